This is an optimization exercise on Yosys and OpenROAD, whose aim is small area and a short achievable clock period, not a production implementation. Where RTL was checked, it was by simulation tests only, not by an equivalence proof against the original. Order is by start time. A run may have started before the one above it ended, and the first run may already hold edits. Some runs may be left out. An edit can pass the tests and still lose a function that they never use. For runs 1 to 4, 8, 9, 13 and 15, only the layout was checked, not whether the RTL still works.

<file path="flow/config.mk">
export PLATFORM = sky130hd
export DESIGN_NAME = OnboardTop
export DESIGN_NICKNAME = OnboardTop
export VERILOG_FILES = /design/flow/design.v
export SDC_FILE = /design/flow/constraint.sdc
export NUM_CORES = 8
export LEC_CHECK = 0
export CAP_MARGIN = 20
export CORE_MARGIN = 2
export CORE_UTILIZATION = 40
export SLEW_MARGIN = 20
</file>
<file path="flow/constraint.sdc">
create_clock -name core_clock -period 7.0 [get_ports {JB_TCK}]
set_input_delay 1.4000 -clock core_clock [delete_from_list [all_inputs] [get_ports {JB_TCK}]]
set_output_delay 1.4000 -clock core_clock [all_outputs]
set_load 0.01 [all_outputs]
</file>
<file path="flow/design.v">
`timescale 1ns / 1ps
module DebugSYS(
    input                           TCK,
    input                           RST,
    input                           TMS,
    input                           TDI,
    output                          TDO,
    input  [4:0]                    from_SYS_to_BSR,
    output [4:0]                    from_BSR_to_CL,
    input  [3:0]                    from_CL_to_BSR,
    output [3:0]                    from_BSR_to_SYS,
    output [7:0]                    start_addr,
    output [7:0]                    end_addr,
    output reg                      state_idle,
    output                          runbist,
    input  [13:0]                   signature,
    output                          write_en,
    output reg [7:0]                addr,
    output reg [7:0]                write_data,
    output                          mem_reset
    );
    localparam [3:0] STATE_TEST_LOGIC_RESET   = 4'b0000;
    localparam [3:0] STATE_RUN_TEST_IDLE      = 4'b0001;
    localparam [3:0] STATE_SELECT_DR_SCAN     = 4'b0010;
    localparam [3:0] STATE_CAPTURE_DR         = 4'b0011;
    localparam [3:0] STATE_SHIFT_DR           = 4'b0100;
    localparam [3:0] STATE_EXIT1_DR           = 4'b0101;
    localparam [3:0] STATE_PAUSE_DR           = 4'b0110;
    localparam [3:0] STATE_EXIT2_DR           = 4'b0111;
    localparam [3:0] STATE_UPDATE_DR          = 4'b1000;
    localparam [3:0] STATE_SELECT_IR_SCAN     = 4'b1001;
    localparam [3:0] STATE_CAPTURE_IR         = 4'b1010;
    localparam [3:0] STATE_SHIFT_IR           = 4'b1011;
    localparam [3:0] STATE_EXIT1_IR           = 4'b1100;
    localparam [3:0] STATE_PAUSE_IR           = 4'b1101;
    localparam [3:0] STATE_EXIT2_IR           = 4'b1110;
    localparam [3:0] STATE_UPDATE_IR          = 4'b1111;
    localparam [3:0] CMD_BYPASS               = 4'b1111;
    localparam [3:0] CMD_SAMPLE_PRELOAD       = 4'b0001;
    localparam [3:0] CMD_EXTEST               = 4'b0010;
    localparam [3:0] CMD_INTEST               = 4'b0011;
    localparam [3:0] CMD_IDCODE               = 4'b0100;
    localparam [3:0] CMD_RUNBIST              = 4'b0101;
    localparam [3:0] CMD_DATALOAD             = 4'b0110;
    localparam [3:0] CMD_ADDRLOAD             = 4'b0111;
    localparam [2:0] NUM_BYPASS               = 3'b000;
    localparam [2:0] NUM_DEVICEID             = 3'b001;
    localparam [2:0] NUM_BSR                  = 3'b010;
    localparam [2:0] NUM_ADDR                 = 3'b011;
    localparam [2:0] NUM_DLOAD                = 3'b100;
    localparam [2:0] NUM_BIST                 = 3'b101;
    localparam INPUT_WIDTH  = 5;
    localparam OUTPUT_WIDTH = 4;
    localparam TOTAL_WIDTH  = INPUT_WIDTH + OUTPUT_WIDTH;
    reg         enable;          
    reg         select;          
    reg         clk_DR;          
    reg         update_DR;
    reg         shift_DR;
    reg         clk_IR;          
    reg         update_IR;
    reg         shift_IR;
    reg         rst;             
    reg [3:0]   state;           
    wire        tdo_IR;
    wire [2:0]  num_DR;
    wire        intest;
    wire        extest;
    reg [3:0]   shifted_IR;
    reg [3:0]   main_IR;
    wire        tdo_DR;
    reg         tdo_output;
    reg [31:0]  shifted_deviceID;
    reg         bypass;
    reg [TOTAL_WIDTH-1:0]   shifted_BSR;
    reg [TOTAL_WIDTH-1:0]   main_BSR;
    reg [15:0]  shifted_ADDR;
    reg [15:0]  main_ADDR;
    reg [15:0]  shifted_DLOAD;
    reg [13:0]  shifted_BIST;
    assign mem_reset = rst;
    reg [3:0]   state_nx;
    always @(*) begin
        state_nx = state;
        if (RST) begin
            state_nx = STATE_TEST_LOGIC_RESET;
        end else begin
            case (state)
            STATE_TEST_LOGIC_RESET: if (!TMS) state_nx = STATE_RUN_TEST_IDLE;
            STATE_RUN_TEST_IDLE:    if (TMS)  state_nx = STATE_SELECT_DR_SCAN;
            STATE_SELECT_DR_SCAN:   state_nx = TMS ? STATE_SELECT_IR_SCAN : STATE_CAPTURE_DR;
            STATE_CAPTURE_DR:       state_nx = TMS ? STATE_EXIT1_DR : STATE_SHIFT_DR;
            STATE_SHIFT_DR:         if (TMS)  state_nx = STATE_EXIT1_DR;
            STATE_EXIT1_DR:         state_nx = TMS ? STATE_UPDATE_DR : STATE_PAUSE_DR;
            STATE_PAUSE_DR:         if (TMS)  state_nx = STATE_EXIT2_DR;
            STATE_EXIT2_DR:         state_nx = TMS ? STATE_UPDATE_DR : STATE_SHIFT_DR;
            STATE_UPDATE_DR:        state_nx = TMS ? STATE_SELECT_DR_SCAN : STATE_RUN_TEST_IDLE;
            STATE_SELECT_IR_SCAN:   state_nx = TMS ? STATE_TEST_LOGIC_RESET : STATE_CAPTURE_IR;
            STATE_CAPTURE_IR:       state_nx = TMS ? STATE_EXIT1_IR : STATE_SHIFT_IR;
            STATE_SHIFT_IR:         if (TMS)  state_nx = STATE_EXIT1_IR;
            STATE_EXIT1_IR:         state_nx = TMS ? STATE_UPDATE_IR : STATE_PAUSE_IR;
            STATE_PAUSE_IR:         if (TMS)  state_nx = STATE_EXIT2_IR;
            STATE_EXIT2_IR:         state_nx = TMS ? STATE_UPDATE_IR : STATE_SHIFT_IR;
            STATE_UPDATE_IR:        state_nx = TMS ? STATE_SELECT_DR_SCAN : STATE_RUN_TEST_IDLE;
            endcase
        end
    end
    always @(posedge TCK) begin
        state <= state_nx;
    end
    always @(posedge TCK) begin
        case (state_nx)
        STATE_TEST_LOGIC_RESET: begin
            update_DR   <= 0;
            shift_DR    <= 0;
            update_IR   <= 0;
            shift_IR    <= 0;
            clk_DR      <= 0;
            clk_IR      <= 0;
            select      <= 0;
            rst         <= 1;
            state_idle  <= 0;
        end
        STATE_RUN_TEST_IDLE: begin
            update_IR   <= 0;
            update_DR   <= 0;
            rst         <= 0;
            state_idle  <= 1;
        end
        STATE_SELECT_DR_SCAN: begin
            update_IR   <= 0;
            update_DR   <= 0;
            state_idle  <= 0;
        end
        STATE_CAPTURE_DR: begin
            select      <= 0;
            clk_DR      <= 1;
        end
        STATE_SHIFT_DR: begin
            shift_DR    <= 1;
        end
        STATE_EXIT1_DR: begin
            shift_DR    <= 0;
            clk_DR      <= 0;
        end
        STATE_UPDATE_DR: begin
            update_DR   <= 1;
        end
        STATE_CAPTURE_IR: begin
            select      <= 1;
            shift_IR    <= 0;
            clk_IR      <= 1;
        end
        STATE_SHIFT_IR: begin
            shift_IR    <= 1;
        end
        STATE_EXIT1_IR: begin
            shift_IR    <= 0;
            clk_IR      <= 0;
        end
        STATE_UPDATE_IR: begin
            update_IR   <= 1;
        end
        default: ;
        endcase
    end
    always @(posedge TCK) begin
        case (state_nx)
        STATE_TEST_LOGIC_RESET, STATE_EXIT1_DR, STATE_EXIT1_IR: enable <= 1'b0;
        STATE_SHIFT_DR, STATE_SHIFT_IR:                         enable <= 1'b1;
        default: ;
        endcase
    end
    wire upd_IR_rise = (state_nx == STATE_UPDATE_IR) && !update_IR;
    wire upd_DR_rise = (state_nx == STATE_UPDATE_DR) && !update_DR;
    assign tdo_IR = shifted_IR[0];
    assign num_DR = (main_IR == CMD_BYPASS) ? NUM_BYPASS :
                    (main_IR == CMD_IDCODE) ? NUM_DEVICEID :
                    (main_IR == CMD_SAMPLE_PRELOAD || main_IR == CMD_INTEST || main_IR == CMD_EXTEST) ? NUM_BSR :
                    (main_IR == CMD_ADDRLOAD) ? NUM_ADDR :
                    (main_IR == CMD_DATALOAD) ? NUM_DLOAD :
                    (main_IR == CMD_RUNBIST) ? NUM_BIST :
                    3'b111;
    assign extest   = (main_IR == CMD_EXTEST);
    assign intest   = (main_IR == CMD_INTEST);
    assign runbist  = (main_IR == CMD_RUNBIST);
    always @(posedge TCK) begin
        if (RST)
            shifted_IR <= CMD_IDCODE;
        else if (clk_IR && shift_IR)
            shifted_IR <= {TDI, shifted_IR[3:1]};
    end
    always @(posedge TCK) begin
        if (RST)
            main_IR <= CMD_IDCODE;
        else if (upd_IR_rise)
            main_IR <= shifted_IR;
    end
    wire en_bypass   = clk_DR && (num_DR == NUM_BYPASS);
    wire en_deviceID = clk_DR && (num_DR == NUM_DEVICEID);
    wire en_BSR      = clk_DR && (num_DR == NUM_BSR);
    wire en_ADDR     = clk_DR && (num_DR == NUM_ADDR);
    wire en_DLOAD    = clk_DR && (num_DR == NUM_DLOAD);
    wire en_BIST     = clk_DR && (num_DR == NUM_BIST);
    assign tdo_DR = (num_DR == NUM_BYPASS)   ? bypass :
                    (num_DR == NUM_DEVICEID) ? shifted_deviceID[0] :
                    (num_DR == NUM_BSR)      ? shifted_BSR[0] :
                    (num_DR == NUM_ADDR)     ? shifted_ADDR[0] :
                    (num_DR == NUM_DLOAD)    ? shifted_DLOAD[0] :
                    (num_DR == NUM_BIST)     ? shifted_BIST[0] :
                    1'b0;
    always @(*) begin
        tdo_output = select ? tdo_IR : tdo_DR;
    end
    assign TDO = enable & tdo_output;
    always @(posedge TCK) begin
        if (en_deviceID) begin
            if (shift_DR)
                shifted_deviceID <= {1'b1, shifted_deviceID[31:1]};
            else
                shifted_deviceID <= 32'hDEAD104D;
        end
    end
    always @(posedge TCK) begin
        if (en_bypass)
            bypass <= shift_DR ? TDI : 1'b0;
    end
    assign from_BSR_to_CL  = intest ? main_BSR[TOTAL_WIDTH-1:OUTPUT_WIDTH] : from_SYS_to_BSR;
    assign from_BSR_to_SYS = extest ? main_BSR[OUTPUT_WIDTH-1:0] : from_CL_to_BSR;
    always @(posedge TCK) begin
        if (RST)
            shifted_BSR <= {TOTAL_WIDTH{1'b0}};
        else if (en_BSR) begin
            if (shift_DR)
                shifted_BSR <= {TDI, shifted_BSR[TOTAL_WIDTH-1:1]};
            else
                shifted_BSR <= {from_SYS_to_BSR, from_CL_to_BSR};
        end
    end
    always @(posedge TCK) begin
        if (RST)
            main_BSR <= {TOTAL_WIDTH{1'b0}};
        else if (upd_DR_rise)
            main_BSR <= shifted_BSR;
    end
    assign start_addr = main_ADDR[15:8];
    assign end_addr   = main_ADDR[7:0];
    always @(posedge TCK) begin
        if (rst)
            main_ADDR <= {8'h00, 8'h6C};
        else if (update_DR && (main_IR == CMD_ADDRLOAD))
            main_ADDR <= shifted_ADDR;
    end
    always @(posedge TCK) begin
        if (en_ADDR) begin
            if (shift_DR)
                shifted_ADDR <= {TDI, shifted_ADDR[15:1]};
            else
                shifted_ADDR <= main_ADDR;
        end
    end
    assign write_en = update_DR && (main_IR == CMD_DATALOAD);
    always @(posedge TCK) begin
        if (en_DLOAD) begin
            if (shift_DR)
                shifted_DLOAD <= {TDI, shifted_DLOAD[15:1]};
            else
                shifted_DLOAD <= 16'h0000;
        end
    end
    always @(posedge TCK) begin
        if (upd_DR_rise) begin
            addr       <= shifted_DLOAD[15:8];
            write_data <= shifted_DLOAD[7:0];
        end
    end
    always @(posedge TCK) begin
        if (en_BIST) begin
            if (shift_DR)
                shifted_BIST <= {1'b0, shifted_BIST[13:1]};
            else
                shifted_BIST <= signature;
        end
    end
endmodule
`timescale 1ns / 1ps
module TMemory(
    input clk,
    input rst,
    input write_en,
    input [7:0] addr,
    input [7:0] write_data,
    output [7:0] read_data
    );
    localparam integer NWORDS = 256;
    localparam integer NINIT  = 109;
    localparam [NINIT*8-1:0] INIT = {
        256'h4C6FB3A128F532FAFDC0E5FD0017D40E5C54FB5CD49E2BF1A4931D3AC7AEA9EC,
        256'h0902C0251609522DD8BBA80AEF965CD4FE965C549B86C0F53A373886C025A66F,
        256'hD3285517F4F5325517A4E35CA4C36FB3F1CEC21704090200670220FDC0F5329A,
        104'hF0A12BA1C8F1A4B31186F0B102
    };
    reg [NWORDS*8-1:0] MEM;
    integer k;
    always @(posedge clk) begin
        if (rst) begin
            for (k = 0; k < NINIT; k = k + 1)
                MEM[k*8 +: 8] <= INIT[k*8 +: 8];
        end else if (write_en) begin
            for (k = 0; k < NWORDS; k = k + 1)
                if (addr == k[7:0])
                    MEM[k*8 +: 8] <= write_data;
        end
    end
    assign read_data = MEM[addr*8 +: 8];
endmodule
`timescale 1ns / 1ps
module BIST_FSM(
    input                   clk,
    input                   RST,
    input                   runbist_en,
    input                   idle_en,
    output     [13:0]       signature,
    input   [7:0]           mem_data,
    output reg [7:0]        addr,
    input   [7:0]           start_addr,
    input   [7:0]           end_addr,
    input   [3:0]           result,
    output reg [4:0]        impact
    );
    localparam [2:0] STATE_IDLE         = 3'b000;
    localparam [2:0] STATE_TEST_INIT    = 3'b001;
    localparam [2:0] STATE_MEM_ASK      = 3'b010;
    localparam [2:0] STATE_MEM_GET      = 3'b011;
    localparam [2:0] STATE_FSM_IMPACT   = 3'b100;
    localparam [2:0] STATE_VERIF_RESULT = 3'b101;
    localparam [2:0] STATE_WAIT_FOR_END = 3'b110;
    reg [2:0]  state;
    reg [2:0]  state_nx;
    reg [7:0]  actual_addr;
    reg [3:0]  ref_data;
    reg [3:0]  impact_data;
    reg [13:0] actual_sig;
    wire       enabled;
    reg        failed, done;
    assign enabled   = runbist_en && idle_en;
    assign signature = actual_sig;
    always @(*) begin
        state_nx = state;
        if (RST) begin
            state_nx = STATE_IDLE;
        end else begin
            case (state)
            STATE_IDLE: begin
                if (enabled)
                    state_nx = STATE_TEST_INIT;
            end
            STATE_TEST_INIT: begin
                if (enabled)
                    state_nx = STATE_MEM_ASK;
                else
                    state_nx = STATE_IDLE;
            end
            STATE_MEM_ASK: begin
                if (enabled && !done)
                    state_nx = STATE_MEM_GET;
                else if (done && enabled)
                    state_nx = STATE_WAIT_FOR_END;
                else
                    state_nx = STATE_IDLE;
            end
            STATE_MEM_GET: begin
                if (enabled)
                    state_nx = STATE_FSM_IMPACT;
                else
                    state_nx = STATE_IDLE;
            end
            STATE_FSM_IMPACT: begin
                if (enabled)
                    state_nx = STATE_VERIF_RESULT;
                else
                    state_nx = STATE_IDLE;
            end
            STATE_VERIF_RESULT: begin
                if (enabled && !failed)
                    state_nx = STATE_MEM_ASK;
                else if (failed && enabled)
                    state_nx = STATE_WAIT_FOR_END;
                else
                    state_nx = STATE_IDLE;
            end
            STATE_WAIT_FOR_END: begin
                if (!enabled)
                    state_nx = STATE_IDLE;
            end
            default: state_nx = STATE_IDLE;
            endcase
        end
    end
    always @(posedge clk) begin
        state <= state_nx;
    end
    always @(posedge clk) begin
        case (state_nx)
        STATE_IDLE: begin
            addr        <= 8'b00000000;
            impact      <= 5'b00000;
            done        <= 1'b0;
            failed      <= 1'b0;
        end
        STATE_TEST_INIT: begin
            actual_addr <= start_addr;
            actual_sig  <= 14'b0;
        end
        STATE_MEM_ASK: begin
            if (actual_addr > end_addr) begin
                done            <= 1'b1;
                actual_sig[12]  <= 1'b0;
            end else begin
                addr            <= actual_addr;
            end
        end
        STATE_MEM_GET: begin
            actual_addr         <= actual_addr + 1'b1;
            impact[4]           <= 1'b0;
            impact_data         <= mem_data[7:4];
            impact[3:0]         <= mem_data[7:4];
            ref_data            <= mem_data[3:0];
        end
        STATE_FSM_IMPACT: begin
            impact[4]   <= 1'b1;
        end
        STATE_VERIF_RESULT: begin
            impact[4] <= 1'b0;
            if (result != ref_data) begin
                failed      <= 1'b1;
                actual_sig  <= {1'b1, (actual_addr - 1'b1) != end_addr, impact_data, ref_data, result};
            end else begin
                actual_sig  <= {1'b0, (actual_addr - 1'b1) != end_addr, 12'b0000_0000_0000};
            end
        end
        default: ;
        endcase
        if (RST)
            actual_sig <= 14'b0;
    end
endmodule
`timescale 1ns / 1ps
module Core_FSM(
    input           clk,
    input           RST,
    input           core_clk,
    input [3:0]     impact,
    output reg [3:0]    result,
    output     [3:0]    result_nx    
    );
    reg [3:0] state;
    reg [3:0] nextstate;
    reg       core_clk_q;
    assign result_nx = RST ? 4'b0000 : (core_clk && !core_clk_q) ? nextstate : result;
    always @(posedge clk) begin
        core_clk_q <= core_clk;
        if (RST) begin
            state  <= 4'b0000;
            result <= 4'b0000;
        end else if (core_clk && !core_clk_q) begin
            state  <= nextstate;
            result <= nextstate;
        end
    end
    always @(*) begin
        nextstate = state;
        case (state)
            4'b0000: begin
                case(impact)
                    4'b0000: begin nextstate = 4'b0010; end
                    4'b1000: begin nextstate = 4'b0110; end
                    4'b1001: begin nextstate = 4'b1010; end
                    4'b1111: begin nextstate = 4'b1101; end
                endcase
            end
            4'b0001: begin
                case(impact)
                    4'b1111: begin nextstate = 4'b0000; end
                    4'b1011: begin nextstate = 4'b0011; end
                    4'b1100: begin nextstate = 4'b1000; end
                    4'b0010: begin nextstate = 4'b1011; end
                endcase
            end
            4'b0010: begin
                case(impact)
                    4'b1011: begin nextstate = 4'b0001; end
                    4'b1111: begin nextstate = 4'b0101; end
                    4'b0110: begin nextstate = 4'b0111; end
                    4'b0000: begin nextstate = 4'b1001; end
                    4'b1100: begin nextstate = 4'b1110; end
                endcase
            end
            4'b0011: begin
                case(impact)
                    4'b1010: begin nextstate = 4'b0100; end
                    4'b0110: begin nextstate = 4'b1111; end
                endcase
            end
            4'b0100: begin
                case(impact)
                    4'b1111: begin nextstate = 4'b0001; end
                    4'b0001: begin nextstate = 4'b0111; end
                    4'b0101: begin nextstate = 4'b1100; end
                endcase
            end
            4'b0101: begin
                case(impact)
                    4'b1100: begin nextstate = 4'b0000; end
                    4'b0011: begin nextstate = 4'b0010; end
                    4'b1111: begin nextstate = 4'b0100; end
                    4'b0010: begin nextstate = 4'b1000; end
                endcase
            end
            4'b0110: begin
                case(impact)
                    4'b0001: begin nextstate = 4'b0001; end
                    4'b0010: begin nextstate = 4'b0101; end
                    4'b0011: begin nextstate = 4'b1000; end
                    4'b1001: begin nextstate = 4'b1011; end
                    4'b1111: begin nextstate = 4'b1110; end
                    4'b1110: begin nextstate = 4'b1111; end
                endcase
            end
            4'b0111: begin
                case(impact)
                    4'b0000: begin nextstate = 4'b0000; end
                    4'b1100: begin nextstate = 4'b0010; end
                    4'b0101: begin nextstate = 4'b0101; end
                    4'b0011: begin nextstate = 4'b1010; end
                endcase
            end
            4'b1000: begin
                case(impact)
                    4'b1010: begin nextstate = 4'b0001; end
                    4'b1101: begin nextstate = 4'b0011; end
                    4'b0011: begin nextstate = 4'b0111; end
                    4'b1011: begin nextstate = 4'b1011; end
                    4'b0010: begin nextstate = 4'b1101; end
                endcase
            end
            4'b1001: begin
                case(impact)
                    4'b0000: begin nextstate = 4'b0100; end
                    4'b0001: begin nextstate = 4'b0110; end
                    4'b1110: begin nextstate = 4'b1100; end
                    4'b1010: begin nextstate = 4'b1110; end
                endcase
            end
            4'b1010: begin
                case(impact)
                    4'b0011: begin nextstate = 4'b0010; end
                    4'b1111: begin nextstate = 4'b0101; end
                    4'b1010: begin nextstate = 4'b1000; end
                    4'b0001: begin nextstate = 4'b1101; end
                endcase
            end
            4'b1011: begin
                case(impact)
                    4'b1010: begin nextstate = 4'b0001; end
                    4'b0101: begin nextstate = 4'b0100; end
                    4'b1101: begin nextstate = 4'b1000; end
                    4'b1001: begin nextstate = 4'b1110; end
                endcase
            end
            4'b1100: begin
                case(impact)
                    4'b1110: begin nextstate = 4'b0011; end
                    4'b1001: begin nextstate = 4'b0110; end
                    4'b1010: begin nextstate = 4'b1001; end
                    4'b1111: begin nextstate = 4'b1011; end
                    4'b0000: begin nextstate = 4'b1110; end
                endcase
            end
            4'b1101: begin
                case(impact)
                    4'b0010: begin nextstate = 4'b0000; end
                    4'b0101: begin nextstate = 4'b0010; end
                    4'b1001: begin nextstate = 4'b0011; end
                    4'b1110: begin nextstate = 4'b0101; end
                    4'b1111: begin nextstate = 4'b1010; end
                endcase
            end
            4'b1110: begin
                case(impact)
                    4'b1111: begin nextstate = 4'b0001; end
                    4'b1101: begin nextstate = 4'b0100; end
                    4'b1100: begin nextstate = 4'b0111; end
                endcase
            end
            4'b1111: begin
                case(impact)
                    4'b1100: begin nextstate = 4'b0011; end
                    4'b1010: begin nextstate = 4'b0110; end
                    4'b0000: begin nextstate = 4'b1010; end
                    4'b0100: begin nextstate = 4'b1100; end
                endcase
            end
        endcase
    end
endmodule
`timescale 1ns / 1ps
module OnboardTop(
    input   [15:0]  SW,
    output  [15:0]  LED,
    input           RST,
    input           JB_TCK,
    input           JB_TMS,
    input           JB_TDI,
    output          JB_TDO,
    output          JA_1,
    output          JA_2,
    output          JA_3,
    output          JA_4,
    output          JA_5,
    output          JC_1,
    output          JC_2,
    output          JC_3,
    output          JC_4
    );
    wire TCK, TMS, TDI, TDO;
    wire [4:0] from_SYS_to_BSR;
    wire [4:0] from_BSR_to_CL;
    wire [3:0] from_CL_to_BSR;
    wire [3:0] from_BSR_to_SYS;
    wire [7:0] start_addr;
    wire [7:0] end_addr;
    wire write_en;
    wire [7:0] write_data;
    wire [7:0] addr_debug;
    wire [7:0] addr_bistfsm;
    wire [7:0] addr_result;
    wire runbist;
    wire state_idle;
    wire [13:0] signature;
    wire mem_reset;
    wire [7:0] read_data;
    wire [3:0] from_CL_to_BISTFSM;
    wire [4:0] from_BISTFSM_to_CL;
    wire [4:0] result_to_CL;
    wire [3:0] result_from_CL;
    wire [3:0] result_nx_from_CL;
    assign from_SYS_to_BSR = SW[15:11];
    assign LED[15:12] = result_from_CL;
    assign LED[11:5]  = 7'b0000000;
    assign LED[4:0]   = from_BISTFSM_to_CL;
    assign JA_1 = result_to_CL[4];
    assign JA_2 = result_to_CL[3];
    assign JA_3 = result_to_CL[2];
    assign JA_4 = result_to_CL[1];
    assign JA_5 = result_to_CL[0];
    assign JC_1 = result_from_CL[3];
    assign JC_2 = result_from_CL[2];
    assign JC_3 = result_from_CL[1];
    assign JC_4 = result_from_CL[0];
    assign TDI = JB_TDI;
    assign TMS = JB_TMS;
    assign TCK = JB_TCK;
    assign JB_TDO = TDO;
    assign addr_result        = runbist ? addr_bistfsm : addr_debug;
    assign result_to_CL       = runbist ? from_BISTFSM_to_CL : from_BSR_to_CL;
    assign from_CL_to_BSR     = runbist ? 4'b0000 : result_from_CL;
    assign from_CL_to_BISTFSM = runbist ? result_nx_from_CL : 4'b0000;
DebugSYS debugsys1(
    .TCK(TCK),
    .RST(RST),
    .TMS(TMS),
    .TDI(TDI),
    .TDO(TDO),
    .from_SYS_to_BSR(from_SYS_to_BSR),
    .from_BSR_to_CL(from_BSR_to_CL),
    .from_CL_to_BSR(from_CL_to_BSR),
    .from_BSR_to_SYS(from_BSR_to_SYS),
    .start_addr(start_addr),
    .end_addr(end_addr),
    .write_en(write_en),
    .write_data(write_data),
    .addr(addr_debug),
    .runbist(runbist),
    .state_idle(state_idle),
    .signature(signature),
    .mem_reset(mem_reset)
    );
TMemory tmem1(
    .clk(TCK),
    .rst(mem_reset),
    .write_en(write_en),
    .addr(addr_result),
    .write_data(write_data),
    .read_data(read_data)
    );
BIST_FSM bistfsm1(
    .clk(TCK),
    .RST(RST),
    .runbist_en(runbist),
    .idle_en(state_idle),
    .signature(signature),
    .mem_data(read_data),
    .addr(addr_bistfsm),
    .start_addr(start_addr),
    .end_addr(end_addr),
    .result(from_CL_to_BISTFSM),
    .impact(from_BISTFSM_to_CL)
    );
Core_FSM cfsm1(
    .clk(TCK),
    .RST(RST),
    .core_clk(result_to_CL[4]),
    .impact(result_to_CL[3:0]),
    .result(result_from_CL),
    .result_nx(result_nx_from_CL)
    );
endmodule
</file>
<file path="flow/run.sh">
#!/bin/bash
# synth_recipe.tcl (not shown) runs the flow's synth.tcl, then flattens the netlist and writes it again
# the make line also repeats each setting of config.mk as NAME=value (left out here)
make -C /OpenROAD-flow-scripts/flow DESIGN_CONFIG=/design/flow/config.mk WORK_HOME=/design/flow/orfs CLKGATE_MAP_FILE= SYNTH_SCRIPT=/design/flow/synth_recipe.tcl finish
</file>
==> results of run 1 <==
registers in the layout, indices dropped and copies added, names as in the netlist, 5 cells and up:
register and count:
debugsys1.shifted_BIST 14, tmem1.MEM 2048, bistfsm1.actual_sig 14, bistfsm1.addr 8, debugsys1.shifted_deviceID 30, debugsys1.main_BSR 5
bistfsm1.impact 5, debugsys1.shifted_DLOAD 16, bistfsm1.actual_addr 8, debugsys1.shifted_ADDR 16, debugsys1.addr 8, debugsys1.shifted_BSR 9
debugsys1.write_data 8, debugsys1.main_ADDR 16
worst max-delay path, stage by stage (launching register included):
cell	delay [ns]
dfxtp_1	0.69
nor4bb_4	0.66
mux2_8	0.72
buf_4	0.32
buf_4	0.27
mux4_2	0.54
nand2_1	0.09
and3_1	0.24
a211oi_1	0.08
or4_1	0.72
nor4_1	0.34
nand3_1	0.36
and2_1	0.30
metrics by stage:
stage | setup WS (ns) | instance area, sq um | cells
global route | 0.900 | 107000 | 10800
global placement | 0.857 | 98800 | 10300
detailed placement | 0.946 | 98900 | 10300
floorplan | 2.51 | 95700 | 7623
CTS | 1.22 | 107000 | 10800
finish | 1.24 | 107000 | 10800
worst max path at each step:
stage	from	endpoint	slack, ns
floorplan	RST	bistfsm1.impact_data[0]	2.51
global placement	SW[12]	bistfsm1.failed	0.86
detailed placement	SW[12]	bistfsm1.failed	0.95
CTS	debugsys1.main_IR[0]	bistfsm1.impact[0]	1.22
global route	debugsys1.main_IR[0]	bistfsm1.impact[0]	0.90
finish	debugsys1.main_IR[0]	bistfsm1.impact[0]	1.24
Yosys cell counts (164+ instances only):
cell type  instances
a211o_1          339
a21oi_1          377
clkbuf_1         385
dfxtp_1          940
edfxtp_1        1310
mux2i_1          187
mux4_2           512
nand2_1         1356
nand3_1          299
nor2_1           486
nor2b_1          349
o21ai_0          164
layout make-up:
| type | count | area share (%) |
|---|---|---|
| clock inverters | 117 | 1.35 |
| clock buffers | 307 | 5.88 |
| inverters | 32 | 0.115 |
| well taps | 3167 | 3.72 |
| diodes | 3 | 0.00704 |
| repair buffers | 188 | 1.85 |
| flip-flops and latches | 2250 | 54.5 |
| multi-input cells | 4712 | 32.5 |
cells by family (layout without fill, tap and decap cells):
family	Yosys count	after routing	share of synthesized area, %
simple gates	2847	2847	13.6
flops	2250	2250	60.8
compound gates	1099	1099	7.76
mux	722	722	14.3
buf+inv	661	644	3.15
xor+xnor	27	27	0.247
fa+ha+maj	10	10	0.131
other cells	1	10	0.00392
placed cells by master (no fill, tap or decap), types with 33 or more instances in the layout:
master     instances
nor2b_1          349
a21oi_1          377
clkinv_2          42
mux4_2           512
and2_1            60
nand2b_1          39
clkbuf_1          48
a211oi_1          35
o21ai_0          164
nand3b_1          90
clkbuf_16        225
edfxtp_1        1310
buf_12            38
mux2i_1          185
clkbuf_8          33
buf_4            122
nor2_1           470
and3_1            54
nand2_1         1354
nand3_1          299
dfxtp_1          940
a211o_1          339
per-layer routing:
layer,vias to the layer above,GRT usage [%],share of wire [%]
met3,460,3.89,7.8
met4,10,7.48,3.4
met5,-,0,0.023
li1,27600,-,-
met2,2405,33.7,47
met1,31600,29.5,42
==> impl_metrics.csv, run 1 <==
group,metric,value,unit
setup_path,r2r_cells,12,
timing,drv_slew,0,
timing,hold-worst-slack,0.445,ns
layout,drive_above_1_share,14.7,%
setup_path,crit_type,"flip-flop to flip-flop",
clocking,clockBufferDepth,3,
drt,wl_per_cell,24.7,um
yosys,yosys-top-cells-area,"edfxtp_1, dfxtp_1, mux4_2",
timing,tightest_slew,1.18,ns
drt,vias,62100,
die,die-area,243000,sq um
layout,multi_input_area,34700,sq um
yosys,seq_area_frac_synth,60.8,%
timing,fmax,174,MHz
yosys,ys_types,89,
yosys,yosys_warnings,4,
global_routing,antenna_found_initial,15,
timing,fin_skew,0.0680,ns
timing,finalSetupTns,0,ns
worst_hold_path,hp-start,"debugsys1.shifted_DLOAD[9]",
clocking,clkSlewWorstSetupHoldPaths,0.07,ns
setup_path,r2r_setup_slack,1.24,ns
clocking,cts_inserted_buffers,225,
place,gp_congestion,0.875,
clocking,clk-insertion-delay-late,0.90,ns
drt,drc,0,
yosys,synthCells,7617,
die,start_util,40.2,%
layout,final_util,44.8,%
yosys,avgSynthCellArea,12.6,sq um
drt,drt_wl_total,266,mm
yosys,synth_area,95600,sq um
die,die_x,493,um
global_routing,grt_max_degree,243,
timing,post-route-period-util,82.3,%
global_routing,grtUsageTotal,21.3,%
place,port-buffer-count,27,
clocking,clockRootBuffer,"clkbuf_16",
timing,final_hold_viol_count,0,
yosys,synth-edff-count,1310,
yosys,ys_ff_latch,2250,
yosys,synth_ff_type,"edfxtp_1",
job,cap_violations,0,
setup_path,r2r_end,"bistfsm1.impact[0]",
die,die_height,493,um
drt,ant_nets,0,
setup_path,r2r_start,"debugsys1.main_IR[0]",
clocking,htreeDepth,4,
die,rows,179,
drt,drtIter0Drc,6660,
clocking,cts_sinks,2250,
clocking,post_cts_buffers,0,
worst_hold_path,worstHoldPathCells,0,
setup_path,start_kind,"flip-flop",
yosys,yosys.area.top_type,"edfxtp_1",
timing,relSlewSlack,20.7,%
die,core,238000,sq um
global_routing,grt_pass1_wl,393,mm
setup_path,cp.required,7.59,ns
timing,period_needed,5.76,ns
clocking,cts_tree,"yes",
global_routing,gr-total-overflow,0,
global_routing,grt_pass1_vias,60300,
outcome,status,"timing/DRC/antenna clean",
drt,viasPerCell,5.76,
layout,syn_to_final_growth,11.5,%
layout,regArea,58200,sq um
worst_hold_path,hp-class,"flip-flop to flip-flop",
worst_hold_path,holdPathEnd,"debugsys1.addr[1]",
layout,fin_nets,7439,
yosys,async_flop_share,0,%
yosys,synth_top_area_share,41.1,%
setup_path,cp_max_fo,43,
die,pin_count,46,
timing,rsz0062_at_grt,"no",
clocking,ctsResizeCount,0,
place,hpwl,158,mm
drt,dr.pass1.iters,17,
clocking,holdBufCountCts,0,
layout,fillers,21300,
timing,setup_viol,0,
setup_path,crit_arrival,6.35,ns
setup_path,endpoint_kind,"flip-flop",
Power of run 1 is not shown: the default activity estimate is doubtful for this run.
==> inputs of run 2 (changes only) <==
==> flow/design.v (replaced) <==
`timescale 1ns / 1ps
`timescale 1ns / 1ps
module TMemory(
    input           clk,
    input           rst,
    input           write_en,
    input  [7:0]    addr,
    input  [7:0]    write_data,
    output [7:0]    read_data
    );
    localparam integer NWORDS = 256;
    localparam integer NINIT  = 109;
    localparam [NINIT*8-1:0] INIT = {
        256'h4C6FB3A128F532FAFDC0E5FD0017D40E5C54FB5CD49E2BF1A4931D3AC7AEA9EC,
        256'h0902C0251609522DD8BBA80AEF965CD4FE965C549B86C0F53A373886C025A66F,
        256'hD3285517F4F5325517A4E35CA4C36FB3F1CEC21704090200670220FDC0F5329A,
        104'hF0A12BA1C8F1A4B31186F0B102
    };
    wire [7:0] d_set = write_data | {8{rst}};
    wire [7:0] d_clr = write_data & ~{8{rst}};
    wire [15:0] hi = 16'd1 << addr[7:4];
    wire [15:0] lo = 16'd1 << addr[3:0];
    reg  [NWORDS*8-1:0] MEM;
    wire [NWORDS-1:0]   sel;
    wire [NWORDS-1:0]   wen;
    genvar k, j;
    generate
        for (k = 0; k < NWORDS; k = k + 1) begin : g_word
            assign sel[k] = hi[k / 16] & lo[k % 16];
            if (k < NINIT) begin : g_init
                assign wen[k] = (write_en & sel[k]) | rst;
                for (j = 0; j < 8; j = j + 1) begin : g_bit
                    wire d = INIT[k*8+j] ? d_set[j] : d_clr[j];
                    always @(posedge clk)
                        MEM[k*8+j] <= (wen[k] & d) | (~wen[k] & MEM[k*8+j]);
                end
            end else begin : g_plain
                assign wen[k] = write_en & sel[k];
                for (j = 0; j < 8; j = j + 1) begin : g_bit
                    always @(posedge clk)
                        MEM[k*8+j] <= (wen[k] & write_data[j]) | (~wen[k] & MEM[k*8+j]);
                end
            end
        end
        for (j = 0; j < 8; j = j + 1) begin : g_rd
            wire [NWORDS-1:0] t;
            for (k = 0; k < NWORDS; k = k + 1) begin : g_t
                assign t[k] = sel[k] & MEM[k*8+j];
            end
            assign read_data[j] = |t;
        end
    endgenerate
endmodule
`timescale 1ns / 1ps
`timescale 1ns / 1ps
module Core_FSM(
    input      [3:0]    state,
    input      [3:0]    impact,
    output reg [3:0]    nextstate
    );
    always @(*) begin
        nextstate = state;
        case (state)
            4'b0000: case (impact)
                4'b0000: nextstate = 4'b0010;
                4'b1000: nextstate = 4'b0110;
                4'b1001: nextstate = 4'b1010;
                4'b1111: nextstate = 4'b1101;
                default: ;
            endcase
            4'b0001: case (impact)
                4'b1111: nextstate = 4'b0000;
                4'b1011: nextstate = 4'b0011;
                4'b1100: nextstate = 4'b1000;
                4'b0010: nextstate = 4'b1011;
                default: ;
            endcase
            4'b0010: case (impact)
                4'b1011: nextstate = 4'b0001;
                4'b1111: nextstate = 4'b0101;
                4'b0110: nextstate = 4'b0111;
                4'b0000: nextstate = 4'b1001;
                4'b1100: nextstate = 4'b1110;
                default: ;
            endcase
            4'b0011: case (impact)
                4'b1010: nextstate = 4'b0100;
                4'b0110: nextstate = 4'b1111;
                default: ;
            endcase
            4'b0100: case (impact)
                4'b1111: nextstate = 4'b0001;
                4'b0001: nextstate = 4'b0111;
                4'b0101: nextstate = 4'b1100;
                default: ;
            endcase
            4'b0101: case (impact)
                4'b1100: nextstate = 4'b0000;
                4'b0011: nextstate = 4'b0010;
                4'b1111: nextstate = 4'b0100;
                4'b0010: nextstate = 4'b1000;
                default: ;
            endcase
            4'b0110: case (impact)
                4'b0001: nextstate = 4'b0001;
                4'b0010: nextstate = 4'b0101;
                4'b0011: nextstate = 4'b1000;
                4'b1001: nextstate = 4'b1011;
                4'b1111: nextstate = 4'b1110;
                4'b1110: nextstate = 4'b1111;
                default: ;
            endcase
            4'b0111: case (impact)
                4'b0000: nextstate = 4'b0000;
                4'b1100: nextstate = 4'b0010;
                4'b0101: nextstate = 4'b0101;
                4'b0011: nextstate = 4'b1010;
                default: ;
            endcase
            4'b1000: case (impact)
                4'b1010: nextstate = 4'b0001;
                4'b1101: nextstate = 4'b0011;
                4'b0011: nextstate = 4'b0111;
                4'b1011: nextstate = 4'b1011;
                4'b0010: nextstate = 4'b1101;
                default: ;
            endcase
            4'b1001: case (impact)
                4'b0000: nextstate = 4'b0100;
                4'b0001: nextstate = 4'b0110;
                4'b1110: nextstate = 4'b1100;
                4'b1010: nextstate = 4'b1110;
                default: ;
            endcase
            4'b1010: case (impact)
                4'b0011: nextstate = 4'b0010;
                4'b1111: nextstate = 4'b0101;
                4'b1010: nextstate = 4'b1000;
                4'b0001: nextstate = 4'b1101;
                default: ;
            endcase
            4'b1011: case (impact)
                4'b1010: nextstate = 4'b0001;
                4'b0101: nextstate = 4'b0100;
                4'b1101: nextstate = 4'b1000;
                4'b1001: nextstate = 4'b1110;
                default: ;
            endcase
            4'b1100: case (impact)
                4'b1110: nextstate = 4'b0011;
                4'b1001: nextstate = 4'b0110;
                4'b1010: nextstate = 4'b1001;
                4'b1111: nextstate = 4'b1011;
                4'b0000: nextstate = 4'b1110;
                default: ;
            endcase
            4'b1101: case (impact)
                4'b0010: nextstate = 4'b0000;
                4'b0101: nextstate = 4'b0010;
                4'b1001: nextstate = 4'b0011;
                4'b1110: nextstate = 4'b0101;
                4'b1111: nextstate = 4'b1010;
                default: ;
            endcase
            4'b1110: case (impact)
                4'b1111: nextstate = 4'b0001;
                4'b1101: nextstate = 4'b0100;
                4'b1100: nextstate = 4'b0111;
                default: ;
            endcase
            4'b1111: case (impact)
                4'b1100: nextstate = 4'b0011;
                4'b1010: nextstate = 4'b0110;
                4'b0000: nextstate = 4'b1010;
                4'b0100: nextstate = 4'b1100;
                default: ;
            endcase
        endcase
    end
endmodule
`timescale 1ns / 1ps
module OnboardTop(
    input   [15:0]  SW,
    output  [15:0]  LED,
    input           RST,
    input           JB_TCK,
    input           JB_TMS,
    input           JB_TDI,
    output          JB_TDO,
    output          JA_1,
    output          JA_2,
    output          JA_3,
    output          JA_4,
    output          JA_5,
    output          JC_1,
    output          JC_2,
    output          JC_3,
    output          JC_4
    );
    wire TCK = JB_TCK;
    wire TMS = JB_TMS;
    wire TDI = JB_TDI;
    localparam [3:0] S_TLR   = 4'd0,  S_RTI   = 4'd1,  S_SELDR = 4'd2,  S_CAPDR = 4'd3;
    localparam [3:0] S_SHDR  = 4'd4,  S_EX1DR = 4'd5,  S_PDR   = 4'd6,  S_EX2DR = 4'd7;
    localparam [3:0] S_UPDR  = 4'd8,  S_SELIR = 4'd9,  S_CAPIR = 4'd10, S_SHIR  = 4'd11;
    localparam [3:0] S_EX1IR = 4'd12, S_PIR   = 4'd13, S_EX2IR = 4'd14, S_UPIR  = 4'd15;
    localparam [3:0] CMD_BYPASS   = 4'b1111;
    localparam [3:0] CMD_SAMPLE   = 4'b0001;
    localparam [3:0] CMD_EXTEST   = 4'b0010;
    localparam [3:0] CMD_INTEST   = 4'b0011;
    localparam [3:0] CMD_IDCODE   = 4'b0100;
    localparam [3:0] CMD_RUNBIST  = 4'b0101;
    localparam [3:0] CMD_DATALOAD = 4'b0110;
    localparam [3:0] CMD_ADDRLOAD = 4'b0111;
    localparam [31:0] IDCODE = 32'hDEAD104D;
    localparam [2:0] B_IDLE = 3'd0, B_INIT = 3'd1, B_ASK = 3'd2, B_GET = 3'd3;
    localparam [2:0] B_IMP  = 3'd4, B_VER  = 3'd5, B_WAIT = 3'd6;
    reg  [3:0]  ts;          
    reg         clk_DR;      
    reg         clk_IR;      
    reg  [3:0]  sir;         
    reg  [3:0]  ir;          
    reg         bypass;
    reg  [5:0]  idcnt;       
    reg  [8:0]  sbsr;        
    reg  [4:0]  mbsr;        
    reg  [15:0] sr;          
    reg  [15:0] maddr;       
    reg         mrst;        
    reg         we;          
    reg         ben;         
    reg         tdo_q;
    reg  [4:0]  ja_q;        
    reg         sw_sel;      
    reg  [2:0]  bs;          
    reg  [7:0]  q;           
    reg         done;
    reg  [3:0]  ref_data;
    reg  [3:0]  imp_data;
    reg  [4:0]  impact;
    reg         sig_f;       
    reg         sig_nl;      
    reg  [3:0]  sig_res;     
    reg  [3:0]  cstate;      
    reg         cclk_q;
    reg [3:0] ts_n;
    always @(*) begin
        ts_n = ts;
        if (RST) begin
            ts_n = S_TLR;
        end else begin
            case (ts)
            S_TLR:   if (!TMS) ts_n = S_RTI;
            S_RTI:   if (TMS)  ts_n = S_SELDR;
            S_SELDR: ts_n = TMS ? S_SELIR : S_CAPDR;
            S_CAPDR: ts_n = TMS ? S_EX1DR : S_SHDR;
            S_SHDR:  if (TMS)  ts_n = S_EX1DR;
            S_EX1DR: ts_n = TMS ? S_UPDR : S_PDR;
            S_PDR:   if (TMS)  ts_n = S_EX2DR;
            S_EX2DR: ts_n = TMS ? S_UPDR : S_SHDR;
            S_UPDR:  ts_n = TMS ? S_SELDR : S_RTI;
            S_SELIR: ts_n = TMS ? S_TLR : S_CAPIR;
            S_CAPIR: ts_n = TMS ? S_EX1IR : S_SHIR;
            S_SHIR:  if (TMS)  ts_n = S_EX1IR;
            S_EX1IR: ts_n = TMS ? S_UPIR : S_PIR;
            S_PIR:   if (TMS)  ts_n = S_EX2IR;
            S_EX2IR: ts_n = TMS ? S_UPIR : S_SHIR;
            S_UPIR:  ts_n = TMS ? S_SELDR : S_RTI;
            endcase
        end
    end
    wire shDR = (ts == S_SHDR);
    wire shIR = (ts == S_SHIR);
    wire updDR = (ts == S_UPDR);
    wire clk_DR_n = (ts_n == S_CAPDR) ? 1'b1 :
                    (ts_n == S_EX1DR || ts_n == S_TLR) ? 1'b0 : clk_DR;
    wire clk_IR_n = (ts_n == S_CAPIR) ? 1'b1 :
                    (ts_n == S_EX1IR || ts_n == S_TLR) ? 1'b0 : clk_IR;
    wire [3:0] sir_n = RST ? CMD_IDCODE :
                       (clk_IR && shIR) ? {TDI, sir[3:1]} : sir;
    wire [3:0] ir_n  = RST ? CMD_IDCODE :
                       (ts_n == S_UPIR) ? sir : ir;
    wire i_bypass = (ir == CMD_BYPASS);
    wire i_idcode = (ir == CMD_IDCODE);
    wire i_bsr    = (ir == CMD_SAMPLE || ir == CMD_EXTEST || ir == CMD_INTEST);
    wire i_addr   = (ir == CMD_ADDRLOAD);
    wire i_dload  = (ir == CMD_DATALOAD);
    wire i_bist   = (ir == CMD_RUNBIST);
    wire i_sr     = i_addr | i_dload | i_bist;
    wire rb_n = (ir_n == CMD_RUNBIST);
    wire it_n = (ir_n == CMD_INTEST);
    wire byp_n = (clk_DR && i_bypass) ? (shDR & TDI) : bypass;
    wire [5:0] idcnt_n = !(clk_DR && i_idcode) ? idcnt :
                         !shDR ? 6'd0 :
                         idcnt[5] ? idcnt : idcnt + 6'd1;
    wire id_bit_n = idcnt_n[5] | IDCODE[idcnt_n[4:0]];
    wire [8:0] sbsr_n = RST ? 9'd0 :
                        !(clk_DR && i_bsr) ? sbsr :
                        shDR ? {TDI, sbsr[8:1]} : {SW[15:11], cstate};
    wire [4:0] mbsr_n = RST ? 5'd0 :
                        (ts_n == S_UPDR) ? sbsr[8:4] : mbsr;
    wire [13:0] signature = {sig_f, sig_nl, imp_data & {4{sig_f}}, ref_data & {4{sig_f}}, sig_res};
    wire [15:0] sr_cap = i_addr ? maddr : i_bist ? {2'b00, signature} : 16'd0;
    wire [15:0] sr_n = !(clk_DR && i_sr) ? sr :
                       shDR ? {TDI & ~i_bist, sr[15:1]} : sr_cap;
    wire [7:0] start_addr = maddr[15:8];
    wire [7:0] end_addr   = maddr[7:0];
    wire tdo_dr_n = i_bypass ? byp_n :
                    i_idcode ? id_bit_n :
                    i_bsr    ? sbsr_n[0] :
                    i_sr     ? sr_n[0] : 1'b0;
    wire tdo_n = ((ts_n == S_SHIR) & sir_n[0]) | ((ts_n == S_SHDR) & tdo_dr_n);
    wire [7:0] rd;
    wire [3:0] cnext;
    reg [2:0] bs_n;
    always @(*) begin
        bs_n = bs;
        if (RST) begin
            bs_n = B_IDLE;
        end else begin
            case (bs)
            B_IDLE: if (ben) bs_n = B_INIT;
            B_INIT: bs_n = ben ? B_ASK : B_IDLE;
            B_ASK:  bs_n = !ben ? B_IDLE : done ? B_WAIT : B_GET;
            B_GET:  bs_n = ben ? B_IMP : B_IDLE;
            B_IMP:  bs_n = ben ? B_VER : B_IDLE;
            B_VER:  bs_n = !ben ? B_IDLE : sig_f ? B_WAIT : B_ASK;
            B_WAIT: if (!ben) bs_n = B_IDLE;
            default: bs_n = B_IDLE;
            endcase
        end
    end
    wire [7:0] q_inc = q + 8'd1;
    wire [7:0] q_ask = (bs == B_VER) ? q_inc : q;
    wire       past_end = (q_ask > end_addr);
    wire       mismatch = (cnext != ref_data);
    reg [4:0] impact_n;
    always @(*) begin
        impact_n = impact;
        case (bs_n)
        B_IDLE: impact_n = 5'd0;
        B_GET:  impact_n = {1'b0, rd[7:4]};
        B_IMP:  impact_n[4] = 1'b1;
        B_VER:  impact_n[4] = 1'b0;
        default: ;
        endcase
    end
    always @(posedge TCK) begin
        bs     <= bs_n;
        impact <= impact_n;
        case (bs_n)
        B_INIT: q <= start_addr;
        B_ASK: begin
            q    <= q_ask;
            done <= past_end;
        end
        B_GET: begin
            imp_data <= rd[7:4];
            ref_data <= rd[3:0];
        end
        default: ;
        endcase
        if (ts_n == S_UPDR && i_dload)
            q <= sr[15:8];
        if (RST || bs_n == B_INIT) begin
            sig_f   <= 1'b0;
            sig_nl  <= 1'b0;
            sig_res <= 4'd0;
        end else if (bs_n == B_ASK) begin
            if (past_end)
                sig_nl <= 1'b0;
        end else if (bs_n == B_VER) begin
            sig_f   <= mismatch;
            sig_nl  <= (q != end_addr);
            sig_res <= mismatch ? cnext : 4'd0;
        end
    end
    wire       rb = (ir == CMD_RUNBIST);
    wire       it = (ir == CMD_INTEST);
    wire [4:0] to_core = rb ? impact : it ? mbsr : SW[15:11];
    wire       cstep = to_core[4] & ~cclk_q;
    Core_FSM cfsm1(
        .state(cstate),
        .impact(to_core[3:0]),
        .nextstate(cnext)
    );
    always @(posedge TCK) begin
        cclk_q <= to_core[4];
        if (RST)
            cstate <= 4'd0;
        else if (cstep)
            cstate <= cnext;
    end
    always @(posedge TCK) begin
        ts     <= ts_n;
        clk_DR <= clk_DR_n;
        clk_IR <= clk_IR_n;
        sir    <= sir_n;
        ir     <= ir_n;
        bypass <= byp_n;
        idcnt  <= idcnt_n;
        sbsr   <= sbsr_n;
        mbsr   <= mbsr_n;
        sr     <= sr_n;
        mrst   <= (ts_n == S_TLR);
        we     <= (ts_n == S_UPDR) && i_dload;
        ben    <= rb_n && (ts_n == S_RTI);
        tdo_q  <= tdo_n;
        ja_q   <= rb_n ? impact_n : it_n ? mbsr_n : 5'd0;
        sw_sel <= !rb_n && !it_n;
        if (mrst)
            maddr <= {8'h00, 8'h6C};
        else if (updDR && i_addr)
            maddr <= sr;
    end
    TMemory tmem1(
        .clk(TCK),
        .rst(mrst),
        .write_en(we),
        .addr(q),
        .write_data(sr[7:0]),
        .read_data(rd)
    );
    wire [4:0] ja = ja_q | (SW[15:11] & {5{sw_sel}});
    assign JB_TDO = tdo_q;
    assign LED[15:12] = cstate;
    assign LED[11:5]  = 7'b0000000;
    assign LED[4:0]   = impact;
    assign JA_1 = ja[4];
    assign JA_2 = ja[3];
    assign JA_3 = ja[2];
    assign JA_4 = ja[1];
    assign JA_5 = ja[0];
    assign JC_1 = cstate[3];
    assign JC_2 = cstate[2];
    assign JC_3 = cstate[1];
    assign JC_4 = cstate[0];
endmodule
==> run 2 against run 1 <==
- now fails the layout checks on capacitance limit, slew limit
- clock skew down 0.011 ns
- global-route usage grew 36 points
- largest cell class unchanged
- routed wire length rose by 130%
==> impl_metrics.csv, run 2 <==
group,metric,value,unit
outcome,status,"failed layout checks",
outcome,failed_checks,"capacitance limit, slew limit",
clocking,clockRootBuffer,"clkbuf_16",
yosys,synth-edff-count,2080,
layout,fillers,17900,
setup_path,crit_arrival,7.67,ns
drt,dr.pass1.iters,8,
timing,hold-worst-slack,0.488,ns
place,port-buffer-count,27,
clocking,post_cts_buffers,0,
clocking,clockBufferDepth,3,
yosys,yosys-top-cells-area,"edfxtp_1, a22oi_1, dfxtp_1",
clocking,htreeDepth,4,
die,die-area,212000,sq um
yosys,yosys_warnings,3,
yosys,ys_types,91,
yosys,async_flop_share,0,%
timing,final_hold_viol_count,0,
place,hpwl,434,mm
global_routing,antenna_found_initial,146,
drt,vias,73300,
clocking,clk-insertion-delay-late,0.92,ns
setup_path,critPathSlowestCell,"edfxtp_1",
timing,period_needed,6.88,ns
timing,rsz0062_at_grt,"no",
layout,syn_to_final_growth,20.3,%
die,start_util,40.3,%
clocking,clkSlewWorstSetupHoldPaths,0.06,ns
setup_path,r2r_end,"ja_q[0]",
clocking,ctsResizeCount,0,
timing,tightest_slew,1.59,ns
setup_path,r2r_cells,12,
setup_path,r2r_start,"q[3]",
place,gp_congestion,1.14,
die,die_height,461,um
global_routing,grtUsageTotal,57.4,%
clocking,holdBufCountCts,0,
setup_path,cp.required,7.79,ns
setup_path,worstPathCellList,"nor2b_1, nand2_1, buf_4, nor2_1, buf_4, a22oi_1, nand4_1, nor4_1, nand4_1, or4_1, a22oi_1, o32ai_1",
layout,final_common_cell,"edfxtp_1",
worst_hold_path,worstHoldPathCells,2,
timing,fmax,145,MHz
global_routing,grt_pass1_wl,748,mm
timing,relSlewSlack,-5.74,%
worst_hold_path,hp-class,"flip-flop to flip-flop",
job,cap_violations,1,
global_routing,grt_pass1_vias,60300,
setup_path,r2r_setup_slack,0.12,ns
layout,drive_above_1_share,21.7,%
die,rows,167,
setup_path,cp_top_family,"simple AND/OR/NAND/NOR gates",
drt,drc,0,
layout,fin_nets,5891,
timing,setup_viol,0,
drt,drtIter0Drc,19000,
drt,wl_per_cell,69.1,um
clocking,cts_sinks,2161,
yosys,synth_top_area_share,74.8,%
setup_path,endpoint_kind,"flip-flop",
yosys,ys_ff_latch,2161,
drt,viasPerCell,8.17,
yosys,avgSynthCellArea,15.9,sq um
timing,finalSetupTns,0,ns
global_routing,grt_max_degree,101,
setup_path,crit_type,"flip-flop to flip-flop",
global_routing,gr-total-overflow,0,
clocking,cts_inserted_buffers,227,
drt,ant_nets,0,
yosys,synth.most_common_cell,"edfxtp_1",
die,die_x,461,um
die,core,207000,sq um
drt,drt_wl_total,620,mm
place,placed_area,92500,sq um
yosys,synth_ff_type,"edfxtp_1",
timing,fin_skew,0.0565,ns
setup_path,start_kind,"flip-flop",
worst_hold_path,hp-start,"maddr[13]",
setup_path,crit_buf_inv,2,
timing,drv_slew,8,
yosys,synthCells,5243,
layout,final_cell_mix,"edfxtp_1, buf_4, a22oi_1, nor2_1, clkbuf_16",
die,pin_count,46,
worst_hold_path,holdPathEnd,"maddr[13]",
setup_path,cp_max_fo,14,
yosys,yosys.area.top_type,"edfxtp_1",
setup_path,max_stage_delay,1.16,ns
yosys,seq_area_frac_synth,76.8,%
clocking,cts_tree,"yes",
timing,post-route-period-util,98.3,%
layout,final_cell_area,100000,sq um
yosys,synth_area,83400,sq um
yosys,synthTopCellsByCount,"edfxtp_1, a22oi_1, nor2_1, clkbuf_1, nand2_1",
==> run 2: cells by family (layout without fill, tap and decap cells) <==
group,count (synthesis),after routing,synth area share [%]
buffers and inverters,354,1151,1.67
AND/OR/NAND/NOR,1117,1117,6.41
other,1,144,0.00449
XOR/XNOR,23,23,0.241
adder cells (fa/ha/maj),15,15,0.225
multiplexers,50,50,0.613
AO/OA/AOI/OAI,1522,1522,14.0
flip-flops,2161,2161,76.8
==> run 2: routing by layer <==
metal | share of wire [%] | global-route usage (%)
met5 | 0.31 | 10.4
met4 | 12 | 52.3
met3 | 20 | 40.2
met2 | 37 | 71.9
met1 | 31 | 62.3
==> run 2: cell type report <==
type                       count  area (sq um)  area share (%)
antenna                      137           343           0.341
multi-input combinational   2734         19200            19.1
clock inverter               149          1470            1.47
sequential                  2161         64100            63.8
inverter                      29           109           0.108
tap                         2788          3490            3.47
clock buffer                 270          5860            5.84
timing repair buffer         703          5870            5.85
==> run 2: metrics by stage <==
stage          util (%)  instances  setup WS (ns)
2_1_floorplan         -       5249           2.58
3_3_place_gp       44.5       8397           1.12
3_5_place_dp       44.6       8401          0.916
4_1_cts            48.1       8820          0.912
5_1_grt            48.3       8865          0.780
6_report           48.4       8971          0.118
==> run 2: worst min-delay path: cells and delay by family, from the launching register on <==
family / cells / cell delay, ns
flip-flops: 1 / 0.32
AND/OR/NAND/NOR: 1 / 0.06
AO/OA/AOI/OAI: 1 / 0.06
==> run 2: worst max-delay path by stage <==
stage | cells past startpoint | end | slack [ns] | startpoint
finish | 12 | ja_q[0] | 0.12 | q[3]
global route | 12 | ja_q[0] | 0.78 | q[3]
CTS | 10 | ja_q[0] | 0.91 | q[3]
detailed placement | 13 | ja_q[2] | 0.92 | q[3]
global placement | 12 | sig_res[2] | 1.12 | SW[11]
floorplan | 1 | flip-flop | 2.58 | sr[3]
Power of run 2 is not shown: the default activity estimate is doubtful for this run.
==> inputs of run 3 (changes only) <==
--- a/flow/config.mk
+++ b/flow/config.mk
@@ -5,7 +5,9 @@
 export SDC_FILE = /design/flow/constraint.sdc
 export NUM_CORES = 8
 export LEC_CHECK = 0
+export ABC_CLOCK_PERIOD_IN_PS = 3300
 export CAP_MARGIN = 20
 export CORE_MARGIN = 2
-export CORE_UTILIZATION = 40
+export CORE_UTILIZATION = 60
+export SETUP_SLACK_MARGIN = 3.5
 export SLEW_MARGIN = 20
==> run 3 against run 2 <==
- area after synthesis unchanged
- synthesized cell count is the same
- the flow now stops in global routing
==> impl_metrics.csv, run 3 <==
group,metric,value,unit
die,die_height,377,um
clocking,htreeDepth,4,
yosys,synthCells,5243,
place,hpwl,351,mm
yosys,synth_simple_gate_area_share,6.41,%
yosys,post_synth_fa_ha_maj_area_fraction,0.225,%
yosys,synth_top_area_share,74.8,%
yosys,synth_area,83400,sq um
clocking,clockBufferDepth,3,
yosys,synth_top_family_by_area,"compound AO/OA/AOI/OAI gates",
yosys,yosys-top-cells-area,"edfxtp_1, a22oi_1, dfxtp_1",
outcome,lastStage,"global routing",
clocking,cts_inserted_buffers,207,
yosys,synth-compound-area-share,14.0,%
place,port-buffer-count,27,
global_routing,grtUsageTotal,79.4,%
yosys,async_flop_share,0,%
global_routing,gr-total-overflow,2,
clocking,cts_sinks,2161,
yosys,seq_area_frac_synth,76.8,%
yosys,synth.most_common_cell,"edfxtp_1",
outcome,status,"stopped before the end",
die,start_util,60.5,%
yosys,avgSynthCellArea,15.9,sq um
yosys,yosys_warnings,3,
die,die_x,377,um
yosys,synthTopCellsByCount,"edfxtp_1, a22oi_1, nor2_1, clkbuf_1, nand2_1",
yosys,synthMuxAreaShare,0.613,%
die,rows,136,
yosys,synth_ff_type,"edfxtp_1",
yosys,synth-edff-count,2080,
clocking,clockRootBuffer,"clkbuf_16",
global_routing,grt_max_degree,151,
outcome,error_line,"[ERROR GRT-0232] Routing congestion too high. Check the congestion heatmap in the GUI.",
place,gp_congestion,1.28,
yosys,ys_types,91,
yosys,yosys.area.top_type,"edfxtp_1",
yosys,synth_xor_area_share,0.241,%
yosys,ys_ff_latch,2161,
clocking,holdBufCountCts,0,
die,pin_count,46,
## run 3: kinds of logic after synthesis
kind of cell             Yosys count
flip-flops                      2161
AO/OA/AOI/OAI                   1522
AND/OR/NAND/NOR                 1117
buffers and inverters            354
multiplexers                      50
XOR/XNOR                          23
adder cells (fa/ha/maj)           15
other                              1
## run 3: stage by stage
stage | instances | area, sq um | setup slack, ns
after floorplan | 5249 | 83800 | 2.66
after global placement | 7213 | 89400 | 1.12
after detailed placement | 7220 | 89600 | 1.30
after CTS | 7764 | 100000 | 2.65
## run 3: timing repair
action	in CTS
endpoints found under the setup margin	1583
resized for setup	531
setup buffers	162
pin swaps	87
cloned	9
## run 3: worst min path at each step
stage          cells after the start  slack [ns]      start   endpoint
3_5_place_dp                       2        0.46     bypass     bypass
3_3_place_gp                       2        0.46  maddr[10]  maddr[10]
2_1_floorplan                      2        0.43     bypass     bypass
4_1_cts                            2        0.47     bypass     bypass
## run 3: metal layers
metal,GRT overflow,track usage (%)
met1,0,80.7
met4,2,73.7
met3,0,73.9
met2,0,86.5
met5,0,61.8
==> inputs of run 4 (changes only) <==
--- a/flow/design.v
+++ b/flow/design.v
@@ -4,7 +4,8 @@
     input           clk,
     input           rst,
     input           write_en,
-    input  [7:0]    addr,
+    input  [15:0]   hi,          
+    input  [15:0]   lo,          
     input  [7:0]    write_data,
     output [7:0]    read_data
     );
@@ -18,8 +19,6 @@
     };
     wire [7:0] d_set = write_data | {8{rst}};
     wire [7:0] d_clr = write_data & ~{8{rst}};
-    wire [15:0] hi = 16'd1 << addr[7:4];
-    wire [15:0] lo = 16'd1 << addr[3:0];
     reg  [NWORDS*8-1:0] MEM;
     wire [NWORDS-1:0]   sel;
     wire [NWORDS-1:0]   wen;
@@ -43,11 +42,16 @@
             end
         end
         for (j = 0; j < 8; j = j + 1) begin : g_rd
-            wire [NWORDS-1:0] t;
-            for (k = 0; k < NWORDS; k = k + 1) begin : g_t
-                assign t[k] = sel[k] & MEM[k*8+j];
+            wire [15:0] g;
+            genvar i, w;
+            for (i = 0; i < 16; i = i + 1) begin : g_grp
+                wire [15:0] t;
+                for (w = 0; w < 16; w = w + 1) begin : g_t
+                    assign t[w] = lo[w] & MEM[(16*i+w)*8+j];
+                end
+                assign g[i] = hi[i] & (|t);
             end
-            assign read_data[j] = |t;
+            assign read_data[j] = |g;
         end
     endgenerate
 endmodule
@@ -234,6 +238,10 @@
     reg         sw_sel;      
     reg  [2:0]  bs;          
     reg  [7:0]  q;           
+    reg  [7:0]  rdq;         
+    reg  [15:0] q_hi;        
+    reg  [15:0] q_lo;        
+    reg         lastw;       
     reg         done;
     reg  [3:0]  ref_data;
     reg  [3:0]  imp_data;
@@ -330,38 +338,39 @@
             endcase
         end
     end
-    wire [7:0] q_inc = q + 8'd1;
-    wire [7:0] q_ask = (bs == B_VER) ? q_inc : q;
-    wire       past_end = (q_ask > end_addr);
+    wire       past_end = (q > end_addr);
+    wire       at_end   = (q == end_addr);
     wire       mismatch = (cnext != ref_data);
     reg [4:0] impact_n;
     always @(*) begin
         impact_n = impact;
         case (bs_n)
         B_IDLE: impact_n = 5'd0;
-        B_GET:  impact_n = {1'b0, rd[7:4]};
+        B_GET:  impact_n = {1'b0, rdq[7:4]};
         B_IMP:  impact_n[4] = 1'b1;
         B_VER:  impact_n[4] = 1'b0;
         default: ;
         endcase
     end
+    wire [7:0] q_n = (bs_n == B_INIT) ? start_addr :
+                     (bs_n == B_GET)  ? q + 8'd1 :
+                     (ts_n == S_UPDR && i_dload) ? sr[15:8] : q;
     always @(posedge TCK) begin
         bs     <= bs_n;
         impact <= impact_n;
+        rdq    <= rd;
+        q    <= q_n;
+        q_hi <= 16'd1 << q_n[7:4];
+        q_lo <= 16'd1 << q_n[3:0];
         case (bs_n)
-        B_INIT: q <= start_addr;
-        B_ASK: begin
-            q    <= q_ask;
-            done <= past_end;
-        end
+        B_ASK:  done <= past_end;
         B_GET: begin
-            imp_data <= rd[7:4];
-            ref_data <= rd[3:0];
+            lastw    <= at_end;
+            imp_data <= rdq[7:4];
+            ref_data <= rdq[3:0];
         end
         default: ;
         endcase
-        if (ts_n == S_UPDR && i_dload)
-            q <= sr[15:8];
         if (RST || bs_n == B_INIT) begin
             sig_f   <= 1'b0;
             sig_nl  <= 1'b0;
@@ -371,7 +380,7 @@
                 sig_nl <= 1'b0;
         end else if (bs_n == B_VER) begin
             sig_f   <= mismatch;
-            sig_nl  <= (q != end_addr);
+            sig_nl  <= !lastw;
             sig_res <= mismatch ? cnext : 4'd0;
         end
     end
@@ -417,7 +426,8 @@
         .clk(TCK),
         .rst(mrst),
         .write_en(we),
-        .addr(q),
+        .hi(q_hi),
+        .lo(q_lo),
         .write_data(sr[7:0]),
         .read_data(rd)
     );
==> flow/config.mk (replaced) <==
export PLATFORM = sky130hd
export DESIGN_NAME = OnboardTop
export DESIGN_NICKNAME = OnboardTop
export VERILOG_FILES = /design/flow/design.v
export SDC_FILE = /design/flow/constraint.sdc
export NUM_CORES = 8
export LEC_CHECK = 0
export CAP_MARGIN = 20
export CORE_MARGIN = 2
export CORE_UTILIZATION = 50
export SETUP_SLACK_MARGIN = 3.8
export SLEW_MARGIN = 20
==> run 4 against run 3 <==
- now clean on timing, DRC and antenna
- area after synthesis decreased by 0.75%
- synthesized cell count decreased by 6.2%
==> impl_metrics.csv, run 4 <==
group,metric,value,unit
outcome,status,"timing/DRC/antenna clean",
yosys,yosys.area.top_type,"edfxtp_1",
timing,post-route-period-util,47.7,%
setup_path,endpoint_kind,"flip-flop",
timing,setup_viol,0,
setup_path,cp_max_fo,43,
yosys,avgSynthCellArea,16.8,sq um
drt,vias,49400,
setup_path,critPathSlowestCell,"a221oi_1",
yosys,synth_ff_type,"edfxtp_1",
timing,tightest_slew,1.12,ns
yosys,ys_types,83,
setup_path,crit_arrival,3.98,ns
timing,relSlewSlack,25.4,%
drt,drt_wl_total,247,mm
drt,wl_per_cell,33.8,um
layout,final_util,56.6,%
place,placed_area,85600,sq um
job,cap_violations,0,
clocking,cts_tree,"yes",
drt,ant_nets,0,
drt,drc,0,
place,port-buffer-count,27,
die,start_util,50.3,%
clocking,clkSlewWorstSetupHoldPaths,0.06,ns
clocking,cts_sinks,2202,
yosys,synth.most_common_cell,"edfxtp_1",
place,gp_congestion,0.857,
timing,drv_slew,0,
global_routing,grtUsageTotal,29.0,%
clocking,htreeDepth,4,
layout,final_cell_mix,"edfxtp_1, a22oi_1, a221oi_1, a22o_1, clkbuf_16",
die,die_x,411,um
clocking,cts_inserted_buffers,217,
yosys,synthTopCellsByCount,"edfxtp_1, a22oi_1, a221oi_1, a22o_1, clkbuf_1",
setup_path,max_stage_delay,0.78,ns
clocking,holdBufCountCts,0,
setup_path,crit_type,"flip-flop to flip-flop",
setup_path,cp.required,7.64,ns
yosys,synthCells,4918,
yosys,ys_ff_latch,2202,
timing,period_needed,3.34,ns
global_routing,antenna_found_initial,6,
layout,final_cell_area,93300,sq um
global_routing,gr-total-overflow,0,
yosys,async_flop_share,0,%
yosys,seq_area_frac_synth,78.3,%
layout,fin_nets,4982,
layout,syn_to_final_growth,12.7,%
drt,viasPerCell,6.75,
clocking,clockRootBuffer,"clkbuf_16",
yosys,synth_top_area_share,75.2,%
drt,drtIter0Drc,6532,
yosys,yosys-top-cells-area,"edfxtp_1, a221oi_1, a22oi_1",
yosys,yosys_warnings,3,
global_routing,grt_max_degree,152,
die,rows,149,
place,hpwl,138,mm
setup_path,start_kind,"flip-flop",
global_routing,grt_pass1_wl,352,mm
clocking,clockBufferDepth,3,
worst_hold_path,hp-class,"flip-flop to flip-flop",
timing,rsz0062_at_grt,"yes",
layout,final_common_cell,"edfxtp_1",
layout,fillers,12700,
setup_path,worstPathCellList,"buf_4, a22o_1, a221oi_1, nand4_1, a221oi_1, nand4_1",
timing,fmax,300,MHz
yosys,synth-edff-count,2073,
die,die-area,169000,sq um
timing,fin_skew,0.0319,ns
drt,dr.pass1.iters,6,
layout,regArea,64900,sq um
timing,finalSetupTns,0,ns
clocking,clk-insertion-delay-late,0.85,ns
yosys,synth_area,82800,sq um
global_routing,grt_pass1_vias,47400,
layout,drive_above_1_share,12.1,%
timing,final_hold_viol_count,0,
die,pin_count,46,
place,dpl.cell_count,6859,
layout,multi_input_area,17000,sq um
layout,fin_cells,7319,
die,core,165000,sq um
die,die_height,411,um
==> run 4: changes by cell type after synthesis, sizes merged, moves of 89 or more <==
cell | previous run | this run
nor2 | 421 | 131
a221oi | 142 | 360
a22o | 118 | 334
a22oi | 518 | 391
o22ai | 116 | 12
and3 | 63 | 152
o21bai | 91 | 2
==> run 4: worst max-delay path, delay by kind of cell (launching register included) <==
| family | cells | cell delay (ns) |
|---|---|---|
| compound gates | 3 | 1.29 |
| simple gates | 2 | 0.77 |
| buf+inv | 1 | 0.42 |
| flops | 1 | 0.59 |
==> run 4: worst paths after layout <==
check | cells past startpoint | end | slack, ns | startpoint
worst min register to register | 0 | ref_data[1] | 0.41 | rdq[1]
worst min-delay path | 0 | ref_data[1] | 0.41 | rdq[1]
worst max register to register | 6 | rdq[6] | 3.66 | q_lo[6]
worst max-delay path | 6 | rdq[6] | 3.66 | q_lo[6]
==> run 4: logic make-up after synthesis <==
group	share of synthesized area, %
flip-flops	78.3
AO/OA/AOI/OAI	13.9
AND/OR/NAND/NOR	5.22
buffers and inverters	1.96
multiplexers	0.354
XOR/XNOR	0.169
adder cells (fa/ha/maj)	0.151
other	0.00453
==> run 4: layer usage <==
layer | wire (um) | track usage (%)
met5 | 39 | 0
met4 | 7780 | 8.92
met3 | 22700 | 5.34
met2 | 115000 | 45.0
met1 | 102000 | 41.8
==> run 4: layout make-up <==
class                      count  area share (%)
clock inverter               122            1.03
multi-input combinational   2309            18.2
sequential                  2202            69.6
inverter                      27           0.122
tap                         2189            2.93
clock buffer                 273            6.18
timing repair buffer         195            1.95
antenna                        2         0.00536
==> run 4: metrics by stage <==
| stage | setup slack [ns] | hold WS [ns] |
|---|---|---|
| after detailed placement | 1.71 | 0.396 |
| final | 3.66 | 0.413 |
| after global placement | 1.76 | 0.396 |
| after global routing | 3.57 | 0.409 |
| after CTS | 3.73 | 0.406 |
| after floorplan | 3.25 | 0.386 |
==> run 4: what timing repair did <==
item,in CTS,in global routing
gates resized for setup,146,50
setup buffers,48,13
setup endpoints to repair,76,81
cloned,1,1
pin swaps,28,24
Power of run 4 is not shown: the default activity estimate is doubtful for this run.
==> inputs of run 5 (changes only) <==
--- a/flow/design.v
+++ b/flow/design.v
@@ -21,20 +21,21 @@
     wire [7:0] d_clr = write_data & ~{8{rst}};
     reg  [NWORDS*8-1:0] MEM;
     wire [NWORDS-1:0]   sel;
+    wire [15:0]         whi = hi & {16{write_en}};
     wire [NWORDS-1:0]   wen;
     genvar k, j;
     generate
         for (k = 0; k < NWORDS; k = k + 1) begin : g_word
-            assign sel[k] = hi[k / 16] & lo[k % 16];
+            assign sel[k] = whi[k / 16] & lo[k % 16];
             if (k < NINIT) begin : g_init
-                assign wen[k] = (write_en & sel[k]) | rst;
+                assign wen[k] = sel[k] | rst;
                 for (j = 0; j < 8; j = j + 1) begin : g_bit
                     wire d = INIT[k*8+j] ? d_set[j] : d_clr[j];
                     always @(posedge clk)
                         MEM[k*8+j] <= (wen[k] & d) | (~wen[k] & MEM[k*8+j]);
                 end
             end else begin : g_plain
-                assign wen[k] = write_en & sel[k];
+                assign wen[k] = sel[k];
                 for (j = 0; j < 8; j = j + 1) begin : g_bit
                     always @(posedge clk)
                         MEM[k*8+j] <= (wen[k] & write_data[j]) | (~wen[k] & MEM[k*8+j]);
@@ -64,121 +65,74 @@
     );
     always @(*) begin
         nextstate = state;
-        case (state)
-            4'b0000: case (impact)
-                4'b0000: nextstate = 4'b0010;
-                4'b1000: nextstate = 4'b0110;
-                4'b1001: nextstate = 4'b1010;
-                4'b1111: nextstate = 4'b1101;
-                default: ;
-            endcase
-            4'b0001: case (impact)
-                4'b1111: nextstate = 4'b0000;
-                4'b1011: nextstate = 4'b0011;
-                4'b1100: nextstate = 4'b1000;
-                4'b0010: nextstate = 4'b1011;
-                default: ;
-            endcase
-            4'b0010: case (impact)
-                4'b1011: nextstate = 4'b0001;
-                4'b1111: nextstate = 4'b0101;
-                4'b0110: nextstate = 4'b0111;
-                4'b0000: nextstate = 4'b1001;
-                4'b1100: nextstate = 4'b1110;
-                default: ;
-            endcase
-            4'b0011: case (impact)
-                4'b1010: nextstate = 4'b0100;
-                4'b0110: nextstate = 4'b1111;
-                default: ;
-            endcase
-            4'b0100: case (impact)
-                4'b1111: nextstate = 4'b0001;
-                4'b0001: nextstate = 4'b0111;
-                4'b0101: nextstate = 4'b1100;
-                default: ;
-            endcase
-            4'b0101: case (impact)
-                4'b1100: nextstate = 4'b0000;
-                4'b0011: nextstate = 4'b0010;
-                4'b1111: nextstate = 4'b0100;
-                4'b0010: nextstate = 4'b1000;
-                default: ;
-            endcase
-            4'b0110: case (impact)
-                4'b0001: nextstate = 4'b0001;
-                4'b0010: nextstate = 4'b0101;
-                4'b0011: nextstate = 4'b1000;
-                4'b1001: nextstate = 4'b1011;
-                4'b1111: nextstate = 4'b1110;
-                4'b1110: nextstate = 4'b1111;
-                default: ;
-            endcase
-            4'b0111: case (impact)
-                4'b0000: nextstate = 4'b0000;
-                4'b1100: nextstate = 4'b0010;
-                4'b0101: nextstate = 4'b0101;
-                4'b0011: nextstate = 4'b1010;
-                default: ;
-            endcase
-            4'b1000: case (impact)
-                4'b1010: nextstate = 4'b0001;
-                4'b1101: nextstate = 4'b0011;
-                4'b0011: nextstate = 4'b0111;
-                4'b1011: nextstate = 4'b1011;
-                4'b0010: nextstate = 4'b1101;
-                default: ;
-            endcase
-            4'b1001: case (impact)
-                4'b0000: nextstate = 4'b0100;
-                4'b0001: nextstate = 4'b0110;
-                4'b1110: nextstate = 4'b1100;
-                4'b1010: nextstate = 4'b1110;
-                default: ;
-            endcase
-            4'b1010: case (impact)
-                4'b0011: nextstate = 4'b0010;
-                4'b1111: nextstate = 4'b0101;
-                4'b1010: nextstate = 4'b1000;
-                4'b0001: nextstate = 4'b1101;
-                default: ;
-            endcase
-            4'b1011: case (impact)
-                4'b1010: nextstate = 4'b0001;
-                4'b0101: nextstate = 4'b0100;
-                4'b1101: nextstate = 4'b1000;
-                4'b1001: nextstate = 4'b1110;
-                default: ;
-            endcase
-            4'b1100: case (impact)
-                4'b1110: nextstate = 4'b0011;
-                4'b1001: nextstate = 4'b0110;
-                4'b1010: nextstate = 4'b1001;
-                4'b1111: nextstate = 4'b1011;
-                4'b0000: nextstate = 4'b1110;
-                default: ;
-            endcase
-            4'b1101: case (impact)
-                4'b0010: nextstate = 4'b0000;
-                4'b0101: nextstate = 4'b0010;
-                4'b1001: nextstate = 4'b0011;
-                4'b1110: nextstate = 4'b0101;
-                4'b1111: nextstate = 4'b1010;
-                default: ;
-            endcase
-            4'b1110: case (impact)
-                4'b1111: nextstate = 4'b0001;
-                4'b1101: nextstate = 4'b0100;
-                4'b1100: nextstate = 4'b0111;
-                default: ;
-            endcase
-            4'b1111: case (impact)
-                4'b1100: nextstate = 4'b0011;
-                4'b1010: nextstate = 4'b0110;
-                4'b0000: nextstate = 4'b1010;
-                4'b0100: nextstate = 4'b1100;
-                default: ;
-            endcase
+        case ({state, impact})
+            8'h00: nextstate = 4'h2;
+            8'h08: nextstate = 4'h6;
+            8'h09: nextstate = 4'hA;
+            8'h0F: nextstate = 4'hD;
+            8'h1F: nextstate = 4'h0;
+            8'h1B: nextstate = 4'h3;
+            8'h1C: nextstate = 4'h8;
+            8'h12: nextstate = 4'hB;
+            8'h2B: nextstate = 4'h1;
+            8'h2F: nextstate = 4'h5;
+            8'h26: nextstate = 4'h7;
+            8'h20: nextstate = 4'h9;
+            8'h2C: nextstate = 4'hE;
+            8'h3A: nextstate = 4'h4;
+            8'h36: nextstate = 4'hF;
+            8'h4F: nextstate = 4'h1;
+            8'h41: nextstate = 4'h7;
+            8'h45: nextstate = 4'hC;
+            8'h5C: nextstate = 4'h0;
+            8'h53: nextstate = 4'h2;
+            8'h5F: nextstate = 4'h4;
+            8'h52: nextstate = 4'h8;
+            8'h61: nextstate = 4'h1;
+            8'h62: nextstate = 4'h5;
+            8'h63: nextstate = 4'h8;
+            8'h69: nextstate = 4'hB;
+            8'h6F: nextstate = 4'hE;
+            8'h6E: nextstate = 4'hF;
+            8'h70: nextstate = 4'h0;
+            8'h7C: nextstate = 4'h2;
+            8'h75: nextstate = 4'h5;
+            8'h73: nextstate = 4'hA;
+            8'h8A: nextstate = 4'h1;
+            8'h8D: nextstate = 4'h3;
+            8'h83: nextstate = 4'h7;
+            8'h8B: nextstate = 4'hB;
+            8'h82: nextstate = 4'hD;
+            8'h90: nextstate = 4'h4;
+            8'h91: nextstate = 4'h6;
+            8'h9E: nextstate = 4'hC;
+            8'h9A: nextstate = 4'hE;
+            8'hA3: nextstate = 4'h2;
+            8'hAF: nextstate = 4'h5;
+            8'hAA: nextstate = 4'h8;
+            8'hA1: nextstate = 4'hD;
+            8'hBA: nextstate = 4'h1;
+            8'hB5: nextstate = 4'h4;
+            8'hBD: nextstate = 4'h8;
+            8'hB9: nextstate = 4'hE;
+            8'hCE: nextstate = 4'h3;
+            8'hC9: nextstate = 4'h6;
+            8'hCA: nextstate = 4'h9;
+            8'hCF: nextstate = 4'hB;
+            8'hC0: nextstate = 4'hE;
+            8'hD2: nextstate = 4'h0;
+            8'hD5: nextstate = 4'h2;
+            8'hD9: nextstate = 4'h3;
+            8'hDE: nextstate = 4'h5;
+            8'hDF: nextstate = 4'hA;
+            8'hEF: nextstate = 4'h1;
+            8'hED: nextstate = 4'h4;
+            8'hEC: nextstate = 4'h7;
+            8'hFC: nextstate = 4'h3;
+            8'hFA: nextstate = 4'h6;
+            8'hF0: nextstate = 4'hA;
+            8'hF4: nextstate = 4'hC;
+            default: ;
         endcase
     end
 endmodule
@@ -223,7 +177,13 @@
     reg         clk_DR;      
     reg         clk_IR;      
     reg  [3:0]  sir;         
-    reg  [3:0]  ir;          
+    reg         i_bypass;    
+    reg         i_idcode;    
+    reg         i_bsr;       
+    reg         it;          
+    reg         i_addr;      
+    reg         i_dload;     
+    reg         i_bist;      
     reg         bypass;
     reg  [5:0]  idcnt;       
     reg  [8:0]  sbsr;        
@@ -242,6 +202,7 @@
     reg  [15:0] q_hi;        
     reg  [15:0] q_lo;        
     reg         lastw;       
+    reg         mis_q;       
     reg         done;
     reg  [3:0]  ref_data;
     reg  [3:0]  imp_data;
@@ -286,17 +247,16 @@
                     (ts_n == S_EX1IR || ts_n == S_TLR) ? 1'b0 : clk_IR;
     wire [3:0] sir_n = RST ? CMD_IDCODE :
                        (clk_IR && shIR) ? {TDI, sir[3:1]} : sir;
-    wire [3:0] ir_n  = RST ? CMD_IDCODE :
-                       (ts_n == S_UPIR) ? sir : ir;
-    wire i_bypass = (ir == CMD_BYPASS);
-    wire i_idcode = (ir == CMD_IDCODE);
-    wire i_bsr    = (ir == CMD_SAMPLE || ir == CMD_EXTEST || ir == CMD_INTEST);
-    wire i_addr   = (ir == CMD_ADDRLOAD);
-    wire i_dload  = (ir == CMD_DATALOAD);
-    wire i_bist   = (ir == CMD_RUNBIST);
+    wire [3:0] ir_src = (ts_n == S_UPIR) ? sir : CMD_IDCODE;
+    wire upd_ir = RST || (ts_n == S_UPIR);
+    wire i_bypass_n = upd_ir ? (ir_src == CMD_BYPASS) : i_bypass;
+    wire i_idcode_n = upd_ir ? (ir_src == CMD_IDCODE) : i_idcode;
+    wire i_bsr_n    = upd_ir ? (ir_src == CMD_SAMPLE || ir_src == CMD_EXTEST || ir_src == CMD_INTEST) : i_bsr;
+    wire it_n       = upd_ir ? (ir_src == CMD_INTEST) : it;
+    wire i_addr_n   = upd_ir ? (ir_src == CMD_ADDRLOAD) : i_addr;
+    wire i_dload_n  = upd_ir ? (ir_src == CMD_DATALOAD) : i_dload;
+    wire rb_n       = upd_ir ? (ir_src == CMD_RUNBIST) : i_bist;
     wire i_sr     = i_addr | i_dload | i_bist;
-    wire rb_n = (ir_n == CMD_RUNBIST);
-    wire it_n = (ir_n == CMD_INTEST);
     wire byp_n = (clk_DR && i_bypass) ? (shDR & TDI) : bypass;
     wire [5:0] idcnt_n = !(clk_DR && i_idcode) ? idcnt :
                          !shDR ? 6'd0 :
@@ -364,6 +324,7 @@
         q_lo <= 16'd1 << q_n[3:0];
         case (bs_n)
         B_ASK:  done <= past_end;
+        B_IMP:  mis_q <= mismatch;
         B_GET: begin
             lastw    <= at_end;
             imp_data <= rdq[7:4];
@@ -374,19 +335,19 @@
         if (RST || bs_n == B_INIT) begin
             sig_f   <= 1'b0;
             sig_nl  <= 1'b0;
-            sig_res <= 4'd0;
         end else if (bs_n == B_ASK) begin
             if (past_end)
                 sig_nl <= 1'b0;
         end else if (bs_n == B_VER) begin
-            sig_f   <= mismatch;
+            sig_f   <= mis_q;
             sig_nl  <= !lastw;
-            sig_res <= mismatch ? cnext : 4'd0;
         end
+        if (RST || bs_n == B_INIT)
+            sig_res <= 4'd0;
+        else if (bs == B_VER && sig_f)
+            sig_res <= cstate;
     end
-    wire       rb = (ir == CMD_RUNBIST);
-    wire       it = (ir == CMD_INTEST);
-    wire [4:0] to_core = rb ? impact : it ? mbsr : SW[15:11];
+    wire [4:0] to_core = i_bist ? impact : it ? mbsr : SW[15:11];
     wire       cstep = to_core[4] & ~cclk_q;
     Core_FSM cfsm1(
         .state(cstate),
@@ -405,7 +366,13 @@
         clk_DR <= clk_DR_n;
         clk_IR <= clk_IR_n;
         sir    <= sir_n;
-        ir     <= ir_n;
+        i_bypass <= i_bypass_n;
+        i_idcode <= i_idcode_n;
+        i_bsr    <= i_bsr_n;
+        it       <= it_n;
+        i_addr   <= i_addr_n;
+        i_dload  <= i_dload_n;
+        i_bist   <= rb_n;
         bypass <= byp_n;
         idcnt  <= idcnt_n;
         sbsr   <= sbsr_n;
--- a/flow/config.mk
+++ b/flow/config.mk
@@ -8,5 +8,7 @@
 export CAP_MARGIN = 20
 export CORE_MARGIN = 2
 export CORE_UTILIZATION = 50
+export CTS_CLUSTER_DIAMETER = 80
+export CTS_CLUSTER_SIZE = 30
 export SETUP_SLACK_MARGIN = 3.8
 export SLEW_MARGIN = 20
==> run 5 against run 4 <==
- worst hold slack worse by 0.0034 ns
- synthesized cell count down 0.59%
- critical path depth increased by 5
- area after synthesis about the same
- highest routed layer unchanged
==> impl_metrics.csv, run 5 <==
group,metric,value,unit
yosys,synth_ff_type,"edfxtp_1",
timing,drv_slew,0,
clocking,clkSlewWorstSetupHoldPaths,0.11,ns
layout,fillers,12700,
setup_path,cp.required,7.50,ns
yosys,yosys.area.top_type,"edfxtp_1",
die,core,165000,sq um
timing,setup_viol,0,
clocking,cts_sinks,2206,
setup_path,r2r_start,"q_lo[7]",
timing,relSlewSlack,22.2,%
global_routing,grt_max_degree,152,
global_routing,antenna_found_initial,6,
die,die_x,411,um
setup_path,crit_arrival,3.83,ns
yosys,seq_area_frac_synth,78.5,%
outcome,status,"timing/DRC/antenna clean",
yosys,ys_types,82,
clocking,cts_inserted_buffers,105,
drt,vias,48200,
place,gp_congestion,0.843,
timing,post-route-period-util,47.5,%
global_routing,gr-total-overflow,0,
place,dpl_worst_slack,2.06,ns
timing,finalSetupTns,0,ns
setup_path,start_kind,"input pin",
timing,final_hold_viol_count,0,
global_routing,grtUsageTotal,27.6,%
yosys,synth_area,82800,sq um
setup_path,endpoint_kind,"flip-flop",
setup_path,r2r_cells,7,
die,pin_count,46,
yosys,synth_top_area_share,75.4,%
yosys,ys_ff_latch,2206,
place,port-buffer-count,27,
die,die-area,169000,sq um
setup_path,crit_type,"input pin to flip-flop",
layout,drive_above_1_share,10.4,%
yosys,yosys_warnings,3,
drt,dr.pass1.iters,5,
clocking,clk-insertion-delay-late,0.78,ns
layout,syn_to_final_growth,9.13,%
yosys,synthCells,4889,
yosys,avgSynthCellArea,16.9,sq um
timing,fin_skew,0.0409,ns
global_routing,grt_pass1_vias,45700,
job,cap_violations,0,
yosys,synth-edff-count,2079,
drt,drt_wl_total,239,mm
clocking,htreeDepth,3,
drt,wl_per_cell,33.7,um
setup_path,crit_end,"mis_q",
layout,final_cell_mix,"edfxtp_1, a22oi_1, a22o_1, a221oi_1, nand4_1",
worst_hold_path,hp-class,"flip-flop to flip-flop",
drt,drc,0,
drt,drtIter0Drc,6381,
setup_path,cp_max_fo,11,
yosys,yosys-top-cells-area,"edfxtp_1, a22oi_1, a22o_1",
clocking,clockBufferDepth,3,
timing,rsz0062_at_grt,"yes",
setup_path,crit_start,"SW[12]",
timing,fmax,300,MHz
timing,worst_slack,3.67,ns
clocking,cts_tree,"yes",
global_routing,grt_pass1_wl,337,mm
setup_path,r2r_end,"rdq[7]",
timing,period_needed,3.33,ns
layout,final_common_cell,"edfxtp_1",
clocking,clockRootBuffer,"clkbuf_16",
layout,fin_nets,4863,
setup_path,r2r_setup_slack,3.76,ns
die,start_util,50.3,%
drt,viasPerCell,6.79,
layout,multi_input_area,16600,sq um
place,hpwl,133,mm
die,die_height,411,um
yosys,async_flop_share,0,%
yosys,synthTopCellsByCount,"edfxtp_1, a22oi_1, a22o_1, a221oi_1, clkbuf_1",
clocking,holdBufCountCts,0,
die,rows,149,
drt,ant_nets,0,
timing,tightest_slew,1.17,ns
yosys,synth.most_common_cell,"edfxtp_1",
layout,regArea,65100,sq um
==> run 5: cell count changes after synthesis, moves of 11 or more <==
cell      change
o21ai_0      +19
nor4_1       +14
nor2_1       -20
buf_1        -16
a221oi_1     -43
a22o_1       -15
a22oi_1      +55
nand2_1      -13
nand3_1      +11
==> run 5: layer usage <==
| metal | vias to the layer above | track usage, % | share of wire (%) | wire length, um |
|---|---|---|---|---|
| li1 | 20100 | - | - | - |
| met1 | 25500 | 40.6 | 42 | 99400 |
| met2 | 2415 | 43.5 | 47 | 113000 |
| met3 | 215 | 4.57 | 9.4 | 22500 |
| met4 | 2 | 5.98 | 1.9 | 4610 |
| met5 | - | 0 | 0.0054 | 13 |
==> run 5: worst min-delay path by stage <==
stage	cells past startpoint	from	slack, ns	end
after floorplan	0	rdq[0]	0.39	ref_data[0]
after global placement	0	rdq[3]	0.39	ref_data[3]
after detailed placement	0	rdq[3]	0.39	ref_data[3]
after CTS	0	rdq[3]	0.41	ref_data[3]
after global routing	0	rdq[2]	0.41	ref_data[2]
final	0	rdq[2]	0.41	ref_data[2]
==> run 5: critical path: stages <==
cell and delay (ns):
buf_8 0.10, mux2_4 0.30, o21ai_4 0.18, buf_12 0.15
mux2_4 0.30, nand4_1 0.10, o211ai_1 0.20, or4_4 0.58
a41oi_4 0.23, xor2_1 0.17, nand4_1 0.11
==> run 5: layout make-up <==
class                      count  share of cell area [%]
antenna                        1                 0.00277
clock buffer                 107                    2.94
clock inverter                77                    1.11
inverter                      33                   0.145
multi-input combinational   2276                    18.4
sequential                  2206                    72.0
tap                         2189                    3.03
timing repair buffer         211                    2.32
==> run 5: repair_timing <==
| action | in CTS | in global routing |
|---|---|---|
| buffers inserted | 44 | 33 |
| gates cloned | 3 | 1 |
| setup endpoints to repair | 73 | 53 |
| pin swaps | 22 | 16 |
| resized for setup | 139 | 41 |
==> run 5: stage by stage <==
| stage | utilization, % | instance area [sq um] | hold slack (ns) | instances |
|---|---|---|---|---|
| after floorplan | - | 83000 | 0.386 | 4895 |
| after global placement | 51.9 | 85500 | 0.393 | 6833 |
| after detailed placement | 51.9 | 85500 | 0.389 | 6833 |
| after CTS | 54.6 | 89800 | 0.414 | 7064 |
| after global routing | 54.9 | 90300 | 0.412 | 7099 |
| final | 54.9 | 90300 | 0.410 | 7100 |
==> run 5: cells by family after synthesis <==
kind of cell	count (synthesis)	synth area share [%]
flip-flops	2206	78.5
AO/OA/AOI/OAI	1435	13.7
AND/OR/NAND/NOR	769	5.03
buffers and inverters	415	2.00
multiplexers	41	0.520
XOR/XNOR	12	0.127
adder cells (fa/ha/maj)	10	0.151
other	1	0.00453
Power of run 5 is not shown: the default activity estimate is doubtful for this run.
==> inputs of run 6 (changes only) <==
--- a/flow/design.v
+++ b/flow/design.v
@@ -3,11 +3,14 @@
 module TMemory(
     input           clk,
     input           rst,
-    input           write_en,
+    input           rst_n,       
+    input  [15:0]   whi,         
     input  [15:0]   hi,          
     input  [15:0]   lo,          
+    input  [15:0]   lo_n,        
     input  [7:0]    write_data,
-    output [7:0]    read_data
+    input           par,
+    output [7:0]    read_raw
     );
     localparam integer NWORDS = 256;
     localparam integer NINIT  = 109;
@@ -17,28 +20,29 @@
         256'hD3285517F4F5325517A4E35CA4C36FB3F1CEC21704090200670220FDC0F5329A,
         104'hF0A12BA1C8F1A4B31186F0B102
     };
-    wire [7:0] d_set = write_data | {8{rst}};
-    wire [7:0] d_clr = write_data & ~{8{rst}};
+    wire [7:0] c_wr  = write_data ^ {8{par}};
+    wire [7:0] c_one = rst ? {8{~par}} : c_wr;      
+    wire [7:0] c_zer = rst ? {8{par}}  : c_wr;      
     reg  [NWORDS*8-1:0] MEM;
-    wire [NWORDS-1:0]   sel;
-    wire [15:0]         whi = hi & {16{write_en}};
-    wire [NWORDS-1:0]   wen;
+    wire [NWORDS-1:0]   wen;         
+    wire [NWORDS-1:0]   keep;        
     genvar k, j;
     generate
         for (k = 0; k < NWORDS; k = k + 1) begin : g_word
-            assign sel[k] = whi[k / 16] & lo[k % 16];
             if (k < NINIT) begin : g_init
-                assign wen[k] = sel[k] | rst;
+                assign wen[k]  = (whi[k / 16] & ~lo_n[k % 16]) | rst;
+                assign keep[k] = ~(whi[k / 16] & lo[k % 16]) & rst_n;
                 for (j = 0; j < 8; j = j + 1) begin : g_bit
-                    wire d = INIT[k*8+j] ? d_set[j] : d_clr[j];
+                    wire c = INIT[k*8+j] ? c_one[j] : c_zer[j];
                     always @(posedge clk)
-                        MEM[k*8+j] <= (wen[k] & d) | (~wen[k] & MEM[k*8+j]);
+                        MEM[k*8+j] <= ~((wen[k] | MEM[k*8+j]) & (keep[k] | c));
                 end
             end else begin : g_plain
-                assign wen[k] = sel[k];
+                assign wen[k]  = whi[k / 16] & ~lo_n[k % 16];
+                assign keep[k] = ~(whi[k / 16] & lo[k % 16]);
                 for (j = 0; j < 8; j = j + 1) begin : g_bit
                     always @(posedge clk)
-                        MEM[k*8+j] <= (wen[k] & write_data[j]) | (~wen[k] & MEM[k*8+j]);
+                        MEM[k*8+j] <= ~((wen[k] | MEM[k*8+j]) & (keep[k] | c_wr[j]));
                 end
             end
         end
@@ -48,11 +52,11 @@
             for (i = 0; i < 16; i = i + 1) begin : g_grp
                 wire [15:0] t;
                 for (w = 0; w < 16; w = w + 1) begin : g_t
-                    assign t[w] = lo[w] & MEM[(16*i+w)*8+j];
+                    assign t[w] = lo_n[w] | MEM[(16*i+w)*8+j];
                 end
-                assign g[i] = hi[i] & (|t);
+                assign g[i] = hi[i] & (&t);
             end
-            assign read_data[j] = |g;
+            assign read_raw[j] = |g;
         end
     endgenerate
 endmodule
@@ -191,7 +195,6 @@
     reg  [15:0] sr;          
     reg  [15:0] maddr;       
     reg         mrst;        
-    reg         we;          
     reg         ben;         
     reg         tdo_q;
     reg  [4:0]  ja_q;        
@@ -199,10 +202,13 @@
     reg  [2:0]  bs;          
     reg  [7:0]  q;           
     reg  [7:0]  rdq;         
+    reg         par;         
     reg  [15:0] q_hi;        
     reg  [15:0] q_lo;        
+    reg  [15:0] q_lo_n;      
+    reg  [15:0] q_wh;        
+    reg         mrst_n;      
     reg         lastw;       
-    reg         mis_q;       
     reg         done;
     reg  [3:0]  ref_data;
     reg  [3:0]  imp_data;
@@ -278,7 +284,8 @@
                     i_bsr    ? sbsr_n[0] :
                     i_sr     ? sr_n[0] : 1'b0;
     wire tdo_n = ((ts_n == S_SHIR) & sir_n[0]) | ((ts_n == S_SHDR) & tdo_dr_n);
-    wire [7:0] rd;
+    wire [7:0] rd_raw;
+    wire [7:0] rdv = rdq ^ {8{~par}};    
     wire [3:0] cnext;
     reg [2:0] bs_n;
     always @(*) begin
@@ -292,7 +299,7 @@
             B_ASK:  bs_n = !ben ? B_IDLE : done ? B_WAIT : B_GET;
             B_GET:  bs_n = ben ? B_IMP : B_IDLE;
             B_IMP:  bs_n = ben ? B_VER : B_IDLE;
-            B_VER:  bs_n = !ben ? B_IDLE : sig_f ? B_WAIT : B_ASK;
+            B_VER:  bs_n = !ben ? B_IDLE : fail_now ? B_WAIT : B_ASK;
             B_WAIT: if (!ben) bs_n = B_IDLE;
             default: bs_n = B_IDLE;
             endcase
@@ -300,13 +307,13 @@
     end
     wire       past_end = (q > end_addr);
     wire       at_end   = (q == end_addr);
-    wire       mismatch = (cnext != ref_data);
+    wire       fail_now = (cstate != ref_data);
     reg [4:0] impact_n;
     always @(*) begin
         impact_n = impact;
         case (bs_n)
         B_IDLE: impact_n = 5'd0;
-        B_GET:  impact_n = {1'b0, rdq[7:4]};
+        B_GET:  impact_n = {1'b0, rdv[7:4]};
         B_IMP:  impact_n[4] = 1'b1;
         B_VER:  impact_n[4] = 1'b0;
         default: ;
@@ -318,34 +325,37 @@
     always @(posedge TCK) begin
         bs     <= bs_n;
         impact <= impact_n;
-        rdq    <= rd;
+        rdq    <= rd_raw;
+        par    <= ~par;
         q    <= q_n;
         q_hi <= 16'd1 << q_n[7:4];
         q_lo <= 16'd1 << q_n[3:0];
+        q_wh <= ((ts_n == S_UPDR) && i_dload) ? (16'd1 << q_n[7:4]) : 16'd0;
+        q_lo_n <= ~(16'd1 << q_n[3:0]);
         case (bs_n)
         B_ASK:  done <= past_end;
-        B_IMP:  mis_q <= mismatch;
         B_GET: begin
             lastw    <= at_end;
-            imp_data <= rdq[7:4];
-            ref_data <= rdq[3:0];
+            imp_data <= rdv[7:4];
+            ref_data <= rdv[3:0];
         end
         default: ;
         endcase
         if (RST || bs_n == B_INIT) begin
             sig_f   <= 1'b0;
             sig_nl  <= 1'b0;
-        end else if (bs_n == B_ASK) begin
-            if (past_end)
+            sig_res <= 4'd0;
+        end else begin
+            if (bs_n == B_ASK && past_end)
                 sig_nl <= 1'b0;
-        end else if (bs_n == B_VER) begin
-            sig_f   <= mis_q;
-            sig_nl  <= !lastw;
+            else if (bs_n == B_VER)
+                sig_nl <= !lastw;
+            if (bs == B_VER) begin
+                sig_f <= fail_now;
+                if (fail_now)
+                    sig_res <= cstate;
+            end
         end
-        if (RST || bs_n == B_INIT)
-            sig_res <= 4'd0;
-        else if (bs == B_VER && sig_f)
-            sig_res <= cstate;
     end
     wire [4:0] to_core = i_bist ? impact : it ? mbsr : SW[15:11];
     wire       cstep = to_core[4] & ~cclk_q;
@@ -379,7 +389,7 @@
         mbsr   <= mbsr_n;
         sr     <= sr_n;
         mrst   <= (ts_n == S_TLR);
-        we     <= (ts_n == S_UPDR) && i_dload;
+        mrst_n <= (ts_n != S_TLR);
         ben    <= rb_n && (ts_n == S_RTI);
         tdo_q  <= tdo_n;
         ja_q   <= rb_n ? impact_n : it_n ? mbsr_n : 5'd0;
@@ -392,11 +402,14 @@
     TMemory tmem1(
         .clk(TCK),
         .rst(mrst),
-        .write_en(we),
+        .rst_n(mrst_n),
+        .whi(q_wh),
         .hi(q_hi),
         .lo(q_lo),
+        .lo_n(q_lo_n),
         .write_data(sr[7:0]),
-        .read_data(rd)
+        .par(par),
+        .read_raw(rd_raw)
     );
     wire [4:0] ja = ja_q | (SW[15:11] & {5{sw_sel}});
     assign JB_TDO = tdo_q;
--- a/flow/config.mk
+++ b/flow/config.mk
@@ -5,6 +5,7 @@
 export SDC_FILE = /design/flow/constraint.sdc
 export NUM_CORES = 8
 export LEC_CHECK = 0
+export ABC_AREA = 1
 export CAP_MARGIN = 20
 export CORE_MARGIN = 2
 export CORE_UTILIZATION = 50
==> run 6 against run 5 <==
- worst setup slack gained 0.041 ns
- maximum frequency grew 1.2%
- clock skew grew 0.0069 ns
- sequential share of layout area shrank 18 points
- critical path type is now flip-flop to flip-flop
==> impl_metrics.csv, run 6 <==
group,metric,value,unit
die,die-area,159000,sq um
clocking,clockRootBuffer,"clkbuf_16",
layout,final_cell_mix,"o22ai_1, dfxtp_1, nor2_1, nand2_1, nor4_1",
die,pin_count,46,
clocking,clk-insertion-delay-late,0.79,ns
timing,setup_viol,0,
yosys,synth_top_area_share,56.7,%
global_routing,grt_pass1_wl,420,mm
setup_path,max_stage_delay,0.63,ns
setup_path,cp_max_fo,108,
global_routing,grt_pass1_vias,63900,
timing,fmax,304,MHz
yosys,async_flop_share,0,%
place,gp_congestion,0.895,
yosys,synthCells,8525,
yosys,synth_ff_type,"dfxtp_1",
drt,drt_wl_total,290,mm
yosys,synth_area,78000,sq um
yosys,synthTopCellsByCount,"o22ai_1, dfxtp_1, nor2_1, clkbuf_1, nand2_1",
timing,drv_slew,0,
setup_path,critPathSlowestCell,"dfxtp_4",
yosys,ys_ff_latch,2238,
worst_hold_path,hp-class,"flip-flop to flip-flop",
clocking,cts_inserted_buffers,107,
layout,final_common_cell,"o22ai_1",
layout,largest_reg_flops,2048,
yosys,synth_simple_gate_area_share,13.6,%
layout,largest_register,"tmem1.MEM",
die,start_util,50.5,%
timing,fin_skew,0.0478,ns
setup_path,endpoint_kind,"flip-flop",
timing,finalSetupTns,0,ns
timing,relSlewSlack,16.4,%
layout,syn_to_final_growth,7.77,%
clocking,cts_sinks,2238,
place,dpl.cell_count,10100,
yosys,post_synth_fa_ha_maj_area_fraction,0.160,%
setup_path,cp.required,7.73,ns
die,core,155000,sq um
drt,viasPerCell,6.83,
drt,dr.pass1.iters,6,
global_routing,busiest_layer,"met2",
yosys,yosys-top-cells-area,"dfxtp_1, o22ai_1, nor2_1",
global_routing,gr-total-overflow,0,
yosys,yosys_warnings,3,
die,die_x,399,um
global_routing,grtUsageTotal,34.5,%
yosys,synth_top_family_by_area,"compound AO/OA/AOI/OAI gates",
timing,rsz0062_at_grt,"yes",
yosys,synth-edff-count,30,
layout,fin_cells,10300,
clocking,clkSlewWorstSetupHoldPaths,0.11,ns
die,rows,144,
yosys,ys_types,59,
layout,fin_nets,8200,
timing,period_needed,3.29,ns
timing,post-route-period-util,47.0,%
clocking,htreeDepth,3,
drt,wl_per_cell,28.2,um
yosys,avgSynthCellArea,9.15,sq um
setup_path,crit_type,"flip-flop to flip-flop",
place,port-buffer-count,27,
clocking,cts_tree,"yes",
setup_path,worstPathCellList,"buf_12, nor2_1, nor4_1, nand4_1, nand4_1, nor3_1, clkbuf_4, nand3_1",
yosys,synth_xor_area_share,0.292,%
setup_path,start_kind,"flip-flop",
global_routing,grt_max_degree,148,
global_routing,antenna_found_initial,7,
yosys,synth-compound-area-share,24.2,%
drt,vias,70300,
drt,ant_nets,0,
yosys,synth.most_common_cell,"o22ai_1",
yosys,synthMuxAreaShare,0.0513,%
global_routing,grt_use_met1,48.6,%
place,hpwl,170,mm
global_routing,grt_util_met2,52.1,%
outcome,status,"timing/DRC/antenna clean",
timing,tightest_slew,1.25,ns
global_routing,use_met3,6.39,%
setup_path,crit_arrival,4.02,ns
timing,final_hold_viol_count,0,
yosys,yosys.area.top_type,"dfxtp_1",
clocking,clockBufferDepth,3,
drt,drtIter0Drc,8510,
die,die_height,399,um
drt,drc,0,
yosys,seq_area_frac_synth,57.8,%
job,cap_violations,0,
layout,drive_above_1_share,6.27,%
layout,fillers,14200,
setup_path,path_common_cell,"nand4_1",
==> run 6: path summary, 6_finish.rpt <==
kind                  startpoint             end  slack [ns]  cells after the start
hold reg to reg   tmem1.MEM[435]  tmem1.MEM[435]        0.45                      1
setup reg to reg       q_lo_n[4]          rdq[3]        3.71                      8
setup / recovery       q_lo_n[4]          rdq[3]        3.71                      8
hold / removal    tmem1.MEM[435]  tmem1.MEM[435]        0.45                      1
==> run 6: cell families (layout without fill, tap and decap cells) <==
kind of cell | after synthesis | count (layout)
AOI/OAI and AO/OA | 3045 | 3045
and+or+nand+nor | 2405 | 2406
DFF | 2238 | 2238
buffers and inverters | 796 | 515
xor gates and xnor gates | 26 | 26
adders and majority gates | 10 | 10
muxes | 4 | 4
other | 1 | 9
==> run 6: worst max-delay path: cells and delay by family (launching register included) <==
kind	cells	cell delay (ns)
simple gates	6	1.72
flops	1	0.63
buf+inv	2	0.56
==> run 6: per-layer routing <==
metal / wire, um / vias to the layer above
met5: 25 / -
met4: 14000 / 4
met3: 27800 / 594
met2: 126000 / 3429
met1: 122000 / 34900
li1: - / 31400
==> run 6: cell type report <==
type | instances | area [sq um] | area share, %
inverter | 169 | 652 | 0.775
multi-input combinational | 5498 | 30200 | 35.9
clock buffer | 115 | 2790 | 3.32
antenna | 2 | 5.00 | 0.00595
clock inverter | 75 | 986 | 1.17
sequential | 2238 | 45200 | 53.8
timing repair buffer | 156 | 1720 | 2.04
tap | 2044 | 2560 | 3.04
==> run 6: metrics by stage <==
stage / hold WS, ns / setup WS [ns] / instance area (sq um) / util, %
6_report: 0.453 / 3.71 / 84100 / 54.4
5_1_grt: 0.465 / 3.76 / 84100 / 54.4
4_1_cts: 0.454 / 3.80 / 83700 / 54.1
3_5_place_dp: 0.440 / 1.82 / 79600 / 51.5
3_3_place_gp: 0.433 / 1.85 / 79600 / 51.5
2_1_floorplan: 0.426 / 3.86 / 78000 / -
==> run 6: repair_timing <==
action / in CTS / in global routing
hold buffers: 0 / 0
gates cloned: 1 / 1
pin swaps: 7 / 4
resized for setup: 87 / 41
endpoints found under the setup margin: 94 / 297
buffers inserted: 18 / 16
endpoints found under the hold margin: 0 / 0
Power of run 6 is not shown: the default activity estimate is doubtful for this run.
==> inputs of run 7 (changes only) <==
--- a/flow/design.v
+++ b/flow/design.v
@@ -4,7 +4,7 @@
     input           clk,
     input           rst,
     input           rst_n,       
-    input  [15:0]   whi,         
+    input  [3:0]    we4,         
     input  [15:0]   hi,          
     input  [15:0]   lo,          
     input  [15:0]   lo_n,        
@@ -24,10 +24,14 @@
     wire [7:0] c_one = rst ? {8{~par}} : c_wr;      
     wire [7:0] c_zer = rst ? {8{par}}  : c_wr;      
     reg  [NWORDS*8-1:0] MEM;
+    wire [15:0]         whi;
     wire [NWORDS-1:0]   wen;         
     wire [NWORDS-1:0]   keep;        
     genvar k, j;
     generate
+        for (k = 0; k < 16; k = k + 1) begin : g_whi
+            assign whi[k] = hi[k] & we4[k / 4];
+        end
         for (k = 0; k < NWORDS; k = k + 1) begin : g_word
             if (k < NINIT) begin : g_init
                 assign wen[k]  = (whi[k / 16] & ~lo_n[k % 16]) | rst;
@@ -206,7 +210,7 @@
     reg  [15:0] q_hi;        
     reg  [15:0] q_lo;        
     reg  [15:0] q_lo_n;      
-    reg  [15:0] q_wh;        
+    reg  [3:0]  we4;         
     reg         mrst_n;      
     reg         lastw;       
     reg         done;
@@ -330,7 +334,7 @@
         q    <= q_n;
         q_hi <= 16'd1 << q_n[7:4];
         q_lo <= 16'd1 << q_n[3:0];
-        q_wh <= ((ts_n == S_UPDR) && i_dload) ? (16'd1 << q_n[7:4]) : 16'd0;
+        we4  <= ((ts_n == S_UPDR) && i_dload) ? (4'd1 << q_n[7:6]) : 4'd0;
         q_lo_n <= ~(16'd1 << q_n[3:0]);
         case (bs_n)
         B_ASK:  done <= past_end;
@@ -403,7 +407,7 @@
         .clk(TCK),
         .rst(mrst),
         .rst_n(mrst_n),
-        .whi(q_wh),
+        .we4(we4),
         .hi(q_hi),
         .lo(q_lo),
         .lo_n(q_lo_n),
--- a/flow/config.mk
+++ b/flow/config.mk
@@ -5,7 +5,6 @@
 export SDC_FILE = /design/flow/constraint.sdc
 export NUM_CORES = 8
 export LEC_CHECK = 0
-export ABC_AREA = 1
 export CAP_MARGIN = 20
 export CORE_MARGIN = 2
 export CORE_UTILIZATION = 50
==> run 7 against run 6 <==
- largest cell class unchanged
- via count is 5.0% higher
- critical path type unchanged
- still clean on timing, DRC and antenna
- synthesized cell count down 11%
- register-to-register slack lost 0.20 ns
- maximum frequency down 5.8%
==> impl_metrics.csv, run 7 <==
group,metric,value,unit
outcome,status,"timing/DRC/antenna clean",
yosys,synthTopCellsByCount,"o22ai_1, dfxtp_1, clkbuf_1, nor2_1, nand2_1",
drt,ant_nets,0,
place,port-buffer-count,27,
clocking,htreeDepth,3,
timing,drv_slew,0,
layout,fin_cells,9491,
timing,rsz0062_at_grt,"yes",
timing,fmax,287,MHz
job,cap_violations,0,
clocking,cts_inserted_buffers,109,
yosys,async_flop_share,0,%
setup_path,worstPathCellList,"buf_4, o22ai_1, nor4_1, o2111ai_1, nand4_1, or4_1",
layout,largest_register,"tmem1.MEM",
place,gp_congestion,1.02,
setup_path,crit_start,"q_lo_n[3]",
timing,finalSetupTns,0,ns
setup_path,crit_type,"flip-flop to flip-flop",
layout,fin_nets,7355,
yosys,synth_ff_type,"dfxtp_1",
drt,top_layer,"met5",
global_routing,gr-total-overflow,0,
drt,drc,0,
die,die-area,157000,sq um
yosys,ys_types,90,
clocking,holdBufCountCts,0,
die,core,154000,sq um
yosys,seq_area_frac_synth,58.2,%
timing,relSlewSlack,10.4,%
place,dpl.cell_count,9221,
timing,setup_viol,0,
global_routing,grt_max_degree,100,
layout,final_common_cell,"o22ai_1",
timing,worst_slack,3.51,ns
global_routing,grt_pass1_vias,65500,
die,start_util,50.2,%
clocking,clockBufferDepth,3,
global_routing,grt_pass1_wl,513,mm
setup_path,cp_max_fo,28,
setup_path,max_stage_delay,0.79,ns
setup_path,start_kind,"flip-flop",
die,die_height,397,um
yosys,ys_ff_latch,2226,
place,dpl_worst_slack,2.30,ns
clocking,clkSlewWorstSetupHoldPaths,0.11,ns
drt,met1_length,138,mm
global_routing,grtUsageTotal,45.5,%
layout,final_cell_mix,"o22ai_1, dfxtp_1, nor2_1, nand2_1, nor3_1",
setup_path,critPathSlowestCell,"dfxtp_4",
die,pin_count,46,
setup_path,endpoint_kind,"flip-flop",
setup_path,r2r_start,"q_lo_n[3]",
layout,syn_to_final_growth,9.31,%
worst_hold_path,hp-start,"tmem1.MEM[405]",
drt,vias,73800,
yosys,synth_top_area_share,57.1,%
clocking,cts_tree,"yes",
drt,drtIter0Drc,12700,
worst_hold_path,hp-class,"flip-flop to flip-flop",
yosys,synthCells,7607,
timing,fin_skew,0.0631,ns
yosys,avgSynthCellArea,10.1,sq um
setup_path,cp.required,7.78,ns
drt,wl_per_cell,39.7,um
yosys,synth.most_common_cell,"o22ai_1",
setup_path,cp_top_family,"simple AND/OR/NAND/NOR gates",
clocking,clk-insertion-delay-late,0.86,ns
drt,viasPerCell,7.78,
place,hpwl,224,mm
die,rows,144,
yosys,yosys-top-cells-area,"dfxtp_1, o22ai_1, clkbuf_1",
die,die_x,397,um
timing,tightest_slew,1.34,ns
clocking,clockRootBuffer,"clkbuf_16",
timing,period_needed,3.49,ns
layout,largest_reg_flops,2048,
setup_path,crit_arrival,4.27,ns
drt,dr.pass1.iters,6,
timing,post-route-period-util,49.9,%
yosys,synth_area,77000,sq um
layout,drive_above_1_share,7.95,%
global_routing,antenna_found_initial,39,
drt,met2WireLength,146,mm
clocking,cts_sinks,2226,
setup_path,crit_buf_inv,1,
timing,final_hold_viol_count,0,
drt,wl_met3,58.9,mm
yosys,yosys.area.top_type,"dfxtp_1",
yosys,synth-edff-count,30,
yosys,yosys_warnings,3,
drt,drt_wl_total,377,mm
run 7: path summary, 6_finish.rpt:
kind	endpoint	slack, ns	cells past startpoint
hold reg to reg	tmem1.MEM[405]	0.43	1
setup reg to reg	rdq[1]	3.51	6
hold / removal	tmem1.MEM[405]	0.43	1
setup / recovery	rdq[1]	3.51	6
run 7: cell families after synthesis:
family | share of synthesized area, %
buffers and inverters | 3.59
DFF | 58.2
AOI/OAI and AO/OA | 30.4
xor gates and xnor gates | 0.546
adders and majority gates | 0.162
other | 0.00487
muxes | 0.557
and+or+nand+nor | 6.52
run 7: worst reg2reg max path: stages (launching register included):
cell       delay, ns
dfxtp_4         0.79
buf_4           0.59
o22ai_1         0.26
nor4_1          0.51
o2111ai_1       0.62
nand4_1         0.51
or4_1           0.17
run 7: final cells by class:
| cell class | count | area [sq um] |
|---|---|---|
| antenna | 38 | 95.1 |
| clock buffer | 118 | 2810 |
| clock inverter | 77 | 1040 |
| fill | 13600 | 69300 |
| inverter | 45 | 169 |
| multi-input combinational | 4693 | 30000 |
| sequential | 2226 | 45000 |
| tap | 2044 | 2560 |
| timing repair buffer | 250 | 2580 |
run 7: timing repair:
| action | in CTS | in global routing |
|---|---|---|
| setup endpoints to repair | 233 | 326 |
| pin swaps | 5 | 10 |
| hold endpoints to repair | 0 | 0 |
| gates cloned | 0 | 2 |
| gates resized for setup | 85 | 59 |
| setup buffers | 14 | 17 |
run 7: metrics by stage:
stage / hold slack (ns) / utilization (%) / area [sq um]
floorplan: 0.406 / - / 77100
global placement: 0.415 / 51.5 / 79100
detailed placement: 0.422 / 51.7 / 79400
CTS: 0.436 / 54.4 / 83500
global route: 0.447 / 54.8 / 84100
finish: 0.434 / 54.9 / 84200
run 7: per-layer routing:
layer  track usage, %  up-vias
met2             60.5     6503
met1             57.8    36000
met3             19.7     1562
met5             1.14        -
li1                 -    29700
met4             33.2       34
Power of run 7 is not shown: the default activity estimate is doubtful for this run.
==> inputs of run 8 (changes only) <==
--- a/flow/design.v
+++ b/flow/design.v
@@ -7,7 +7,7 @@
     input  [3:0]    we4,         
     input  [15:0]   hi,          
     input  [15:0]   lo,          
-    input  [15:0]   lo_n,        
+    input  [31:0]   lo_n,        
     input  [7:0]    write_data,
     input           par,
     output [7:0]    read_raw
@@ -34,7 +34,7 @@
         end
         for (k = 0; k < NWORDS; k = k + 1) begin : g_word
             if (k < NINIT) begin : g_init
-                assign wen[k]  = (whi[k / 16] & ~lo_n[k % 16]) | rst;
+                assign wen[k]  = (whi[k / 16] & ~lo_n[(k / 128) * 16 + k % 16]) | rst;
                 assign keep[k] = ~(whi[k / 16] & lo[k % 16]) & rst_n;
                 for (j = 0; j < 8; j = j + 1) begin : g_bit
                     wire c = INIT[k*8+j] ? c_one[j] : c_zer[j];
@@ -42,7 +42,7 @@
                         MEM[k*8+j] <= ~((wen[k] | MEM[k*8+j]) & (keep[k] | c));
                 end
             end else begin : g_plain
-                assign wen[k]  = whi[k / 16] & ~lo_n[k % 16];
+                assign wen[k]  = whi[k / 16] & ~lo_n[(k / 128) * 16 + k % 16];
                 assign keep[k] = ~(whi[k / 16] & lo[k % 16]);
                 for (j = 0; j < 8; j = j + 1) begin : g_bit
                     always @(posedge clk)
@@ -56,7 +56,7 @@
             for (i = 0; i < 16; i = i + 1) begin : g_grp
                 wire [15:0] t;
                 for (w = 0; w < 16; w = w + 1) begin : g_t
-                    assign t[w] = lo_n[w] | MEM[(16*i+w)*8+j];
+                    assign t[w] = lo_n[(i / 8) * 16 + w] | MEM[(16*i+w)*8+j];
                 end
                 assign g[i] = hi[i] & (&t);
             end
@@ -209,7 +209,7 @@
     reg         par;         
     reg  [15:0] q_hi;        
     reg  [15:0] q_lo;        
-    reg  [15:0] q_lo_n;      
+    reg  [31:0] q_lo_n;      
     reg  [3:0]  we4;         
     reg         mrst_n;      
     reg         lastw;       
@@ -335,7 +335,7 @@
         q_hi <= 16'd1 << q_n[7:4];
         q_lo <= 16'd1 << q_n[3:0];
         we4  <= ((ts_n == S_UPDR) && i_dload) ? (4'd1 << q_n[7:6]) : 4'd0;
-        q_lo_n <= ~(16'd1 << q_n[3:0]);
+        q_lo_n <= ~(32'd1 << {q_n[7], q_n[3:0]});
         case (bs_n)
         B_ASK:  done <= past_end;
         B_GET: begin
==> run 8 against run 7 <==
- worst setup slack got worse by 0.034 ns
- global-route usage rose by 0.36 points
- core utilization rose by 0.22 points
- count of clock-buffer cells in the layout fell by 1
- largest cell class unchanged
- via count rose by 0.79%
- die area rose by 0.47%
==> impl_metrics.csv, run 8 <==
group,metric,value,unit
yosys,synth-edff-count,30,
yosys,synth.most_common_cell,"o22ai_1",
layout,top_regs,"tmem1.MEM x2048, q_lo_n x32",
yosys,async_flop_share,0,%
global_routing,gr-total-overflow,0,
yosys,synthTopCellsByCount,"o22ai_1, dfxtp_1, clkbuf_1, nor2_1, nand2_1",
layout,drive_above_1_share,8.75,%
layout,final_cell_area,84800,sq um
layout,syn_to_final_growth,9.49,%
place,port-buffer-count,27,
timing,drv_slew,0,
die,pin_count,46,
timing,fmax,284,MHz
yosys,synth_ff_type,"dfxtp_1",
layout,final_cell_mix,"o22ai_1, dfxtp_1, nor2_1, nand2_1, nor3_1",
drt,wl_per_cell,39.6,um
yosys,synth_area,77400,sq um
setup_path,r2r_start,"q_lo_n[20]",
clocking,clockRootBuffer,"clkbuf_16",
worst_hold_path,hp-class,"flip-flop to flip-flop",
layout,fillers,13700,
setup_path,path_depth,7,
timing,rsz0062_at_grt,"yes",
global_routing,antenna_found_initial,40,
place,placed_area,79800,sq um
setup_path,endpoint_kind,"flip-flop",
yosys,synth_top_area_share,57.2,%
setup_path,worstPathCellList,"buf_6, o22a_1, o221ai_1, nor3_1, o2111ai_1, nand4_1, or4_1",
yosys,ys_types,87,
place,gp_congestion,1.02,
drt,viasPerCell,7.77,
setup_path,cp_top_family,"simple AND/OR/NAND/NOR gates",
setup_path,r2r_end,"rdq[2]",
die,die_height,397,um
setup_path,r2r_setup_slack,3.48,ns
yosys,yosys_warnings,3,
global_routing,grt_pass1_vias,66100,
setup_path,critPathSlowestCell,"dfxtp_4",
yosys,synthCells,7680,
timing,period_needed,3.52,ns
yosys,yosys-top-cells-area,"dfxtp_1, o22ai_1, clkbuf_1",
drt,drt_wl_total,379,mm
timing,final_hold_viol_count,0,
clocking,clk-insertion-delay-late,0.84,ns
setup_path,crit_type,"flip-flop to flip-flop",
die,core,154000,sq um
timing,setup_viol,0,
clocking,clkSlewWorstSetupHoldPaths,0.11,ns
timing,post-route-period-util,50.3,%
job,cap_violations,0,
global_routing,grt_max_degree,91,
drt,drc,0,
layout,final_common_cell,"o22ai_1",
drt,ant_nets,0,
setup_path,r2r_cells,7,
layout,largest_register,"tmem1.MEM",
yosys,yosys.area.top_type,"dfxtp_1",
drt,dr.pass1.iters,9,
die,start_util,50.3,%
clocking,htreeDepth,3,
setup_path,crit_buf_inv,1,
drt,vias,74400,
layout,fin_nets,7434,
die,die_x,397,um
yosys,avgSynthCellArea,10.1,sq um
clocking,cts_inserted_buffers,109,
outcome,status,"timing/DRC/antenna clean",
setup_path,crit_arrival,4.28,ns
place,hpwl,230,mm
clocking,cts_tree,"yes",
die,die-area,158000,sq um
timing,fin_skew,0.0660,ns
setup_path,max_stage_delay,0.70,ns
clocking,clockBufferDepth,3,
global_routing,grt_pass1_wl,518,mm
setup_path,start_kind,"flip-flop",
yosys,seq_area_frac_synth,58.4,%
die,rows,144,
timing,relSlewSlack,3.92,%
layout,largest_reg_flops,2048,
yosys,ys_ff_latch,2242,
setup_path,crit_end,"rdq[2]",
setup_path,crit_start,"q_lo_n[20]",
clocking,holdBufCountCts,0,
global_routing,grtUsageTotal,45.8,%
setup_path,cp.required,7.75,ns
timing,tightest_slew,1.44,ns
setup_path,cp_max_fo,46,
timing,hold-worst-slack,0.437,ns
timing,finalSetupTns,0,ns
clocking,cts_sinks,2242,
drt,drtIter0Drc,12600,
run 8: changes by cell type after synthesis, moves of 13 or more:
cell	delta
clkbuf_1	+32
dfxtp_1	+16
nand2_1	+39
nor2_1	+22
inv_1	-13
o22ai_1	+17
buf_1	-26
run 8: metrics by stage:
step	instances	worst slack, ns	util (%)
floorplan	7686	3.41	-
global placement	9289	1.57	51.8
detailed placement	9294	1.56	51.9
CTS	9520	3.80	54.7
global route	9535	3.72	55.0
finish	9570	3.48	55.1
run 8: repair_timing:
action | CTS | global route
cloned | 1 | 2
setup endpoints to repair | 112 | 216
pin swaps | 19 | 14
setup buffers | 31 | 8
resized for setup | 119 | 59
run 8: per-layer routing:
layer | vias up | global-route usage (%) | part of all wire, %
met5 | - | 1.79 | 0.16
li1 | 30000 | - | -
met3 | 1484 | 18.8 | 15
met1 | 36400 | 59.4 | 37
met4 | 26 | 31.0 | 8.1
met2 | 6422 | 61.6 | 39
run 8: worst register-to-register path, stage by stage, from the launching register on:
cell       delay, ns
dfxtp_4         0.70
buf_6           0.59
o22a_1          0.31
o221ai_1        0.12
nor3_1          0.56
o2111ai_1       0.40
nand4_1         0.55
or4_1           0.24
run 8: cell type report:
class | count | area [sq um] | share of cell area, %
sequential | 2242 | 45300 | 53.5
multi-input combinational | 4759 | 30300 | 35.8
clock buffer | 117 | 2870 | 3.39
tap | 2044 | 2560 | 3.02
timing repair buffer | 257 | 2390 | 2.81
clock inverter | 77 | 1030 | 1.21
inverter | 35 | 151 | 0.179
antenna | 39 | 97.6 | 0.115
run 8: logic make-up (layout without fill, tap and decap cells):
logic type,count (synthesis),in the layout,share of synthesized area (%)
buf+inv,686,486,3.47
xor+xnor,41,41,0.464
compound gates,3532,3533,30.3
mux,36,36,0.525
fa+ha+maj,10,10,0.162
flops,2242,2242,58.4
other cells,1,46,0.00484
simple gates,1132,1132,6.75
run 8: worst min path at each step:
stage	slack (ns)	to	cells after the start	start
6_report	0.44	tmem1.MEM[400]	1	tmem1.MEM[400]
5_1_grt	0.45	tmem1.MEM[1338]	1	tmem1.MEM[1338]
4_1_cts	0.44	tmem1.MEM[1131]	1	tmem1.MEM[1131]
3_5_place_dp	0.42	tmem1.MEM[1559]	1	tmem1.MEM[1559]
3_3_place_gp	0.41	tmem1.MEM[531]	1	tmem1.MEM[531]
2_1_floorplan	0.41	tmem1.MEM[1024]	1	tmem1.MEM[1024]
Power of run 8 is not shown: the default activity estimate is doubtful for this run.
==> inputs of run 9 (changes only) <==
--- a/flow/config.mk
+++ b/flow/config.mk
@@ -5,6 +5,7 @@
 export SDC_FILE = /design/flow/constraint.sdc
 export NUM_CORES = 8
 export LEC_CHECK = 0
+export ABC_AREA = 1
 export CAP_MARGIN = 20
 export CORE_MARGIN = 2
 export CORE_UTILIZATION = 50
==> run 9 against run 8 <==
- still clean
- register-to-register slack better by 0.28 ns
- clock skew is 0.017 ns lower
- count of clock-buffer cells in the layout is 3 lower
- flip-flop and latch count stayed put
- via count is 5.7% lower
- final area is 0.37% lower
- area after synthesis is 1.7% higher
- routed wire length is 26% lower
- cell count is 9.1% higher
- critical endpoint unchanged
==> impl_metrics.csv, run 9 <==
group,metric,value,unit
drt,drt_wl_total,281,mm
yosys,synth.most_common_cell,"o22ai_1",
clocking,cts_tree,"yes",
clocking,cts_sinks,2242,
timing,drv_slew,0,
die,die-area,161000,sq um
layout,largest_register,"tmem1.MEM",
layout,largest_reg_flops,2048,
timing,period_needed,3.25,ns
clocking,clockRootBuffer,"clkbuf_16",
yosys,avgSynthCellArea,9.10,sq um
die,start_util,50.4,%
global_routing,grt_util_met2,51.0,%
timing,fin_skew,0.0490,ns
yosys,synth_area,78700,sq um
outcome,status,"timing/DRC/antenna clean",
layout,fillers,14500,
layout,top_regs,"tmem1.MEM x2048, q_lo_n x32",
die,die_height,401,um
layout,syn_to_final_growth,7.27,%
yosys,yosys_warnings,3,
global_routing,grt_pass1_wl,416,mm
place,port-buffer-count,27,
die,core,156000,sq um
yosys,synth_ff_type,"dfxtp_1",
clocking,htreeDepth,3,
timing,fmax,308,MHz
global_routing,antenna_found_initial,9,
clocking,holdBufCountCts,0,
yosys,synth_top_area_share,56.3,%
setup_path,crit_arrival,3.93,ns
setup_path,start_kind,"flip-flop",
yosys,synthCells,8648,
worst_hold_path,hp-class,"flip-flop to flip-flop",
global_routing,grtUsageTotal,33.3,%
timing,tightest_slew,1.16,ns
layout,drive_above_1_share,6.30,%
layout,final_common_cell,"o22ai_1",
timing,setup_viol,0,
timing,rsz0062_at_grt,"yes",
timing,finalSetupTns,0,ns
global_routing,use_met3,5.22,%
setup_path,critPathSlowestCell,"dfxtp_4",
setup_path,path_common_cell,"nand4_1",
die,die_x,401,um
global_routing,grt_use_met1,46.4,%
global_routing,gr-total-overflow,0,
clocking,clkSlewWorstSetupHoldPaths,0.10,ns
layout,multi_input_area,30300,sq um
clocking,cts_inserted_buffers,109,
drt,drc,0,
drt,dr.pass1.iters,6,
setup_path,crit_type,"flip-flop to flip-flop",
setup_path,cp.required,7.68,ns
setup_path,endpoint_kind,"flip-flop",
drt,ant_nets,0,
drt,vias,70100,
place,hpwl,171,mm
yosys,ys_ff_latch,2242,
timing,post-route-period-util,46.4,%
yosys,ys_types,58,
yosys,synthTopCellsByCount,"o22ai_1, dfxtp_1, nor2_1, clkbuf_1, nand2_1",
drt,drtIter0Drc,8353,
die,rows,145,
layout,fin_nets,8322,
yosys,yosys.area.top_type,"dfxtp_1",
global_routing,grt_pass1_vias,64600,
yosys,async_flop_share,0,%
setup_path,r2r_cells,7,
worst_hold_path,worstHoldPathCells,1,
die,pin_count,46,
place,gp_congestion,0.895,
yosys,seq_area_frac_synth,57.4,%
clocking,clk-insertion-delay-late,0.79,ns
global_routing,busiest_layer,"met2",
yosys,yosys-top-cells-area,"dfxtp_1, o22ai_1, nor2_1",
timing,final_hold_viol_count,0,
layout,final_cell_mix,"o22ai_1, dfxtp_1, nor2_1, nand2_1, nor4_1",
yosys,synth-edff-count,30,
job,cap_violations,0,
layout,regArea,45300,sq um
setup_path,cp_max_fo,37,
setup_path,r2r_setup_slack,3.75,ns
global_routing,grt_max_degree,150,
clocking,clockBufferDepth,3,
drt,viasPerCell,6.72,
setup_path,worstPathCellList,"buf_4, o22ai_1, nor4_1, nand4_1, nand4_1, nor2_1, nand2_1",
drt,wl_per_cell,26.9,um
timing,relSlewSlack,22.4,%
setup_path,max_stage_delay,0.71,ns
## run 9: critical path, delay by kind of cell (launching register included)
family	cells	cell delay, ns
buffers and inverters	1	0.60
AND/OR/NAND/NOR	5	1.52
AO/OA/AOI/OAI	1	0.22
flip-flops	1	0.71
## run 9: final cells by class
class | instances | area share [%]
timing repair inverter | 1 | 0.00741
inverter | 283 | 1.28
clock buffer | 114 | 3.29
sequential | 2242 | 53.6
multi-input combinational | 5510 | 35.9
timing repair buffer | 145 | 1.61
clock inverter | 81 | 1.24
tap | 2058 | 3.05
antenna | 5 | 0.0148
## run 9: timing repair
item	CTS	global route
cloned	4	0
gates resized for setup	81	27
setup buffers	9	6
pin swaps	8	5
setup endpoints to repair	728	128
## run 9: kinds of logic (layout without fill, tap and decap cells)
group	count (synthesis)	in the layout	share of synthesized area (%)
AO/OA/AOI/OAI	3052	3054	24.1
AND/OR/NAND/NOR	2412	2412	13.6
flip-flops	2242	2242	57.4
buffers and inverters	904	624	4.45
XOR/XNOR	26	26	0.289
adder cells (fa/ha/maj)	10	10	0.159
other	1	12	0.00476
multiplexers	1	1	0.0143
## run 9: layer usage
metal  share of wire (%)  wire length, um
met5               0.018               50
met4                 4.9            13900
met3                 8.2            23000
met2                  44           124000
met1                  43           120000
## run 9: final timing paths
kind	startpoint	end
worst max-delay path	q_lo_n[26]	rdq[2]
worst min-delay path	tmem1.MEM[417]	tmem1.MEM[417]
worst max register to register	q_lo_n[26]	rdq[2]
worst min register to register	tmem1.MEM[417]	tmem1.MEM[417]
## run 9: stage by stage
stage               utilization, %  cell area (sq um)  hold WS, ns  worst slack [ns]  std cells
global placement              51.4              80200        0.433              1.99      10200
global route                  54.1              84400        0.466              3.76      10400
finish                        54.1              84400        0.452              3.75      10400
detailed placement            51.4              80200        0.440              2.02      10200
floorplan                        -              78700        0.426              3.94       8654
CTS                           53.9              84300        0.455              3.70      10400
Power of run 9 is not shown: the default activity estimate is doubtful for this run.
==> inputs of run 10 (changes only) <==
--- a/flow/design.v
+++ b/flow/design.v
@@ -193,7 +193,6 @@
     reg         i_dload;     
     reg         i_bist;      
     reg         bypass;
-    reg  [5:0]  idcnt;       
     reg  [8:0]  sbsr;        
     reg  [4:0]  mbsr;        
     reg  [15:0] sr;          
@@ -208,7 +207,6 @@
     reg  [7:0]  rdq;         
     reg         par;         
     reg  [15:0] q_hi;        
-    reg  [15:0] q_lo;        
     reg  [31:0] q_lo_n;      
     reg  [3:0]  we4;         
     reg         mrst_n;      
@@ -268,10 +266,6 @@
     wire rb_n       = upd_ir ? (ir_src == CMD_RUNBIST) : i_bist;
     wire i_sr     = i_addr | i_dload | i_bist;
     wire byp_n = (clk_DR && i_bypass) ? (shDR & TDI) : bypass;
-    wire [5:0] idcnt_n = !(clk_DR && i_idcode) ? idcnt :
-                         !shDR ? 6'd0 :
-                         idcnt[5] ? idcnt : idcnt + 6'd1;
-    wire id_bit_n = idcnt_n[5] | IDCODE[idcnt_n[4:0]];
     wire [8:0] sbsr_n = RST ? 9'd0 :
                         !(clk_DR && i_bsr) ? sbsr :
                         shDR ? {TDI, sbsr[8:1]} : {SW[15:11], cstate};
@@ -279,8 +273,11 @@
                         (ts_n == S_UPDR) ? sbsr[8:4] : mbsr;
     wire [13:0] signature = {sig_f, sig_nl, imp_data & {4{sig_f}}, ref_data & {4{sig_f}}, sig_res};
     wire [15:0] sr_cap = i_addr ? maddr : i_bist ? {2'b00, signature} : 16'd0;
-    wire [15:0] sr_n = !(clk_DR && i_sr) ? sr :
+    wire [5:0]  id_inc = sr[5] ? sr[5:0] : sr[5:0] + 6'd1;
+    wire [15:0] sr_n = !(clk_DR && (i_sr || i_idcode)) ? sr :
+                       i_idcode ? {sr[15:6], shDR ? id_inc : 6'd0} :
                        shDR ? {TDI & ~i_bist, sr[15:1]} : sr_cap;
+    wire id_bit_n = sr_n[5] | IDCODE[sr_n[4:0]];
     wire [7:0] start_addr = maddr[15:8];
     wire [7:0] end_addr   = maddr[7:0];
     wire tdo_dr_n = i_bypass ? byp_n :
@@ -333,7 +330,6 @@
         par    <= ~par;
         q    <= q_n;
         q_hi <= 16'd1 << q_n[7:4];
-        q_lo <= 16'd1 << q_n[3:0];
         we4  <= ((ts_n == S_UPDR) && i_dload) ? (4'd1 << q_n[7:6]) : 4'd0;
         q_lo_n <= ~(32'd1 << {q_n[7], q_n[3:0]});
         case (bs_n)
@@ -388,7 +384,6 @@
         i_dload  <= i_dload_n;
         i_bist   <= rb_n;
         bypass <= byp_n;
-        idcnt  <= idcnt_n;
         sbsr   <= sbsr_n;
         mbsr   <= mbsr_n;
         sr     <= sr_n;
@@ -409,7 +404,7 @@
         .rst_n(mrst_n),
         .we4(we4),
         .hi(q_hi),
-        .lo(q_lo),
+        .lo(16'd1 << q[3:0]),
         .lo_n(q_lo_n),
         .write_data(sr[7:0]),
         .par(par),
==> run 10 against run 9 <==
- maximum frequency down 3.0%
- global-route usage up 0.46 points
- worst setup slack worse by 0.10 ns
- first-iteration DRC count down 3.7%
- routed wire length down 0.64%
- area after synthesis down 1.1%
- non-clock buffer count up 4
- core utilization about the same
- cell count down 1.5%
- clock skew down 0.013 ns
- critical endpoint is now rdq[3]
- highest routed layer is now met4
==> impl_metrics.csv, run 10 <==
group,metric,value,unit
timing,fmax,299,MHz
yosys,synthTopCellsByCount,"o22ai_1, dfxtp_1, nor2_1, clkbuf_1, nand2_1",
timing,rsz0062_at_grt,"yes",
layout,fillers,14100,
die,die-area,159000,sq um
drt,wl_per_cell,27.2,um
timing,final_hold_viol_count,0,
yosys,synth_simple_gate_area_share,13.7,%
clocking,cts_inserted_buffers,104,
timing,tightest_slew,1.20,ns
yosys,synth-compound-area-share,24.4,%
yosys,synth_xor_area_share,0.281,%
clocking,clkSlewWorstSetupHoldPaths,0.12,ns
layout,largest_register,"tmem1.MEM",
setup_path,crit_arrival,4.05,ns
yosys,synth_top_area_share,56.4,%
place,port-buffer-count,27,
yosys,synthCells,8511,
setup_path,cp_max_fo,27,
yosys,ys_ff_latch,2220,
drt,dr.pass1.iters,8,
yosys,ys_types,55,
clocking,cts_tree,"yes",
outcome,status,"timing/DRC/antenna clean",
yosys,synth_ff_type,"dfxtp_1",
drt,drtIter0Drc,8047,
setup_path,r2r_end,"rdq[3]",
layout,multi_input_area,30400,sq um
place,gp_congestion,0.919,
yosys,synth_top_family_by_area,"compound AO/OA/AOI/OAI gates",
yosys,post_synth_fa_ha_maj_area_fraction,0.241,%
timing,post-route-period-util,47.8,%
drt,wl_met3,22.9,mm
timing,fin_skew,0.0360,ns
clocking,cts_sinks,2220,
layout,largest_reg_flops,2048,
global_routing,grt_pass1_wl,412,mm
yosys,yosys.area.top_type,"dfxtp_1",
clocking,holdBufCountCts,0,
die,rows,144,
drt,vias,69800,
yosys,synthMuxAreaShare,0,%
job,cap_violations,0,
setup_path,start_kind,"flip-flop",
drt,drc,0,
global_routing,antenna_found_initial,3,
yosys,async_flop_share,0,%
drt,met1_length,118,mm
drt,met2WireLength,126,mm
timing,finalSetupTns,0,ns
layout,final_cell_mix,"o22ai_1, dfxtp_1, nor2_1, nand2_1, nor4_1",
setup_path,r2r_cells,7,
clocking,clk-insertion-delay-late,0.79,ns
layout,drive_above_1_share,6.09,%
timing,hold-worst-slack,0.453,ns
setup_path,crit_type,"flip-flop to flip-flop",
clocking,clockRootBuffer,"clkbuf_16",
layout,regArea,44800,sq um
drt,drt_wl_total,279,mm
yosys,yosys_warnings,3,
setup_path,endpoint_kind,"flip-flop",
timing,drv_slew,0,
timing,relSlewSlack,20.0,%
layout,fin_nets,8190,
yosys,yosys-top-cells-area,"dfxtp_1, o22ai_1, nor2_1",
die,pin_count,46,
setup_path,r2r_setup_slack,3.65,ns
worst_hold_path,hp-class,"flip-flop to flip-flop",
yosys,seq_area_frac_synth,57.4,%
clocking,htreeDepth,3,
yosys,synth.most_common_cell,"o22ai_1",
drt,viasPerCell,6.79,
drt,ant_nets,0,
yosys,synth_area,77900,sq um
timing,setup_viol,0,
global_routing,gr-total-overflow,0,
yosys,avgSynthCellArea,9.15,sq um
die,start_util,50.4,%
layout,final_common_cell,"o22ai_1",
worst_hold_path,holdPathEnd,"tmem1.MEM[286]",
place,hpwl,170,mm
global_routing,grt_max_degree,150,
global_routing,grtUsageTotal,33.8,%
layout,top_regs,"tmem1.MEM x2048, q_lo_n x32",
drt,top_layer,"met4",
die,die_x,399,um
clocking,clockBufferDepth,3,
yosys,synth-edff-count,25,
setup_path,cp.required,7.70,ns
worst_hold_path,hp-start,"tmem1.MEM[286]",
die,die_height,399,um
setup_path,r2r_start,"q_lo_n[30]",
timing,period_needed,3.35,ns
layout,syn_to_final_growth,7.23,%
global_routing,grt_pass1_vias,64200,
worst_hold_path,worstHoldPathCells,1,
die,core,154000,sq um
==> run 10: cell count changes in the layout (fill, tap and decap cells not counted), moves of 10 or more <==
cell,delta
dfxtp_1,-17
o21a_1,+10
or2_2,-25
buf_4,+11
o2111ai_1,-10
inv_1,-102
nand4_1,+30
nor3_2,+11
o21ai_0,-133
nor2_1,-30
o22ai_1,+31
a21oi_1,+108
==> run 10: how the worst max path moves through the flow <==
stage	from	end	slack, ns	cells after the start
final	q_lo_n[30]	rdq[3]	3.65	7
after global placement	RST	q_lo_n[17]	2.42	11
after CTS	SW[13]	JA_3	3.71	4
after detailed placement	RST	q_lo_n[26]	2.42	10
after global routing	RST	q_lo_n[12]	3.76	13
after floorplan	RST	q_lo_n[17]	3.82	12
==> run 10: cell type report <==
| cell class | instances | area share, % |
|---|---|---|
| sequential | 2220 | 53.6 |
| antenna | 6 | 0.0180 |
| timing repair buffer | 149 | 1.64 |
| clock buffer | 114 | 3.26 |
| multi-input combinational | 5503 | 36.4 |
| clock inverter | 68 | 1.13 |
| inverter | 177 | 0.812 |
| tap | 2044 | 3.06 |
==> run 10: layer usage <==
| layer | global-route usage, % | vias up |
|---|---|---|
| li1 | - | 31500 |
| met1 | 46.5 | 34300 |
| met2 | 52.6 | 3314 |
| met3 | 5.16 | 573 |
| met4 | 14.7 | 0 |
| met5 | 0 | - |
==> run 10: kinds of logic (layout without fill, tap and decap cells) <==
kind of cell,after synthesis,in the layout
xor gates and xnor gates,25,25
buffers and inverters,796,508
DFF,2220,2220
and+or+nand+nor,2400,2400
other,1,13
adders and majority gates,15,15
AOI/OAI and AO/OA,3054,3056
==> run 10: what timing repair did <==
action                                  CTS  global route
setup buffers                            13             5
pin swaps                                11             7
endpoints found under the setup margin  394           134
endpoints found under the hold margin     0             0
gates resized for setup                  76            31
gates cloned                              2             0
==> run 10: critical path: stages (launching register included) <==
cell and delay, ns:
dfxtp_2 0.76, buf_4 0.46, o22ai_1 0.21, nor4_1 0.77
nand4_1 0.38, nand4_1 0.22, nor2_1 0.18, nand2_1 0.23
==> run 10: per-stage QoR <==
step                      instance area (sq um)  setup WS [ns]  instances  utilization, %
final                                     83500           3.65      10300            54.1
after global routing                      83500           3.76      10300            54.1
after CTS                                 83400           3.71      10300            54.0
after detailed placement                  79500           2.42      10100            51.5
after global placement                    79500           2.42      10100            51.5
after floorplan                           77900           3.82       8517               -
Power of run 10 is not shown: the default activity estimate is doubtful for this run.
==> inputs of run 11 (changes only) <==
--- a/flow/config.mk
+++ b/flow/config.mk
@@ -8,8 +8,8 @@
 export ABC_AREA = 1
 export CAP_MARGIN = 20
 export CORE_MARGIN = 2
-export CORE_UTILIZATION = 50
+export CORE_UTILIZATION = 60
 export CTS_CLUSTER_DIAMETER = 80
 export CTS_CLUSTER_SIZE = 30
-export SETUP_SLACK_MARGIN = 3.8
+export SETUP_SLACK_MARGIN = 4.0
 export SLEW_MARGIN = 20
==> run 11 against run 10 <==
- still clean on timing, DRC and antenna
- first-iteration DRC count increased by 15%
- area after synthesis unchanged
- maximum frequency increased by 5.1%
- synthesized cell count unchanged
- final area decreased by 0.75%
- worst setup slack improved by 0.16 ns
- global-route usage increased by 5.7 points
- register-to-register slack improved by 0.23 ns
- critical path type is now input pin to output port
==> impl_metrics.csv, run 11 <==
group,metric,value,unit
clocking,clockRootBuffer,"clkbuf_16",
outcome,status,"timing/DRC/antenna clean",
timing,final_hold_viol_count,0,
place,port-buffer-count,27,
drt,drc,0,
layout,drive_above_1_share,6.25,%
yosys,async_flop_share,0,%
drt,dr.pass1.iters,6,
die,rows,132,
global_routing,grt_max_degree,150,
global_routing,grt_pass1_vias,64300,
layout,syn_to_final_growth,6.42,%
yosys,synth_top_area_share,56.4,%
setup_path,start_kind,"input pin",
job,cap_violations,0,
clocking,cts_tree,"yes",
timing,period_needed,3.18,ns
layout,largest_reg_flops,2048,
die,die-area,133000,sq um
drt,drtIter0Drc,9233,
clocking,clkSlewWorstSetupHoldPaths,0.10,ns
timing,fin_skew,0.0341,ns
setup_path,endpoint_kind,"output port",
timing,rsz0062_at_grt,"yes",
yosys,avgSynthCellArea,9.15,sq um
timing,finalSetupTns,0,ns
setup_path,cp.required,5.60,ns
setup_path,cp_max_fo,2,
timing,post-route-period-util,45.5,%
timing,tightest_slew,1.19,ns
clocking,clk-insertion-delay-late,0.77,ns
yosys,ys_types,55,
yosys,ys_ff_latch,2220,
drt,ant_nets,0,
layout,fin_nets,8208,
yosys,synth_area,77900,sq um
global_routing,antenna_found_initial,3,
place,hpwl,165,mm
global_routing,gr-total-overflow,0,
drt,vias,70600,
layout,final_common_cell,"o22ai_1",
global_routing,grtUsageTotal,39.5,%
timing,hold-worst-slack,0.452,ns
die,start_util,60.3,%
yosys,seq_area_frac_synth,57.4,%
layout,fillers,11000,
setup_path,crit_arrival,1.78,ns
clocking,holdBufCountCts,0,
yosys,synth-edff-count,25,
layout,top_regs,"tmem1.MEM x2048, q_lo_n x32",
yosys,yosys.area.top_type,"dfxtp_1",
yosys,synthCells,8511,
layout,largest_register,"tmem1.MEM",
place,gp_congestion,0.932,
die,core,129000,sq um
clocking,cts_inserted_buffers,91,
clocking,cts_sinks,2220,
die,die_x,364,um
die,pin_count,46,
drt,viasPerCell,7.08,
global_routing,grt_pass1_wl,403,mm
worst_hold_path,hp-class,"flip-flop to flip-flop",
drt,drt_wl_total,273,mm
timing,setup_viol,0,
yosys,yosys-top-cells-area,"dfxtp_1, o22ai_1, nor2_1",
timing,fmax,314,MHz
yosys,synth.most_common_cell,"o22ai_1",
clocking,htreeDepth,3,
clocking,clockBufferDepth,3,
yosys,synth_ff_type,"dfxtp_1",
drt,wl_per_cell,27.4,um
layout,final_cell_mix,"o22ai_1, dfxtp_1, nor2_1, nand2_1, nor4_1",
timing,relSlewSlack,20.3,%
timing,drv_slew,0,
yosys,yosys_warnings,3,
die,die_height,364,um
layout,final_util,64.2,%
yosys,synthTopCellsByCount,"o22ai_1, dfxtp_1, nor2_1, clkbuf_1, nand2_1",
setup_path,crit_type,"input pin to output port",
run 11: cell counts after synthesis:
No cell type changed its count.
run 11: worst paths after layout:
| path | cells after the start | from | end | slack [ns] |
|---|---|---|---|---|
| max reg2reg | 7 | q_lo_n[11] | rdq[2] | 3.88 |
| min | 1 | tmem1.MEM[1695] | tmem1.MEM[1695] | 0.45 |
| min reg2reg | 1 | tmem1.MEM[1695] | tmem1.MEM[1695] | 0.45 |
| max | 4 | SW[14] | JA_2 | 3.82 |
run 11: metrics by stage:
step / setup slack, ns / std cells / area [sq um]
floorplan: 3.94 / 8517 / 78000
global placement: 2.51 / 9767 / 79100
detailed placement: 2.45 / 9767 / 79100
CTS: 3.86 / 9945 / 82500
global route: 3.80 / 9956 / 82900
finish: 3.82 / 9962 / 82900
run 11: final cells by class:
cell class | instances | area, sq um | share of cell area [%]
sequential | 2220 | 44800 | 54.1
multi-input combinational | 5506 | 30700 | 37.0
clock buffer | 106 | 2430 | 2.93
tap | 1742 | 2180 | 2.63
timing repair buffer | 177 | 1740 | 2.10
inverter | 177 | 701 | 0.845
clock inverter | 28 | 354 | 0.427
antenna | 6 | 15.0 | 0.0181
run 11: cell families (layout without fill, tap and decap cells):
| family | after synthesis | count (layout) | synth area share [%] |
|---|---|---|---|
| compound gates | 3054 | 3057 | 24.4 |
| xor+xnor | 25 | 26 | 0.281 |
| fa+ha+maj | 15 | 15 | 0.241 |
| buf+inv | 796 | 488 | 4.00 |
| flops | 2220 | 2220 | 57.4 |
| other cells | 1 | 13 | 0.00481 |
| simple gates | 2400 | 2401 | 13.7 |
run 11: what timing repair did:
| item | 4_1_cts | 5_1_grt |
|---|---|---|
| pin swaps | 8 | 9 |
| endpoints found under the setup margin | 724 | 226 |
| setup buffers | 39 | 10 |
| gates resized for setup | 149 | 69 |
| gates cloned | 5 | 1 |
run 11: worst max-delay path, stage by stage:
cell      delay (ns)
buf_8           0.08
inv_4           0.04
o21bai_4        0.14
buf_6           0.13
run 11: routing by layer:
layer | global-route usage, % | routed length [um] | vias up
met1 | 52.4 | 109000 | 34400
met3 | 8.35 | 26500 | 818
met2 | 59.9 | 120000 | 3842
met4 | 22.6 | 18100 | 2
met5 | 0 | 13 | -
li1 | - | - | 31500
Power of run 11 is not shown: the default activity estimate is doubtful for this run.
==> inputs of run 12 (changes only) <==
--- a/flow/config.mk
+++ b/flow/config.mk
@@ -8,7 +8,7 @@
 export ABC_AREA = 1
 export CAP_MARGIN = 20
 export CORE_MARGIN = 2
-export CORE_UTILIZATION = 60
+export CORE_UTILIZATION = 80
 export CTS_CLUSTER_DIAMETER = 80
 export CTS_CLUSTER_SIZE = 30
 export SETUP_SLACK_MARGIN = 4.0
==> run 12 against run 11 <==
- flip-flop and latch count did not move
- maximum frequency fell by 0.83%
- register-to-register slack got worse by 0.09 ns
- core utilization rose by 20 points
- routed wire length fell by 3.7%
- critical path depth rose by 3
- cell count fell by 5.1%
- first-iteration DRC count rose by 43%
- highest routed layer unchanged
- final area fell by 1.5%
==> impl_metrics.csv, run 12 <==
group,metric,value,unit
yosys,synth_ff_type,"dfxtp_1",
place,dpl.cell_count,9292,
timing,rsz0062_at_grt,"yes",
clocking,clk-insertion-delay-late,0.73,ns
clocking,clockRootBuffer,"clkbuf_16",
clocking,holdBufCountCts,0,
global_routing,antenna_found_initial,9,
outcome,status,"timing/DRC/antenna clean",
yosys,seq_area_frac_synth,57.4,%
yosys,synth.most_common_cell,"o22ai_1",
layout,fin_nets,8190,
clocking,cts_tree,"yes",
drt,ant_nets,0,
timing,post-route-period-util,45.9,%
setup_path,cp_max_fo,45,
die,die_height,316,um
clocking,clkSlewWorstSetupHoldPaths,0.11,ns
yosys,synth_top_area_share,56.4,%
yosys,yosys-top-cells-area,"dfxtp_1, o22ai_1, nor2_1",
setup_path,crit_type,"flip-flop to flip-flop",
place,gp_congestion,0.989,
yosys,yosys.area.top_type,"dfxtp_1",
yosys,synthTopCellsByCount,"o22ai_1, dfxtp_1, nor2_1, clkbuf_1, nand2_1",
drt,drc,0,
clocking,clockBufferDepth,3,
global_routing,grt_max_degree,78,
yosys,ys_types,55,
clocking,htreeDepth,3,
timing,tightest_slew,1.16,ns
layout,largest_register,"tmem1.MEM",
clocking,cts_inserted_buffers,84,
timing,finalSetupTns,0,ns
layout,final_cell_area,81600,sq um
timing,fmax,311,MHz
yosys,synth-edff-count,25,
setup_path,critPathSlowestCell,"dfxtp_2",
drt,dr.pass1.iters,14,
yosys,ys_ff_latch,2220,
layout,final_cell_mix,"o22ai_1, dfxtp_1, nor2_1, nand2_1, nor4_1",
setup_path,r2r_setup_slack,3.79,ns
setup_path,start_kind,"flip-flop",
setup_path,endpoint_kind,"flip-flop",
timing,relSlewSlack,22.9,%
drt,vias,74700,
layout,fin_cells,9456,
place,placed_area,78300,sq um
yosys,synthCells,8511,
die,pin_count,46,
worst_hold_path,worstHoldPathCells,1,
place,port-buffer-count,27,
timing,drv_slew,0,
die,rows,114,
job,cap_violations,0,
global_routing,grt_pass1_vias,68200,
drt,wl_per_cell,27.8,um
layout,largest_reg_flops,2048,
drt,drtIter0Drc,13200,
yosys,synth_area,77900,sq um
timing,period_needed,3.21,ns
drt,viasPerCell,7.90,
layout,syn_to_final_growth,4.77,%
setup_path,max_stage_delay,0.85,ns
die,die-area,99900,sq um
layout,final_common_cell,"o22ai_1",
die,start_util,80.7,%
yosys,async_flop_share,0,%
die,core,96600,sq um
timing,fin_skew,0.0358,ns
drt,drt_wl_total,263,mm
yosys,yosys_warnings,3,
die,die_x,316,um
setup_path,worstPathCellList,"buf_6, nor2_1, nor4_1, nand4_1, nand4_1, nor2_1, nand2_1",
worst_hold_path,hp-class,"flip-flop to flip-flop",
layout,fillers,5641,
setup_path,r2r_cells,7,
setup_path,cp.required,7.63,ns
layout,top_regs,"tmem1.MEM x2048, q_lo_n x32",
global_routing,grtUsageTotal,49.9,%
layout,drive_above_1_share,5.57,%
clocking,cts_sinks,2220,
timing,setup_viol,0,
global_routing,gr-total-overflow,0,
setup_path,crit_arrival,3.84,ns
place,hpwl,157,mm
yosys,avgSynthCellArea,9.15,sq um
timing,final_hold_viol_count,0,
global_routing,grt_pass1_wl,390,mm
run 12: worst max-delay path, delay by kind of cell, from the launching register on:
family	cells	cell delay, ns
buffers and inverters	1	0.45
flip-flops	1	0.85
AND/OR/NAND/NOR	6	1.72
run 12: metal layers:
metal	up-vias	routed length (um)	global-route usage [%]
met4	17	24300	38.4
met5	-	341	1.56
met3	1781	38000	14.5
met2	6650	112000	73.5
li1	31500	-	-
met1	34800	89100	62.0
run 12: path summary, 6_finish.rpt:
kind,from,to
worst max register to register,q_lo_n[1],rdq[1]
worst min-delay path,tmem1.MEM[421],tmem1.MEM[421]
worst min register to register,tmem1.MEM[421],tmem1.MEM[421]
worst max-delay path,q_lo_n[1],rdq[1]
run 12: final cells by class:
class,count,area [sq um],area share (%)
flip-flops and latches,2220,44800,54.9
multi-input cells,5507,30600,37.5
clock buffers,91,2190,2.69
repair buffers,165,1600,1.96
well taps,1276,1600,1.96
inverters,177,706,0.865
clock inverters,4,51.3,0.0629
diodes,16,40.0,0.0491
run 12: stage by stage:
step	setup WS, ns	util, %	hold WS (ns)
6_report	3.79	84.5	0.456
4_1_cts	3.84	83.9	0.455
5_1_grt	3.83	84.5	0.466
3_3_place_gp	2.56	81.1	0.433
2_1_floorplan	3.94	-	0.425
3_5_place_dp	2.50	81.1	0.440
run 12: repair_timing:
item                        CTS  global route
setup buffers                35            11
gates cloned                  3             3
pin swaps                    10            17
gates resized for setup     114            98
setup endpoints to repair  1231           640
run 12: kinds of logic (layout without fill, tap and decap cells):
logic type | Yosys count | count (layout) | share of synthesized area [%]
AOI/OAI and AO/OA | 3054 | 3058 | 24.4
adders and majority gates | 15 | 15 | 0.241
and+or+nand+nor | 2400 | 2401 | 13.7
DFF | 2220 | 2220 | 57.4
xor gates and xnor gates | 25 | 26 | 0.281
buffers and inverters | 796 | 437 | 4.00
other | 1 | 23 | 0.00481
Power of run 12 is not shown: the default activity estimate is doubtful for this run.
==> inputs of run 13 (changes only) <==
--- a/flow/design.v
+++ b/flow/design.v
@@ -7,7 +7,7 @@
     input  [3:0]    we4,         
     input  [15:0]   hi,          
     input  [15:0]   lo,          
-    input  [31:0]   lo_n,        
+    input  [15:0]   lo_n,        
     input  [7:0]    write_data,
     input           par,
     output [7:0]    read_raw
@@ -34,7 +34,7 @@
         end
         for (k = 0; k < NWORDS; k = k + 1) begin : g_word
             if (k < NINIT) begin : g_init
-                assign wen[k]  = (whi[k / 16] & ~lo_n[(k / 128) * 16 + k % 16]) | rst;
+                assign wen[k]  = (whi[k / 16] & ~lo_n[k % 16]) | rst;
                 assign keep[k] = ~(whi[k / 16] & lo[k % 16]) & rst_n;
                 for (j = 0; j < 8; j = j + 1) begin : g_bit
                     wire c = INIT[k*8+j] ? c_one[j] : c_zer[j];
@@ -42,7 +42,7 @@
                         MEM[k*8+j] <= ~((wen[k] | MEM[k*8+j]) & (keep[k] | c));
                 end
             end else begin : g_plain
-                assign wen[k]  = whi[k / 16] & ~lo_n[(k / 128) * 16 + k % 16];
+                assign wen[k]  = whi[k / 16] & ~lo_n[k % 16];
                 assign keep[k] = ~(whi[k / 16] & lo[k % 16]);
                 for (j = 0; j < 8; j = j + 1) begin : g_bit
                     always @(posedge clk)
@@ -56,7 +56,7 @@
             for (i = 0; i < 16; i = i + 1) begin : g_grp
                 wire [15:0] t;
                 for (w = 0; w < 16; w = w + 1) begin : g_t
-                    assign t[w] = lo_n[(i / 8) * 16 + w] | MEM[(16*i+w)*8+j];
+                    assign t[w] = lo_n[w] | MEM[(16*i+w)*8+j];
                 end
                 assign g[i] = hi[i] & (&t);
             end
@@ -206,8 +206,7 @@
     reg  [7:0]  q;           
     reg  [7:0]  rdq;         
     reg         par;         
-    reg  [15:0] q_hi;        
-    reg  [31:0] q_lo_n;      
+    reg  [15:0] q_lo_n;      
     reg  [3:0]  we4;         
     reg         mrst_n;      
     reg         lastw;       
@@ -329,9 +328,8 @@
         rdq    <= rd_raw;
         par    <= ~par;
         q    <= q_n;
-        q_hi <= 16'd1 << q_n[7:4];
         we4  <= ((ts_n == S_UPDR) && i_dload) ? (4'd1 << q_n[7:6]) : 4'd0;
-        q_lo_n <= ~(32'd1 << {q_n[7], q_n[3:0]});
+        q_lo_n <= ~(16'd1 << q_n[3:0]);
         case (bs_n)
         B_ASK:  done <= past_end;
         B_GET: begin
@@ -403,7 +401,7 @@
         .rst(mrst),
         .rst_n(mrst_n),
         .we4(we4),
-        .hi(q_hi),
+        .hi(16'd1 << q[7:4]),
         .lo(16'd1 << q[3:0]),
         .lo_n(q_lo_n),
         .write_data(sr[7:0]),
--- a/flow/config.mk
+++ b/flow/config.mk
@@ -8,7 +8,7 @@
 export ABC_AREA = 1
 export CAP_MARGIN = 20
 export CORE_MARGIN = 2
-export CORE_UTILIZATION = 80
+export CORE_UTILIZATION = 70
 export CTS_CLUSTER_DIAMETER = 80
 export CTS_CLUSTER_SIZE = 30
 export SETUP_SLACK_MARGIN = 4.0
==> run 13 against run 12 <==
- still clean
- critical path depth is 1 higher
- clock skew rose by 0.029 ns
- flip-flop and latch count fell by 32
- largest cell class unchanged
- highest routed layer unchanged
==> impl_metrics.csv, run 13 <==
group,metric,value,unit
yosys,ys_types,57,
clocking,htreeDepth,3,
clocking,cts_inserted_buffers,85,
clocking,clockBufferDepth,3,
clocking,cts_tree,"yes",
setup_path,start_kind,"flip-flop",
yosys,synth.most_common_cell,"o22ai_1",
yosys,synth-edff-count,27,
die,rows,122,
yosys,async_flop_share,0,%
global_routing,grt_pass1_wl,411,mm
global_routing,grt_max_degree,150,
drt,met1_length,103,mm
outcome,status,"timing/DRC/antenna clean",
timing,setup_viol,0,
drt,drt_wl_total,282,mm
timing,final_hold_viol_count,0,
yosys,synth_area,77900,sq um
layout,fin_nets,8057,
drt,wl_per_cell,29.6,um
timing,tightest_slew,1.14,ns
layout,largest_reg_flops,2048,
layout,syn_to_final_growth,6.47,%
yosys,synth_top_area_share,55.5,%
drt,drtIter0Drc,11900,
clocking,clockRootBuffer,"clkbuf_16",
place,hpwl,159,mm
place,port-buffer-count,27,
global_routing,antenna_found_initial,13,
drt,met2WireLength,118,mm
clocking,cts_sinks,2188,
layout,fillers,8074,
die,die-area,114000,sq um
timing,fin_skew,0.0650,ns
die,start_util,70.5,%
timing,period_needed,3.21,ns
setup_path,crit_buf_inv,1,
drt,top_layer,"met5",
setup_path,cp.required,7.65,ns
drt,ant_nets,0,
layout,largest_register,"tmem1.MEM",
yosys,ys_ff_latch,2188,
job,cap_violations,0,
setup_path,cp_top_family,"simple AND/OR/NAND/NOR gates",
timing,drv_slew,0,
drt,viasPerCell,7.70,
drt,drc,0,
setup_path,worstPathCellList,"buf_16, o22a_1, o221ai_1, nor3_1, nand4_1, nand4_1, nor2_2, nand4_1",
die,pin_count,46,
yosys,synthCells,8345,
die,die_height,338,um
drt,dr.pass1.iters,8,
die,core,111000,sq um
timing,rsz0062_at_grt,"yes",
setup_path,cp_max_fo,54,
yosys,synth_ff_type,"dfxtp_1",
timing,relSlewSlack,23.8,%
global_routing,gr-total-overflow,0,
drt,wl_met3,40.6,mm
setup_path,crit_type,"flip-flop to flip-flop",
setup_path,critPathSlowestCell,"dfxtp_4",
worst_hold_path,hp-class,"flip-flop to flip-flop",
yosys,yosys.area.top_type,"dfxtp_1",
yosys,synthTopCellsByCount,"o22ai_1, dfxtp_1, nor2_1, nand2_1, clkbuf_1",
setup_path,path_common_cell,"nand4_1",
drt,vias,73400,
die,die_x,338,um
yosys,yosys_warnings,3,
setup_path,max_stage_delay,0.70,ns
timing,finalSetupTns,0,ns
clocking,clk-insertion-delay-late,0.77,ns
yosys,seq_area_frac_synth,56.5,%
timing,fmax,311,MHz
layout,drive_above_1_share,9.48,%
global_routing,grtUsageTotal,47.0,%
layout,final_cell_mix,"o22ai_1, dfxtp_1, nor2_1, nand2_1, nor4_1",
place,gp_congestion,0.938,
layout,final_common_cell,"o22ai_1",
yosys,avgSynthCellArea,9.34,sq um
timing,post-route-period-util,45.9,%
clocking,holdBufCountCts,0,
setup_path,crit_arrival,3.86,ns
setup_path,endpoint_kind,"flip-flop",
clocking,clkSlewWorstSetupHoldPaths,0.12,ns
global_routing,grt_pass1_vias,67200,
yosys,yosys-top-cells-area,"dfxtp_1, o22ai_1, nor2_1",
==> run 13: area by class of cell <==
cell class	count	area (sq um)	area share, %
Inverter	240	965	1.16
Clock inverter	12	159	0.191
Antenna cell	11	27.5	0.0332
Sequential cell	2188	44200	53.2
Tap cell	1488	1860	2.24
Timing Repair Buffer	171	2140	2.58
Clock buffer	95	2230	2.69
Timing Repair inverter	3	18.8	0.0226
Multi-Input combinational cell	5333	31400	37.9
==> run 13: per-layer routing <==
| metal | global-route usage [%] | vias up |
|---|---|---|
| li1 | - | 31100 |
| met1 | 61.5 | 34900 |
| met2 | 68.2 | 6100 |
| met3 | 13.7 | 1326 |
| met4 | 29.6 | 16 |
| met5 | 0 | - |
==> run 13: final timing paths <==
path,slack (ns),depth (start not counted),end,from
hold / removal,0.44,1,tmem1.MEM[1627],tmem1.MEM[1627]
setup / recovery,3.79,8,rdq[3],q_lo_n[14]
hold reg to reg,0.44,1,tmem1.MEM[1627],tmem1.MEM[1627]
setup reg to reg,3.79,8,rdq[3],q_lo_n[14]
==> run 13: timing repair <==
| action | 4_1_cts | 5_1_grt |
|---|---|---|
| buffers inserted | 17 | 41 |
| setup endpoints to repair | 1501 | 1438 |
| gates resized for setup | 184 | 102 |
| pin swaps | 6 | 11 |
| cloned | 9 | 2 |
==> run 13: kinds of logic after synthesis <==
kind of cell / synth area share, %
adder cells (fa/ha/maj): 0.241
other: 0.00481
flip-flops: 56.5
AND/OR/NAND/NOR: 12.8
buffers and inverters: 4.24
AO/OA/AOI/OAI: 25.9
XOR/XNOR: 0.281
==> run 13: metrics by stage <==
stage,hold slack [ns],instances,util (%),cell area (sq um),setup slack [ns]
after floorplan,0.416,8351,-,78000,3.99
after global placement,0.427,9354,71.3,78800,2.83
after detailed placement,0.433,9354,71.3,78800,2.83
after CTS,0.447,9487,74.3,82100,3.80
after global routing,0.458,9530,75.1,83000,3.83
final,0.442,9541,75.1,83000,3.79
Power of run 13 is not shown: the default activity estimate is doubtful for this run.
==> inputs of run 14 (changes only) <==
==> flow/design.v: back to that of run 10 <==
==> run 14 against run 13 <==
- largest cell class unchanged
- maximum frequency grew 1.2%
- worst hold slack better by 0.012 ns
- highest routed layer unchanged
- flip-flop and latch count increased by 32
- critical path depth is 1 lower
- still clean
- non-clock buffer count shrank 25
- critical endpoint is now rdq[4]
==> impl_metrics.csv, run 14 <==
group,metric,value,unit
die,core,111000,sq um
timing,rsz0062_at_grt,"yes",
layout,top_regs,"tmem1.MEM x2048, q_lo_n x32",
die,die_height,338,um
layout,fin_nets,8170,
timing,fin_skew,0.0364,ns
global_routing,grt_pass1_wl,390,mm
timing,fmax,315,MHz
die,die-area,114000,sq um
yosys,synth_top_area_share,56.4,%
global_routing,grtUsageTotal,44.2,%
yosys,seq_area_frac_synth,57.4,%
global_routing,gr-total-overflow,0,
clocking,clockRootBuffer,"clkbuf_16",
yosys,synth.most_common_cell,"o22ai_1",
drt,vias,72000,
global_routing,grt_use_met1,58.0,%
setup_path,crit_arrival,3.83,ns
setup_path,cp_top_family,"simple AND/OR/NAND/NOR gates",
clocking,cts_inserted_buffers,84,
die,start_util,70.5,%
setup_path,crit_buf_inv,1,
worst_hold_path,hp-class,"flip-flop to flip-flop",
clocking,clkSlewWorstSetupHoldPaths,0.11,ns
timing,drv_slew,0,
setup_path,cp_max_fo,37,
layout,drive_above_1_share,5.37,%
timing,final_hold_viol_count,0,
timing,post-route-period-util,45.4,%
place,hpwl,159,mm
timing,relSlewSlack,23.6,%
yosys,avgSynthCellArea,9.15,sq um
yosys,synthCells,8511,
setup_path,crit_type,"flip-flop to flip-flop",
clocking,clk-insertion-delay-late,0.73,ns
yosys,ys_ff_latch,2220,
clocking,cts_sinks,2220,
timing,setup_viol,0,
clocking,cts_tree,"yes",
layout,final_cell_mix,"o22ai_1, dfxtp_1, nor2_1, nand2_1, nor4_1",
yosys,synth_ff_type,"dfxtp_1",
timing,finalSetupTns,0,ns
yosys,yosys.area.top_type,"dfxtp_1",
die,rows,122,
yosys,synthTopCellsByCount,"o22ai_1, dfxtp_1, nor2_1, clkbuf_1, nand2_1",
place,port-buffer-count,27,
layout,syn_to_final_growth,4.86,%
clocking,clockBufferDepth,3,
layout,largest_register,"tmem1.MEM",
job,cap_violations,0,
layout,largest_reg_flops,2048,
setup_path,critPathSlowestCell,"dfxtp_4",
yosys,synth-edff-count,25,
yosys,ys_types,55,
global_routing,grt_pass1_vias,65400,
drt,drt_wl_total,264,mm
setup_path,worstPathCellList,"buf_4, o22ai_1, nor4_1, nand3_1, nand4_1, nor2_1, nand3b_1",
drt,ant_nets,0,
drt,drtIter0Drc,10600,
drt,drc,0,
setup_path,cp.required,7.66,ns
yosys,yosys_warnings,3,
timing,tightest_slew,1.15,ns
place,gp_congestion,0.951,
yosys,yosys-top-cells-area,"dfxtp_1, o22ai_1, nor2_1",
drt,dr.pass1.iters,6,
setup_path,start_kind,"flip-flop",
setup_path,max_stage_delay,0.71,ns
global_routing,grt_util_met2,65.3,%
yosys,synth_area,77900,sq um
die,die_x,338,um
global_routing,antenna_found_initial,7,
layout,final_common_cell,"o22ai_1",
drt,wl_per_cell,27.4,um
timing,period_needed,3.18,ns
outcome,status,"timing/DRC/antenna clean",
setup_path,endpoint_kind,"flip-flop",
global_routing,use_met3,10.0,%
global_routing,grt_max_degree,150,
yosys,async_flop_share,0,%
clocking,htreeDepth,3,
global_routing,busiest_layer,"met2",
drt,viasPerCell,7.47,
die,pin_count,46,
[run 14: final cells by class]
cell class / count / area [sq um]
clock inverter: 6 / 80.1
sequential: 2220 / 44800
tap: 1488 / 1860
inverter: 177 / 717
timing repair inverter: 1 / 8.76
multi-input combinational: 5505 / 30600
timing repair buffer: 146 / 1440
clock buffer: 89 / 2140
fill: 8476 / 28800
antenna: 10 / 25.0
[run 14: kinds of logic after synthesis]
family / after synthesis / synth area share, %
AO/OA/AOI/OAI: 3054 / 24.4
XOR/XNOR: 25 / 0.281
adder cells (fa/ha/maj): 15 / 0.241
buffers and inverters: 796 / 4.00
flip-flops: 2220 / 57.4
other: 1 / 0.00481
AND/OR/NAND/NOR: 2400 / 13.7
[run 14: metrics by stage]
| step | instance area [sq um] | utilization, % | std cells | hold WS, ns | setup slack [ns] |
|---|---|---|---|---|---|
| 6_report | 81700 | 73.9 | 9642 | 0.455 | 3.82 |
| 5_1_grt | 81600 | 73.9 | 9632 | 0.470 | 3.84 |
| 4_1_cts | 81300 | 73.5 | 9621 | 0.456 | 3.72 |
| 3_5_place_dp | 78700 | 71.2 | 9508 | 0.440 | 2.57 |
| 3_3_place_gp | 78700 | 71.2 | 9508 | 0.433 | 2.58 |
| 2_1_floorplan | 78000 | - | 8517 | 0.425 | 3.94 |
[run 14: worst reg2reg max path, stage by stage, from the launching register on]
cell	delay, ns
dfxtp_4	0.71
buf_4	0.64
o22ai_1	0.23
nor4_1	0.59
nand3_1	0.33
nand4_1	0.24
nor2_1	0.17
nand3b_1	0.21
[run 14: layer usage]
layer  vias up  part of all wire [%]
li1      31400                     -
met1     34300                    37
met2      5263                    43
met3      1088                    12
met4        10                   7.3
met5         -                 0.025
[run 14: final timing paths]
check / endpoint / slack [ns] / cells after the start / start
setup / recovery: rdq[4] / 3.82 / 7 / q_lo_n[14]
hold / removal: tmem1.MEM[1437] / 0.45 / 1 / tmem1.MEM[1437]
setup reg to reg: rdq[4] / 3.82 / 7 / q_lo_n[14]
hold reg to reg: tmem1.MEM[1437] / 0.45 / 1 / tmem1.MEM[1437]
[run 14: what timing repair did]
action	CTS	global route
pin swaps	9	3
hold buffers	0	0
endpoints found under the setup margin	870	603
gates cloned	4	3
hold endpoints to repair	0	0
buffers inserted	14	8
resized for setup	135	70
Power of run 14 is not shown: the default activity estimate is doubtful for this run.
==> inputs of run 15 (changes only) <==
--- a/flow/design.v
+++ b/flow/design.v
@@ -51,19 +51,32 @@
             end
         end
         for (j = 0; j < 8; j = j + 1) begin : g_rd
-            wire [15:0] g;
+            wire [15:0] g_n;
             genvar i, w;
             for (i = 0; i < 16; i = i + 1) begin : g_grp
-                wire [15:0] t;
-                for (w = 0; w < 16; w = w + 1) begin : g_t
-                    assign t[w] = lo_n[(i / 8) * 16 + w] | MEM[(16*i+w)*8+j];
+                wire [15:0] m;
+                for (w = 0; w < 16; w = w + 1) begin : g_m
+                    assign m[w] = MEM[(16*i+w)*8+j];
                 end
-                assign g[i] = hi[i] & (&t);
+                TMemRead16 rd16(
+                    .sel_n(lo_n[(i / 8) * 16 +: 16]),
+                    .bits(m),
+                    .grp(hi[i]),
+                    .out_n(g_n[i])
+                );
             end
-            assign read_raw[j] = |g;
+            assign read_raw[j] = ~(&g_n);
         end
     endgenerate
 endmodule
+module TMemRead16(
+    input  [15:0]   sel_n,
+    input  [15:0]   bits,
+    input           grp,
+    output          out_n
+    );
+    assign out_n = ~(grp & (&(sel_n | bits)));
+endmodule
 `timescale 1ns / 1ps
 `timescale 1ns / 1ps
 module Core_FSM(
--- a/flow/config.mk
+++ b/flow/config.mk
@@ -5,7 +5,6 @@
 export SDC_FILE = /design/flow/constraint.sdc
 export NUM_CORES = 8
 export LEC_CHECK = 0
-export ABC_AREA = 1
 export CAP_MARGIN = 20
 export CORE_MARGIN = 2
 export CORE_UTILIZATION = 70
@@ -13,3 +12,5 @@
 export CTS_CLUSTER_SIZE = 30
 export SETUP_SLACK_MARGIN = 4.0
 export SLEW_MARGIN = 20
+export SYNTH_HIERARCHICAL = 1
+export SYNTH_MINIMUM_KEEP_SIZE = 0
==> run 15 against run 14 <==
- largest cell class unchanged
- maximum frequency decreased by 3.6%
- highest routed layer unchanged
- via count decreased by 2.9%
- non-clock buffer count increased by 36
==> impl_metrics.csv, run 15 <==
group,metric,value,unit
layout,syn_to_final_growth,5.69,%
drt,wl_per_cell,29.0,um
clocking,clk-insertion-delay-late,0.73,ns
die,start_util,70.6,%
yosys,synth-compound-area-share,28.7,%
yosys,seq_area_frac_synth,57.2,%
yosys,synth_xor_area_share,0.586,%
global_routing,grtUsageTotal,43.3,%
yosys,ys_ff_latch,2220,
layout,final_cell_area,82600,sq um
place,dpl.cell_count,8893,
place,placed_area,79200,sq um
timing,rsz0062_at_grt,"yes",
die,die-area,114000,sq um
yosys,yosys_warnings,9,
timing,finalSetupTns,0,ns
clocking,cts_inserted_buffers,85,
clocking,cts_tree,"yes",
timing,final_hold_viol_count,0,
yosys,async_flop_share,0,%
yosys,synthMuxAreaShare,0.576,%
layout,final_util,74.6,%
timing,post-route-period-util,47.1,%
global_routing,grt_pass1_vias,64900,
yosys,synth_ff_type,"dfxtp_1",
die,pin_count,46,
setup_path,endpoint_kind,"flip-flop",
layout,drive_above_1_share,6.53,%
place,hpwl,154,mm
yosys,yosys.area.top_type,"dfxtp_1",
timing,relSlewSlack,16.8,%
yosys,synth.most_common_cell,"o22ai_1",
yosys,synth_simple_gate_area_share,9.50,%
global_routing,gr-total-overflow,0,
drt,drt_wl_total,263,mm
layout,largest_reg_flops,2048,
yosys,synth_top_family_by_area,"compound AO/OA/AOI/OAI gates",
layout,fin_cells,9054,
layout,final_common_cell,"o22ai_1",
die,die_x,338,um
yosys,synth_top_area_share,56.2,%
drt,viasPerCell,7.72,
setup_path,start_kind,"input pin",
clocking,htreeDepth,3,
drt,vias,69900,
timing,drv_slew,0,
clocking,clockBufferDepth,3,
global_routing,grt_pass1_wl,391,mm
drt,ant_nets,0,
setup_path,crit_type,"input pin to flip-flop",
clocking,clockRootBuffer,"clkbuf_16",
clocking,cts_sinks,2220,
timing,period_needed,3.29,ns
yosys,post_synth_fa_ha_maj_area_fraction,0.240,%
timing,fmax,304,MHz
global_routing,grt_max_degree,133,
worst_hold_path,hp-class,"flip-flop to flip-flop",
setup_path,crit_arrival,3.90,ns
place,port-buffer-count,27,
global_routing,antenna_found_initial,12,
layout,final_cell_mix,"o22ai_1, dfxtp_1, nor2_1, nand3_1, o21ai_0",
drt,drc,0,
yosys,synth_area,78200,sq um
layout,largest_register,"tmem1.MEM",
place,gp_congestion,0.969,
drt,drtIter0Drc,10100,
yosys,avgSynthCellArea,10.0,sq um
layout,fin_nets,7584,
timing,tightest_slew,1.25,ns
outcome,status,"timing/DRC/antenna clean",
setup_path,cp_max_fo,6,
yosys,synthCells,7802,
die,die_height,338,um
die,core,111000,sq um
job,cap_violations,0,
timing,fin_skew,0.0290,ns
layout,top_regs,"tmem1.MEM x2048, q_lo_n x32",
yosys,yosys-top-cells-area,"dfxtp_1, o22ai_1, nor2_1",
setup_path,cp.required,7.60,ns
drt,dr.pass1.iters,6,
yosys,ys_types,103,
yosys,synth-edff-count,25,
yosys,synthTopCellsByCount,"o22ai_1, dfxtp_1, nor2_1, nand3_1, clkbuf_1",
clocking,clkSlewWorstSetupHoldPaths,0.11,ns
die,rows,122,
timing,setup_viol,0,
-- run 15: worst max-delay path: stages --
cell,delay (ns)
buf_8,0.08
mux2i_4,0.06
o21ai_2,0.26
buf_2,0.27
or4bb_1,0.17
o32ai_2,0.09
a211oi_2,0.35
nand3_1,0.20
nor3_2,0.28
nand4_4,0.18
mux2_4,0.34
mux2i_1,0.16
nor2_1,0.06
-- run 15: final timing paths --
path	start	endpoint	slack (ns)	cells past startpoint
max reg2reg	it	cstate[3]	3.78	13
max	SW[13]	cstate[3]	3.71	13
min	tmem1.MEM[1002]	tmem1.MEM[1002]	0.43	1
min reg2reg	tmem1.MEM[1002]	tmem1.MEM[1002]	0.43	1
-- run 15: area by class of cell --
type	instances	area, sq um
Antenna cell	3	7.51
Clock buffer	92	2220
Clock inverter	9	103
Fill cell	8023	28100
Inverter	26	101
Multi-Input combinational cell	5034	31900
Sequential cell	2220	44800
Tap cell	1488	1860
Timing Repair Buffer	182	1670
-- run 15: Yosys stat by module (local to each module, per instance) --
module	times used	cells	area, sq um
TMemory	1	5188	60300
OnboardTop	1	781	7320
Core_FSM	1	169	1270
TMemRead16	128	13	72.6
-- run 15: kinds of logic (layout without fill, tap and decap cells) --
family / Yosys count / count (layout)
and+or+nand+nor: 1452 / 1453
xor gates and xnor gates: 42 / 42
buffers and inverters: 560 / 309
muxes: 43 / 44
adders and majority gates: 15 / 15
other: 1 / 10
AOI/OAI and AO/OA: 3469 / 3473
DFF: 2220 / 2220
-- run 15: metrics by stage --
step	setup WS, ns	hold slack, ns
after floorplan	3.48	0.399
after global placement	2.03	0.408
after detailed placement	1.95	0.416
after CTS	3.80	0.432
after global routing	3.68	0.443
final	3.71	0.432
-- run 15: repair_timing --
item | in CTS | in global routing
pin swaps | 17 | 8
buffers inserted | 31 | 15
setup endpoints to repair | 241 | 127
gates resized for setup | 143 | 65
hold buffers | 0 | 0
cloned | 8 | 3
-- run 15: layer usage --
| layer | GRT usage (%) | up-vias | share of wire, % |
|---|---|---|---|
| met4 | 28.5 | 18 | 7.6 |
| met3 | 9.89 | 1117 | 12 |
| met1 | 56.6 | 33400 | 37 |
| met2 | 64.7 | 5056 | 43 |
| li1 | - | 30300 | - |
| met5 | 0 | - | 0.045 |
Power of run 15 is not shown: the default activity estimate is doubtful for this run.
==> inputs of run 16 (changes only) <==
--- a/flow/design.v
+++ b/flow/design.v
@@ -51,32 +51,19 @@
             end
         end
         for (j = 0; j < 8; j = j + 1) begin : g_rd
-            wire [15:0] g_n;
+            wire [15:0] g;
             genvar i, w;
             for (i = 0; i < 16; i = i + 1) begin : g_grp
-                wire [15:0] m;
-                for (w = 0; w < 16; w = w + 1) begin : g_m
-                    assign m[w] = MEM[(16*i+w)*8+j];
+                wire [15:0] t;
+                for (w = 0; w < 16; w = w + 1) begin : g_t
+                    assign t[w] = lo_n[(i / 8) * 16 + w] | MEM[(16*i+w)*8+j];
                 end
-                TMemRead16 rd16(
-                    .sel_n(lo_n[(i / 8) * 16 +: 16]),
-                    .bits(m),
-                    .grp(hi[i]),
-                    .out_n(g_n[i])
-                );
+                assign g[i] = hi[i] & (&t);
             end
-            assign read_raw[j] = ~(&g_n);
+            assign read_raw[j] = |g;
         end
     endgenerate
 endmodule
-module TMemRead16(
-    input  [15:0]   sel_n,
-    input  [15:0]   bits,
-    input           grp,
-    output          out_n
-    );
-    assign out_n = ~(grp & (&(sel_n | bits)));
-endmodule
 `timescale 1ns / 1ps
 `timescale 1ns / 1ps
 module Core_FSM(
==> flow/flow/run.sh (new file) <==
#!/bin/bash
# Layout flow: the standard flow (standard.sh), except that synthesis runs
# flow/hybrid_synth.tcl instead of synth_recipe.tcl. hybrid_synth.tcl is the
# standard synthesis with the memory read tree mapped by ABC's speed script;
# the registers, their names and cell types are those of the standard
# synthesis (ABC runs after flip-flop mapping and maps only logic).
set -euo pipefail
here=$(pwd)
cp flow/hybrid_synth.tcl "$here/hybrid_synth.tcl"
sed "s#SYNTH_SCRIPT=[^ ]*#SYNTH_SCRIPT=$here/hybrid_synth.tcl#" standard.sh > hybrid_standard.sh
grep -q "SYNTH_SCRIPT=$here/hybrid_synth.tcl" hybrid_standard.sh
bash hybrid_standard.sh > flow.log 2>&1
==> flow/flow/hybrid_synth.tcl (new file) <==
proc synth {args} { yosys synth -nofsm -noshare {*}$args }
proc abc {args} {
  set i [lsearch -exact $args -script]
  set speed_args [lreplace $args [expr {$i+1}] [expr {$i+1}] $::env(SCRIPTS_DIR)/abc_speed.script]
  yosys select -set rdcone {c:rdq*} {%ci1:+[D]} {%ci*:-sky130_fd_sc_hd__dfxtp_1:-sky130_fd_sc_hd__edfxtp_1}
  yosys select -set rdgates {@rdcone} {t:$_*} {%i}
  yosys abc {*}$speed_args {@rdgates}
  yosys abc {*}$args
}
source $::env(SCRIPTS_DIR)/synth.tcl
# left out here: clear keep_hierarchy, flatten, clean up, hide names made inside functions, write 1_2_yosys.v
==> flow/standard.sh (new file) <==
#!/bin/bash
# synth_recipe.tcl (not shown) runs the flow's synth.tcl, then flattens the netlist and writes it again
# the make line also repeats each setting of config.mk as NAME=value (left out here)
make -C /OpenROAD-flow-scripts/flow DESIGN_CONFIG=/design/flow/config.mk WORK_HOME=/design/flow/orfs CLKGATE_MAP_FILE= SYNTH_SCRIPT=/design/flow/synth_recipe.tcl "${@:-finish}"
--- a/flow/config.mk
+++ b/flow/config.mk
@@ -5,6 +5,7 @@
 export SDC_FILE = /design/flow/constraint.sdc
 export NUM_CORES = 8
 export LEC_CHECK = 0
+export ABC_AREA = 1
 export CAP_MARGIN = 20
 export CORE_MARGIN = 2
 export CORE_UTILIZATION = 70
@@ -12,5 +13,3 @@
 export CTS_CLUSTER_SIZE = 30
 export SETUP_SLACK_MARGIN = 4.0
 export SLEW_MARGIN = 20
-export SYNTH_HIERARCHICAL = 1
-export SYNTH_MINIMUM_KEEP_SIZE = 0
removed: flow/run.sh
==> run 16 against run 15 <==
- routed wire length rose by 6.3%
- non-clock buffer count is 14 lower
- flip-flop and latch count unchanged
- critical endpoint is now rdq[6]
==> impl_metrics.csv, run 16 <==
group,metric,value,unit
layout,final_cell_mix,"o22ai_1, dfxtp_1, nand2_1, nor2_1, nor3_1",
setup_path,crit_start,"q_lo_n[2]",
setup_path,crit_arrival,3.92,ns
setup_path,crit_type,"flip-flop to flip-flop",
timing,fmax,308,MHz
place,gp_congestion,0.969,
setup_path,r2r_setup_slack,3.75,ns
clocking,holdBufCountCts,0,
die,rows,121,
timing,period_needed,3.25,ns
clocking,cts_tree,"yes",
setup_path,cp.required,7.68,ns
drt,viasPerCell,7.92,
global_routing,grtUsageTotal,47.1,%
timing,relSlewSlack,27.2,%
die,die-area,113000,sq um
setup_path,start_kind,"flip-flop",
global_routing,grt_pass1_wl,409,mm
job,cap_violations,0,
setup_path,crit_end,"rdq[6]",
layout,final_cell_area,81100,sq um
yosys,seq_area_frac_synth,57.7,%
outcome,status,"timing/DRC/antenna clean",
timing,setup_viol,0,
die,pin_count,46,
timing,finalSetupTns,0,ns
drt,ant_nets,0,
setup_path,r2r_cells,7,
setup_path,r2r_start,"q_lo_n[2]",
yosys,yosys_warnings,3,
timing,drv_slew,0,
yosys,synth_ff_type,"dfxtp_1",
clocking,cts_sinks,2220,
yosys,ys_ff_latch,2220,
die,start_util,70.8,%
layout,drive_above_1_share,6.04,%
place,placed_area,77900,sq um
clocking,clockBufferDepth,3,
timing,rsz0062_at_grt,"yes",
drt,dr.pass1.iters,9,
worst_hold_path,worstHoldPathCells,1,
yosys,synthCells,7931,
setup_path,r2r_end,"rdq[6]",
drt,drtIter0Drc,12200,
yosys,yosys.area.top_type,"dfxtp_1",
global_routing,gr-total-overflow,0,
yosys,synthTopCellsByCount,"o22ai_1, dfxtp_1, nand2_1, nor2_1, clkbuf_1",
yosys,avgSynthCellArea,9.76,sq um
global_routing,antenna_found_initial,15,
yosys,synth_top_area_share,56.8,%
place,port-buffer-count,27,
yosys,synth-edff-count,25,
drt,wl_per_cell,30.7,um
clocking,htreeDepth,3,
yosys,synth_area,77400,sq um
timing,fin_skew,0.0454,ns
timing,tightest_slew,1.09,ns
clocking,clk-insertion-delay-late,0.75,ns
layout,largest_register,"tmem1.MEM",
drt,drc,0,
global_routing,grt_pass1_vias,65700,
yosys,yosys-top-cells-area,"dfxtp_1, o22ai_1, nand2_1",
clocking,clkSlewWorstSetupHoldPaths,0.12,ns
yosys,async_flop_share,0,%
clocking,clockRootBuffer,"clkbuf_16",
timing,post-route-period-util,46.4,%
layout,largest_reg_flops,2048,
die,core,109000,sq um
setup_path,cp_max_fo,37,
layout,fillers,8008,
layout,syn_to_final_growth,4.77,%
layout,final_common_cell,"o22ai_1",
global_routing,grt_max_degree,150,
die,die_height,337,um
clocking,cts_inserted_buffers,85,
place,hpwl,169,mm
timing,final_hold_viol_count,0,
layout,fin_nets,7621,
die,die_x,337,um
worst_hold_path,hp-class,"flip-flop to flip-flop",
setup_path,endpoint_kind,"flip-flop",
layout,top_regs,"tmem1.MEM x2048, q_lo_n x32",
yosys,synth.most_common_cell,"o22ai_1",
drt,vias,71900,
yosys,ys_types,57,
drt,drt_wl_total,279,mm
-- run 16: changes by cell type after synthesis, sizes merged, moves of 129 or more --
cell / delta
o2bb2ai: -129
nand3: -149
nand2: +344
o22a: +159
a21oi: +130
and2: -135
inv: +149
o22ai: -146
-- run 16: cells by family (layout without fill, tap and decap cells) --
logic type / after synthesis / count (layout) / share of synthesized area, %
buffers and inverters: 791 / 451 / 4.59
AOI/OAI and AO/OA: 3508 / 3510 / 29.2
DFF: 2220 / 2220 / 57.7
xor gates and xnor gates: 23 / 23 / 0.260
other: 1 / 13 / 0.00484
and+or+nand+nor: 1373 / 1373 / 7.97
adders and majority gates: 15 / 15 / 0.242
-- run 16: how the worst min path moves through the flow --
stage / startpoint / end / slack (ns)
floorplan: tmem1.MEM[1041] / tmem1.MEM[1041] / 0.43
finish: tmem1.MEM[1428] / tmem1.MEM[1428] / 0.46
detailed placement: tmem1.MEM[1428] / tmem1.MEM[1428] / 0.44
global route: tmem1.MEM[1045] / tmem1.MEM[1045] / 0.47
global placement: tmem1.MEM[1319] / tmem1.MEM[1319] / 0.44
CTS: tmem1.MEM[1428] / tmem1.MEM[1428] / 0.46
-- run 16: what timing repair did --
item,4_1_cts,5_1_grt
endpoints found under the setup margin,893,471
gates cloned,5,1
gates resized for setup,138,66
pin swaps,7,5
setup buffers,18,9
-- run 16: layout make-up --
cell class / instances / area (sq um) / share of cell area [%]
timing repair buffer: 168 / 1630 / 2.00
multi-input combinational: 4928 / 29800 / 36.7
clock inverter: 9 / 118 / 0.145
timing repair inverter: 1 / 8.76 / 0.0108
clock buffer: 91 / 2190 / 2.70
sequential: 2220 / 44800 / 55.2
antenna: 6 / 15.0 / 0.0185
inverter: 182 / 747 / 0.921
tap: 1476 / 1850 / 2.28
-- run 16: through the flow --
step	worst slack (ns)	utilization (%)	std cells	hold WS (ns)
after global routing	3.84	74.2	9075	0.469
after global placement	2.52	71.3	8942	0.436
after CTS	3.80	73.8	9065	0.459
after detailed placement	2.41	71.3	8942	0.444
final	3.75	74.2	9081	0.458
after floorplan	3.99	-	7937	0.429
-- run 16: worst max-delay path, stage by stage (launching register included) --
cell and delay (ns):
dfxtp_2 0.34, buf_4 0.48, buf_6 0.45, o22ai_1 0.17, nor4_1 0.56, o2111ai_1 0.28, nand4_1 0.56, or4_1 0.27
-- run 16: metal layers --
layer / share of wire [%] / GRT usage [%] / wire [um]
met2: 42 / 67.8 / 116000
met5: 0.062 / 0 / 172
met3: 14 / 14.2 / 39400
met4: 7.7 / 31.2 / 21400
met1: 37 / 61.4 / 102000
Power of run 16 is not shown: the default activity estimate is doubtful for this run.
==> inputs of run 17 (changes only) <==
--- a/flow/config.mk
+++ b/flow/config.mk
@@ -11,5 +11,5 @@
 export CORE_UTILIZATION = 70
 export CTS_CLUSTER_DIAMETER = 80
 export CTS_CLUSTER_SIZE = 30
-export SETUP_SLACK_MARGIN = 4.0
+export SETUP_SLACK_MARGIN = 4.2
 export SLEW_MARGIN = 20
==> run 17 against run 16 <==
- still clean
- die area unchanged
- synthesized cell count unchanged
- non-clock buffer count grew 18
- critical path depth unchanged
- global-route usage is 0.35 points higher
- flip-flop and latch count stayed put
- final area is 1.3% higher
- core utilization increased by 0.97 points
- register-to-register slack worse by 0.10 ns
- clock skew decreased by 0.011 ns
- area after synthesis unchanged
- largest cell class unchanged
==> impl_metrics.csv, run 17 <==
group,metric,value,unit
yosys,synth-edff-count,25,
layout,syn_to_final_growth,6.14,%
global_routing,grtUsageTotal,47.5,%
place,hpwl,169,mm
die,rows,121,
timing,relSlewSlack,12.4,%
yosys,ys_ff_latch,2220,
yosys,synthMuxAreaShare,0,%
global_routing,grt_max_degree,150,
place,gp_congestion,0.965,
clocking,holdBufCountCts,0,
clocking,clkSlewWorstSetupHoldPaths,0.12,ns
job,cap_violations,0,
global_routing,grt_pass1_vias,66600,
global_routing,gr-total-overflow,0,
die,die_x,337,um
clocking,clk-insertion-delay-late,0.76,ns
yosys,ys_types,57,
timing,hold-worst-slack,0.458,ns
drt,viasPerCell,7.99,
yosys,synth_top_area_share,56.8,%
yosys,synth_top_family_by_area,"compound AO/OA/AOI/OAI gates",
timing,post-route-period-util,47.8,%
clocking,cts_sinks,2220,
drt,drtIter0Drc,11800,
setup_path,start_kind,"flip-flop",
setup_path,crit_type,"flip-flop to flip-flop",
yosys,synth_xor_area_share,0.260,%
clocking,clockBufferDepth,3,
yosys,synth-compound-area-share,29.2,%
clocking,clockRootBuffer,"clkbuf_16",
layout,final_cell_mix,"o22ai_1, dfxtp_1, nand2_1, nor2_1, nor3_1",
die,core,109000,sq um
global_routing,grt_pass1_wl,412,mm
drt,ant_nets,0,
yosys,yosys-top-cells-area,"dfxtp_1, o22ai_1, nand2_1",
drt,drt_wl_total,282,mm
yosys,synth_area,77400,sq um
drt,met1_length,103,mm
timing,final_hold_viol_count,0,
yosys,avgSynthCellArea,9.76,sq um
timing,drv_slew,0,
yosys,seq_area_frac_synth,57.7,%
drt,top_layer,"met5",
timing,fin_skew,0.0348,ns
yosys,yosys_warnings,3,
timing,fmax,299,MHz
drt,met2WireLength,117,mm
die,die-area,113000,sq um
yosys,async_flop_share,0,%
yosys,synthCells,7931,
global_routing,antenna_found_initial,15,
die,pin_count,46,
layout,largest_reg_flops,2048,
yosys,synthTopCellsByCount,"o22ai_1, dfxtp_1, nand2_1, nor2_1, clkbuf_1",
setup_path,endpoint_kind,"flip-flop",
timing,period_needed,3.35,ns
setup_path,cp_max_fo,37,
drt,wl_per_cell,31.0,um
outcome,status,"timing/DRC/antenna clean",
setup_path,crit_arrival,4.03,ns
worst_hold_path,hp-class,"flip-flop to flip-flop",
layout,drive_above_1_share,7.63,%
place,port-buffer-count,27,
timing,setup_viol,0,
die,start_util,70.8,%
clocking,cts_inserted_buffers,84,
layout,fin_nets,7641,
clocking,cts_tree,"yes",
yosys,post_synth_fa_ha_maj_area_fraction,0.242,%
yosys,yosys.area.top_type,"dfxtp_1",
setup_path,cp.required,7.69,ns
drt,wl_met3,41.9,mm
setup_path,r2r_setup_slack,3.65,ns
timing,tightest_slew,1.31,ns
yosys,synth.most_common_cell,"o22ai_1",
drt,drc,0,
drt,dr.pass1.iters,9,
yosys,synth_simple_gate_area_share,7.97,%
layout,largest_register,"tmem1.MEM",
layout,final_common_cell,"o22ai_1",
yosys,synth_ff_type,"dfxtp_1",
layout,top_regs,"tmem1.MEM x2048, q_lo_n x32",
timing,rsz0062_at_grt,"yes",
clocking,htreeDepth,3,
timing,finalSetupTns,0,ns
die,die_height,337,um
drt,vias,72700,
==> run 17: cell counts after synthesis <==
No cell type changed its count.
==> run 17: worst paths after layout <==
path	start	endpoint	cells past startpoint
min reg2reg	tmem1.MEM[765]	tmem1.MEM[765]	1
max	q_lo_n[1]	rdq[1]	7
max reg2reg	q_lo_n[1]	rdq[1]	7
min	tmem1.MEM[765]	tmem1.MEM[765]	1
==> run 17: stage by stage <==
step	area (sq um)	std cells	setup WS, ns	utilization, %
3_3_place_gp	78000	8932	2.48	71.4
4_1_cts	81300	9067	3.85	74.4
2_1_floorplan	77700	7937	4.05	-
6_report	82200	9101	3.65	75.2
5_1_grt	82100	9094	3.82	75.1
3_5_place_dp	78000	8932	2.40	71.4
==> run 17: area by class of cell <==
cell class                 count  area [sq um]
fill                        7824         27200
timing repair inverter         1          8.76
tap                         1476          1850
timing repair buffer         186          2090
inverter                     182           835
clock inverter                 6          81.3
antenna                        7          17.5
sequential                  2220         44800
clock buffer                  92          2230
multi-input combinational   4931         30200
==> run 17: critical path, stage by stage (launching register included) <==
cell and delay (ns):
dfxtp_2 0.35, buf_6 0.36, buf_6 0.41, nor2_1 0.13, nor4_1 0.30, nand3_1 0.28, o211ai_1 1.10, or4_4 0.32
==> run 17: per-layer routing <==
layer | track usage [%] | up-vias
met5 | 0.468 | -
met4 | 30.7 | 18
met3 | 14.3 | 1370
met2 | 67.4 | 6088
met1 | 62.9 | 34800
li1 | - | 30400
==> run 17: kinds of logic after synthesis <==
group,after synthesis
compound gates,3508
flops,2220
simple gates,1373
buf+inv,791
xor+xnor,23
fa+ha+maj,15
other cells,1
==> run 17: what timing repair did <==
action | in CTS | in global routing
resized for setup | 230 | 160
setup endpoints to repair | 1368 | 1259
cloned | 8 | 2
pin swaps | 10 | 26
buffers inserted | 29 | 25
Power of run 17 is not shown: the default activity estimate is doubtful for this run.
==> inputs of run 18 (changes only) <==
==> flow/run.sh (new file) <==
#!/bin/bash
# synth_recipe.tcl (not shown) runs the flow's synth.tcl, then flattens the netlist and writes it again
# the make line also repeats each setting of config.mk as NAME=value (left out here)
make -C /OpenROAD-flow-scripts/flow DESIGN_CONFIG=/design/flow/config.mk WORK_HOME=/design/flow/orfs CLKGATE_MAP_FILE= SYNTH_SCRIPT=/design/flow/synth_recipe.tcl finish
removed: flow/flow/run.sh
removed: flow/flow/hybrid_synth.tcl
removed: flow/standard.sh
==> run 18 against run 17 <==
- worst hold slack got worse by 0.0045 ns
- clock skew rose by 0.014 ns
- maximum frequency is 6.3% higher
- core utilization decreased by 0.28 points
- critical path depth decreased by 3
- still clean on timing, DRC and antenna
- first-iteration DRC count hardly changed
- worst setup slack improved by 0.20 ns
==> impl_metrics.csv, run 18 <==
group,metric,value,unit
clocking,holdBufCountCts,0,
place,hpwl,158,mm
die,die_x,338,um
layout,top_regs,"tmem1.MEM x2048, q_lo_n x32",
yosys,async_flop_share,0,%
timing,post-route-period-util,44.9,%
global_routing,grt_pass1_vias,66200,
clocking,clockBufferDepth,3,
drt,viasPerCell,7.47,
setup_path,worstPathCellList,"buf_12, inv_12, o21bai_4, buf_6",
setup_path,crit_buf_inv,3,
timing,finalSetupTns,0,ns
drt,dr.pass1.iters,8,
clocking,clockRootBuffer,"clkbuf_16",
timing,tightest_slew,1.17,ns
global_routing,grt_max_degree,150,
layout,multi_input_area,30900,sq um
layout,largest_reg_flops,2048,
place,gp_congestion,0.949,
timing,final_hold_viol_count,0,
setup_path,crit_arrival,1.75,ns
drt,vias,72400,
die,core,111000,sq um
timing,worst_slack,3.85,ns
layout,final_cell_mix,"o22ai_1, dfxtp_1, nor2_1, nand2_1, nor4_1",
yosys,synthCells,8511,
place,dpl.cell_count,9512,
timing,drv_slew,0,
setup_path,cp_max_fo,2,
layout,fin_nets,8211,
timing,setup_viol,0,
yosys,synthTopCellsByCount,"o22ai_1, dfxtp_1, nor2_1, clkbuf_1, nand2_1",
layout,fin_cells,9687,
layout,syn_to_final_growth,6.24,%
yosys,ys_types,55,
setup_path,cp_top_family,"buffers and inverters",
clocking,htreeDepth,3,
die,pin_count,46,
clocking,cts_tree,"yes",
timing,relSlewSlack,21.8,%
timing,fmax,318,MHz
clocking,clk-insertion-delay-late,0.75,ns
yosys,ys_ff_latch,2220,
job,cap_violations,0,
layout,fillers,8151,
place,port-buffer-count,27,
yosys,yosys_warnings,3,
setup_path,max_stage_delay,0.12,ns
setup_path,start_kind,"input pin",
clocking,cts_inserted_buffers,86,
setup_path,critPathSlowestCell,"buf_6",
drt,drtIter0Drc,11800,
worst_hold_path,hp-class,"flip-flop to flip-flop",
global_routing,grt_pass1_wl,392,mm
die,die-area,114000,sq um
setup_path,crit_type,"input pin to output port",
outcome,status,"timing/DRC/antenna clean",
die,die_height,338,um
layout,drive_above_1_share,6.62,%
yosys,synth-edff-count,25,
yosys,synth_top_area_share,56.4,%
setup_path,cp.required,5.60,ns
yosys,synth.most_common_cell,"o22ai_1",
global_routing,gr-total-overflow,0,
yosys,synth_ff_type,"dfxtp_1",
timing,fin_skew,0.0484,ns
drt,drt_wl_total,268,mm
clocking,clkSlewWorstSetupHoldPaths,0.11,ns
die,start_util,70.5,%
global_routing,grtUsageTotal,44.4,%
timing,rsz0062_at_grt,"yes",
clocking,cts_sinks,2220,
yosys,seq_area_frac_synth,57.4,%
yosys,yosys-top-cells-area,"dfxtp_1, o22ai_1, nor2_1",
drt,wl_per_cell,27.6,um
layout,regArea,44800,sq um
setup_path,endpoint_kind,"output port",
timing,period_needed,3.15,ns
global_routing,antenna_found_initial,8,
drt,drc,0,
die,rows,122,
yosys,synth_area,77900,sq um
drt,ant_nets,0,
yosys,yosys.area.top_type,"dfxtp_1",
yosys,avgSynthCellArea,9.15,sq um
layout,final_util,74.9,%
layout,largest_register,"tmem1.MEM",
layout,final_common_cell,"o22ai_1",
place,dpl_worst_slack,2.56,ns
[run 18: cell count changes after synthesis, sizes merged, moves of 42 or more]
cell / delta
o22a: -148
nor2: +778
nor4: +168
nor3: -71
clkbuf: +171
o221ai: -52
buf: -161
o22ai: -130
o2111ai: -113
nand4: +100
or2: +42
[run 18: layout make-up]
class / count / area share, %
Sequential cell: 2220 / 54.1
Multi-Input combinational cell: 5508 / 37.3
Clock buffer: 90 / 2.67
Timing Repair Buffer: 182 / 2.45
Tap cell: 1488 / 2.25
Inverter: 177 / 0.948
Clock inverter: 13 / 0.187
Antenna cell: 8 / 0.0242
Timing Repair inverter: 1 / 0.0106
[run 18: cell families after synthesis]
kind of cell / share of synthesized area (%)
adders and majority gates: 0.241
buffers and inverters: 4.00
other: 0.00481
and+or+nand+nor: 13.7
DFF: 57.4
xor gates and xnor gates: 0.281
AOI/OAI and AO/OA: 24.4
[run 18: timing repair]
item / 4_1_cts / 5_1_grt
cloned: 4 / 6
pin swaps: 14 / 12
setup buffers: 28 / 25
endpoints found under the setup margin: 1293 / 1106
resized for setup: 187 / 131
[run 18: final timing paths]
check,from,end,slack (ns),cells past startpoint
max reg2reg,q_lo_n[7],rdq[1],3.93,9
min reg2reg,tmem1.MEM[1717],tmem1.MEM[1717],0.45,1
min,tmem1.MEM[1717],tmem1.MEM[1717],0.45,1
max,SW[12],JA_4,3.85,4
[run 18: metal layers]
metal	global-route usage, %	up-vias	routed length [um]
li1	-	31500	-
met1	58.4	34600	99100
met2	65.3	5243	114000
met3	11.5	1071	35200
met4	27.9	6	19300
met5	0	-	46
[run 18: worst reg2reg max path, cell delays in order (launching register included)]
cell      delay, ns
dfxtp_2        0.68
buf_6          0.39
nor2_1         0.09
nor2_1         0.12
o221ai_1       0.16
nor4_2         0.45
nand4_1        0.37
nand4_1        0.38
nor2_1         0.11
nand2_1        0.24
[run 18: through the flow]
| stage | cell area (sq um) | hold slack [ns] |
|---|---|---|
| after detailed placement | 78800 | 0.440 |
| after global placement | 78800 | 0.433 |
| after CTS | 81900 | 0.455 |
| final | 82800 | 0.454 |
| after global routing | 82700 | 0.469 |
| after floorplan | 78100 | 0.425 |
Power of run 18 is not shown: the default activity estimate is doubtful for this run.
==> inputs of run 19 (changes only) <==
==> flow/flow/run.sh (new file) <==
#!/bin/bash
# Layout flow: the standard flow (standard.sh) with one step added after
# the standard synthesis: flow/rdtree.py rebuilds the memory read tree (the
# logic feeding the rdq registers) from sky130 cells in a balanced form, and
# yosys removes the old tree. Registers, their names and cell types are those
# of the standard synthesis. Each tool writes its output to a log here.
set -euo pipefail
here=$(pwd)
R=$here/orfs/results/sky130hd/OnboardTop/base
bash standard.sh synth > synth.log 2>&1
cp $R/1_2_yosys.v standard_synth.v
python3 flow/rdtree.py standard_synth.v patched.v > rdtree.log 2>&1
YOSYS=$FLOW_HOME/../tools/install/yosys/bin/yosys
LIB=$FLOW_HOME/platforms/sky130hd/lib/sky130_fd_sc_hd__tt_025C_1v80.lib
$YOSYS -p "read_liberty -lib $LIB; read_verilog patched.v; hierarchy -top OnboardTop; opt_clean -purge; stat -liberty $LIB; write_verilog -noattr -nohex -nodec $R/1_2_yosys.v" > yosys_patch.log 2>&1
rm -f $R/1_synth.odb $R/1_synth.sdc
bash standard.sh > layout.log 2>&1
==> flow/flow/rdtree.py (new file) <==
#!/usr/bin/env python3
"""Replace the memory read tree of the synthesized netlist.

The standard synthesis maps the read tree (the logic from the memory bits and
the one-hot address registers q_hi / q_lo_n to the rdq registers' D inputs)
with mixed single-leaf and paired cells. This script builds the same function
from sky130 cells in a fixed, balanced form, per data bit j:

  for each group i of 16 words (high address nibble i):
    8 x o22ai   : !((lo_n[w] | M[w]) & (lo_n[w+1] | M[w+1]))  (pairs of words)
    2 x nor4    : AND of 8 words' (lo_n | M)
    1 x nand3   : !(q_hi[i] & both halves)        -> group result, active low
  4 x nand4 + 1 x or4 : OR over the 16 groups    -> rd[j]

and points the rdq[j] D inputs at it. The old tree is left without loads;
yosys opt_clean removes it afterwards. Registers are not touched.

usage: rdtree.py IN.v OUT.v
"""
import re, sys

src = open(sys.argv[1]).read()

def need(pat):
    if not re.search(pat, src):
        sys.exit('rdtree.py: not found in netlist: ' + pat)

for k in range(2048):
    need(r'\.Q\(\\tmem1\.MEM\[%d\] \)' % k)
for i in range(32):
    need(r'\.Q\(\\q_lo_n\[%d\] \)' % i)
for i in range(16):
    need(r'\.Q\(\\q_hi\[%d\] \)' % i)

wires, cells = [], []
cnt = [0]

def net():
    cnt[0] += 1
    n = '_rdt_n%05d_' % cnt[0]
    wires.append('  wire %s;' % n)
    return n

def cell(typ, pins):
    cnt[0] += 1
    body = ',\n'.join('    .%s(%s)' % (p, n) for p, n in pins)
    cells.append('  sky130_fd_sc_hd__%s _rdt_c%05d_ (\n%s\n  );' % (typ, cnt[0], body))

def mem(k): return '\\tmem1.MEM[%d] ' % k
def lon(i): return '\\q_lo_n[%d] ' % i
def hi(i): return '\\q_hi[%d] ' % i

rd = []
for j in range(8):
    gn = []
    for i in range(16):
        ys = []
        for p in range(8):
            w0, w1 = 2 * p, 2 * p + 1
            y = net()
            cell('o22ai_1', [('A1', lon((i // 8) * 16 + w0)), ('A2', mem((16 * i + w0) * 8 + j)),
                             ('B1', lon((i // 8) * 16 + w1)), ('B2', mem((16 * i + w1) * 8 + j)),
                             ('Y', y)])
            ys.append(y)
        a = net(); cell('nor4_1', [('A', ys[0]), ('B', ys[1]), ('C', ys[2]), ('D', ys[3]), ('Y', a)])
        b = net(); cell('nor4_1', [('A', ys[4]), ('B', ys[5]), ('C', ys[6]), ('D', ys[7]), ('Y', b)])
        g = net(); cell('nand3_1', [('A', hi(i)), ('B', a), ('C', b), ('Y', g)])
        gn.append(g)
    o = []
    for k in range(4):
        x = net()
        cell('nand4_1', [('A', gn[4*k]), ('B', gn[4*k+1]), ('C', gn[4*k+2]), ('D', gn[4*k+3]), ('Y', x)])
        o.append(x)
    r = net()
    cell('or4_1', [('A', o[0]), ('B', o[1]), ('C', o[2]), ('D', o[3]), ('X', r)])
    rd.append(r)

out = src
for j in range(8):
    pat = re.compile(r'(\\rdq\[%d\]\$_DFF_P_\s*\(\s*\.CLK\([^)]*\),\s*\.D\()([^)]*)(\))' % j)
    out, n = pat.subn(lambda m: m.group(1) + rd[j] + m.group(3), out)
    if n != 1:
        sys.exit('rdtree.py: rdq[%d] flip-flop not found' % j)

i = out.rindex('endmodule')
out = out[:i] + '\n'.join(wires) + '\n' + '\n'.join(cells) + '\n' + out[i:]
open(sys.argv[2], 'w').write(out)
print('rdtree.py: %d cells added' % len(cells))
==> flow/standard.sh (new file) <==
#!/bin/bash
# synth_recipe.tcl (not shown) runs the flow's synth.tcl, then flattens the netlist and writes it again
# the make line also repeats each setting of config.mk as NAME=value (left out here)
make -C /OpenROAD-flow-scripts/flow DESIGN_CONFIG=/design/flow/config.mk WORK_HOME=/design/flow/orfs CLKGATE_MAP_FILE= SYNTH_SCRIPT=/design/flow/synth_recipe.tcl "${@:-finish}"
removed: flow/run.sh
==> run 19 against run 18 <==
- still clean
- via count is 3.0% lower
- sequential share of layout area grew 1.8 points
- clock skew fell by 0.011 ns
- global-route usage increased by 0.098 points
- die area decreased by 3.1%
- register-to-register slack better by 0.13 ns
- first-iteration DRC count up 1.4%
- critical path depth unchanged
- worst setup slack got worse by 0.0060 ns
- maximum frequency is 0.19% lower
- critical path type unchanged
- critical endpoint is now JA_5
- highest routed layer unchanged
==> impl_metrics.csv, run 19 <==
group,metric,value,unit
outcome,status,"timing/DRC/antenna clean",
layout,final_cell_mix,"o22ai_1, dfxtp_1, nand2_1, nor2_1, nor4_1",
setup_path,crit_type,"input pin to output port",
layout,drive_above_1_share,5.71,%
timing,drv_slew,0,
drt,wl_per_cell,29.2,um
global_routing,grt_pass1_wl,384,mm
global_routing,grt_pass1_vias,64300,
timing,finalSetupTns,0,ns
die,pin_count,46,
die,die_height,332,um
clocking,cts_inserted_buffers,84,
global_routing,antenna_found_initial,6,
clocking,cts_sinks,2220,
job,cap_violations,0,
die,core,107000,sq um
layout,fin_nets,7557,
clocking,htreeDepth,3,
drt,drt_wl_total,261,mm
drt,dr.pass1.iters,9,
drt,vias,70200,
clocking,clkSlewWorstSetupHoldPaths,0.10,ns
setup_path,cp_max_fo,2,
setup_path,crit_arrival,1.75,ns
place,dpl_worst_slack,2.56,ns
clocking,clk-insertion-delay-late,0.74,ns
place,gp_congestion,0.944,
setup_path,cp.required,5.60,ns
drt,drc,0,
yosys,synthCells,7720,
timing,post-route-period-util,45.0,%
place,hpwl,151,mm
timing,period_needed,3.15,ns
die,die_x,332,um
layout,largest_reg_flops,2048,
drt,viasPerCell,7.85,
layout,syn_to_final_growth,6.21,%
layout,final_common_cell,"o22ai_1",
timing,tightest_slew,1.18,ns
timing,fmax,317,MHz
layout,final_cell_area,80100,sq um
die,rows,120,
timing,rsz0062_at_grt,"yes",
setup_path,endpoint_kind,"output port",
clocking,clockRootBuffer,"clkbuf_16",
timing,final_hold_viol_count,0,
yosys,avgSynthCellArea,9.77,sq um
global_routing,grtUsageTotal,44.5,%
worst_hold_path,hp-class,"flip-flop to flip-flop",
clocking,cts_tree,"yes",
place,port-buffer-count,27,
global_routing,gr-total-overflow,0,
yosys,yosys_warnings,3,
yosys,synth_area,75400,sq um
drt,drtIter0Drc,12000,
layout,largest_register,"tmem1.MEM",
clocking,holdBufCountCts,0,
timing,relSlewSlack,21.4,%
timing,fin_skew,0.0377,ns
die,die-area,110000,sq um
die,start_util,70.5,%
timing,worst_slack,3.85,ns
clocking,clockBufferDepth,3,
place,placed_area,76800,sq um
drt,ant_nets,0,
global_routing,grt_max_degree,150,
timing,setup_viol,0,
layout,final_util,74.8,%
layout,top_regs,"tmem1.MEM x2048, q_lo_n x32",
setup_path,start_kind,"input pin",
run 19: per-stage QoR:
stage | cells | hold slack (ns)
3_5_place_dp | 8789 | 0.450
4_1_cts | 8915 | 0.464
2_1_floorplan | 7726 | 0.430
6_report | 8945 | 0.462
5_1_grt | 8936 | 0.471
3_3_place_gp | 8789 | 0.442
run 19: worst max-delay path, cell delays in order:
cell      delay, ns
buf_12         0.09
inv_12         0.03
o21bai_4       0.11
buf_6          0.12
run 19: layer usage:
metal  part of all wire (%)  global-route usage (%)  wire [um]
met3                     13                    11.7      34500
met4                    7.1                    28.0      18600
met1                     37                    58.7      96800
met5                  0.018                       0         47
met2                     43                    65.2     112000
run 19: what timing repair did:
item,CTS,global route
pin swaps,11,16
setup endpoints to repair,1162,933
gates resized for setup,159,92
gates cloned,7,2
buffers inserted,22,19
run 19: worst paths after layout:
check	start	slack [ns]	to	cells past startpoint
setup / recovery	SW[11]	3.85	JA_5	4
hold / removal	tmem1.MEM[1622]	0.46	tmem1.MEM[1622]	1
setup reg to reg	q_lo_n[8]	4.06	rdq[2]	6
hold reg to reg	tmem1.MEM[1622]	0.46	tmem1.MEM[1622]	1
run 19: final cells by class:
class                   count  area [sq um]
multi-input cells        4887         29000
diodes                      9          22.5
flip-flops and latches   2220         44800
repair buffers            153          1590
inverters                 176           751
well taps                1403          1760
clock inverters             7          81.3
clock buffers              90          2190
fillers                  7690         26900
Power of run 19 is not shown: the default activity estimate is doubtful for this run.
==> inputs of run 20 (changes only) <==
--- a/flow/flow/rdtree.py
+++ b/flow/flow/rdtree.py
@@ -14,6 +14,10 @@
 
 and points the rdq[j] D inputs at it. The old tree is left without loads;
 yosys opt_clean removes it afterwards. Registers are not touched.
+
+It also rebuilds the five JA outputs, JA = ja_q | (SW & sw_sel), as
+nand2(nand2(SW, sw_sel), ~ja_q) so that the path from the SW input to the
+JA output crosses two fast gates and no inverter.
 
 usage: rdtree.py IN.v OUT.v
 """
@@ -82,6 +86,20 @@
     if n != 1:
         sys.exit('rdtree.py: rdq[%d] flip-flop not found' % j)
 
+# JA outputs: JA_1..JA_5 carry bit 4..0, from SW[15..11]
+need(r'\.Q\(sw_sel\)')
+for k in range(5):
+    need(r'\.Q\(\\ja_q\[%d\] \)' % k)
+    port = 'JA_%d' % (5 - k)
+    pat = re.compile(r'\.([XY])\(%s\)' % port)
+    dead = net()
+    out, n = pat.subn(lambda m: '.%s(%s)' % (m.group(1), dead), out)
+    if n != 1:
+        sys.exit('rdtree.py: driver of %s not found' % port)
+    a = net(); cell('nand2_1', [('A', 'SW[%d]' % (11 + k)), ('B', 'sw_sel'), ('Y', a)])
+    b = net(); cell('inv_1', [('A', '\\ja_q[%d] ' % k), ('Y', b)])
+    cell('nand2_1', [('A', a), ('B', b), ('Y', port)])
+
 i = out.rindex('endmodule')
 out = out[:i] + '\n'.join(wires) + '\n' + '\n'.join(cells) + '\n' + out[i:]
 open(sys.argv[2], 'w').write(out)
==> run 20 against run 19 <==
- critical path depth stayed put
- global-route usage is 0.57 points higher
- non-clock buffer count is 11 higher
==> impl_metrics.csv, run 20 <==
group,metric,value,unit
timing,post-route-period-util,44.5,%
drt,drc,0,
clocking,clk-insertion-delay-late,0.73,ns
setup_path,crit_type,"input pin to output port",
die,rows,120,
setup_path,r2r_end,"rdq[5]",
timing,fmax,321,MHz
drt,viasPerCell,7.89,
drt,wl_met3,35.2,mm
drt,met2WireLength,115,mm
place,gp_congestion,0.930,
clocking,clkSlewWorstSetupHoldPaths,0.09,ns
drt,dr.pass1.iters,9,
worst_hold_path,hp-class,"flip-flop to flip-flop",
timing,rsz0062_at_grt,"yes",
setup_path,worstPathCellList,"buf_8, nand2_4, nand2_2, buf_6",
setup_path,r2r_start,"q_lo_n[22]",
setup_path,crit_arrival,1.71,ns
yosys,yosys_warnings,3,
setup_path,start_kind,"input pin",
global_routing,grt_pass1_wl,389,mm
global_routing,grtUsageTotal,45.1,%
drt,met1_length,96.2,mm
job,cap_violations,0,
layout,drive_above_1_share,6.17,%
layout,fillers,7731,
yosys,avgSynthCellArea,9.76,sq um
layout,syn_to_final_growth,6.36,%
worst_hold_path,holdPathEnd,"tmem1.MEM[1848]",
timing,fin_skew,0.0433,ns
clocking,cts_inserted_buffers,84,
global_routing,grt_pass1_vias,65400,
timing,tightest_slew,1.35,ns
die,die_height,332,um
timing,drv_slew,0,
global_routing,gr-total-overflow,0,
layout,fin_nets,7575,
setup_path,cp.required,5.60,ns
die,die_x,332,um
die,start_util,70.5,%
timing,final_hold_viol_count,0,
drt,drt_wl_total,266,mm
setup_path,r2r_setup_slack,4.00,ns
drt,drtIter0Drc,12200,
setup_path,endpoint_kind,"output port",
place,hpwl,152,mm
die,core,107000,sq um
drt,top_layer,"met5",
worst_hold_path,hp-start,"tmem1.MEM[1848]",
layout,top_regs,"tmem1.MEM x2048, q_lo_n x32",
setup_path,max_stage_delay,0.12,ns
worst_hold_path,worstHoldPathCells,1,
layout,final_common_cell,"o22ai_1",
outcome,status,"timing/DRC/antenna clean",
setup_path,r2r_cells,6,
global_routing,antenna_found_initial,5,
yosys,synth_area,75500,sq um
yosys,synthCells,7729,
setup_path,cp_max_fo,2,
timing,period_needed,3.11,ns
drt,vias,70700,
timing,relSlewSlack,9.89,%
layout,largest_reg_flops,2048,
clocking,clockRootBuffer,"clkbuf_16",
drt,ant_nets,0,
clocking,cts_tree,"yes",
clocking,htreeDepth,3,
global_routing,grt_max_degree,150,
die,pin_count,46,
timing,setup_viol,0,
place,port-buffer-count,27,
setup_path,critPathSlowestCell,"buf_6",
clocking,cts_sinks,2220,
die,die-area,110000,sq um
drt,wl_per_cell,29.7,um
clocking,holdBufCountCts,0,
layout,final_cell_mix,"o22ai_1, dfxtp_1, nand2_1, nor2_1, nor4_1",
timing,finalSetupTns,0,ns
layout,largest_register,"tmem1.MEM",
clocking,clockBufferDepth,3,
run 20: final cells by class:
cell class | count | area (sq um) | area share (%)
timing repair inverter | 1 | 6.26 | 0.00779
sequential | 2220 | 44800 | 55.8
clock inverter | 5 | 53.8 | 0.0670
clock buffer | 91 | 2170 | 2.70
antenna | 1 | 2.50 | 0.00312
multi-input combinational | 4889 | 29000 | 36.1
inverter | 180 | 709 | 0.884
timing repair buffer | 164 | 1760 | 2.19
tap | 1403 | 1760 | 2.19
run 20: routing by layer:
metal / vias to the layer above / track usage (%)
met5: - / 0
met4: 6 / 31.0
met3: 1192 / 10.3
met2: 5609 / 67.6
met1: 33600 / 58.1
li1: 30300 / -
run 20: how the worst max path moves through the flow:
stage / start / endpoint / slack, ns / depth (start not counted)
floorplan: RST / q_lo_n[19] / 3.95 / 12
global placement: RST / q_lo_n[31] / 2.59 / 10
CTS: SW[11] / JA_5 / 3.89 / 4
finish: SW[11] / JA_5 / 3.89 / 4
detailed placement: RST / q_lo_n[29] / 2.55 / 10
global route: SW[12] / JA_4 / 3.88 / 4
run 20: timing repair:
action,4_1_cts,5_1_grt
gates cloned,8,3
pin swaps,16,14
resized for setup,152,115
endpoints found under the setup margin,1126,1125
setup buffers,22,25
run 20: per-stage QoR:
step	utilization, %	setup WS (ns)	hold WS [ns]	instances	instance area, sq um
global placement	71.7	2.59	0.442	8799	76700
detailed placement	71.7	2.55	0.450	8799	76700
CTS	74.3	3.89	0.463	8925	79600
global route	75.0	3.88	0.473	8953	80300
finish	75.0	3.89	0.461	8954	80300
floorplan	-	3.95	0.430	7735	75600
run 20: worst max-delay path: cells and delay by family:
kind,cells,cell delay (ns)
buffers and inverters,2,0.22
and+or+nand+nor,2,0.09
Power of run 20 is not shown: the default activity estimate is doubtful for this run.
==> inputs of run 21 (changes only) <==
--- a/flow/config.mk
+++ b/flow/config.mk
@@ -11,5 +11,5 @@
 export CORE_UTILIZATION = 70
 export CTS_CLUSTER_DIAMETER = 80
 export CTS_CLUSTER_SIZE = 30
-export SETUP_SLACK_MARGIN = 4.2
+export SETUP_SLACK_MARGIN = 4.0
 export SLEW_MARGIN = 20
==> run 21 against run 20 <==
- still clean
- worst setup slack worse by 0.029 ns
- clock skew is 0.0066 ns lower
- final area is 1.1% lower
- register-to-register slack worse by 0.14 ns
- flip-flop and latch count stayed put
- cell count is 0.21% lower
- count of clock-buffer cells in the layout stayed put
- maximum frequency is 0.92% lower
- core utilization is 0.79 points lower
- critical path depth is 2 higher
- critical path type is now flip-flop to flip-flop
- critical endpoint is now rdq[6]
- largest cell class unchanged
- highest routed layer unchanged
==> impl_metrics.csv, run 21 <==
group,metric,value,unit
outcome,status,"timing/DRC/antenna clean",
die,die-area,110000,sq um
clocking,cts_sinks,2220,
die,start_util,70.5,%
layout,top_regs,"tmem1.MEM x2048, q_lo_n x32",
timing,setup_viol,0,
clocking,clockRootBuffer,"clkbuf_16",
timing,rsz0062_at_grt,"yes",
drt,drc,0,
drt,vias,69900,
global_routing,antenna_found_initial,8,
drt,ant_nets,0,
setup_path,endpoint_kind,"flip-flop",
layout,fin_nets,7551,
setup_path,crit_start,"q_lo_n[23]",
timing,period_needed,3.14,ns
yosys,yosys_warnings,3,
clocking,cts_tree,"yes",
layout,final_common_cell,"o22ai_1",
clocking,clkSlewWorstSetupHoldPaths,0.11,ns
setup_path,cp_max_fo,72,
clocking,holdBufCountCts,0,
clocking,htreeDepth,3,
setup_path,cp_top_family,"simple AND/OR/NAND/NOR gates",
drt,viasPerCell,7.82,
setup_path,max_stage_delay,0.71,ns
timing,relSlewSlack,11.7,%
setup_path,crit_buf_inv,1,
yosys,synth_area,75500,sq um
timing,final_hold_viol_count,0,
setup_path,critPathSlowestCell,"nor4_1",
clocking,clk-insertion-delay-late,0.74,ns
setup_path,cp.required,7.67,ns
worst_hold_path,worstHoldPathCells,1,
job,cap_violations,0,
die,rows,120,
setup_path,crit_type,"flip-flop to flip-flop",
place,gp_congestion,0.962,
layout,drive_above_1_share,4.84,%
die,die_x,332,um
global_routing,grt_pass1_wl,381,mm
timing,fin_skew,0.0367,ns
place,hpwl,152,mm
drt,dr.pass1.iters,10,
clocking,cts_inserted_buffers,84,
layout,syn_to_final_growth,5.23,%
timing,post-route-period-util,44.9,%
worst_hold_path,hp-start,"par",
place,placed_area,76700,sq um
timing,finalSetupTns,0,ns
die,pin_count,46,
global_routing,grtUsageTotal,44.1,%
clocking,clockBufferDepth,3,
drt,wl_per_cell,29.0,um
place,port-buffer-count,27,
setup_path,r2r_cells,6,
yosys,synthCells,7729,
global_routing,grt_pass1_vias,64300,
timing,fmax,318,MHz
layout,final_cell_mix,"o22ai_1, dfxtp_1, nand2_1, nor2_1, nor4_1",
setup_path,worstPathCellList,"buf_4, o22ai_1, nor4_1, nand3_1, nand4_1, or4_1",
drt,drt_wl_total,259,mm
setup_path,path_depth,6,
drt,drtIter0Drc,11700,
timing,drv_slew,0,
global_routing,gr-total-overflow,0,
layout,final_cell_area,79400,sq um
setup_path,r2r_start,"q_lo_n[23]",
die,core,107000,sq um
layout,largest_reg_flops,2048,
yosys,avgSynthCellArea,9.76,sq um
die,die_height,332,um
layout,largest_register,"tmem1.MEM",
setup_path,crit_arrival,3.81,ns
setup_path,start_kind,"flip-flop",
timing,tightest_slew,1.31,ns
global_routing,grt_max_degree,150,
worst_hold_path,hp-class,"flip-flop to flip-flop",
[run 21: path summary, 6_finish.rpt]
| kind | end | slack, ns |
|---|---|---|
| worst min-delay path | par | 0.43 |
| worst max-delay path | rdq[6] | 3.86 |
| worst min register to register | par | 0.43 |
| worst max register to register | rdq[6] | 3.86 |
[run 21: final cells by class]
cell class | instances | area, sq um
Fill cell | 7881 | 27600
Clock buffer | 91 | 2170
Timing Repair Buffer | 139 | 1260
Inverter | 180 | 691
Multi-Input combinational cell | 4891 | 28700
Tap cell | 1403 | 1760
Clock inverter | 4 | 52.6
Sequential cell | 2220 | 44800
Antenna cell | 7 | 17.5
[run 21: per-layer routing]
| layer | wire [um] | vias up | GRT usage [%] |
|---|---|---|---|
| met5 | 157 | - | 0 |
| met4 | 19000 | 18 | 27.6 |
| met3 | 32700 | 1139 | 11.0 |
| met2 | 112000 | 5139 | 65.8 |
| met1 | 95500 | 33400 | 57.6 |
| li1 | - | 30200 | - |
[run 21: through the flow]
stage,setup WS (ns),hold WS (ns),util (%),std cells
finish,3.86,0.433,74.2,8935
global route,3.86,0.441,74.2,8928
CTS,3.84,0.419,73.9,8919
detailed placement,2.53,0.402,71.7,8806
global placement,2.58,0.383,71.7,8806
floorplan,3.95,0.430,-,7735
[run 21: worst register-to-register path, cell delays in order, from the launching register on]
cell and delay, ns:
dfxtp_2 0.33, buf_4 0.69, o22ai_1 0.33, nor4_1 0.71, nand3_1 0.28, nand4_1 0.47, or4_1 0.25
[run 21: repair_timing]
action | in CTS | in global routing
setup endpoints to repair | 611 | 751
buffers inserted | 15 | 3
pin swaps | 11 | 7
resized for setup | 94 | 43
gates cloned | 3 | 5
Power of run 21 is not shown: the default activity estimate is doubtful for this run.
==> inputs of run 22 (changes only) <==
--- a/flow/config.mk
+++ b/flow/config.mk
@@ -8,7 +8,7 @@
 export ABC_AREA = 1
 export CAP_MARGIN = 20
 export CORE_MARGIN = 2
-export CORE_UTILIZATION = 70
+export CORE_UTILIZATION = 65
 export CTS_CLUSTER_DIAMETER = 80
 export CTS_CLUSTER_SIZE = 30
 export SETUP_SLACK_MARGIN = 4.0
==> run 22 against run 21 <==
- still clean
- sequential share of layout area down 0.42 points
- worst hold slack better by 0.028 ns
- critical path depth unchanged
- clock skew down 0.0075 ns
- global-route usage down 2.7 points
- routed wire length about the same
- die area up 7.6%
- via count down 1.2%
- critical endpoint is now rdq[7]
- highest routed layer unchanged
==> impl_metrics.csv, run 22 <==
group,metric,value,unit
timing,drv_slew,0,
setup_path,crit_type,"flip-flop to flip-flop",
drt,top_layer,"met5",
die,rows,125,
drt,wl_per_cell,28.5,um
setup_path,worstPathCellList,"buf_4, o22ai_1, nor4_1, nand3_1, nand4_1, or4_1",
clocking,cts_inserted_buffers,89,
drt,viasPerCell,7.60,
clocking,clockBufferDepth,3,
place,gp_congestion,0.945,
drt,drt_wl_total,259,mm
die,core,116000,sq um
layout,syn_to_final_growth,6.02,%
setup_path,endpoint_kind,"flip-flop",
yosys,synth_area,75500,sq um
die,start_util,65.2,%
place,hpwl,153,mm
setup_path,crit_buf_inv,1,
outcome,status,"timing/DRC/antenna clean",
clocking,clkSlewWorstSetupHoldPaths,0.11,ns
setup_path,cp_max_fo,38,
global_routing,grt_pass1_vias,63100,
timing,fmax,315,MHz
die,die-area,119000,sq um
yosys,synthCells,7729,
yosys,yosys_warnings,3,
clocking,holdBufCountCts,0,
timing,worst_slack,3.83,ns
layout,final_common_cell,"o22ai_1",
clocking,htreeDepth,3,
global_routing,grtUsageTotal,41.4,%
global_routing,grt_pass1_wl,381,mm
layout,final_cell_mix,"o22ai_1, dfxtp_1, nand2_1, nor2_1, nor4_1",
worst_hold_path,hp-class,"flip-flop to flip-flop",
global_routing,grt_max_degree,150,
setup_path,crit_arrival,3.86,ns
timing,finalSetupTns,0,ns
place,dpl_worst_slack,2.49,ns
die,pin_count,46,
drt,met1_length,100,mm
setup_path,start_kind,"flip-flop",
clocking,cts_tree,"yes",
layout,drive_above_1_share,5.26,%
clocking,clockRootBuffer,"clkbuf_16",
global_routing,gr-total-overflow,0,
layout,top_regs,"tmem1.MEM x2048, q_lo_n x32",
drt,drc,0,
place,port-buffer-count,27,
clocking,cts_sinks,2220,
timing,relSlewSlack,25.0,%
timing,final_hold_viol_count,0,
drt,vias,69000,
drt,ant_nets,0,
clocking,clk-insertion-delay-late,0.74,ns
drt,wl_met3,28.6,mm
timing,post-route-period-util,45.4,%
drt,drtIter0Drc,9987,
drt,met2WireLength,113,mm
layout,fin_nets,7552,
layout,largest_register,"tmem1.MEM",
timing,period_needed,3.17,ns
layout,largest_reg_flops,2048,
setup_path,max_stage_delay,0.65,ns
die,die_x,345,um
timing,setup_viol,0,
setup_path,critPathSlowestCell,"dfxtp_4",
drt,dr.pass1.iters,9,
timing,rsz0062_at_grt,"yes",
setup_path,cp.required,7.68,ns
die,die_height,345,um
timing,tightest_slew,1.13,ns
yosys,avgSynthCellArea,9.76,sq um
setup_path,cp_top_family,"simple AND/OR/NAND/NOR gates",
timing,fin_skew,0.0292,ns
job,cap_violations,0,
global_routing,antenna_found_initial,8,
==> run 22: cell type report <==
class	count	area, sq um
sequential	2220	44800
multi-input combinational	4890	28700
tap	1524	1910
clock inverter	23	309
fill	9160	35700
inverter	180	709
antenna	5	12.5
timing repair buffer	136	1240
clock buffer	99	2330
==> run 22: worst register-to-register path, stage by stage (launching register included) <==
cell and delay [ns]:
dfxtp_4 0.65, buf_4 0.51, o22ai_1 0.27, nor4_1 0.65
nand3_1 0.35, nand4_1 0.47, or4_1 0.21
==> run 22: through the flow <==
stage | hold slack (ns) | instance area (sq um) | std cells | util [%]
finish | 0.461 | 80000 | 9077 | 69.1
global route | 0.472 | 80000 | 9072 | 69.1
CTS | 0.464 | 79800 | 9066 | 68.9
detailed placement | 0.450 | 76900 | 8925 | 66.4
global placement | 0.442 | 76900 | 8925 | 66.4
floorplan | 0.430 | 75500 | 7735 | -
==> run 22: repair_timing <==
item	in CTS	in global routing
endpoints found under the setup margin	891	673
buffers inserted	16	4
gates cloned	3	2
gates resized for setup	101	44
pin swaps	11	9
==> run 22: path summary, 6_finish.rpt <==
kind                                 startpoint               to  slack, ns  cells past startpoint
worst max register to register       q_lo_n[27]           rdq[7]       3.83                      6
worst min register to register  tmem1.MEM[2041]  tmem1.MEM[2041]       0.46                      1
worst min-delay path            tmem1.MEM[2041]  tmem1.MEM[2041]       0.46                      1
worst max-delay path                 q_lo_n[27]           rdq[7]       3.83                      6
==> run 22: routing by layer <==
layer / vias to the layer above / track usage [%]
met5: - / 0
met4: 6 / 24.0
met3: 878 / 8.10
met2: 4479 / 62.2
met1: 33400 / 55.7
li1: 30200 / -
Power of run 22 is not shown: the default activity estimate is doubtful for this run.
==> inputs of run 23 (changes only) <==
--- a/flow/config.mk
+++ b/flow/config.mk
@@ -8,7 +8,7 @@
 export ABC_AREA = 1
 export CAP_MARGIN = 20
 export CORE_MARGIN = 2
-export CORE_UTILIZATION = 65
+export CORE_UTILIZATION = 75
 export CTS_CLUSTER_DIAMETER = 80
 export CTS_CLUSTER_SIZE = 30
 export SETUP_SLACK_MARGIN = 4.0
==> run 23 against run 22 <==
- global-route usage rose by 6.1 points
- count of clock-buffer cells in the layout fell by 7
- clock skew fell by 0.0041 ns
- maximum frequency rose by 1.4%
- final area fell by 0.62%
- register-to-register slack improved by 0.04 ns
- worst setup slack improved by 0.043 ns
- area after synthesis did not move
- cell count fell by 2.6%
- critical path depth fell by 2
- largest cell class unchanged
- highest routed layer unchanged
==> impl_metrics.csv, run 23 <==
group,metric,value,unit
timing,fin_skew,0.0251,ns
layout,top_regs,"tmem1.MEM x2048, q_lo_n x32",
yosys,avgSynthCellArea,9.76,sq um
die,start_util,75.6,%
die,core,99900,sq um
clocking,clkSlewWorstSetupHoldPaths,0.10,ns
worst_hold_path,hp-class,"flip-flop to flip-flop",
clocking,htreeDepth,3,
drt,wl_per_cell,29.5,um
place,port-buffer-count,27,
timing,fmax,319,MHz
setup_path,worstPathCellList,"buf_8, nand2_2, nand2_1, buf_2",
drt,dr.pass1.iters,14,
die,die_height,321,um
timing,setup_viol,0,
setup_path,crit_buf_inv,2,
timing,relSlewSlack,19.7,%
clocking,cts_tree,"yes",
setup_path,cp_max_fo,2,
timing,tightest_slew,1.20,ns
drt,vias,71400,
timing,rsz0062_at_grt,"yes",
yosys,yosys_warnings,3,
die,pin_count,46,
global_routing,grt_pass1_wl,383,mm
setup_path,start_kind,"input pin",
setup_path,max_stage_delay,0.14,ns
outcome,status,"timing/DRC/antenna clean",
timing,period_needed,3.13,ns
timing,drv_slew,0,
clocking,cts_sinks,2220,
place,hpwl,151,mm
die,die_x,321,um
global_routing,grtUsageTotal,47.4,%
setup_path,crit_type,"input pin to output port",
setup_path,critPathSlowestCell,"buf_2",
clocking,clockRootBuffer,"clkbuf_16",
timing,post-route-period-util,44.7,%
layout,final_cell_mix,"o22ai_1, dfxtp_1, nand2_1, nor2_1, nor4_1",
place,gp_congestion,0.992,
setup_path,endpoint_kind,"output port",
timing,finalSetupTns,0,ns
clocking,clk-insertion-delay-late,0.75,ns
timing,final_hold_viol_count,0,
job,cap_violations,0,
clocking,cts_inserted_buffers,84,
layout,fillers,6619,
layout,largest_register,"tmem1.MEM",
drt,drtIter0Drc,12800,
global_routing,grt_pass1_vias,65500,
setup_path,cp_top_family,"buffers and inverters",
layout,fin_nets,7554,
global_routing,gr-total-overflow,0,
layout,final_util,79.6,%
layout,largest_reg_flops,2048,
drt,met2WireLength,110,mm
drt,drt_wl_total,260,mm
die,rows,116,
drt,viasPerCell,8.07,
global_routing,grt_max_degree,150,
layout,drive_above_1_share,5.00,%
drt,drc,0,
setup_path,path_depth,4,
setup_path,cp.required,5.60,ns
clocking,holdBufCountCts,0,
drt,met1_length,90.7,mm
layout,syn_to_final_growth,5.36,%
drt,ant_nets,0,
worst_hold_path,worstHoldPathCells,1,
global_routing,antenna_found_initial,12,
yosys,synth_area,75500,sq um
yosys,synthCells,7729,
setup_path,r2r_cells,6,
die,die-area,103000,sq um
clocking,clockBufferDepth,3,
setup_path,crit_arrival,1.73,ns
layout,final_common_cell,"o22ai_1",
drt,wl_met3,37.4,mm
drt,top_layer,"met5",
==> run 23: per-layer routing <==
metal | up-vias | global-route usage, %
met4 | 22 | 33.5
met3 | 1476 | 13.3
met5 | - | 0
met1 | 33600 | 60.8
li1 | 30200 | -
met2 | 6035 | 69.3
==> run 23: timing repair <==
| item | CTS | global route |
|---|---|---|
| resized for setup | 102 | 58 |
| cloned | 3 | 5 |
| setup buffers | 19 | 6 |
| endpoints found under the setup margin | 507 | 595 |
| pin swaps | 9 | 10 |
==> run 23: area by class of cell <==
| cell class | instances | area [sq um] | share of cell area, % |
|---|---|---|---|
| Multi-Input combinational cell | 4889 | 28600 | 36.0 |
| Clock inverter | 8 | 88.8 | 0.112 |
| Tap cell | 1298 | 1620 | 2.04 |
| Antenna cell | 10 | 25.0 | 0.0315 |
| Clock buffer | 92 | 2210 | 2.77 |
| Sequential cell | 2220 | 44800 | 56.3 |
| Timing Repair Buffer | 144 | 1430 | 1.79 |
| Inverter | 180 | 701 | 0.881 |
==> run 23: through the flow <==
stage / worst slack, ns / hold WS (ns) / cells / cell area [sq um]
after global placement: 2.64 / 0.442 / 8698 / 76600
after CTS: 3.84 / 0.464 / 8820 / 79100
after floorplan: 3.95 / 0.430 / 7735 / 75500
after global routing: 3.86 / 0.473 / 8833 / 79500
final: 3.87 / 0.463 / 8841 / 79500
after detailed placement: 2.59 / 0.450 / 8698 / 76600
==> run 23: final timing paths <==
| check | startpoint | endpoint | slack (ns) |
|---|---|---|---|
| hold / removal | tmem1.MEM[1627] | tmem1.MEM[1627] | 0.46 |
| setup reg to reg | q_lo_n[13] | rdq[0] | 3.87 |
| setup / recovery | SW[12] | JA_4 | 3.87 |
| hold reg to reg | tmem1.MEM[1627] | tmem1.MEM[1627] | 0.46 |
Power of run 23 is not shown: the default activity estimate is doubtful for this run.
==> inputs of run 24 (changes only) <==
--- a/flow/config.mk
+++ b/flow/config.mk
@@ -8,8 +8,8 @@
 export ABC_AREA = 1
 export CAP_MARGIN = 20
 export CORE_MARGIN = 2
-export CORE_UTILIZATION = 75
+export CORE_UTILIZATION = 70
 export CTS_CLUSTER_DIAMETER = 80
 export CTS_CLUSTER_SIZE = 30
-export SETUP_SLACK_MARGIN = 4.0
+export SETUP_SLACK_MARGIN = 4.1
 export SLEW_MARGIN = 20
==> run 24 against run 23 <==
- critical path depth did not move
- cell count up 1.1%
- via count down 1.9%
- sequential share of layout area fell by 0.18 points
- clock skew up 0.0096 ns
- still clean
- register-to-register slack better by 0.05 ns
==> impl_metrics.csv, run 24 <==
group,metric,value,unit
clocking,cts_inserted_buffers,84,
yosys,synthCells,7729,
clocking,cts_tree,"yes",
die,die-area,110000,sq um
drt,drt_wl_total,259,mm
layout,fin_cells,8936,
clocking,cts_sinks,2220,
worst_hold_path,hp-class,"flip-flop to flip-flop",
setup_path,cp_max_fo,3,
global_routing,grt_max_degree,150,
timing,period_needed,3.12,ns
drt,ant_nets,0,
place,placed_area,76800,sq um
clocking,clkSlewWorstSetupHoldPaths,0.11,ns
timing,tightest_slew,1.19,ns
global_routing,gr-total-overflow,0,
timing,finalSetupTns,0,ns
layout,fillers,7816,
clocking,clk-insertion-delay-late,0.74,ns
global_routing,grt_pass1_wl,383,mm
timing,post-route-period-util,44.5,%
global_routing,grtUsageTotal,44.3,%
timing,hold-worst-slack,0.462,ns
layout,top_regs,"tmem1.MEM x2048, q_lo_n x32",
clocking,clockRootBuffer,"clkbuf_16",
setup_path,r2r_setup_slack,3.92,ns
layout,largest_register,"tmem1.MEM",
drt,dr.pass1.iters,8,
layout,fin_nets,7549,
layout,syn_to_final_growth,5.70,%
setup_path,start_kind,"input pin",
layout,final_cell_mix,"o22ai_1, dfxtp_1, nand2_1, nor2_1, nand3_1",
drt,wl_per_cell,29.0,um
yosys,yosys_warnings,3,
timing,fin_skew,0.0347,ns
drt,viasPerCell,7.84,
place,port-buffer-count,27,
timing,rsz0062_at_grt,"yes",
place,gp_congestion,0.951,
die,core,107000,sq um
setup_path,crit_arrival,1.72,ns
place,hpwl,153,mm
timing,drv_slew,0,
yosys,synth_area,75500,sq um
job,cap_violations,0,
timing,final_hold_viol_count,0,
place,dpl.cell_count,8804,
layout,largest_reg_flops,2048,
setup_path,crit_type,"input pin to output port",
layout,final_cell_area,79800,sq um
die,rows,120,
yosys,avgSynthCellArea,9.76,sq um
die,start_util,70.5,%
layout,drive_above_1_share,5.58,%
die,die_height,332,um
drt,drc,0,
timing,setup_viol,0,
drt,vias,70000,
timing,fmax,321,MHz
drt,drtIter0Drc,11600,
clocking,htreeDepth,3,
die,pin_count,46,
setup_path,endpoint_kind,"output port",
layout,final_common_cell,"o22ai_1",
global_routing,grt_pass1_vias,64400,
clocking,clockBufferDepth,3,
setup_path,cp.required,5.60,ns
outcome,status,"timing/DRC/antenna clean",
global_routing,antenna_found_initial,7,
die,die_x,332,um
timing,relSlewSlack,20.8,%
==> run 24: final cells by class <==
| type | count | area (sq um) | share of cell area [%] |
|---|---|---|---|
| Sequential cell | 2220 | 44800 | 56.2 |
| Multi-Input combinational cell | 4888 | 28900 | 36.2 |
| Clock buffer | 91 | 2180 | 2.73 |
| Tap cell | 1403 | 1760 | 2.20 |
| Timing Repair Buffer | 140 | 1340 | 1.68 |
| Inverter | 180 | 691 | 0.866 |
| Clock inverter | 9 | 93.8 | 0.118 |
| Antenna cell | 5 | 12.5 | 0.0157 |
==> run 24: worst max-delay path, cell delays in order <==
cell	delay [ns]
buf_8	0.10
nand2_4	0.04
nand2_2	0.05
buf_6	0.11
==> run 24: worst paths after layout <==
path	startpoint	to	depth (start not counted)
setup / recovery	SW[11]	JA_5	4
hold / removal	tmem1.MEM[528]	tmem1.MEM[528]	1
setup reg to reg	q_lo_n[27]	rdq[1]	6
hold reg to reg	tmem1.MEM[528]	tmem1.MEM[528]	1
==> run 24: what timing repair did <==
| action | CTS | global route |
|---|---|---|
| gates resized for setup | 133 | 66 |
| hold buffers | 0 | 0 |
| endpoints found under the setup margin | 641 | 708 |
| buffers inserted | 15 | 8 |
| pin swaps | 11 | 5 |
| cloned | 3 | 1 |
==> run 24: through the flow <==
step           util, %  setup WS (ns)
6_report          74.5           3.88
3_5_place_dp      71.7           2.52
3_3_place_gp      71.7           2.62
2_1_floorplan        -           3.95
5_1_grt           74.5           3.87
4_1_cts           74.2           3.89
==> run 24: layer usage <==
| layer | wire length, um | share of wire (%) | vias up | global-route usage [%] |
|---|---|---|---|---|
| li1 | - | - | 30200 | - |
| met1 | 95700 | 37 | 33500 | 58.2 |
| met2 | 112000 | 43 | 5279 | 66.2 |
| met3 | 31800 | 12 | 1117 | 9.93 |
| met4 | 19600 | 7.6 | 10 | 28.3 |
| met5 | 92 | 0.036 | - | 0 |
Power of run 24 is not shown: the default activity estimate is doubtful for this run.
==> inputs of run 25 (changes only) <==
--- a/flow/config.mk
+++ b/flow/config.mk
@@ -11,5 +11,6 @@
 export CORE_UTILIZATION = 70
 export CTS_CLUSTER_DIAMETER = 80
 export CTS_CLUSTER_SIZE = 30
-export SETUP_SLACK_MARGIN = 4.1
+export GPL_ROUTABILITY_DRIVEN = 0
+export SETUP_SLACK_MARGIN = 4.0
 export SLEW_MARGIN = 20
==> run 25 against run 24 <==
- critical path depth rose by 2
- flip-flop and latch count did not move
- highest routed layer unchanged
- global-route usage fell by 0.13 points
- non-clock buffer count rose by 8
==> impl_metrics.csv, run 25 <==
group,metric,value,unit
outcome,status,"timing/DRC/antenna clean",
clocking,cts_tree,"yes",
yosys,synthCells,7729,
drt,dr.pass1.iters,9,
setup_path,crit_type,"flip-flop to flip-flop",
die,pin_count,46,
drt,viasPerCell,7.82,
die,die_x,332,um
drt,drtIter0Drc,11100,
timing,fin_skew,0.0381,ns
yosys,synth_area,75500,sq um
timing,fmax,310,MHz
setup_path,cp_max_fo,37,
timing,post-route-period-util,46.0,%
layout,syn_to_final_growth,5.38,%
yosys,yosys_warnings,3,
drt,vias,69900,
clocking,cts_inserted_buffers,84,
timing,period_needed,3.22,ns
timing,worst_slack,3.78,ns
drt,drt_wl_total,258,mm
place,dpl_worst_slack,2.56,ns
worst_hold_path,hp-class,"flip-flop to flip-flop",
clocking,htreeDepth,3,
setup_path,worstPathCellList,"buf_4, o22ai_1, nor4_1, nand3_1, nand4_1, or4_1",
clocking,holdBufCountCts,0,
global_routing,grt_pass1_vias,64200,
layout,final_common_cell,"o22ai_1",
timing,finalSetupTns,0,ns
layout,final_util,74.3,%
setup_path,endpoint_kind,"flip-flop",
layout,largest_reg_flops,2048,
die,core,107000,sq um
setup_path,start_kind,"flip-flop",
layout,top_regs,"tmem1.MEM x2048, q_lo_n x32",
timing,rsz0062_at_grt,"yes",
setup_path,crit_arrival,3.89,ns
layout,fillers,7834,
global_routing,grtUsageTotal,44.1,%
global_routing,antenna_found_initial,9,
drt,drc,0,
clocking,clk-insertion-delay-late,0.73,ns
setup_path,critPathSlowestCell,"dfxtp_2",
place,hpwl,153,mm
setup_path,r2r_cells,6,
layout,final_cell_mix,"o22ai_1, dfxtp_1, nand2_1, nor2_1, nor4_1",
die,start_util,70.5,%
layout,regArea,44800,sq um
yosys,avgSynthCellArea,9.76,sq um
global_routing,grt_max_degree,150,
drt,ant_nets,0,
worst_hold_path,worstHoldPathCells,1,
drt,wl_per_cell,28.8,um
setup_path,cp.required,7.67,ns
layout,largest_register,"tmem1.MEM",
clocking,cts_sinks,2220,
layout,multi_input_area,28700,sq um
die,die_height,332,um
timing,setup_viol,0,
global_routing,grt_pass1_wl,382,mm
timing,drv_slew,0,
timing,hold-worst-slack,0.462,ns
layout,fin_nets,7559,
setup_path,max_stage_delay,0.88,ns
timing,final_hold_viol_count,0,
global_routing,gr-total-overflow,0,
clocking,clockBufferDepth,3,
job,cap_violations,0,
layout,drive_above_1_share,4.99,%
place,port-buffer-count,27,
timing,relSlewSlack,21.6,%
clocking,clockRootBuffer,"clkbuf_16",
die,rows,120,
die,die-area,110000,sq um
timing,tightest_slew,1.18,ns
clocking,clkSlewWorstSetupHoldPaths,0.11,ns
## run 25: area by class of cell
type | instances | area share (%)
timing repair buffer | 148 | 1.66
clock inverter | 4 | 0.0629
inverter | 180 | 0.880
sequential | 2220 | 56.3
clock buffer | 91 | 2.76
antenna | 2 | 0.00629
tap | 1403 | 2.21
multi-input combinational | 4890 | 36.1
## run 25: path summary, 6_finish.rpt
check | end | slack, ns | startpoint
hold / removal | tmem1.MEM[135] | 0.46 | tmem1.MEM[135]
setup reg to reg | rdq[0] | 3.78 | q_lo_n[19]
hold reg to reg | tmem1.MEM[135] | 0.46 | tmem1.MEM[135]
setup / recovery | rdq[0] | 3.78 | q_lo_n[19]
## run 25: worst max-delay path, delay by kind of cell, from the launching register on
family                 cells  cell delay (ns)
AND/OR/NAND/NOR            4             1.51
flip-flops                 1             0.88
buffers and inverters      1             0.55
AO/OA/AOI/OAI              1             0.20
## run 25: timing repair
| action | CTS | global route |
|---|---|---|
| pin swaps | 10 | 9 |
| cloned | 4 | 1 |
| setup endpoints to repair | 517 | 434 |
| setup buffers | 17 | 13 |
| resized for setup | 102 | 40 |
## run 25: stage by stage
step                      cells  area, sq um
after floorplan            7735        75500
after global routing       8936        79500
after CTS                  8922        79200
final                      8938        79500
after global placement     8806        76700
after detailed placement   8806        76700
## run 25: metal layers
metal / wire (um) / global-route usage [%]
met1: 95000 / 57.3
met2: 112000 / 67.0
met3: 31200 / 9.84
met4: 19100 / 27.9
met5: 115 / 0
Power of run 25 is not shown: the default activity estimate is doubtful for this run.
==> inputs of run 26 (changes only) <==
--- a/flow/config.mk
+++ b/flow/config.mk
@@ -11,6 +11,6 @@
 export CORE_UTILIZATION = 70
 export CTS_CLUSTER_DIAMETER = 80
 export CTS_CLUSTER_SIZE = 30
-export GPL_ROUTABILITY_DRIVEN = 0
+export PLACE_DENSITY = 0.9
 export SETUP_SLACK_MARGIN = 4.0
 export SLEW_MARGIN = 20
==> run 26 against run 25 <==
- still clean on timing, DRC and antenna
- die area stayed put
- maximum frequency is 1.4% higher
- synthesized cell count did not move
- critical path depth did not move
- count of clock-buffer cells in the layout rose by 3
- core utilization grew 0.065 points
- first-iteration DRC count is 28% higher
- worst setup slack better by 0.043 ns
- routed wire length down 1.1%
- flip-flop and latch count did not move
- cell count about the same
- critical path type unchanged
==> impl_metrics.csv, run 26 <==
group,metric,value,unit
place,dpl_worst_slack,2.59,ns
setup_path,crit_end,"rdq[4]",
die,rows,120,
layout,fin_cells,8942,
drt,wl_per_cell,28.5,um
timing,worst_slack,3.82,ns
place,port-buffer-count,27,
die,start_util,70.5,%
drt,viasPerCell,8.06,
drt,drt_wl_total,255,mm
layout,final_common_cell,"o22ai_1",
outcome,status,"timing/DRC/antenna clean",
drt,dr.pass1.iters,12,
setup_path,max_stage_delay,0.87,ns
layout,largest_reg_flops,2048,
clocking,clk-insertion-delay-late,0.74,ns
setup_path,cp.required,7.66,ns
timing,drv_slew,0,
layout,final_cell_mix,"o22ai_1, dfxtp_1, nand2_1, nor2_1, nor4_1",
yosys,yosys_warnings,3,
timing,finalSetupTns,0,ns
die,die_height,332,um
setup_path,endpoint_kind,"flip-flop",
layout,largest_register,"tmem1.MEM",
timing,period_needed,3.18,ns
yosys,avgSynthCellArea,9.76,sq um
clocking,clockRootBuffer,"clkbuf_16",
clocking,cts_tree,"yes",
clocking,clkSlewWorstSetupHoldPaths,0.11,ns
setup_path,worstPathCellList,"buf_4, o22ai_1, nor4_1, nand3_1, nand4_1, or4_1",
setup_path,cp_max_fo,72,
setup_path,crit_start,"q_lo_n[8]",
drt,drc,0,
die,pin_count,46,
setup_path,crit_buf_inv,1,
timing,fmax,315,MHz
yosys,synthCells,7729,
setup_path,crit_arrival,3.84,ns
setup_path,r2r_setup_slack,3.82,ns
global_routing,grt_pass1_wl,380,mm
global_routing,grt_pass1_vias,66300,
layout,top_regs,"tmem1.MEM x2048, q_lo_n x32",
global_routing,grt_max_degree,150,
place,dpl.cell_count,8802,
place,hpwl,150,mm
place,gp_congestion,0.952,
drt,ant_nets,0,
drt,vias,72100,
setup_path,r2r_cells,6,
global_routing,grtUsageTotal,43.4,%
layout,drive_above_1_share,4.94,%
clocking,cts_inserted_buffers,85,
setup_path,critPathSlowestCell,"nor4_1",
setup_path,path_depth,6,
timing,rsz0062_at_grt,"yes",
layout,final_util,74.3,%
clocking,htreeDepth,3,
layout,syn_to_final_growth,5.47,%
worst_hold_path,hp-class,"flip-flop to flip-flop",
timing,post-route-period-util,45.4,%
global_routing,gr-total-overflow,0,
setup_path,r2r_end,"rdq[4]",
clocking,clockBufferDepth,3,
die,die_x,332,um
layout,fin_nets,7552,
setup_path,crit_type,"flip-flop to flip-flop",
die,die-area,110000,sq um
clocking,cts_sinks,2220,
die,core,107000,sq um
timing,final_hold_viol_count,0,
setup_path,cp_top_family,"simple AND/OR/NAND/NOR gates",
timing,setup_viol,0,
setup_path,r2r_start,"q_lo_n[8]",
global_routing,antenna_found_initial,13,
timing,relSlewSlack,19.9,%
drt,drtIter0Drc,14300,
yosys,synth_area,75500,sq um
job,cap_violations,0,
layout,fillers,7197,
setup_path,start_kind,"flip-flop",
timing,fin_skew,0.0432,ns
timing,tightest_slew,1.20,ns
## run 26: repair_timing
action | 4_1_cts | 5_1_grt
setup endpoints to repair | 1287 | 344
hold buffers | 0 | 0
setup buffers | 18 | 6
pin swaps | 13 | 10
resized for setup | 102 | 30
cloned | 3 | 1
## run 26: area by class of cell
type / instances / area [sq um] / share of cell area, %
Sequential cell: 2220 / 44800 / 56.2
Multi-Input combinational cell: 4888 / 28700 / 36.0
Clock buffer: 94 / 2260 / 2.83
Tap cell: 1403 / 1760 / 2.21
Timing Repair Buffer: 142 / 1320 / 1.66
Inverter: 180 / 698 / 0.877
Clock inverter: 7 / 110 / 0.138
Antenna cell: 8 / 20.0 / 0.0252
## run 26: routing by layer
layer	track usage (%)	wire length [um]	vias to the layer above
met4	30.3	21900	10
met1	55.2	88100	33600
li1	-	-	30200
met2	63.6	107000	6598
met3	12.8	38200	1629
met5	0.347	64	-
## run 26: stage by stage
step | hold WS (ns) | instance area [sq um]
after CTS | 0.463 | 79300
after detailed placement | 0.450 | 76700
after global routing | 0.474 | 79600
after floorplan | 0.430 | 75500
after global placement | 0.442 | 76700
final | 0.462 | 79600
## run 26: worst min-delay path by stage
stage                         start         endpoint  slack [ns]  depth (start not counted)
global placement    tmem1.MEM[1615]  tmem1.MEM[1615]        0.44                          1
global route        tmem1.MEM[1911]  tmem1.MEM[1911]        0.47                          1
floorplan                    bypass           bypass        0.43                          2
CTS                  tmem1.MEM[141]   tmem1.MEM[141]        0.46                          1
detailed placement   tmem1.MEM[793]   tmem1.MEM[793]        0.45                          1
finish              tmem1.MEM[1628]  tmem1.MEM[1628]        0.46                          1
Power of run 26 is not shown: the default activity estimate is doubtful for this run.

static timing again, ports no longer ideal:
The flow's constraints put no driver on any port. The routed layouts listed below were extracted and timed again, unchanged, in two steps.
Step 1, drivers: a clkbuf_16 drives JB_TCK and a buf_2 each remaining input, both assumed.
Step 2 moves the port delays by t, midway between the first and last clock arrival at a register: inputs arrive t later, outputs are due t later. That takes back most of the time a late clock gives input paths.
a / b / c = ideal / step 1 / step 2; a / b = the first two.
run	t, ns	slack for setup (ns)	slew at the worst register clock pin (ns)
run 1	0.951	1.239 / 1.239 / 0.875	0.07 / 0.07
run 2	1.015	0.118 / 0.118 / 0.118	0.07 / 0.07
run 4	0.924	3.662 / 3.662 / 2.810	0.07 / 0.07
run 5	0.841	3.672 / 3.716 / 2.875	0.12 / 0.12
run 6	0.859	3.713 / 3.713 / 3.270	0.12 / 0.12
run 7	0.904	3.510 / 3.510 / 3.079	0.12 / 0.12
run 8	0.883	3.476 / 3.476 / 3.020	0.12 / 0.12
run 9	0.846	3.754 / 3.754 / 3.275	0.12 / 0.12
run 10	0.847	3.653 / 3.653 / 3.084	0.12 / 0.12
run 11	0.829	3.816 / 3.765 / 3.025	0.12 / 0.12
run 12	0.794	3.789 / 3.771 / 3.213	0.12 / 0.12
run 13	0.811	3.786 / 3.786 / 3.563	0.12 / 0.12
run 14	0.792	3.823 / 3.794 / 3.322	0.12 / 0.12
run 15	0.807	3.706 / 3.733 / 2.926	0.12 / 0.12
run 16	0.804	3.755 / 3.755 / 3.350	0.12 / 0.12
run 17	0.817	3.655 / 3.655 / 3.498	0.12 / 0.12
run 18	0.814	3.854 / 3.777 / 3.493	0.12 / 0.12
run 19	0.803	3.848 / 3.785 / 3.489	0.12 / 0.12
run 20	0.784	3.887 / 3.849 / 3.527	0.12 / 0.12
run 21	0.808	3.858 / 3.830 / 3.378	0.12 / 0.12
run 22	0.803	3.825 / 3.825 / 3.307	0.12 / 0.12
run 23	0.804	3.868 / 3.823 / 3.339	0.12 / 0.12
run 24	0.814	3.884 / 3.845 / 3.439	0.12 / 0.12
run 25	0.797	3.779 / 3.779 / 3.404	0.12 / 0.12
run 26	0.792	3.822 / 3.822 / 3.344	0.12 / 0.12
The setup slack of run 4, which loses most, moves by 0.000 ns with the drivers and by -0.852 ns with both steps.
